What follows belongs to an exercise in optimizing a design on an open flow for small area, a short achievable clock period and few clock cycles; a production flow would make more cautious choices. Where RTL was checked, it was by simulation tests only, not by an equivalence proof against the original. Order is by start time. A run may have started before the one above it ended, and the first run may already hold edits. Some runs may be left out. An edit can pass the tests and still lose a function that they never use. Only the layout flow was run in runs 2 and 3; the RTL was not checked for function there. Power is estimated from default activity; no workload was simulated.

<file path="design/flow/design.v">
module MonMult(
    input pclk,
    input nreset,
    input GO,
    input [63:0] A,
    input [63:0] B,
    input [63:0] M,
    output reg [65:0] P,
    output reg is_ready);
    reg [65:0] P_n;
    reg is_ready_n;
    reg [6:0] counter;
    reg [6:0] counter_n;
    reg [2:0] state;
    reg [2:0] state_n;
    reg [63:0] add;
    reg [63:0] add_n;
    always @* begin
        P_n = P;
        is_ready_n = is_ready;
        counter_n = counter;
        state_n = state;
        add_n = add;
        if (~counter[6]) begin
            is_ready_n = 1'b0;
            if(state == 3'd0) begin
                add_n = (P[0] ^ (A[counter] & B[0])) ? M : 64'b0;
                state_n = 3'd1;
            end else if(state == 3'd1) begin
                state_n = 3'd2;
            end else if(state == 3'd2) begin
                add_n = A[counter] ? B : 64'b0;
                state_n = 3'd3;
            end else if(state == 3'd3) begin
                state_n = 3'd4;
            end else if(state == 3'd4) begin
                P_n = P >> 1;
                state_n = 3'd5;
            end else if(state == 3'd5) begin
                add_n = ~M + 1;
                state_n = 3'd6;
            end else if(state == 3'd6) begin
                counter_n = counter + 1'b1;
                state_n = 3'd0;
            end
            if(state == 3'd1 || state == 3'd3 || (state == 3'd6 && (& counter[5:0]) && P >= M) ) begin
                P_n = P + add;
            end
        end
        else if (counter[6]) begin
            is_ready_n = 1'b1;
            counter_n = counter;
        end
    end
    always @(posedge pclk) begin
        if(~nreset | ~GO) begin
            P <= 66'b0;
            is_ready <= 1'b0;
            counter <= 7'b0;
            state <= 1'b0;
        end else begin
            counter <= counter_n;
            is_ready <= is_ready_n;
            P <= P_n;
            state <= state_n;
            add <= add_n;
        end
    end
endmodule
module rsa(
    input pclk,  
    input nreset,  
    input bus_write_en,
    input bus_read_en,
    input RSA_ENABLE,
    input [7:0] bus_addr,  
    input wire [31:0] bus_write_data,  
    output reg [31:0] bus_read_data,  
    output reg result_valid,
    output reg [31:0] RAM_DINA,
    output reg [31:0] RAM_DINB,
    output reg [6:0] RAM_ADDRA,
    output reg [6:0] RAM_ADDRB,
    output reg RAM_RWA,
    output reg RAM_RWB,
    output reg RAM_BLKA,
    output reg RAM_BLKB,
    input [31:0] RAM_DOUTA,
    input [31:0] RAM_DOUTB
);
reg bit_switch;
reg bit_switch_n;
reg [31:0] RAM_DINA_n;
reg [31:0] RAM_DINB_n;
reg [6:0] RAM_ADDRA_n;
reg [6:0] RAM_ADDRB_n;
reg RAM_RWA_n;
reg RAM_RWB_n;
reg RAM_BLKA_n;
reg RAM_BLKB_n;
reg [2:0] read_wait_counter;
reg [2:0] read_wait_counter_n;
reg [31:0] modulus_upper;  
reg [31:0] modulus_lower;
reg [31:0] modulus_upper_n;
reg [31:0] modulus_lower_n;
reg rsa_encrypt;  
reg rsa_encrypt_n;
reg [4:0] encrypt_state;
reg [4:0] encrypt_state_n;
reg [6:0] counter;
reg [6:0] counter_n;
reg result_valid_n;
reg MonMult_GO;
reg MonMult_GO_n;
reg [63:0] A;
reg [63:0] A_n;
reg [63:0] B;
reg [63:0] B_n;
wire [65:0] P;
wire MonMult_ready;
MonMult MonMult_0(
    .pclk(pclk),
    .nreset(nreset),
    .GO(MonMult_GO),
    .A(A),
    .B(B),
    .M({modulus_upper, modulus_lower}),
    .P(P),
    .is_ready(MonMult_ready));
wire rsa_write;
wire rsa_read;
assign rsa_write = bus_write_en && RSA_ENABLE;
assign rsa_read = bus_read_en && RSA_ENABLE;
always @* begin
    bit_switch_n = bit_switch;
    modulus_upper_n = modulus_upper;
    modulus_lower_n = modulus_lower;
    rsa_encrypt_n = rsa_encrypt;
    A_n = A;
    B_n = B;
    encrypt_state_n = encrypt_state;
    counter_n = counter;
    result_valid_n = (encrypt_state == 5'd21) && rsa_encrypt;
    RAM_DINA_n = RAM_DINA; 
    RAM_DINB_n = RAM_DINB; 
    RAM_ADDRA_n = RAM_ADDRA; 
    RAM_ADDRB_n = RAM_ADDRB; 
    RAM_RWA_n = RAM_RWA; 
    RAM_RWB_n = RAM_RWB; 
    RAM_BLKA_n = RAM_BLKA; 
    RAM_BLKB_n = RAM_BLKB; 
    read_wait_counter_n = read_wait_counter;
    MonMult_GO_n = MonMult_GO;
    bus_read_data = 32'b0;
    if(bus_addr == 8'h10 && rsa_write) begin
        if(bit_switch)
            modulus_upper_n = bus_write_data;
        else
            modulus_lower_n = bus_write_data;
    end
    if(bus_addr == 8'h08 & rsa_write) begin
        bit_switch_n = bus_write_data[0];
    end else if((bus_addr == 8'h0C ||
                 bus_addr == 8'h10 ||
                 bus_addr == 8'h14 ||
                 bus_addr == 8'h18)
                && rsa_write) begin
        if(bit_switch) begin
            RAM_DINB_n = bus_write_data;
            RAM_BLKB_n = 1'b0;
            RAM_ADDRB_n = bus_addr[6:0] + 1;
            RAM_RWB_n = 1'b0;
        end else begin
            RAM_DINA_n = bus_write_data;
            RAM_BLKA_n = 1'b0;
            RAM_ADDRA_n = bus_addr[6:0];
            RAM_RWA_n = 1'b0;
        end
        rsa_encrypt_n = 1'b0;
        result_valid_n = 1'b0;
    end else if(bus_addr == 8'h1C) begin
        if (rsa_write) begin
            rsa_encrypt_n = bus_write_data[0];
            encrypt_state_n = 5'b0;
            if(rsa_encrypt == 1'b1 && bus_write_data[0] == 0) begin
                result_valid_n = 1'b0;
            end
        end
        if (rsa_read) begin
            bus_read_data = {31'b0, rsa_encrypt}; 
        end
    end else if (bus_addr == 8'h20 & rsa_read) begin
            bus_read_data = (bit_switch) ? P[63:32] : P[31:0];
    end else if (bus_addr == 8'h24 & rsa_read) begin
            bus_read_data = {31'b0, result_valid};
    end
    if(rsa_encrypt) begin
        if(encrypt_state == 5'd0) begin
            RAM_ADDRA_n = 8'h18;
            RAM_ADDRB_n = 8'h18 + 1;
            RAM_RWA_n = 1'b1;
            RAM_RWB_n = 1'b1;
            RAM_BLKA_n = 1'b0;
            RAM_BLKB_n = 1'b0;
            MonMult_GO_n = 1'b0;
            read_wait_counter_n = 3'd0;
            B_n = 64'd1;
            encrypt_state_n = 5'd1;
        end else if(encrypt_state == 5'd1) begin
            if(read_wait_counter == 3'd5) begin
                A_n = {RAM_DOUTB, RAM_DOUTA};
                MonMult_GO_n = 1'b1;
                encrypt_state_n = 5'd2;
            end else begin
                read_wait_counter_n = read_wait_counter + 1;
            end
        end else if(encrypt_state == 5'd2) begin
            if(MonMult_ready) begin
                encrypt_state_n = 5'd3;
            end
        end else if(encrypt_state == 5'd3) begin
            RAM_ADDRA_n = 8'h20;
            RAM_ADDRB_n = 8'h20 + 1;
            RAM_RWA_n = 1'b0;
            RAM_RWB_n = 1'b0;
            RAM_BLKA_n = 1'b0;
            RAM_BLKB_n = 1'b0;
            RAM_DINA_n = P[31:0];
            RAM_DINB_n = P[63:32];
            MonMult_GO_n = 1'b0;
            encrypt_state_n = 5'd4;
        end else if(encrypt_state == 5'd4) begin
            RAM_ADDRA_n = 8'h0C;
            RAM_ADDRB_n = 8'h0C + 1;
            RAM_RWA_n = 1'b1;
            RAM_RWB_n = 1'b1;
            RAM_BLKA_n = 1'b0;
            RAM_BLKB_n = 1'b0;
            read_wait_counter_n = 3'd0;
            encrypt_state_n = 5'd5;
        end else if(encrypt_state == 5'd5) begin
            if(read_wait_counter == 3'd5) begin
                B_n = {RAM_DOUTB, RAM_DOUTA};
                MonMult_GO_n = 1'b1;
                encrypt_state_n = 5'd6;
            end else begin
                read_wait_counter_n = read_wait_counter + 1;
            end
        end else if(encrypt_state == 5'd6) begin
            if(MonMult_ready) begin
                encrypt_state_n = 5'd7;
            end
        end else if(encrypt_state == 5'd7) begin
            MonMult_GO_n = 1'b0;
            RAM_ADDRA_n = 8'h20;
            RAM_ADDRB_n = 8'h20 + 1;
            RAM_RWA_n = 1'b1;
            RAM_RWB_n = 1'b1;
            RAM_BLKA_n = 1'b0;
            RAM_BLKB_n = 1'b0;
            B_n = P[63:0];
            read_wait_counter_n = 3'd0;
            counter_n = 1'b0;
            encrypt_state_n = 5'd8;
        end else if(encrypt_state == 5'd8) begin
            if(read_wait_counter == 3'd5) begin
                A_n = {RAM_DOUTB, RAM_DOUTA};
                MonMult_GO_n = 1'b1;
                encrypt_state_n = 5'd9;
            end else begin
                read_wait_counter_n = read_wait_counter + 1;
            end
        end else if(encrypt_state == 5'd9) begin
            if(MonMult_ready) begin
                encrypt_state_n = 5'd10;
            end
        end else if(encrypt_state == 5'd10) begin
            RAM_ADDRA_n = 8'h28;
            RAM_ADDRB_n = 8'h28 + 1;
            RAM_RWA_n = 1'b0;
            RAM_RWB_n = 1'b0;
            RAM_BLKA_n = 1'b0;
            RAM_BLKB_n = 1'b0;
            RAM_DINA_n = P[31:0];
            RAM_DINB_n = P[63:32];
            MonMult_GO_n = 1'b0;
            A_n = B;
            encrypt_state_n = 5'd11;
        end else if(encrypt_state == 5'd11) begin
            MonMult_GO_n = 1'b1;
            if(MonMult_ready & MonMult_GO) begin
                encrypt_state_n = 5'd12;
            end
        end else if(encrypt_state == 5'd12) begin
            B_n = P[63:0];
            MonMult_GO_n = 1'b0;
            RAM_ADDRA_n = 8'h14;
            RAM_ADDRB_n = 8'h14 + 1;
            RAM_RWA_n = 1'b1;
            RAM_RWB_n = 1'b1;
            RAM_BLKA_n = 1'b0;
            RAM_BLKB_n = 1'b0;
            read_wait_counter_n = 3'd0;
            encrypt_state_n = 5'd13;
        end else if(encrypt_state == 5'd13) begin
            if(read_wait_counter == 3'd5) begin
                encrypt_state_n = 5'd14;
            end else begin
                read_wait_counter_n = read_wait_counter + 1;
            end
        end else if(encrypt_state == 5'd14) begin
            counter_n = counter + 1'b1;
            if((counter[5] & RAM_DOUTB[counter[4:0]]) |
               (~counter[5] & RAM_DOUTA[counter[4:0]])) begin
                RAM_ADDRA_n = 8'h28;
                RAM_ADDRB_n = 8'h28 + 1;
                RAM_RWA_n = 1'b1;
                RAM_RWB_n = 1'b1;
                RAM_BLKA_n = 1'b0;
                RAM_BLKB_n = 1'b0;
                read_wait_counter_n = 3'd0;
                encrypt_state_n = 5'd15;
            end else begin
                encrypt_state_n = 5'd17;
            end
        end else if(encrypt_state == 5'd15) begin
            if(read_wait_counter == 3'd5) begin
                RAM_DINA_n = RAM_DOUTA;
                RAM_DINB_n = RAM_DOUTB;
                encrypt_state_n = 5'd16;
            end else begin
                read_wait_counter_n = read_wait_counter + 1;
            end
        end else if(encrypt_state == 5'd16) begin
            RAM_ADDRA_n = 8'h20;
            RAM_ADDRB_n = 8'h20 + 1;
            RAM_RWA_n = 1'b0;
            RAM_RWB_n = 1'b0;
            RAM_BLKA_n = 1'b0;
            RAM_BLKB_n = 1'b0;
            encrypt_state_n = 5'd17;
        end else if(encrypt_state == 5'd17) begin
            RAM_ADDRA_n = 8'h20;
            RAM_ADDRB_n = 8'h20 + 1;
            RAM_RWA_n = 1'b1;
            RAM_RWB_n = 1'b1;
            RAM_BLKA_n = 1'b0;
            RAM_BLKB_n = 1'b0;
            read_wait_counter_n = 3'd0;
            encrypt_state_n = 5'd18;
        end else if(encrypt_state == 5'd18) begin
            if(read_wait_counter == 3'd5) begin
                encrypt_state_n = 5'd19;
            end else begin
                read_wait_counter_n = read_wait_counter + 1;
            end
        end else if(encrypt_state == 5'd19) begin
            if(counter[6]) begin
                A_n = 64'd1;
                B_n = {RAM_DOUTB, RAM_DOUTA};
                encrypt_state_n = 5'd20;
                MonMult_GO_n = 1'b1;
            end else begin
                A_n = {RAM_DOUTB, RAM_DOUTA};
                encrypt_state_n = 5'd9;
                MonMult_GO_n = 1'b1;
            end
        end else if(encrypt_state == 5'd20) begin
            if(MonMult_ready) begin
                encrypt_state_n = 5'd21;
            end
        end else if(encrypt_state == 5'd21) begin
            encrypt_state_n = 5'd21;
        end
    end
end
always @(posedge pclk) begin
    if(!nreset) begin
        bit_switch <= 1'b0;
        modulus_upper <= 32'b0;
        modulus_lower <= 32'b0;
        rsa_encrypt <= 1'b0;
        result_valid <= 1'b0;
        MonMult_GO <= 1'b0;
        A <= 64'b0;
        B <= 64'b0;
        encrypt_state <= 5'b0;
        counter <= 7'b0;
        RAM_DINA <= 32'b0;
        RAM_DINB <= 32'b0;
        RAM_ADDRA <= 7'b0;
        RAM_ADDRB <= 7'b0;
        RAM_RWA <= 1'b1;
        RAM_RWB <= 1'b1;
        RAM_BLKA <= 1'b1;
        RAM_BLKB <= 1'b1;
        read_wait_counter <= 3'b0;
    end else begin 
        RAM_DINA <= RAM_DINA_n;
        RAM_DINB <= RAM_DINB_n;
        RAM_ADDRA <= RAM_ADDRA_n;
        RAM_ADDRB <= RAM_ADDRB_n;
        RAM_RWA <= RAM_RWA_n;
        RAM_RWB <= RAM_RWB_n;
        RAM_BLKA <= RAM_BLKA_n;
        RAM_BLKB <= RAM_BLKB_n;
        bit_switch <= bit_switch_n;
        read_wait_counter <= read_wait_counter_n;
        modulus_upper <= modulus_upper_n;
        modulus_lower <= modulus_lower_n;
        rsa_encrypt <= rsa_encrypt_n;
        result_valid <= result_valid_n;
        MonMult_GO <= MonMult_GO_n;
        A <= A_n;
        B <= B_n;
        encrypt_state <= encrypt_state_n;
        counter <= counter_n;
    end
end
endmodule
module rsa_ram(
    input             clk,
    input      [31:0] DINA,
    input      [31:0] DINB,
    input      [6:0]  ADDRA,
    input      [6:0]  ADDRB,
    input             RWA,
    input             RWB,
    input             BLKA,
    input             BLKB,
    output reg [31:0] DOUTA,
    output reg [31:0] DOUTB
);
reg [31:0] mem [0:11];
function [3:0] slot(input [6:0] a);
    case (a)
        7'h0C: slot = 4'd0;
        7'h0D: slot = 4'd1;
        7'h10: slot = 4'd2;
        7'h11: slot = 4'd3;
        7'h14: slot = 4'd4;
        7'h15: slot = 4'd5;
        7'h18: slot = 4'd6;
        7'h19: slot = 4'd7;
        7'h20: slot = 4'd8;
        7'h21: slot = 4'd9;
        7'h28: slot = 4'd10;
        7'h29: slot = 4'd11;
        default: slot = 4'd15;
    endcase
endfunction
wire [3:0] sa = slot(ADDRA);
wire [3:0] sb = slot(ADDRB);
integer i;
always @(posedge clk) begin
    for (i = 0; i < 12; i = i + 1) begin
        if (!BLKA && !RWA && sa == i[3:0])
            mem[i] <= DINA;
        if (!BLKB && !RWB && sb == i[3:0])
            mem[i] <= DINB;
    end
    if (!BLKA && RWA)
        DOUTA <= (sa == 4'd15) ? 32'b0 : mem[sa];
    if (!BLKB && RWB)
        DOUTB <= (sb == 4'd15) ? 32'b0 : mem[sb];
end
endmodule
module locknet_rsa(
    input         PCLK,
    input         PRESETN,
    input         PSEL,
    input         PENABLE,
    input         PWRITE,
    input  [7:0]  PADDR,
    input  [31:0] PWDATA,
    output [31:0] PRDATA,
    output        PREADY,
    output        PSLVERR,
    output        FABINT
);
wire BUS_WRITE_EN = PENABLE & PWRITE & PSEL;
wire BUS_READ_EN = ~PWRITE & PSEL;
assign PREADY = 1'b1;
assign PSLVERR = 1'b0;
wire RSA_EN = (PADDR[7:0] == 8'h08 || PADDR[7:0] == 8'h0C
              || PADDR[7:0] == 8'h10 || PADDR[7:0] == 8'h14
              || PADDR[7:0] == 8'h18 || PADDR[7:0] == 8'h1C
              || PADDR[7:0] == 8'h20 || PADDR[7:0] == 8'h24);
wire [31:0] RSA_PRDATA;
assign PRDATA = RSA_EN ? RSA_PRDATA : 32'b0;
wire [31:0] RAM_DINA, RAM_DINB, RAM_DOUTA, RAM_DOUTB;
wire [6:0] RAM_ADDRA, RAM_ADDRB;
wire RAM_RWA, RAM_RWB, RAM_BLKA, RAM_BLKB;
rsa rsa_0(
    .pclk(PCLK),
    .nreset(PRESETN),
    .bus_write_en(BUS_WRITE_EN),
    .bus_read_en(BUS_READ_EN),
    .RSA_ENABLE(RSA_EN),
    .bus_addr(PADDR),
    .bus_write_data(PWDATA),
    .bus_read_data(RSA_PRDATA),
    .result_valid(FABINT),
    .RAM_DINA(RAM_DINA),
    .RAM_DINB(RAM_DINB),
    .RAM_ADDRA(RAM_ADDRA),
    .RAM_ADDRB(RAM_ADDRB),
    .RAM_RWA(RAM_RWA),
    .RAM_RWB(RAM_RWB),
    .RAM_BLKA(RAM_BLKA),
    .RAM_BLKB(RAM_BLKB),
    .RAM_DOUTA(RAM_DOUTA),
    .RAM_DOUTB(RAM_DOUTB)
);
rsa_ram ram_0(
    .clk(PCLK),
    .DINA(RAM_DINA),
    .DINB(RAM_DINB),
    .ADDRA(RAM_ADDRA),
    .ADDRB(RAM_ADDRB),
    .RWA(RAM_RWA),
    .RWB(RAM_RWB),
    .BLKA(RAM_BLKA),
    .BLKB(RAM_BLKB),
    .DOUTA(RAM_DOUTA),
    .DOUTB(RAM_DOUTB)
);
endmodule
</file>
<file path="design/flow/run.sh">
#!/bin/bash
# synth_recipe.tcl (not shown) runs the flow's synth.tcl, then flattens the netlist and writes it again
# the make line also repeats each setting of config.mk as NAME=value (left out here)
make -C /OpenROAD-flow-scripts/flow DESIGN_CONFIG=/design/flow/config.mk WORK_HOME=/design/flow/orfs CLKGATE_MAP_FILE= SYNTH_SCRIPT=/design/flow/synth_recipe.tcl finish
</file>
<file path="design/flow/config.mk">
export PLATFORM = sky130hd
export DESIGN_NAME = locknet_rsa
export DESIGN_NICKNAME = locknet_rsa
export VERILOG_FILES = /design/flow/design.v
export SDC_FILE = /design/flow/constraint.sdc
export NUM_CORES = 4
export LEC_CHECK = 0
export CAP_MARGIN = 20
export CORE_MARGIN = 2
export CORE_UTILIZATION = 40
export PLACE_DENSITY = 0.6
export SLEW_MARGIN = 20
</file>
<file path="design/flow/constraint.sdc">
create_clock -name core_clock -period 10.0 [get_ports {PCLK}]
set_input_delay 2.0000 -clock core_clock [delete_from_list [all_inputs] [get_ports {PCLK}]]
set_output_delay 2.0000 -clock core_clock [all_outputs]
set_load 0.01 [all_outputs]
</file>
==> flow_summary.rst, run 1 <==
.. list-table::
   :header-rows: 1

   * - Metric
     - Value
   * - Max-cap viol count
     - 0
   * - Area fraction of the dominant cell type after synthesis
     - between 20% and 30%
   * - Class of the most critical setup path
     - in2out
   * - Setup TNS Final
     - 0 ps
   * - Share of the yosys chip area belonging to registers
     - a little over two fifths
   * - Number of buffers and inverters on the critical path
     - 4
   * - Crit path setup slack, layout
     - ~3600 ps
   * - Routed wirelength normalized by instance count
     - around 29 um
   * - Post-place instance area
     - approximately 55,000 sq um
   * - Nature of the critical path startpoint
     - primary input
   * - Final critical path time including I/O delays and setup
     - 6370 ps
   * - Die area
     - 134,000 sq um
   * - Clock transition at path regs
     - about 60 ps
   * - Worst-case clock buffer depth
     - 3
   * - RR Endpoint
     - ram_0.mem[4][26]
   * - Class of the tightest hold or removal check
     - reg2reg
   * - Critical path required time
     - 8000 ps
   * - Cell-by-cell listing of the critical path
     - clkdlybuf4s50_1, inv_1, ha_1, nand4_1, or3_1, buf_4, nor2_1, clkdlybuf4s50_1
   * - Final weighted congestion of routability-driven global placement
     - ~0.95
   * - Reg2Reg Launch Point
     - rsa_0.RAM_ADDRB[5]
   * - Fraction of registers with async set/reset
     - 0%
   * - FMAX
     - 0.157 GHz
   * - Most common library cell in the layout ignoring fill and taps
     - a21oi_1
   * - # nets final
     - 5,458
   * - Vias per std cell
     - 6.56
   * - Setup slack, reg-to-reg
     - 4860 ps
   * - Number of H-tree branching levels
     - 3
   * - Final setup violation count
     - 0
   * - Warnings, synthesis
     - 4
   * - HPWL reported at the end of detailed placement
     - 131,000 um
   * - Max Fanout on Critical Path
     - 31
   * - Post-route cell area
     - roughly 58,000 sq um
   * - Placeable core region
     - 130,000 sq um
   * - Post-route clock period utilization
     - around 64%
   * - Worst Hold Path EP
     - rsa_0.modulus_upper[24]
   * - Total wire length
     - between 200,000 and 250,000 um
   * - Number of search-and-repair iterations in the first detailed-routing pass
     - 11
   * - Worst Hold Depth
     - 2
   * - Transition at the pin with the smallest max-transition slack
     - 1180 ps
   * - Commonest cells after routing, fill and taps aside
     - a21oi_1, edfxtp_1, nor2_1
   * - Global Route Usage Sum
     - 29.2%
   * - Via count of the first global-routing pass
     - 44,100
   * - DR DRC count
     - 0
   * - Number of pins exceeding their max-slew limit in the final report
     - 0
   * - Worst EP arrival
     - 4370 ps
   * - Cell type contributing the most total cell area after synthesis
     - edfxtp_1
   * - Count of boundary I/O pins
     - 80
   * - Clock Sinks
     - 882
   * - # rows
     - 132
   * - Minimum setup slack after placement
     - 3640 ps
   * - Number of fill cells
     - 12,400
   * - Cell type with the highest occurrence count on the critical path
     - clkdlybuf4s50_1
   * - Number of cells produced by synthesis
     - around 5,500
   * - Max stage delay on crit path
     - 570 ps
   * - Number of cells on the worst reg-to-reg path
     - 11
   * - Max transition margin
     - 21.4%
   * - Die Y-Extent
     - 366 um
   * - CTS hold repair buffers
     - 0
   * - Antenna violations before repair
     - 3
   * - Effective utilization at floorplan
     - 40.4%
   * - Post-Syn Nets
     - 5,680
   * - Cell types with the largest area share after synthesis
     - edfxtp_1, dfxtp_1, mux2_2
   * - Violation count after the first detailed-route iteration
     - 7,670
   * - Number of distinct library cells after synthesis
     - 97
   * - Global-route wire length before repair
     - about 300,000 um
   * - Count of antenna-violating nets left after detailed routing
     - 0
   * - Number of buffers added on ports
     - 77
   * - Syn_area_per_cell
     - 9.57 sq um
   * - Kind of cell with the highest combined delay on the critical path
     - buffers and inverters
   * - Total CTS buffers
     - 100
   * - Share of layout cells above drive strength 1
     - 14.6%
   * - Clock Tree Root
     - clkbuf_16
   * - Pin count of the biggest net entering global routing
     - 127
   * - Synth Flop Type
     - edfxtp_1
   * - Library cell contributing the largest single delay on the critical path
     - clkdlybuf4s50_1
   * - Post-cts resize count
     - 0
   * - Routed via count
     - 46,600
   * - Remaining Overflow, GRT
     - 0
   * - Area growth from synthesis to layout
     - 10.3%
   * - Final hold violations
     - 0
   * - Setup crit end kind
     - output pin
   * - Status
     - timing/DRC/antenna clean
   * - Clock Skews
     - 37.6 ps
   * - EDFF count, synth
     - 512
   * - Synthesized flop and latch total
     - 882
   * - Number of placed instances with taps included
     - 6,910
   * - Die X-Extent
     - ~370 um
   * - HP Start
     - rsa_0.modulus_upper[24]
   * - Final standard cell count with taps included and fillers excluded
     - 7,101
   * - Cell area after technology mapping
     - 52,500 sq um
   * - Setup repair after global routing missed its margin
     - false
   * - Clock latency of the later-clocked register in the worst-skew pair
     - 730 ps
   * - Clock tree from TritonCTS
     - done
   * - Total setup buffers inserted after CTS
     - 0
## layer usage
metal	GRT usage, %	share of wire, %	vias to the layer above
li1	-	-	20500
met1	38.4	40	22500
met2	46.2	45	2966
met3	5.21	10	661
met4	14.8	5.5	0
met5	0	0	-
## how the worst max path moves through the flow
stage                 endpoint  depth (start not counted)  slack, ps          startpoint
2_1_floorplan  ram_0.mem[0][0]                          6       4380  rsa_0.RAM_ADDRA[5]
3_3_place_gp         PRDATA[0]                          7       3680            PADDR[0]
3_5_place_dp         PRDATA[9]                          8       3640            PADDR[0]
4_1_cts              PRDATA[9]                          8       3630            PADDR[0]
5_1_grt              PRDATA[0]                          7       3510            PADDR[0]
6_report            PRDATA[22]                          8       3630            PADDR[0]
## stage by stage
step           hold slack [ps]  utilization (%)
2_1_floorplan              441                -
3_3_place_gp               455             42.0
3_5_place_dp               462             42.0
4_1_cts                    472             44.6
5_1_grt                    502             44.6
6_report                   474             44.6
## state kept, by name, indices dropped and copies added (netlist names), 3 cells and up
name,count
ram_0.mem,384
rsa_0.MonMult_0.P,66
rsa_0.A,64
rsa_0.B,64
rsa_0.MonMult_0.add,64
ram_0.DOUTA,32
ram_0.DOUTB,32
rsa_0.RAM_DINA,32
rsa_0.RAM_DINB,32
rsa_0.modulus_lower,32
rsa_0.modulus_upper,32
rsa_0.MonMult_0.counter,7
rsa_0.RAM_ADDRA,7
rsa_0.RAM_ADDRB,7
rsa_0.counter,7
rsa_0.encrypt_state,5
rsa_0.MonMult_0.state,3
rsa_0.read_wait_counter,3
## logic make-up (layout without fill, tap and decap cells)
group | count (synthesis) | count (layout) | share of synthesized area, %
AND/OR/NAND/NOR | 1430 | 1430 | 12.5
buffers and inverters | 631 | 496 | 4.72
other | 2 | 3 | 0.0143
adder cells (fa/ha/maj) | 142 | 142 | 3.40
multiplexers | 561 | 561 | 12.6
flip-flops | 882 | 882 | 43.4
XOR/XNOR | 92 | 92 | 1.53
AO/OA/AOI/OAI | 1753 | 1753 | 21.9
## final cells by class
| cell class | count | area [sq um] | share of cell area [%] |
|---|---|---|---|
| Multi-Input combinational cell | 3980 | 27600 | 47.6 |
| Clock buffer | 141 | 2820 | 4.86 |
| Inverter | 115 | 437 | 0.753 |
| Antenna cell | 1 | 2.50 | 0.00432 |
| Sequential cell | 882 | 22800 | 39.3 |
| Tap cell | 1742 | 2180 | 3.76 |
| Clock inverter | 48 | 479 | 0.826 |
| Timing Repair Buffer | 192 | 1650 | 2.85 |
## Yosys cell counts, drive strengths merged (67+ instances only)
cell type / count
a211oi: 98
a21oi: 592
a221oi: 67
a222oi: 67
a22oi: 177
buf: 86
clkbuf: 430
dfxtp: 370
edfxtp: 512
ha: 141
inv: 114
mux2: 385
mux2i: 135
nand2: 432
nand3: 111
nor2: 447
nor3: 151
o21ai: 310
## worst register-to-register path, cell delays in order (launching register included)
cell and delay, ps:
dfxtp_1 440, nor2b_1 190, nor4b_1 580, inv_1 150
ha_1 250, o21ai_2 50, buf_4 520, o41ai_1 230
nor2b_1 510, nand3_4 740, o21ai_4 470, buf_4 620
Testbench counts, summed over its fixed seeds: cycles 965,795.
Power of run 1 is not shown: the default activity estimate is doubtful for this run.
==> run 2: changes to the inputs <==
==> design/flow/design.v (replaced) <==
module MonMult #(parameter W = 3) (
    input  [64:0]  s_in,
    input  [64:0]  c_in,
    input  [W-1:0] a,
    input  [63:0]  B,
    input  [63:0]  M,
    output [64:0]  s_out,
    output [64:0]  c_out
);
reg [65:0] s, c, ab, ts, tc, qm, us, uc;
reg q;
integer j;
always @* begin
    s = {1'b0, s_in};
    c = {1'b0, c_in};
    for (j = 0; j < W; j = j + 1) begin
        ab = a[j] ? {2'b0, B} : 66'd0;
        ts = s ^ c ^ ab;
        tc = {((s[64:0] & c[64:0]) | (s[64:0] & ab[64:0]) | (c[64:0] & ab[64:0])), 1'b0};
        q  = ts[0];
        qm = q ? {2'b0, M} : 66'd0;
        us = ts ^ tc ^ qm;
        uc = {((ts[64:0] & tc[64:0]) | (ts[64:0] & qm[64:0]) | (tc[64:0] & qm[64:0])), 1'b0};
        s  = {1'b0, us[65:1]};
        c  = {1'b0, uc[65:1]};
    end
end
assign s_out = s[64:0];
assign c_out = c[64:0];
endmodule
module rsa #(parameter W = 3, parameter K = 66) (
    input             clk,
    input             nreset,
    input             wr_bs,
    input             wr_msg,
    input             wr_mod,
    input             wr_exp,
    input             wr_res,
    input             wr_ctl,
    input      [31:0] wdata,
    input      [7:0]  raddr,
    output     [31:0] rdata,
    output            fabint
);
localparam NC = K / W;            
localparam AW = NC * W;           
localparam ST_IDLE = 3'd0;
localparam ST_DBL  = 3'd1;        
localparam ST_MM   = 3'd2;        
localparam ST_FIN  = 3'd3;        
localparam ST_DONE = 3'd4;
localparam ST_LOAD = 3'd5;        
localparam K_SQ  = 2'd0;
localparam K_MUL = 2'd1;
localparam K_OUT = 2'd2;
reg        bs;
reg        flag;
reg        done;
reg [2:0]  st;
reg [1:0]  kind;
reg [6:0]  cnt;
reg [5:0]  idx;
reg        found;
reg [63:0] acc;
reg [63:0] xb;
reg [64:0] ss, sc;
wire [63:0] msg, M, E;
rsa_ram ram_0(
    .clk(clk), .bs(bs),
    .wr_msg(wr_msg), .wr_mod(wr_mod), .wr_exp(wr_exp),
    .wdata(wdata),
    .msg(msg), .mod(M), .ex(E));
wire [AW+W-1:0] a_all = acc;
wire [4:0]      a_ix  = cnt[4:0] + 5'd1;
reg  [W-1:0]    a_sl;
wire [63:0]   B     = (kind == K_SQ)  ? acc :
                      (kind == K_MUL) ? xb  : 64'd1;
wire [64:0] s_nx, c_nx;
MonMult #(.W(W)) mm_0(
    .s_in(ss), .c_in(sc), .a(a_sl), .B(B), .M(M),
    .s_out(s_nx), .c_out(c_nx));
wire        dbl  = (st == ST_DBL);
wire [64:0] X    = (ss + sc) | ({acc, 1'b0} & {65{dbl}});
wire [65:0] D    = {1'b0, X} - {2'b0, M};
wire [63:0] red  = D[65] ? X[63:0] : D[63:0];
always @(posedge clk)
    a_sl <= (st == ST_MM) ? a_all[a_ix*W +: W] : red[W-1:0];
wire ebit    = E[idx];
wire found_n = found | ebit;
wire op_wr = wr_msg | wr_mod | wr_exp | wr_res;
wire start = wr_ctl &  wdata[0];
wire stop  = wr_ctl & ~wdata[0];
always @(posedge clk) begin
    if (st == ST_MM) begin
        ss <= s_nx;
        sc <= c_nx;
    end else begin
        ss <= 65'd0;
        sc <= 65'd0;
    end
end
always @(posedge clk) begin
    if (!nreset) begin
        bs   <= 1'b0;
        flag <= 1'b0;
        done <= 1'b0;
        st   <= ST_IDLE;
    end else begin
        if (wr_bs)
            bs <= wdata[0];
        if (op_wr | stop) begin
            flag <= 1'b0;
            done <= 1'b0;
            st   <= ST_IDLE;
        end else if (start) begin
            flag  <= 1'b1;
            done  <= 1'b0;
            st    <= ST_LOAD;
        end else begin
            case (st)
            ST_LOAD: begin
                acc   <= msg;
                cnt   <= 7'd0;
                idx   <= 6'd63;
                found <= 1'b0;
                st    <= ST_DBL;
            end
            ST_DBL: begin
                acc <= red;
                xb  <= red;
                cnt <= cnt + 7'd1;
                if (!found) begin
                    if (ebit)
                        found <= 1'b1;
                    else if (idx != 6'd0)
                        idx <= idx - 6'd1;
                end
                if (cnt == K - 1) begin
                    cnt <= 7'd0;
                    if (!found_n) begin
                        acc  <= 64'd1;       
                        done <= 1'b1;
                        st   <= ST_DONE;
                    end else begin
                        st <= ST_MM;
                        if (idx == 6'd0) begin
                            kind <= K_OUT;
                        end else begin
                            kind <= K_SQ;
                            idx  <= idx - 6'd1;
                        end
                    end
                end
            end
            ST_MM: begin
                cnt <= cnt + 7'd1;
                if (cnt == NC - 1)
                    st <= ST_FIN;
            end
            ST_FIN: begin
                acc <= red;
                cnt <= 7'd0;
                st  <= ST_MM;
                if (kind == K_OUT) begin
                    done <= 1'b1;
                    st   <= ST_DONE;
                end else if (kind == K_SQ && ebit) begin
                    kind <= K_MUL;
                end else if (idx == 6'd0) begin
                    kind <= K_OUT;
                end else begin
                    kind <= K_SQ;
                    idx  <= idx - 6'd1;
                end
            end
            default: ;
            endcase
        end
    end
end
assign fabint = done;
assign rdata = ~raddr[5] ? {31'd0, flag} :
                raddr[2] ? {31'd0, done} :
                (bs ? acc[63:32] : acc[31:0]);
endmodule
module rsa_ram(
    input             clk,
    input             bs,
    input             wr_msg,
    input             wr_mod,
    input             wr_exp,
    input      [31:0] wdata,
    output reg [63:0] msg,
    output reg [63:0] mod,
    output reg [63:0] ex
);
always @(posedge clk) begin
    if (wr_msg & ~bs) msg[31:0]  <= wdata;
    if (wr_msg &  bs) msg[63:32] <= wdata;
    if (wr_mod & ~bs) mod[31:0]  <= wdata;
    if (wr_mod &  bs) mod[63:32] <= wdata;
    if (wr_exp & ~bs) ex[31:0]   <= wdata;
    if (wr_exp &  bs) ex[63:32]  <= wdata;
end
endmodule
module locknet_rsa(
    input         PCLK,
    input         PRESETN,
    input         PSEL,
    input         PENABLE,
    input         PWRITE,
    input  [7:0]  PADDR,
    input  [31:0] PWDATA,
    output [31:0] PRDATA,
    output        PREADY,
    output        PSLVERR,
    output        FABINT
);
assign PREADY  = 1'b1;
assign PSLVERR = 1'b0;
wire wr   = PSEL & PENABLE & PWRITE;
wire wsel = wr & (PADDR[7:5] == 3'b000) & (PADDR[1:0] == 2'b00);
rsa rsa_0(
    .clk(PCLK),
    .nreset(PRESETN),
    .wr_bs (wsel & (PADDR[4:2] == 3'b010)),    
    .wr_msg(wsel & (PADDR[4:2] == 3'b011)),    
    .wr_mod(wsel & (PADDR[4:2] == 3'b100)),    
    .wr_exp(wsel & (PADDR[4:2] == 3'b101)),    
    .wr_res(wsel & (PADDR[4:2] == 3'b110)),    
    .wr_ctl(wsel & (PADDR[4:2] == 3'b111)),    
    .wdata(PWDATA),
    .raddr(PADDR),
    .rdata(PRDATA),
    .fabint(FABINT)
);
endmodule
--- a/design/flow/config.mk
+++ b/design/flow/config.mk
@@ -5,8 +5,10 @@
 export SDC_FILE = /design/flow/constraint.sdc
 export NUM_CORES = 4
 export LEC_CHECK = 0
+export ABC_CLOCK_PERIOD_IN_PS = 5000
 export CAP_MARGIN = 20
 export CORE_MARGIN = 2
 export CORE_UTILIZATION = 40
 export PLACE_DENSITY = 0.6
+export SETUP_SLACK_MARGIN = 4.5
 export SLEW_MARGIN = 20
==> run 2 against run 1 <==
Still clean. Synthesized cell count down 35%. Critical path depth up 19. Non-clock buffer count up 58. Core utilization up 4.0 points. Global-route usage down 2.5 points. Hold slack worse by 3.5 ps. First-iteration DRC count down 58%. Die area down 30%. Worst setup slack better by 440 ps. Register-to-register slack worse by 790 ps. Clock-buffer cell count down 78. Flip-flop and latch count down 407. Critical path type is now reg2reg.
==> flow_summary.rst, run 2 <==
.. list-table::
   :header-rows: 1

   * - Metric
     - Value
   * - Synth top cells by count
     - nand2_1, inv_1, fa_1, edfxtp_1, nor2_1 (was a21oi_1, edfxtp_1, nor2_1, nand2_1, clkbuf_1)
   * - Remaining Overflow, GRT
     - 0 (unchanged)
   * - CTS hold repair buffers
     - 0 (unchanged)
   * - Final weighted congestion of routability-driven global placement
     - 1.00 (was 0.946)
   * - Placeable core region
     - 91,500 sq um (was 130,000 sq um)
   * - Number of pins exceeding their max-slew limit in the final report
     - 0 (unchanged)
   * - Nature of the critical path startpoint
     - register (was primary input)
   * - Clock Skews
     - 29.6 ps (was 37.6 ps)
   * - DR DRC count
     - 0 (unchanged)
   * - Post-route clock period utilization
     - 59.3% (was 63.7%)
   * - Clock tree from TritonCTS
     - done (unchanged)
   * - Max Fanout on Critical Path
     - 7 (was 31)
   * - Count of antenna-violating nets left after detailed routing
     - 0 (unchanged)
   * - Global Route Usage Sum
     - 26.7% (was 29.2%)
   * - Share of the yosys chip area belonging to registers
     - 34.9% (was 43.4%)
   * - Count of boundary I/O pins
     - 80 (unchanged)
   * - Max transition margin
     - 21.5% (was 21.4%)
   * - Combined area of the multi-input logic cells
     - 24,100 sq um (was 27,600 sq um)
   * - Die Y-Extent
     - 308 um (was 366 um)
   * - Antenna violations before repair
     - 13 (was 3)
   * - EDFF count, synth
     - 336 (was 512)
   * - Class of the tightest hold or removal check
     - reg2reg (unchanged)
   * - Status
     - timing/DRC/antenna clean (unchanged)
   * - Total wire length
     - 129,000 um (was 205,000 um)
   * - Setup crit end kind
     - register (was output pin)
   * - Top flop regs
     - rsa_0.sc: 65 flops, rsa_0.ss: 65 flops (was ram_0.mem: 384 flops, rsa_0.MonMult_0.P: 66 flops)
   * - Violation count after the first detailed-route iteration
     - 3,204 (was 7,670)
   * - Via count of the first global-routing pass
     - 28,100 (was 44,100)
   * - Most common library cell in the layout ignoring fill and taps
     - nand2_1 (was a21oi_1)
   * - Fraction of registers with async set/reset
     - 0% (unchanged)
   * - Synthesized flop and latch total
     - 475 (was 882)
   * - Die X-Extent
     - 308 um (was 366 um)
   * - Worst-case clock buffer depth
     - 3 (unchanged)
   * - Setup TNS Final
     - 0 ps (unchanged)
   * - Final setup violation count
     - 0 (unchanged)
   * - Clock latency of the later-clocked register in the worst-skew pair
     - 650 ps (was 730 ps)
   * - Total CTS buffers
     - 54 (was 100)
   * - Cell type contributing the most total cell area after synthesis
     - edfxtp_1 (unchanged)
   * - Cell area after technology mapping
     - 36,900 sq um (was 52,500 sq um)
   * - Vias per std cell
     - 5.72 (was 6.56)
   * - # nets final
     - 4,282 (was 5,458)
   * - Clock Sinks
     - 475 (was 882)
   * - Worst EP arrival
     - 6320 ps (was 4370 ps)
   * - Max-cap viol count
     - 0 (unchanged)
   * - Critical path required time
     - 10,390 ps (was 8000 ps)
   * - Flip-flop and latch area
     - 12,900 sq um (was 22,800 sq um)
   * - Cell types with the largest area share after synthesis
     - edfxtp_1, fa_1, dfxtp_1 (was edfxtp_1, dfxtp_1, mux2_2)
   * - Area growth from synthesis to layout
     - 20.7% (was 10.3%)
   * - Number of buffers added on ports
     - 77 (unchanged)
   * - Number of fill cells
     - 8,267 (was 12,400)
   * - Commonest cells after routing, fill and taps aside
     - nand2_1, inv_1, fa_1 (was a21oi_1, edfxtp_1, nor2_1)
   * - Max stage delay on crit path
     - 380 ps (was 570 ps)
   * - Final hold violations
     - 0 (unchanged)
   * - Clock transition at path regs
     - 60 ps (about the same)
   * - Number of search-and-repair iterations in the first detailed-routing pass
     - 5 (was 11)
   * - Library cell contributing the largest single delay on the critical path
     - ha_4 (was clkdlybuf4s50_1)
   * - Routed via count
     - 28,300 (was 46,600)
   * - Number of cells produced by synthesis
     - 3,565 (was 5,493)
   * - Dominant cell by count in the synthesized netlist
     - nand2_1 (was a21oi_1)
   * - Number of distinct library cells after synthesis
     - 80 (was 97)
   * - Die area
     - 94,700 sq um (was 134,000 sq um)
   * - Post-Syn Nets
     - 4,133 (was 5,680)
   * - Number of H-tree branching levels
     - 2 (was 3)
   * - Syn_area_per_cell
     - 10.3 sq um (was 9.57 sq um)
   * - Warnings, synthesis
     - 3 (was 4)
   * - Clock Tree Root
     - clkbuf_16 (unchanged)
   * - Pin count of the biggest net entering global routing
     - 96 (was 127)
   * - HPWL reported at the end of detailed placement
     - 87,500 um (was 131,000 um)
   * - Effective utilization at floorplan
     - 40.3% (was 40.4%)
   * - FMAX
     - 0.169 GHz (was 0.157 GHz)
   * - Transition at the pin with the smallest max-transition slack
     - 1180 ps (about the same)
   * - Area fraction of the dominant cell type after synthesis
     - 27.4% (was 29.3%)
   * - Global-route wire length before repair
     - 187,000 um (was 297,000 um)
   * - Routed wirelength normalized by instance count
     - 26.0 um (was 28.8 um)
   * - Synth Flop Type
     - edfxtp_1 (unchanged)
   * - Class of the most critical setup path
     - reg2reg (was in2out)
   * - Cell type with the highest occurrence count on the critical path
     - buf_12 (was clkdlybuf4s50_1)
   * - Final critical path time including I/O delays and setup
     - 5930 ps (was 6370 ps)
   * - # rows
     - 111 (was 132)
   * - Share of layout cells above drive strength 1
     - 18.6% (was 14.6%)
   * - Setup repair after global routing missed its margin
     - true (was false)
-- run 2: worst paths after layout --
check	startpoint	end	slack, ps	cells after the start
setup / recovery	rsa_0.sc[0]	rsa_0.acc[62]	4070	27
hold / removal	rsa_0.flag	rsa_0.flag	470	2
setup reg to reg	rsa_0.sc[0]	rsa_0.acc[62]	4070	27
hold reg to reg	rsa_0.flag	rsa_0.flag	470	2
-- run 2: what timing repair did --
item / 4_1_cts / 5_1_grt
pin swaps: 80 / 84
hold endpoints to repair: 0 / 0
resized for setup: 331 / 206
gates cloned: 15 / 6
setup buffers: 73 / 54
endpoints found under the setup margin: 292 / 264
-- run 2: cell families (layout without fill, tap and decap cells) --
| group | Yosys count | in the layout | synth area share, % |
|---|---|---|---|
| flip-flops | 475 | 475 | 34.9 |
| XOR/XNOR | 124 | 124 | 2.94 |
| adder cells (fa/ha/maj) | 523 | 523 | 25.6 |
| AO/OA/AOI/OAI | 614 | 614 | 10.8 |
| other | 2 | 7 | 0.0204 |
| AND/OR/NAND/NOR | 1128 | 1128 | 14.4 |
| buffers and inverters | 547 | 741 | 5.73 |
| multiplexers | 152 | 152 | 5.66 |
-- run 2: layer usage --
layer | share of wire, % | wire (um) | up-vias | global-route usage (%)
met3 | 9.3 | 12000 | 310 | 4.52
met1 | 42 | 54100 | 14200 | 37.8
met4 | 5.9 | 7550 | 2 | 12.4
met5 | 0.010 | 13 | - | 0
met2 | 43 | 55200 | 1468 | 40.0
li1 | - | - | 12300 | -
-- run 2: cell type report --
cell class / count / share of cell area [%]
Timing Repair inverter: 1 / 0.0197
Sequential cell: 475 / 29.0
Tap cell: 1186 / 3.33
Clock inverter: 38 / 0.829
Multi-Input combinational cell: 2543 / 54.1
Timing Repair Buffer: 250 / 6.27
Clock buffer: 63 / 3.11
Antenna cell: 5 / 0.0281
Inverter: 389 / 3.32
-- run 2: worst max-delay path, delay by kind of cell (launching register included) --
kind                       cells  cell delay, ps
xor gates and xnor gates       1             260
and+or+nand+nor                4             870
adders and majority gates      3             900
buffers and inverters          7            1010
DFF                            1             350
AOI/OAI and AO/OA             12            2230
-- run 2: through the flow --
stage / hold slack [ps] / cell area [sq um] / utilization (%) / setup WS, ps / std cells
4_1_cts: 466 / 43000 / 47.0 / 4140 / 4885
6_report: 471 / 44500 / 48.6 / 4070 / 4950
5_1_grt: 489 / 44500 / 48.6 / 3950 / 4945
2_1_floorplan: 427 / 37100 / - / 4500 / 3565
3_5_place_dp: 456 / 38900 / 42.5 / 2490 / 4696
3_3_place_gp: 451 / 38900 / 42.5 / 2640 / 4696
Power of run 2 is not shown: the default activity estimate is doubtful for this run.
==> run 3: changes to the inputs <==
==> design/flow/config.mk (replaced) <==
export PLATFORM = sky130hd
export DESIGN_NAME = locknet_rsa
export DESIGN_NICKNAME = locknet_rsa
export VERILOG_FILES = /design/flow/design.v
export SDC_FILE = /design/flow/constraint.sdc
export NUM_CORES = 4
export LEC_CHECK = 0
export CAP_MARGIN = 20
export CORE_MARGIN = 2
export CORE_UTILIZATION = 40
export PLACE_DENSITY = 0.6
export SLEW_MARGIN = 20
==> run 3 against run 2 <==
Still clean on timing, DRC and antenna. Critical path depth shrank 3. Fmax decreased by 25%. Register-to-register slack lost 2000 ps. Routed wire length fell by 9.8%. Clock-buffer cell count grew 2. Non-clock buffer count down 140. Core utilization is 4.2 points lower. Hold slack got worse by 7.4 ps. Via count fell by 5.4%. Synthesized area unchanged. Clock skew down 8.0 ps. Die area is the same. Critical path type unchanged. Largest cell class unchanged. Highest routed layer unchanged.
==> flow_summary.rst, run 3 <==
.. list-table::
   :header-rows: 1

   * - Metric
     - Value
   * - Count of boundary I/O pins
     - 80 (unchanged)
   * - Library cell contributing the largest single delay on the critical path
     - a221oi_2 (was ha_4)
   * - Max-cap viol count
     - 0 (unchanged)
   * - Die area
     - 94,700 sq um (unchanged)
   * - Global Route Usage Sum
     - 24.9% (was 26.7%)
   * - Remaining Overflow, GRT
     - 0 (unchanged)
   * - Flip-flop and latch area
     - 12,900 sq um (about the same)
   * - Cell area after technology mapping
     - 36,900 sq um (unchanged)
   * - Top flop regs
     - rsa_0.sc: 65 flops, rsa_0.ss: 65 flops (unchanged)
   * - Antenna violations before repair
     - 6 (was 13)
   * - Max Fanout on Critical Path
     - 29 (was 7)
   * - CTS hold repair buffers
     - 0 (unchanged)
   * - Area fraction of the dominant cell type after synthesis
     - 27.4% (unchanged)
   * - Cell types with the largest area share after synthesis
     - edfxtp_1, fa_1, dfxtp_1 (unchanged)
   * - Syn_area_per_cell
     - 10.3 sq um (unchanged)
   * - Worst-case clock buffer depth
     - 3 (unchanged)
   * - Synth Flop Type
     - edfxtp_1 (unchanged)
   * - Clock latency of the later-clocked register in the worst-skew pair
     - 630 ps (was 650 ps)
   * - Setup crit end kind
     - register (unchanged)
   * - Post-cts resize count
     - 0 (was 331)
   * - Post-Syn Nets
     - 4,133 (unchanged)
   * - HP Start
     - rsa_0.flag (unchanged)
   * - Setup repair after global routing missed its margin
     - false (was true)
   * - EDFF count, synth
     - 336 (unchanged)
   * - # nets final
     - 4,139 (was 4,282)
   * - Number of search-and-repair iterations in the first detailed-routing pass
     - 6 (was 5)
   * - Number of buffers added on ports
     - 77 (unchanged)
   * - Die X-Extent
     - 308 um (unchanged)
   * - Minimum setup slack after placement
     - 2280 ps (was 2490 ps)
   * - Nature of the critical path startpoint
     - register (unchanged)
   * - Placeable core region
     - 91,500 sq um (unchanged)
   * - Number of cells produced by synthesis
     - 3,565 (unchanged)
   * - Crit path setup slack, layout
     - 2100 ps (was 4070 ps)
   * - RR Endpoint
     - rsa_0.acc[59] (was rsa_0.acc[62])
   * - Count of antenna-violating nets left after detailed routing
     - 0 (unchanged)
   * - Final critical path time including I/O delays and setup
     - 7900 ps (was 5930 ps)
   * - Critical path required time
     - 10,380 ps (was 10,390 ps)
   * - Class of the most critical setup path
     - reg2reg (unchanged)
   * - Post-route clock period utilization
     - 79.0% (was 59.3%)
   * - Fraction of registers with async set/reset
     - 0% (unchanged)
   * - Most common library cell in the layout ignoring fill and taps
     - nand2_1 (unchanged)
   * - Cell type contributing the most total cell area after synthesis
     - edfxtp_1 (unchanged)
   * - Dominant cell by count in the synthesized netlist
     - nand2_1 (unchanged)
   * - Area growth from synthesis to layout
     - 10.2% (was 20.7%)
   * - Setup slack, reg-to-reg
     - 2100 ps (was 4070 ps)
   * - Number of H-tree branching levels
     - 2 (unchanged)
   * - DR DRC count
     - 0 (unchanged)
   * - FMAX
     - 0.127 GHz (was 0.169 GHz)
   * - Vias per std cell
     - 5.58 (was 5.72)
   * - Cell type with the highest occurrence count on the critical path
     - o21ai_1 (was buf_12)
   * - Class of the tightest hold or removal check
     - reg2reg (unchanged)
   * - Clock Skews
     - 21.6 ps (was 29.6 ps)
   * - Commonest cells after routing, fill and taps aside
     - nand2_1, inv_1, fa_1 (unchanged)
   * - Grt met3 use
     - 4.96% (was 4.52%)
   * - Synthesized flop and latch total
     - 475 (unchanged)
   * - Number of cells on the worst reg-to-reg path
     - 24 (was 27)
   * - Combined area of the multi-input logic cells
     - 22,000 sq um (was 24,100 sq um)
   * - Number of fill cells
     - 8,634 (was 8,267)
   * - Final weighted congestion of routability-driven global placement
     - 1.00 (about the same)
   * - Routed via count
     - 26,800 (was 28,300)
   * - Worst Hold Depth
     - 2 (unchanged)
   * - # rows
     - 111 (unchanged)
   * - Final hold violations
     - 0 (unchanged)
   * - Cell-by-cell listing of the critical path
     - ha_1, fa_1, a211oi_1, o21ai_1, a221oi_2, o21ai_0, a21boi_0, nor3_1, or3_1, a22o_1, ha_1, nand2_1, nor4_1, a221oi_1, o21ai_0, o21ai_1, a211oi_1, o21ai_1, o21ai_2, a21oi_4, buf_4, inv_2, mux2_2, a22o_1
   * - HPWL reported at the end of detailed placement
     - 88,000 um (was 87,500 um)
   * - Worst EP arrival
     - 8280 ps (was 6320 ps)
   * - Clock tree from TritonCTS
     - done (unchanged)
   * - Share of layout cells above drive strength 1
     - 7.11% (was 18.6%)
   * - Total wire length
     - 116,000 um (was 129,000 um)
   * - Effective utilization at floorplan
     - 40.3% (unchanged)
   * - Max transition margin
     - 26.5% (was 21.5%)
   * - Pin count of the biggest net entering global routing
     - 100 (was 96)
   * - Violation count after the first detailed-route iteration
     - 2,828 (was 3,204)
   * - Routed wirelength normalized by instance count
     - 24.2 um (was 26.0 um)
   * - Final setup violation count
     - 0 (unchanged)
   * - Share of the yosys chip area belonging to registers
     - 34.9% (unchanged)
   * - Status
     - timing/DRC/antenna clean (unchanged)
   * - GR met1 Demand/Resource
     - 36.1% (was 37.8%)
   * - Reg2Reg Launch Point
     - rsa_0.ss[0] (was rsa_0.sc[0])
   * - Met2 demand-to-capacity share in global routing
     - 36.9% (was 40.0%)
   * - Total setup buffers inserted after CTS
     - 0 (was 73)
   * - Clock transition at path regs
     - 70 ps (was 60 ps)
   * - Die Y-Extent
     - 308 um (unchanged)
   * - Total CTS buffers
     - 52 (was 54)
   * - Via count of the first global-routing pass
     - 27,000 (was 28,100)
   * - Setup TNS Final
     - 0 ps (unchanged)
   * - Synth top cells by count
     - nand2_1, inv_1, fa_1, edfxtp_1, nor2_1 (unchanged)
   * - Warnings, synthesis
     - 3 (unchanged)
   * - Max stage delay on crit path
     - 630 ps (was 380 ps)
   * - Transition at the pin with the smallest max-transition slack
     - 1100 ps (was 1180 ps)
   * - Number of pins exceeding their max-slew limit in the final report
     - 0 (unchanged)
   * - Clock Sinks
     - 475 (unchanged)
   * - Global-route wire length before repair
     - 175,000 um (was 187,000 um)
   * - GR peak layer
     - met2 (unchanged)
   * - Clock Tree Root
     - clkbuf_16 (unchanged)
   * - Worst Hold Path EP
     - rsa_0.flag (unchanged)
   * - Number of distinct library cells after synthesis
     - 80 (unchanged)
run 3: stage by stage:
| stage | hold slack [ps] | std cells | area (sq um) | utilization, % |
|---|---|---|---|---|
| 6_report | 464 | 4803 | 40600 | 44.4 |
| 5_1_grt | 513 | 4800 | 40600 | 44.4 |
| 4_1_cts | 465 | 4799 | 40600 | 44.4 |
| 3_5_place_dp | 453 | 4702 | 38800 | 42.4 |
| 3_3_place_gp | 450 | 4702 | 38800 | 42.4 |
| 2_1_floorplan | 427 | 3565 | 36900 | - |
run 3: cell type report:
class | instances | area share (%)
Multi-Input combinational cell | 2543 | 54.1
Inverter | 389 | 3.59
Tap cell | 1186 | 3.65
Sequential cell | 475 | 31.7
Clock inverter | 32 | 0.948
Clock buffer | 65 | 3.40
Timing Repair Buffer | 110 | 2.59
Antenna cell | 3 | 0.0185
run 3: worst max path at each step:
stage	start	endpoint	slack, ps	depth (start not counted)
after floorplan	PADDR[2]	rsa_0.xb[0]	2190	6
after global placement	rsa_0.ss[0]	rsa_0.acc[59]	2440	24
after detailed placement	rsa_0.ss[0]	rsa_0.acc[59]	2280	24
after CTS	rsa_0.ss[0]	rsa_0.acc[59]	2230	24
after global routing	rsa_0.ss[0]	rsa_0.acc[59]	1640	24
final	rsa_0.ss[0]	rsa_0.acc[59]	2100	24
run 3: per-layer routing:
layer / vias up / wire length [um] / part of all wire [%]
li1: 12000 / - / -
met1: 13500 / 51700 / 44
met2: 1076 / 49400 / 42
met3: 183 / 10500 / 9.0
met4: 2 / 4660 / 4.0
met5: - / 13 / 0.011
run 3: cell families (layout without fill, tap and decap cells):
group | after synthesis | count (layout) | share of synthesized area (%)
and+or+nand+nor | 1128 | 1128 | 14.4
DFF | 475 | 475 | 34.9
other | 2 | 5 | 0.0204
muxes | 152 | 152 | 5.66
AOI/OAI and AO/OA | 614 | 614 | 10.8
adders and majority gates | 523 | 523 | 25.6
buffers and inverters | 547 | 596 | 5.73
xor gates and xnor gates | 124 | 124 | 2.94
run 3: worst max-delay path: cells and delay by family (launching register included):
kind	cells	cell delay [ps]
adder cells (fa/ha/maj)	3	1080
buffers and inverters	2	640
AO/OA/AOI/OAI	14	4130
multiplexers	1	400
AND/OR/NAND/NOR	4	1020
flip-flops	1	330
Power of run 3 is not shown: the default activity estimate is doubtful for this run.
==> run 4: changes to the inputs <==
==> design/flow/design.v (replaced) <==
module MonMult #(parameter W = 3) (
    input  [65:0]  s_in,
    input  [65:0]  c_in,
    input  [W-1:0] a,
    input  [64:0]  B,
    input  [63:0]  M,
    output [65:0]  s_out,
    output [65:0]  c_out
);
reg [66:0] s, c, ab, ts, tc, qm, us, uc;
reg q;
integer j;
always @* begin
    s = {1'b0, s_in};
    c = {1'b0, c_in};
    for (j = 0; j < W; j = j + 1) begin
        ab = a[j] ? {2'b0, B} : 67'd0;
        ts = s ^ c ^ ab;
        tc = {((s[65:0] & c[65:0]) | (s[65:0] & ab[65:0]) | (c[65:0] & ab[65:0])), 1'b0};
        q  = ts[0];
        qm = q ? {3'b0, M} : 67'd0;
        us = ts ^ tc ^ qm;
        uc = {((ts[65:0] & tc[65:0]) | (ts[65:0] & qm[65:0]) | (tc[65:0] & qm[65:0])), 1'b0};
        s  = {1'b0, us[66:1]};
        c  = {1'b0, uc[66:1]};
    end
end
assign s_out = s[65:0];
assign c_out = c[65:0];
endmodule
module rsa #(parameter W = 3) (
    input             clk,
    input             nreset,
    input             wr_bs,
    input             wr_msg,
    input             wr_mod,
    input             wr_exp,
    input             wr_res,
    input             wr_ctl,
    input      [31:0] wdata,
    input      [7:0]  raddr,
    output     [31:0] rdata,
    output            fabint
);
localparam NC = (66 + W - 1) / W;    
localparam K  = NC * W;              
localparam ST_IDLE = 7'b0000001;
localparam ST_LOAD = 7'b0000010;    
localparam ST_DBL  = 7'b0000100;    
localparam ST_MM   = 7'b0001000;    
localparam ST_FIN  = 7'b0010000;    
localparam ST_RED  = 7'b0100000;    
localparam ST_DONE = 7'b1000000;
localparam K_SQ  = 2'd0;
localparam K_MUL = 2'd1;
localparam K_OUT = 2'd2;
reg        bs;
reg        flag;
reg        done;
reg [6:0]  st;
reg [1:0]  kind;
reg [6:0]  cnt;
reg [5:0]  idx;
reg        found;
reg [64:0] acc;
reg [63:0] xb;
reg [65:0] ss, sc;
reg [W-1:0] a_sl;
wire [63:0] msg, M, E;
rsa_ram ram_0(
    .clk(clk), .bs(bs),
    .wr_msg(wr_msg), .wr_mod(wr_mod), .wr_exp(wr_exp),
    .wdata(wdata),
    .msg(msg), .mod(M), .ex(E));
wire [65:0] s_nx, c_nx;
MonMult #(.W(W)) mm_0(
    .s_in(ss), .c_in(sc), .a(a_sl), .B(acc), .M(M),
    .s_out(s_nx), .c_out(c_nx));
wire        dbl  = st[2];
wire        rst_ = st[5];
wire        sub  = dbl | rst_;
wire [64:0] X    = dbl ? {acc[63:0], 1'b0} : acc;
wire [65:0] P    = {1'b0, ss[64:0] | (X & {65{sub}})};
wire [65:0] Q    = sub ? {2'b11, ~M} : {1'b0, sc[64:0]};
wire [65:0] R    = P + Q + {65'd0, sub};
wire [64:0] sum  = R[64:0];
wire [63:0] red  = R[65] ? X[63:0] : R[63:0];
wire ebit    = E[idx];
wire found_n = found | ebit;
wire dbl_end = st[2] && (cnt == K - 1);
wire mm_end  = st[3] && (cnt == NC - 1);
wire       last = (idx == 6'd0);
wire [1:0] kind_n = (st[4] && kind == K_SQ && ebit) ? K_MUL :
                    last ? K_OUT : K_SQ;
wire [K+W-1:0] a_acc = acc;
wire [K+W-1:0] a_xb  = xb;
wire [4:0]     a_ix  = cnt[4:0] + 5'd1;
wire [W-1:0]   a_one = 1;
always @(posedge clk) begin
    if (st[3])
        a_sl <= (kind == K_SQ)  ? a_acc[a_ix*W +: W] :
                (kind == K_MUL) ? a_xb[a_ix*W +: W]  : {W{1'b0}};
    else if (st[4])
        a_sl <= (kind_n == K_SQ)  ? sum[W-1:0] :
                (kind_n == K_MUL) ? xb[W-1:0]  : a_one;
    else
        a_sl <= (kind_n == K_SQ)  ? red[W-1:0] : a_one;
end
always @(posedge clk) begin
    if (st[3]) begin
        ss <= s_nx;
        sc <= c_nx;
    end else begin
        ss <= 66'd0;
        sc <= 66'd0;
    end
end
always @(posedge clk) begin
    case (1'b1)
    st[1]: begin
        acc   <= {1'b0, msg};
        cnt   <= 7'd0;
        idx   <= 6'd63;
        found <= 1'b0;
    end
    st[2]: begin
        acc <= {1'b0, red};
        xb  <= red;
        cnt <= cnt + 7'd1;
        if (!found) begin
            if (ebit)
                found <= 1'b1;
            else if (!last)
                idx <= idx - 6'd1;
        end
        if (dbl_end) begin
            cnt  <= 7'd0;
            kind <= kind_n;
            if (!found_n)
                acc <= 65'd1;            
            else if (kind_n == K_SQ)
                idx <= idx - 6'd1;
        end
    end
    st[3]: begin
        cnt <= cnt + 7'd1;
    end
    st[4]: begin
        acc  <= sum;
        cnt  <= 7'd0;
        kind <= kind_n;
        if (kind_n == K_SQ)
            idx <= idx - 6'd1;
    end
    st[5]: begin
        acc <= {1'b0, red};
    end
    default: ;
    endcase
end
wire op_wr = wr_msg | wr_mod | wr_exp | wr_res;
wire start = wr_ctl &  wdata[0];
wire stop  = wr_ctl & ~wdata[0];
always @(posedge clk) begin
    if (!nreset) begin
        bs   <= 1'b0;
        flag <= 1'b0;
        done <= 1'b0;
        st   <= ST_IDLE;
    end else begin
        if (wr_bs)
            bs <= wdata[0];
        if (op_wr | stop) begin
            flag <= 1'b0;
            done <= 1'b0;
            st   <= ST_IDLE;
        end else if (start) begin
            flag <= 1'b1;
            done <= 1'b0;
            st   <= ST_LOAD;
        end else begin
            case (1'b1)
            st[1]:   st <= ST_DBL;
            st[2]:   if (dbl_end) begin
                         if (!found_n) begin
                             done <= 1'b1;
                             st   <= ST_DONE;
                         end else
                             st <= ST_MM;
                     end
            st[3]:   if (mm_end) st <= ST_FIN;
            st[4]:   st <= (kind == K_OUT) ? ST_RED : ST_MM;
            st[5]:   begin
                         done <= 1'b1;
                         st   <= ST_DONE;
                     end
            default: ;
            endcase
        end
    end
end
assign fabint = done;
assign rdata = ~raddr[5] ? {31'd0, flag} :
                raddr[2] ? {31'd0, done} :
                (bs ? acc[63:32] : acc[31:0]);
endmodule
module rsa_ram(
    input             clk,
    input             bs,
    input             wr_msg,
    input             wr_mod,
    input             wr_exp,
    input      [31:0] wdata,
    output reg [63:0] msg,
    output reg [63:0] mod,
    output reg [63:0] ex
);
always @(posedge clk) begin
    if (wr_msg & ~bs) msg[31:0]  <= wdata;
    if (wr_msg &  bs) msg[63:32] <= wdata;
    if (wr_mod & ~bs) mod[31:0]  <= wdata;
    if (wr_mod &  bs) mod[63:32] <= wdata;
    if (wr_exp & ~bs) ex[31:0]   <= wdata;
    if (wr_exp &  bs) ex[63:32]  <= wdata;
end
endmodule
module locknet_rsa(
    input         PCLK,
    input         PRESETN,
    input         PSEL,
    input         PENABLE,
    input         PWRITE,
    input  [7:0]  PADDR,
    input  [31:0] PWDATA,
    output [31:0] PRDATA,
    output        PREADY,
    output        PSLVERR,
    output        FABINT
);
assign PREADY  = 1'b1;
assign PSLVERR = 1'b0;
wire wr   = PSEL & PENABLE & PWRITE;
wire wsel = wr & (PADDR[7:5] == 3'b000) & (PADDR[1:0] == 2'b00);
rsa rsa_0(
    .clk(PCLK),
    .nreset(PRESETN),
    .wr_bs (wsel & (PADDR[4:2] == 3'b010)),    
    .wr_msg(wsel & (PADDR[4:2] == 3'b011)),    
    .wr_mod(wsel & (PADDR[4:2] == 3'b100)),    
    .wr_exp(wsel & (PADDR[4:2] == 3'b101)),    
    .wr_res(wsel & (PADDR[4:2] == 3'b110)),    
    .wr_ctl(wsel & (PADDR[4:2] == 3'b111)),    
    .wdata(PWDATA),
    .raddr(PADDR),
    .rdata(PRDATA),
    .fabint(FABINT)
);
endmodule
--- a/design/flow/config.mk
+++ b/design/flow/config.mk
@@ -5,8 +5,10 @@
 export SDC_FILE = /design/flow/constraint.sdc
 export NUM_CORES = 4
 export LEC_CHECK = 0
+export ABC_CLOCK_PERIOD_IN_PS = 5000
 export CAP_MARGIN = 20
 export CORE_MARGIN = 2
 export CORE_UTILIZATION = 40
 export PLACE_DENSITY = 0.6
+export SETUP_SLACK_MARGIN = 4.5
 export SLEW_MARGIN = 20
==> run 4 against run 3 <==
Cell count shrank 2.8%. Still clean. Global-route usage grew 1.7 points. Die area shrank 0.50%. First-iteration DRC count grew 14%. Synthesized cell count shrank 2.2%. Largest cell class unchanged. Synthesized area shrank 0.51%.
==> flow_summary.rst, run 4 <==
.. list-table::
   :header-rows: 1

   * - Metric
     - Value
   * - Max transition margin
     - 27.3% (was 26.5%)
   * - Cell area after technology mapping
     - 36,700 sq um (was 36,900 sq um)
   * - Number of buffers added on ports
     - 77 (unchanged)
   * - Dominant cell by count in the synthesized netlist
     - fa_1 (was nand2_1)
   * - Fraction of registers with async set/reset
     - 0% (unchanged)
   * - Routed wirelength normalized by instance count
     - 26.9 um (was 24.2 um)
   * - Via count of the first global-routing pass
     - 27,400 (was 27,000)
   * - Commonest cells after routing, fill and taps aside
     - fa_1, edfxtp_1, inv_1 (was nand2_1, inv_1, fa_1)
   * - Clock network fraction of total power
     - 49.4%
   * - Critical path required time
     - 10,520 ps (was 10,380 ps)
   * - Routed via count
     - 27,700 (was 26,800)
   * - DR DRC count
     - 0 (unchanged)
   * - Number of distinct library cells after synthesis
     - 87 (was 80)
   * - Vias per std cell
     - 5.94 (was 5.58)
   * - Synth Flop Type
     - edfxtp_1 (unchanged)
   * - Most common library cell in the layout ignoring fill and taps
     - fa_1 (was nand2_1)
   * - Clock tree from TritonCTS
     - done (unchanged)
   * - GR met1 Demand/Resource
     - 38.8% (was 36.1%)
   * - Setup crit end kind
     - register (unchanged)
   * - Pin count of the biggest net entering global routing
     - 86 (was 100)
   * - Cell-internal power
     - 0.00362 W
   * - Total CTS buffers
     - 60 (was 52)
   * - Worst-case clock buffer depth
     - 3 (unchanged)
   * - FMAX
     - 0.179 GHz (was 0.127 GHz)
   * - Worst EP arrival
     - 6110 ps (was 8280 ps)
   * - Synthesized flop and latch total
     - 480 (was 475)
   * - Post-route clock period utilization
     - 55.9% (was 79.0%)
   * - Synth top cells by count
     - fa_1, edfxtp_1, inv_1, nor2_1, and2_1 (was nand2_1, inv_1, fa_1, edfxtp_1, nor2_1)
   * - Clock Tree Root
     - clkbuf_16 (unchanged)
   * - Max-cap viol count
     - 0 (unchanged)
   * - GR peak layer
     - met2 (unchanged)
   * - Final setup violation count
     - 0 (unchanged)
   * - Count of antenna-violating nets left after detailed routing
     - 0 (unchanged)
   * - CTS hold repair buffers
     - 0 (unchanged)
   * - Worst Hold Depth
     - 1 (was 2)
   * - Post-route cell area
     - 40,800 sq um (was 40,600 sq um)
   * - Final weighted congestion of routability-driven global placement
     - 1.00 (about the same)
   * - Count of boundary I/O pins
     - 80 (unchanged)
   * - Total wire length
     - 126,000 um (was 116,000 um)
   * - Cell-by-cell listing of the critical path
     - or2_4, buf_16, a21oi_1, ha_1, nand2_1, o211a_1, o31ai_2, o311a_1, a31o_2, nand3_2, and4_4, or3_4, buf_16, mux2_4, o41a_1 (was ha_1, fa_1, a211oi_1, o21ai_1, a221oi_2, o21ai_0, a21boi_0, nor3_1, or3_1, a22o_1, ha_1, nand2_1, nor4_1, a221oi_1, o21ai_0, o21ai_1, a211oi_1, o21ai_1, o21ai_2, a21oi_4, buf_4, inv_2, mux2_2, a22o_1)
   * - Clock latency of the later-clocked register in the worst-skew pair
     - 660 ps (was 630 ps)
   * - Clock Skews
     - 38.4 ps (was 21.6 ps)
   * - Power spent charging and discharging nets
     - ~0.0011 W
   * - Grt met3 use
     - 5.58% (was 4.96%)
   * - Die X-Extent
     - 307 um (was 308 um)
   * - Top flop regs
     - rsa_0.sc: 66 flops, rsa_0.ss: 66 flops, rsa_0.acc: 65 flops (was rsa_0.sc: 65 flops, rsa_0.ss: 65 flops)
   * - Antenna violations before repair
     - 9 (was 6)
   * - EDFF count, synth
     - 322 (was 336)
   * - Remaining Overflow, GRT
     - 0 (unchanged)
   * - Nature of the critical path startpoint
     - register (unchanged)
   * - Share of the yosys chip area belonging to registers
     - 35.0% (was 34.9%)
   * - Die area
     - 94,200 sq um (was 94,700 sq um)
   * - Met2 demand-to-capacity share in global routing
     - 39.7% (was 36.9%)
   * - Share of layout cells above drive strength 1
     - 7.47% (was 7.11%)
   * - Cell types with the largest area share after synthesis
     - edfxtp_1, fa_1, dfxtp_1 (unchanged)
   * - Placeable core region
     - 91,200 sq um (was 91,500 sq um)
   * - Number of search-and-repair iterations in the first detailed-routing pass
     - 6 (unchanged)
   * - Stages on the worst setup path
     - 15 (was 24)
   * - Global Route Usage Sum
     - 26.6% (was 24.9%)
   * - Area fraction of the dominant cell type after synthesis
     - 26.4% (was 27.4%)
   * - Fraction of power consumed by sequential logic
     - between 40% and 50%
   * - Post-Syn Nets
     - 3,996 (was 4,133)
   * - Leakage
     - 15.2 nW
   * - Proportion of power drawn by combinational gates
     - 6.0%
   * - Number of buffers and inverters on the critical path
     - 2 (unchanged)
   * - Kind of cell with the highest combined delay on the critical path
     - compound AO/OA/AOI/OAI gates (unchanged)
   * - Area growth from synthesis to layout
     - 11.2% (was 10.2%)
   * - Areal power density over the cells
     - around 120 nW/um^2
   * - Max stage delay on crit path
     - 540 ps (was 630 ps)
   * - Syn_area_per_cell
     - 10.5 sq um (was 10.3 sq um)
   * - Share of total power consumed by net switching
     - 23.7%
   * - Minimum setup slack after placement
     - 3710 ps (was 2280 ps)
   * - Cell type with the highest occurrence count on the critical path
     - buf_16 (was o21ai_1)
   * - Violation count after the first detailed-route iteration
     - 3,220 (was 2,828)
   * - Status
     - timing/DRC/antenna clean (unchanged)
   * - Crit path setup slack, layout
     - 4410 ps (was 2100 ps)
   * - Final Power
     - roughly 0.0047 W
   * - Clock Sinks
     - 480 (was 475)
   * - Clock transition at path regs
     - 60 ps (was 70 ps)
   * - Class of the most critical setup path
     - reg2reg (unchanged)
   * - Effective utilization at floorplan
     - 40.2% (was 40.3%)
   * - Post-place instance area
     - 38,400 sq um (was 38,800 sq um)
   * - Transition at the pin with the smallest max-transition slack
     - 1080 ps (was 1100 ps)
   * - Number of pins exceeding their max-slew limit in the final report
     - 0 (unchanged)
   * - Warnings, synthesis
     - 3 (unchanged)
   * - Number of H-tree branching levels
     - 2 (unchanged)
   * - Maximum vdd ir drop
     - between 0.1 and 0.15 mV
   * - Number of fill cells
     - 8,593 (was 8,634)
   * - Final critical path time including I/O delays and setup
     - 5590 ps (was 7900 ps)
   * - Setup TNS Final
     - 0 ps (unchanged)
   * - Global-route wire length before repair
     - 186,000 um (was 175,000 um)
   * - Die Y-Extent
     - 307 um (was 308 um)
   * - Setup repair after global routing missed its margin
     - true (was false)
   * - Class of the tightest hold or removal check
     - reg2reg (unchanged)
   * - # rows
     - 111 (unchanged)
   * - Max Fanout on Critical Path
     - 85 (was 29)
   * - Final hold violations
     - 0 (unchanged)
   * - Cell type contributing the most total cell area after synthesis
     - edfxtp_1 (unchanged)
   * - Library cell contributing the largest single delay on the critical path
     - dfxtp_4 (was a221oi_2)
   * - # nets final
     - 3,937 (was 4,139)
   * - Number of cells produced by synthesis
     - 3,487 (was 3,565)
   * - HPWL reported at the end of detailed placement
     - 86,200 um (was 88,000 um)
   * - Number of cells on the worst reg-to-reg path
     - 15 (was 24)
[run 4: cell count changes after synthesis, moves of 54 or more]
cell	change
nand2_1	-311
and2_1	+127
inv_1	-84
mux2i_1	+70
clkbuf_1	+69
mux2_2	-64
nand2b_1	+63
ha_1	-61
a22o_1	-57
a21oi_1	+55
a221o_1	+54
[run 4: cells by family (layout without fill, tap and decap cells)]
logic type      Yosys count  after routing  share of synthesized area [%]
simple gates           1101           1107                           15.8
compound gates          650            650                           11.6
buf+inv                 559            546                           5.92
flops                   480            480                           35.0
fa+ha+maj               464            464                           23.7
mux                     167            167                           6.35
xor+xnor                 64             64                           1.53
other cells               2              3                         0.0205
[run 4: stage by stage]
step	utilization (%)	cells	hold WS (ps)
2_1_floorplan	-	3487	472
3_3_place_gp	42.0	4534	507
3_5_place_dp	42.0	4534	511
4_1_cts	44.6	4659	522
5_1_grt	44.7	4666	556
6_report	44.7	4667	522
[run 4: final timing paths]
| path | slack, ps | end | from |
|---|---|---|---|
| hold reg to reg | 520 | rsa_0.cnt[5] | rsa_0.cnt[5] |
| setup / recovery | 4410 | rsa_0.a_sl[0] | rsa_0.st[2] |
| setup reg to reg | 4410 | rsa_0.a_sl[0] | rsa_0.st[2] |
| hold / removal | 520 | rsa_0.cnt[5] | rsa_0.cnt[5] |
[run 4: metal layers]
metal	share of wire [%]	vias up	wire, um
li1	-	11800	-
met4	3.3	6	4170
met5	0.036	-	45
met1	43	14100	53800
met2	43	1542	54400
met3	10	264	13100
[run 4: worst reg2reg max path: stages, from the launching register on]
cell     delay, ps
dfxtp_4        540
or2_4          370
buf_16         300
a21oi_1        340
ha_1           440
nand2_1        120
o211a_1        250
o31ai_2        480
o311a_1        380
a31o_2         240
nand3_2        150
and4_4         320
or3_4          410
buf_16         230
mux2_4         480
o41a_1         380
[run 4: power groups by stage]
stage,clock (W),sequential (W),combinational [W]
2_1_floorplan,0,0.00215,0.000158
3_3_place_gp,0,0.00216,0.000265
3_5_place_dp,0,0.00216,0.000268
4_1_cts,0.00237,0.00211,0.000283
5_1_grt,0.00244,0.00211,0.000310
6_report,0.00234,0.00211,0.000286
[run 4: what timing repair did]
item | CTS | global route
cloned | 5 | 2
endpoints found under the setup margin | 188 | 120
gates resized for setup | 17 | 12
pin swaps | 3 | 1
setup buffers | 6 | 4
[run 4: final cells by class]
type	count	area, sq um	area share, %
Antenna cell	1	2.50	0.00613
Clock buffer	72	1600	3.92
Clock inverter	42	479	1.17
Inverter	306	1150	2.82
Multi-Input combinational cell	2454	21900	53.7
Sequential cell	480	12800	31.5
Tap cell	1186	1480	3.64
Timing Repair Buffer	126	1340	3.28
Testbench counts for the RTL of run 4, summed over its fixed seeds: cycles 35,344.
==> run 5: changes to the inputs <==
==> design/flow/config.mk (replaced) <==
export PLATFORM = sky130hd
export DESIGN_NAME = locknet_rsa
export DESIGN_NICKNAME = locknet_rsa
export VERILOG_FILES = /design/flow/design.v
export SDC_FILE = /design/flow/constraint.sdc
export NUM_CORES = 4
export LEC_CHECK = 0
export ABC_CLOCK_PERIOD_IN_PS = 4000
export CAP_MARGIN = 20
export CORE_MARGIN = 2
export CORE_UTILIZATION = 50
export PLACE_DENSITY = 0.65
export SETUP_SLACK_MARGIN = 5
export SLEW_MARGIN = 20
==> run 5 against run 4 <==
Fmax grew 8.5%. Via count grew 2.9%. Critical endpoint is now rsa_0.ss[21]. Non-clock buffer count grew 39. Largest cell class unchanged. Worst setup slack gained 440 ps. Synthesized area is the same. Global-route usage grew 8.8 points. Still clean on timing, DRC and antenna. First-iteration DRC count grew 20%. Register-to-register slack gained 440 ps. Clock power is essentially flat. Combinational power grew 17%. Core utilization grew 12 points.
==> flow_summary.rst, run 5 <==
.. list-table::
   :header-rows: 1

   * - Metric
     - Value
   * - Status
     - timing/DRC/antenna clean (unchanged)
   * - Global-route wire length before repair
     - 194,000 um (was 186,000 um)
   * - Vias per std cell
     - 6.37 (was 5.94)
   * - Worst-case clock buffer depth
     - 3 (unchanged)
   * - Fraction of registers with async set/reset
     - 0% (unchanged)
   * - Area growth from synthesis to layout
     - 13.5% (was 11.2%)
   * - Setup crit end kind
     - register (unchanged)
   * - Post-layout utilization of the core
     - 57.2% (was 44.7%)
   * - Most common library cell in the layout ignoring fill and taps
     - fa_1 (unchanged)
   * - Dominant cell by count in the synthesized netlist
     - fa_1 (unchanged)
   * - Clock network fraction of total power
     - 48.7% (was 49.4%)
   * - Effective utilization at floorplan
     - 50.4% (was 40.2%)
   * - Synth top cells by count
     - fa_1, edfxtp_1, inv_1, nor2_1, and2_1 (unchanged)
   * - Worst EP arrival
     - 5730 ps (was 6110 ps)
   * - Clock tree from TritonCTS
     - done (unchanged)
   * - EDFF count, synth
     - 322 (unchanged)
   * - Clock latency of the later-clocked register in the worst-skew pair
     - 640 ps (was 660 ps)
   * - Syn_area_per_cell
     - 10.5 sq um (unchanged)
   * - Die area
     - 75,600 sq um (was 94,200 sq um)
   * - Cell type contributing the most total cell area after synthesis
     - edfxtp_1 (unchanged)
   * - Placeable core region
     - 72,800 sq um (was 91,200 sq um)
   * - Number of pins exceeding their max-slew limit in the final report
     - 0 (unchanged)
   * - Synthesized flop and latch total
     - 480 (unchanged)
   * - Total CTS buffers
     - 58 (was 60)
   * - Fraction of power consumed by sequential logic
     - 44.3% (was 44.6%)
   * - Number of buffers added on ports
     - 77 (unchanged)
   * - Post-Syn Nets
     - 3,996 (unchanged)
   * - Maximum vdd ir drop
     - 0.223 mV (was 0.137 mV)
   * - Setup TNS Final
     - 0 ps (unchanged)
   * - Number of search-and-repair iterations in the first detailed-routing pass
     - 6 (unchanged)
   * - Violation count after the first detailed-route iteration
     - 3,878 (was 3,220)
   * - Remaining Overflow, GRT
     - 0 (unchanged)
   * - Count of boundary I/O pins
     - 80 (unchanged)
   * - Class of the most critical setup path
     - reg2reg (unchanged)
   * - Post-route cell area
     - 41,700 sq um (was 40,800 sq um)
   * - Clock Skews
     - 17.9 ps (was 38.4 ps)
   * - Final hold violations
     - 0 (unchanged)
   * - Clock Tree Root
     - clkbuf_16 (unchanged)
   * - Post-place instance area
     - 38,300 sq um (was 38,400 sq um)
   * - Final setup violation count
     - 0 (unchanged)
   * - Area fraction of the dominant cell type after synthesis
     - 26.4% (unchanged)
   * - Top flop regs
     - rsa_0.sc: 66 flops, rsa_0.ss: 66 flops, rsa_0.acc: 65 flops (unchanged)
   * - Transition at the pin with the smallest max-transition slack
     - 1100 ps (was 1080 ps)
   * - Final critical path time including I/O delays and setup
     - 5150 ps (was 5590 ps)
   * - Share of the yosys chip area belonging to registers
     - 35.0% (unchanged)
   * - DR DRC count
     - 0 (unchanged)
   * - Nature of the critical path startpoint
     - register (unchanged)
   * - Max Fanout on Critical Path
     - 6 (was 85)
   * - Cell-internal power
     - 0.00363 W (was 0.00362 W)
   * - Max-cap viol count
     - 0 (unchanged)
   * - Number of H-tree branching levels
     - 2 (unchanged)
   * - Crit path setup slack, layout
     - 4850 ps (was 4410 ps)
   * - Count of antenna-violating nets left after detailed routing
     - 0 (unchanged)
   * - Critical path required time
     - 10,580 ps (was 10,520 ps)
   * - Clock Sinks
     - 480 (unchanged)
   * - Combined area of the multi-input logic cells
     - 22,500 sq um (was 21,900 sq um)
   * - Share of layout cells above drive strength 1
     - 11.8% (was 7.47%)
   * - # nets final
     - 3,975 (was 3,937)
   * - FMAX
     - 0.194 GHz (was 0.179 GHz)
   * - Flip-flop and latch area
     - 12,900 sq um (was 12,800 sq um)
   * - Final weighted congestion of routability-driven global placement
     - 1.03 (was 1.00)
   * - Cell area after technology mapping
     - 36,700 sq um (unchanged)
   * - Share of total power consumed by net switching
     - 24.0% (was 23.7%)
   * - Cell types with the largest area share after synthesis
     - edfxtp_1, fa_1, dfxtp_1 (unchanged)
   * - Number of distinct library cells after synthesis
     - 87 (unchanged)
   * - Die Y-Extent
     - 275 um (was 307 um)
   * - Pin count of the biggest net entering global routing
     - 97 (was 86)
   * - Setup repair after global routing missed its margin
     - true (unchanged)
   * - Die X-Extent
     - 275 um (was 307 um)
   * - Routed wirelength normalized by instance count
     - 29.6 um (was 26.9 um)
   * - HPWL reported at the end of detailed placement
     - 88,600 um (was 86,200 um)
   * - Commonest cells after routing, fill and taps aside
     - fa_1, edfxtp_1, inv_1 (unchanged)
   * - Clock transition at path regs
     - 60 ps (about the same)
   * - Final standard cell count with taps included and fillers excluded
     - 4,479 (was 4,667)
   * - Minimum setup slack after placement
     - 3220 ps (was 3710 ps)
   * - Global Route Usage Sum
     - 35.4% (was 26.6%)
   * - Number of cells produced by synthesis
     - 3,487 (unchanged)
   * - Warnings, synthesis
     - 3 (unchanged)
   * - Post-route clock period utilization
     - 51.5% (was 55.9%)
   * - Via count of the first global-routing pass
     - 28,900 (was 27,400)
   * - Antenna violations before repair
     - 9 (unchanged)
   * - Total wire length
     - 133,000 um (was 126,000 um)
   * - Leakage
     - 15.8 nW (was 15.2 nW)
   * - # rows
     - 99 (was 111)
   * - Synth Flop Type
     - edfxtp_1 (unchanged)
   * - Class of the tightest hold or removal check
     - reg2reg (unchanged)
   * - Areal power density over the cells
     - 115 nW/um^2 (was 116 nW/um^2)
   * - Power spent charging and discharging nets
     - 0.00115 W (was 0.00112 W)
   * - Routed via count
     - 28,500 (was 27,700)
   * - Proportion of power drawn by combinational gates
     - 7.0% (was 6.0%)
   * - Number of placed instances with taps included
     - 4,311 (was 4,534)
   * - Max transition margin
     - 26.6% (was 27.3%)
   * - Number of fill cells
     - 6,089 (was 8,593)
[run 5: repair_timing]
item                                    CTS  global route
resized for setup                       149            48
endpoints found under the setup margin  291           177
endpoints found under the hold margin     0             0
pin swaps                                29            26
setup buffers                            27            11
gates cloned                             13             3
hold buffers                              0             0
[run 5: layout make-up]
| class | instances | share of cell area, % |
|---|---|---|
| tap | 959 | 2.88 |
| sequential | 480 | 30.8 |
| clock inverter | 42 | 1.25 |
| multi-input combinational | 2455 | 54.1 |
| antenna | 5 | 0.0300 |
| inverter | 306 | 2.76 |
| clock buffer | 67 | 3.69 |
| timing repair buffer | 165 | 4.44 |
[run 5: power by group through the flow]
stage	Clock, W	Combinational (W)	Sequential (W)
floorplan	0	0.000175	0.00215
CTS	0.00235	0.000320	0.00212
global placement	0	0.000268	0.00216
detailed placement	0	0.000276	0.00216
finish	0.00233	0.000336	0.00212
global route	0.00242	0.000358	0.00212
[run 5: logic make-up (layout without fill, tap and decap cells)]
group | count (synthesis) | in the layout | synth area share [%]
and+or+nand+nor | 1101 | 1108 | 15.8
AOI/OAI and AO/OA | 650 | 650 | 11.6
buffers and inverters | 559 | 580 | 5.92
DFF | 480 | 480 | 35.0
adders and majority gates | 464 | 464 | 23.7
muxes | 167 | 167 | 6.35
xor gates and xnor gates | 64 | 64 | 1.53
other | 2 | 7 | 0.0205
[run 5: per-stage QoR]
stage                     hold slack, ps  power, W
after detailed placement             511   0.00244
final                                535   0.00478
after global placement               505   0.00243
after floorplan                      472   0.00233
after CTS                            525   0.00478
after global routing                 554   0.00489
[run 5: critical path, cell delays in order, from the launching register on]
cell	delay, ps
edfxtp_1	520
nand2_2	110
fa_2	480
nand2b_4	170
fa_1	570
fa_4	640
nand2b_4	170
fa_1	470
fa_4	810
buf_12	190
buf_16	210
nor2b_4	60
fa_2	530
and2_4	140
[run 5: path summary, 6_finish.rpt]
path | to | slack (ps) | cells past startpoint | startpoint
max | rsa_0.ss[21] | 4850 | 13 | rsa_0.acc[0]
min | rsa_0.acc[61] | 530 | 2 | rsa_0.ram_0.msg[61]
max reg2reg | rsa_0.ss[21] | 4850 | 13 | rsa_0.acc[0]
min reg2reg | rsa_0.acc[61] | 530 | 2 | rsa_0.ram_0.msg[61]
[run 5: metal layers]
| metal | track usage, % | share of wire [%] | wire length, um |
|---|---|---|---|
| met4 | 15.6 | 5.2 | 6920 |
| met2 | 52.4 | 43 | 57100 |
| met3 | 10.1 | 12 | 16100 |
| met5 | 0 | 0.026 | 35 |
| met1 | 48.7 | 40 | 52400 |
==> run 6: changes to the inputs <==
--- a/design/flow/design.v
+++ b/design/flow/design.v
@@ -1,4 +1,4 @@
-module MonMult #(parameter W = 3) (
+module MonMult #(parameter W = 4) (
     input  [65:0]  s_in,
     input  [65:0]  c_in,
     input  [W-1:0] a,
@@ -8,27 +8,32 @@
     output [65:0]  c_out
 );
 reg [66:0] s, c, ab, ts, tc, qm, us, uc;
-reg q;
+reg q, qp;
 integer j;
 always @* begin
-    s = {1'b0, s_in};
-    c = {1'b0, c_in};
+    s  = {1'b0, s_in};
+    c  = {1'b0, c_in};
+    qp = 1'b0;
     for (j = 0; j < W; j = j + 1) begin
+        if (j == 0)
+            q = s[0] ^ c[0] ^ (a[0] & B[0]);
+        else
+            q = ts[1] ^ tc[1] ^ (a[j] & B[0]) ^ (qp & ~M[1]);
         ab = a[j] ? {2'b0, B} : 67'd0;
         ts = s ^ c ^ ab;
         tc = {((s[65:0] & c[65:0]) | (s[65:0] & ab[65:0]) | (c[65:0] & ab[65:0])), 1'b0};
-        q  = ts[0];
         qm = q ? {3'b0, M} : 67'd0;
         us = ts ^ tc ^ qm;
         uc = {((ts[65:0] & tc[65:0]) | (ts[65:0] & qm[65:0]) | (tc[65:0] & qm[65:0])), 1'b0};
         s  = {1'b0, us[66:1]};
         c  = {1'b0, uc[66:1]};
+        qp = q;
     end
 end
 assign s_out = s[65:0];
 assign c_out = c[65:0];
 endmodule
-module rsa #(parameter W = 3) (
+module rsa #(parameter W = 4) (
     input             clk,
     input             nreset,
     input             wr_bs,
--- a/design/flow/config.mk
+++ b/design/flow/config.mk
@@ -8,7 +8,7 @@
 export ABC_CLOCK_PERIOD_IN_PS = 4000
 export CAP_MARGIN = 20
 export CORE_MARGIN = 2
-export CORE_UTILIZATION = 50
-export PLACE_DENSITY = 0.65
+export CORE_UTILIZATION = 40
+export PLACE_DENSITY = 0.6
 export SETUP_SLACK_MARGIN = 5
 export SLEW_MARGIN = 20
==> run 6 against run 5 <==
Synthesized cell count grew 4.9%. Fmax fell by 5.8%. Still clean on timing, DRC and antenna. Clock power down 15%. Combinational power up 6%. Flip-flop and latch count up 1. Critical endpoint unchanged.
==> flow_summary.rst, run 6 <==
.. list-table::
   :header-rows: 1

   * - Metric
     - Value
   * - Placeable core region
     - 96,900 sq um (was 72,800 sq um)
   * - Clock Skews
     - 27.3 ps (was 17.9 ps)
   * - DR DRC count
     - 0 (unchanged)
   * - Via count of the first global-routing pass
     - 29,600 (was 28,900)
   * - Launching element of the worst setup path
     - rsa_0.acc[0] (unchanged)
   * - Met1 wire length
     - 57,500 um (was 52,400 um)
   * - Worst-case clock buffer depth
     - 3 (unchanged)
   * - Class of the most critical setup path
     - reg2reg (unchanged)
   * - Final critical path time including I/O delays and setup
     - 5470 ps (was 5150 ps)
   * - Critical path required time
     - 10,550 ps (was 10,580 ps)
   * - Commonest cells after routing, fill and taps aside
     - nand2_1, fa_1, edfxtp_1 (was fa_1, edfxtp_1, inv_1)
   * - Clock transition at path regs
     - 60 ps (about the same)
   * - Count of antenna-violating nets left after detailed routing
     - 0 (unchanged)
   * - Total CTS buffers
     - 54 (was 58)
   * - Total length of routed met3 wires
     - 15,900 um (was 16,100 um)
   * - Antenna violations before repair
     - 10 (was 9)
   * - Max transition margin
     - 27.8% (was 26.6%)
   * - EDFF count, synth
     - 322 (unchanged)
   * - Leakage
     - 15.7 nW (was 15.8 nW)
   * - Maximum vdd ir drop
     - 0.136 mV (was 0.223 mV)
   * - # nets final
     - 4,320 (was 3,975)
   * - Clock Sinks
     - 481 (was 480)
   * - Total wire length
     - 143,000 um (was 133,000 um)
   * - Nature of the critical path startpoint
     - register (unchanged)
   * - Final hold violations
     - 0 (unchanged)
   * - Cell area after technology mapping
     - 39,200 sq um (was 36,700 sq um)
   * - Post-Syn Nets
     - 4,303 (was 3,996)
   * - Status
     - timing/DRC/antenna clean (unchanged)
   * - Setup repair after global routing missed its margin
     - true (unchanged)
   * - Violation count after the first detailed-route iteration
     - 3,861 (was 3,878)
   * - Final weighted congestion of routability-driven global placement
     - 1.02 (was 1.03)
   * - Routed via count
     - 29,700 (was 28,500)
   * - HPWL reported at the end of detailed placement
     - 95,000 um (was 88,600 um)
   * - Worst EP arrival
     - 6010 ps (was 5730 ps)
   * - Met2 wire length
     - 63,000 um (was 57,100 um)
   * - Class of the tightest hold or removal check
     - reg2reg (unchanged)
   * - Warnings, synthesis
     - 3 (unchanged)
   * - Clock Tree Root
     - clkbuf_16 (unchanged)
   * - Setup crit end kind
     - register (unchanged)
   * - Cell type contributing the most total cell area after synthesis
     - fa_1 (was edfxtp_1)
   * - Area growth from synthesis to layout
     - 15.6% (was 13.5%)
   * - Synthesized flop and latch total
     - 481 (was 480)
   * - Number of search-and-repair iterations in the first detailed-routing pass
     - 8 (was 6)
   * - Vias per std cell
     - 5.94 (was 6.37)
   * - Clock latency of the later-clocked register in the worst-skew pair
     - 660 ps (was 640 ps)
   * - Syn_area_per_cell
     - 10.7 sq um (was 10.5 sq um)
   * - Synth top cells by count
     - fa_1, nand2_1, edfxtp_1, inv_1, and2_1 (was fa_1, edfxtp_1, inv_1, nor2_1, and2_1)
   * - Number of buffers added on ports
     - 77 (unchanged)
   * - Number of distinct library cells after synthesis
     - 83 (was 87)
   * - Crit path setup slack, layout
     - 4530 ps (was 4850 ps)
   * - CTS hold repair buffers
     - 0 (unchanged)
   * - Cell types with the largest area share after synthesis
     - fa_1, edfxtp_1, dfxtp_1 (was edfxtp_1, fa_1, dfxtp_1)
   * - Die Y-Extent
     - 317 um (was 275 um)
   * - Pin count of the biggest net entering global routing
     - 86 (was 97)
   * - Transition at the pin with the smallest max-transition slack
     - 1080 ps (was 1100 ps)
   * - Post-route clock period utilization
     - 54.7% (was 51.5%)
   * - Global Route Usage Sum
     - 28.6% (was 35.4%)
   * - Max Fanout on Critical Path
     - 7 (was 6)
   * - Areal power density over the cells
     - 98.6 nW/um^2 (was 115 nW/um^2)
   * - Reg2Reg Launch Point
     - rsa_0.acc[0] (unchanged)
   * - Share of layout cells above drive strength 1
     - 16.9% (was 11.8%)
   * - Most common library cell in the layout ignoring fill and taps
     - nand2_1 (was fa_1)
   * - Clock tree from TritonCTS
     - done (unchanged)
   * - # rows
     - 114 (was 99)
   * - Die area
     - 100,000 sq um (was 75,600 sq um)
   * - FMAX
     - 0.183 GHz (was 0.194 GHz)
   * - Remaining Overflow, GRT
     - 0 (unchanged)
   * - Fraction of registers with async set/reset
     - 0% (unchanged)
   * - Die X-Extent
     - 317 um (was 275 um)
   * - Dominant cell by count in the synthesized netlist
     - fa_1 (unchanged)
   * - Highest metal layer with signal wires
     - met5 (unchanged)
   * - Top flop regs
     - rsa_0.sc: 66 flops, rsa_0.ss: 66 flops, rsa_0.acc: 65 flops (unchanged)
   * - Synth Flop Type
     - edfxtp_1 (unchanged)
   * - Count of boundary I/O pins
     - 80 (unchanged)
   * - Global-route wire length before repair
     - 207,000 um (was 194,000 um)
   * - Minimum setup slack after placement
     - 3010 ps (was 3220 ps)
   * - Share of the yosys chip area belonging to registers
     - 32.8% (was 35.0%)
   * - Routed wirelength normalized by instance count
     - 28.7 um (was 29.6 um)
   * - HP Start
     - rsa_0.cnt[6] (was rsa_0.ram_0.msg[61])
   * - Setup TNS Final
     - 0 ps (unchanged)
   * - Number of pins exceeding their max-slew limit in the final report
     - 0 (unchanged)
   * - Effective utilization at floorplan
     - 40.4% (was 50.4%)
   * - Number of cells produced by synthesis
     - 3,659 (was 3,487)
   * - Final setup violation count
     - 0 (unchanged)
   * - Number of H-tree branching levels
     - 2 (unchanged)
   * - Area fraction of the dominant cell type after synthesis
     - 26.4% (about the same)
   * - Max-cap viol count
     - 0 (unchanged)
run 6: cell types whose count changed after synthesis, moves of 33 or more:
cell      delta
a21oi_1     -36
clkbuf_1    -36
a31oi_1     -33
nor2b_1     -63
fa_1       +130
nor2_1      -53
or3_1       -35
nand2_1    +313
nand2b_1    -71
run 6: timing repair:
action | 4_1_cts | 5_1_grt
resized for setup | 373 | 104
buffers inserted | 32 | 16
pin swaps | 39 | 40
gates cloned | 20 | 3
setup endpoints to repair | 296 | 216
run 6: area by class of cell:
cell class	instances	area, sq um
fillers	8822	51600
multi-input cells	2627	25500
flip-flops and latches	481	12900
repair buffers	191	2400
well taps	1276	1600
clock buffers	73	1500
inverters	320	1210
clock inverters	26	190
diodes	5	12.5
repair inverters	1	8.76
run 6: per-stage QoR:
stage                     hold slack, ps  area [sq um]  utilization (%)  total power (W)  cells
after floorplan                      454         39500                -          0.00234   3659
after global placement               485         41200             42.6          0.00246   4823
after detailed placement             494         41200             42.6          0.00247   4823
after CTS                            503         44700             46.2          0.00447   4974
after global routing                 537         45300             46.7          0.00457   4996
final                                509         45300             46.7          0.00447   5000
run 6: worst paths after layout:
path	to	slack [ps]	cells past startpoint
max	rsa_0.ss[21]	4530	16
min	rsa_0.cnt[6]	510	2
max reg2reg	rsa_0.ss[21]	4530	16
min reg2reg	rsa_0.cnt[6]	510	2
run 6: layer usage:
layer	track usage, %	up-vias
met2	43.4	1732
met3	7.42	317
met4	11.1	2
met1	39.3	15400
met5	0	-
li1	-	12300
run 6: cell families after synthesis:
| group | synth area share, % |
|---|---|
| and+or+nand+nor | 14.6 |
| buffers and inverters | 5.57 |
| DFF | 32.8 |
| other | 0.0192 |
| adders and majority gates | 29.0 |
| xor gates and xnor gates | 1.63 |
| muxes | 6.91 |
| AOI/OAI and AO/OA | 9.37 |
run 6: worst max-delay path, cell delays in order, from the launching register on:
cell and delay (ps):
edfxtp_1 400, buf_8 170, nand2_4 60, fa_2 520, buf_12 200, buf_12 150, buf_6 110, nand2b_4 130
fa_1 550, fa_1 470, fa_2 550, fa_1 440, fa_2 550, fa_1 410, inv_1 80, fa_2 420
and2_1 160
run 6: report_power, final:
part	total, W	switching (W)	internal [W]	leakage (nW)
Sequential	0.00212	0.00000810	0.00211	4.22
Clock	0.00199	0.000913	0.00108	0.827
Combinational	0.000355	0.000203	0.000153	10.6
Total	0.00447	0.00112	0.00334	15.7
Testbench counts for the RTL of run 6, summed over its fixed seeds: cycles 28,016.
==> run 7: changes to the inputs <==
--- a/design/flow/design.v
+++ b/design/flow/design.v
@@ -2,6 +2,7 @@
     input  [65:0]  s_in,
     input  [65:0]  c_in,
     input  [W-1:0] a,
+    input          q0,               
     input  [64:0]  B,
     input  [63:0]  M,
     output [65:0]  s_out,
@@ -16,7 +17,7 @@
     qp = 1'b0;
     for (j = 0; j < W; j = j + 1) begin
         if (j == 0)
-            q = s[0] ^ c[0] ^ (a[0] & B[0]);
+            q = q0;
         else
             q = ts[1] ^ tc[1] ^ (a[j] & B[0]) ^ (qp & ~M[1]);
         ab = a[j] ? {2'b0, B} : 67'd0;
@@ -78,8 +79,9 @@
     .wdata(wdata),
     .msg(msg), .mod(M), .ex(E));
 wire [65:0] s_nx, c_nx;
+reg q0;
 MonMult #(.W(W)) mm_0(
-    .s_in(ss), .c_in(sc), .a(a_sl), .B(acc), .M(M),
+    .s_in(ss), .c_in(sc), .a(a_sl), .q0(q0), .B(acc), .M(M),
     .s_out(s_nx), .c_out(c_nx));
 wire        dbl  = st[2];
 wire        rst_ = st[5];
@@ -101,15 +103,21 @@
 wire [K+W-1:0] a_xb  = xb;
 wire [4:0]     a_ix  = cnt[4:0] + 5'd1;
 wire [W-1:0]   a_one = 1;
-always @(posedge clk) begin
+reg [W-1:0] a_sl_n;
+always @* begin
     if (st[3])
-        a_sl <= (kind == K_SQ)  ? a_acc[a_ix*W +: W] :
-                (kind == K_MUL) ? a_xb[a_ix*W +: W]  : {W{1'b0}};
+        a_sl_n = (kind == K_SQ)  ? a_acc[a_ix*W +: W] :
+                 (kind == K_MUL) ? a_xb[a_ix*W +: W]  : {W{1'b0}};
     else if (st[4])
-        a_sl <= (kind_n == K_SQ)  ? sum[W-1:0] :
-                (kind_n == K_MUL) ? xb[W-1:0]  : a_one;
+        a_sl_n = (kind_n == K_SQ)  ? sum[W-1:0] :
+                 (kind_n == K_MUL) ? xb[W-1:0]  : a_one;
     else
-        a_sl <= (kind_n == K_SQ)  ? red[W-1:0] : a_one;
+        a_sl_n = (kind_n == K_SQ)  ? red[W-1:0] : a_one;
+end
+wire b0_n = st[3] ? acc[0] : st[4] ? sum[0] : red[0];
+always @(posedge clk) begin
+    a_sl <= a_sl_n;
+    q0   <= (st[3] ? (s_nx[0] ^ c_nx[0]) : 1'b0) ^ (a_sl_n[0] & b0_n);
 end
 always @(posedge clk) begin
     if (st[3]) begin
--- a/design/flow/config.mk
+++ b/design/flow/config.mk
@@ -8,7 +8,7 @@
 export ABC_CLOCK_PERIOD_IN_PS = 4000
 export CAP_MARGIN = 20
 export CORE_MARGIN = 2
-export CORE_UTILIZATION = 40
-export PLACE_DENSITY = 0.6
+export CORE_UTILIZATION = 50
+export PLACE_DENSITY = 0.65
 export SETUP_SLACK_MARGIN = 5
 export SLEW_MARGIN = 20
==> run 7 against run 6 <==
Cell count fell by 4.0%. Critical path depth rose by 1. Fmax rose by 1.4%. Still clean on timing, DRC and antenna. Clock-buffer cell count rose by 1. Worst setup slack improved by 75 ps. Critical endpoint is now rsa_0.ss[55].
==> flow_summary.rst, run 7 <==
.. list-table::
   :header-rows: 1

   * - Metric
     - Value
   * - Number of pins exceeding their max-slew limit in the final report
     - 0 (unchanged)
   * - Nature of the critical path startpoint
     - register (unchanged)
   * - Number of cells produced by synthesis
     - 3,585 (was 3,659)
   * - Crit path setup slack, layout
     - 4610 ps (was 4530 ps)
   * - Die X-Extent
     - 283 um (was 317 um)
   * - Pin count of the biggest net entering global routing
     - 75 (was 86)
   * - Warnings, synthesis
     - 3 (unchanged)
   * - Post-route clock period utilization
     - 53.9% (was 54.7%)
   * - Top flop regs
     - rsa_0.sc: 66 flops, rsa_0.ss: 66 flops, rsa_0.acc: 65 flops (unchanged)
   * - Synthesized flop and latch total
     - 482 (was 481)
   * - Clock latency of the later-clocked register in the worst-skew pair
     - 650 ps (was 660 ps)
   * - Critical path required time
     - 10,530 ps (was 10,550 ps)
   * - Synth top cells by count
     - nand2_1, fa_1, edfxtp_1, inv_1, and2_1 (was fa_1, nand2_1, edfxtp_1, inv_1, and2_1)
   * - Syn_area_per_cell
     - 10.9 sq um (was 10.7 sq um)
   * - Cell type contributing the most total cell area after synthesis
     - fa_1 (unchanged)
   * - Max-cap viol count
     - 0 (unchanged)
   * - Final hold violations
     - 0 (unchanged)
   * - CTS hold repair buffers
     - 0 (unchanged)
   * - Effective utilization at floorplan
     - 50.4% (was 40.4%)
   * - FMAX
     - 0.185 GHz (was 0.183 GHz)
   * - Share of the yosys chip area belonging to registers
     - 33.0% (was 32.8%)
   * - Area fraction of the dominant cell type after synthesis
     - 26.5% (was 26.4%)
   * - Class of the most critical setup path
     - reg2reg (unchanged)
   * - Max Fanout on Critical Path
     - 9 (was 7)
   * - Clock Skews
     - 30.6 ps (was 27.3 ps)
   * - Die area
     - 80,300 sq um (was 100,000 sq um)
   * - Worst EP arrival
     - 5920 ps (was 6010 ps)
   * - Antenna violations before repair
     - 12 (was 10)
   * - Number of distinct library cells after synthesis
     - 88 (was 83)
   * - Count of antenna-violating nets left after detailed routing
     - 0 (unchanged)
   * - Area growth from synthesis to layout
     - 21.0% (was 15.6%)
   * - Setup TNS Final
     - 0 ps (unchanged)
   * - Number of fill cells
     - 6,275 (was 8,822)
   * - Final critical path time including I/O delays and setup
     - 5390 ps (was 5470 ps)
   * - Worst-case clock buffer depth
     - 3 (unchanged)
   * - Class of the tightest hold or removal check
     - reg2reg (unchanged)
   * - Maximum vdd ir drop
     - 0.127 mV (was 0.136 mV)
   * - Number of H-tree branching levels
     - 2 (unchanged)
   * - Total wire length
     - 144,000 um (was 143,000 um)
   * - Number of search-and-repair iterations in the first detailed-routing pass
     - 5 (was 8)
   * - Power spent charging and discharging nets
     - 0.00113 W (was 0.00112 W)
   * - Violation count after the first detailed-route iteration
     - 3,974 (was 3,861)
   * - Die Y-Extent
     - 283 um (was 317 um)
   * - Minimum setup slack after placement
     - 3110 ps (was 3010 ps)
   * - Post-place instance area
     - 40,500 sq um (was 41,200 sq um)
   * - Clock Sinks
     - 482 (was 481)
   * - Clock Tree Root
     - clkbuf_16 (unchanged)
   * - Areal power density over the cells
     - 99.9 nW/um^2 (was 98.6 nW/um^2)
   * - Post-Syn Nets
     - 4,229 (was 4,303)
   * - DR DRC count
     - 0 (unchanged)
   * - Status
     - timing/DRC/antenna clean (unchanged)
   * - Remaining Overflow, GRT
     - 0 (unchanged)
   * - Routed via count
     - 30,300 (was 29,700)
   * - Setup crit end kind
     - register (unchanged)
   * - Cell area after technology mapping
     - 39,000 sq um (was 39,200 sq um)
   * - HPWL reported at the end of detailed placement
     - 86,700 um (was 95,000 um)
   * - EDFF count, synth
     - 322 (unchanged)
   * - Setup repair after global routing missed its margin
     - true (unchanged)
   * - Dominant cell by count in the synthesized netlist
     - nand2_1 (was fa_1)
   * - Count of boundary I/O pins
     - 80 (unchanged)
   * - Total CTS buffers
     - 56 (was 54)
   * - Final setup violation count
     - 0 (unchanged)
   * - Max transition margin
     - 18.4% (was 27.8%)
   * - Synth Flop Type
     - edfxtp_1 (unchanged)
   * - Vias per std cell
     - 6.31 (was 5.94)
   * - Cell types with the largest area share after synthesis
     - fa_1, edfxtp_1, dfxtp_1 (unchanged)
   * - Final Power
     - 0.00471 W (was 0.00447 W)
   * - Share of layout cells above drive strength 1
     - 25.2% (was 16.9%)
   * - Final hold slack
     - 510 ps (was 509 ps)
   * - Clock transition at path regs
     - 60 ps (about the same)
   * - Post-route cell area
     - 47,200 sq um (was 45,300 sq um)
   * - Commonest cells after routing, fill and taps aside
     - nand2_1, fa_1, edfxtp_1 (unchanged)
   * - Transition at the pin with the smallest max-transition slack
     - 1220 ps (was 1080 ps)
   * - Routed wirelength normalized by instance count
     - 29.9 um (was 28.7 um)
   * - Final weighted congestion of routability-driven global placement
     - 0.978 (was 1.02)
   * - Cell-internal power
     - 0.00359 W (was 0.00334 W)
   * - Clock network fraction of total power
     - 46.8% (was 44.6%)
   * - Proportion of power drawn by combinational gates
     - 8.2% (was 8.0%)
   * - # nets final
     - 4,351 (was 4,320)
   * - Fraction of registers with async set/reset
     - 0% (unchanged)
   * - Leakage
     - 16.6 nW (was 15.7 nW)
   * - Share of total power consumed by net switching
     - 23.9% (was 25.2%)
   * - Global-route wire length before repair
     - 207,000 um (about the same)
   * - Via count of the first global-routing pass
     - 30,100 (was 29,600)
   * - # rows
     - 102 (was 114)
   * - Fraction of power consumed by sequential logic
     - 45.0% (was 47.5%)
   * - Clock tree from TritonCTS
     - done (unchanged)
   * - Most common library cell in the layout ignoring fill and taps
     - nand2_1 (unchanged)
   * - Number of buffers added on ports
     - 77 (unchanged)
   * - Global Route Usage Sum
     - 35.2% (was 28.6%)
   * - Placeable core region
     - 77,300 sq um (was 96,900 sq um)
run 7: changes by cell type after synthesis, sizes merged, moves of 14 or more:
| cell | change |
|---|---|
| nand2 | +96 |
| nand2b | -54 |
| nor2 | -101 |
| o21ai | +53 |
| a21oi | -69 |
| o32ai | +18 |
| a221o | +31 |
| o21bai | -29 |
| a21o | +17 |
| mux2i | -14 |
run 7: layout make-up:
| type | instances | area (sq um) | area share (%) |
|---|---|---|---|
| multi-input cells | 2545 | 25900 | 54.9 |
| repair buffers | 306 | 3940 | 8.35 |
| inverters | 316 | 1190 | 2.52 |
| clock inverters | 32 | 390 | 0.827 |
| well taps | 1040 | 1300 | 2.76 |
| clock buffers | 74 | 1530 | 3.25 |
| diodes | 6 | 15.0 | 0.0318 |
| flip-flops and latches | 482 | 12900 | 27.3 |
run 7: routing by layer:
layer | wire, um | GRT usage (%) | vias to the layer above
li1 | - | - | 12300
met1 | 53100 | 46.7 | 15400
met2 | 61700 | 51.2 | 2045
met3 | 19200 | 11.4 | 501
met4 | 9490 | 19.5 | 14
met5 | 77 | 0 | -
run 7: what timing repair did:
action,in CTS,in global routing
gates resized for setup,567,227
pin swaps,98,121
setup buffers,82,65
gates cloned,36,9
setup endpoints to repair,296,216
run 7: worst max-delay path, cell delays in order, from the launching register on:
cell and delay (ps):
edfxtp_1 490, and2_4 210, fa_1 450, fa_1 510, fa_1 430, fa_1 530
fa_1 450, buf_4 150, buf_6 110, ha_4 270, xor2_4 210, xnor2_4 150
buf_12 240, buf_12 150, buf_16 140, and2_4 150, fa_2 420, and2_4 160
run 7: logic make-up (layout without fill, tap and decap cells):
family,Yosys count,in the layout,synth area share [%]
adder cells (fa/ha/maj),599,599,29.2
XOR/XNOR,77,77,1.80
AND/OR/NAND/NOR,1120,1124,13.6
flip-flops,482,482,33.0
other,2,8,0.0193
AO/OA/AOI/OAI,549,549,9.89
multiplexers,194,194,6.81
buffers and inverters,562,728,5.74
run 7: power groups by stage:
stage	Sequential [W]	Clock, W	Combinational [W]
6_report	0.00212	0.00221	0.000385
5_1_grt	0.00212	0.00228	0.000393
4_1_cts	0.00212	0.00220	0.000359
3_5_place_dp	0.00217	0	0.000296
3_3_place_gp	0.00216	0	0.000296
2_1_floorplan	0.00216	0	0.000167
run 7: metrics by stage:
stage	util, %	cells
4_1_cts	58.7	4721
6_report	61.0	4801
5_1_grt	61.0	4795
3_3_place_gp	52.4	4497
3_5_place_dp	52.4	4497
2_1_floorplan	-	3585
run 7: final timing paths:
kind | startpoint | to | slack (ps) | cells after the start
worst max-delay path | rsa_0.acc[3] | rsa_0.ss[55] | 4610 | 17
worst min-delay path | rsa_0.found | rsa_0.found | 510 | 1
worst min register to register | rsa_0.found | rsa_0.found | 510 | 1
worst max register to register | rsa_0.acc[3] | rsa_0.ss[55] | 4610 | 17
Testbench counts for the RTL of run 7, summed over its fixed seeds: cycles 28,016.
==> run 8: changes to the inputs <==
--- a/design/flow/config.mk
+++ b/design/flow/config.mk
@@ -8,7 +8,7 @@
 export ABC_CLOCK_PERIOD_IN_PS = 4000
 export CAP_MARGIN = 20
 export CORE_MARGIN = 2
-export CORE_UTILIZATION = 50
-export PLACE_DENSITY = 0.65
+export CORE_UTILIZATION = 65
+export PLACE_DENSITY = 0.75
 export SETUP_SLACK_MARGIN = 5
 export SLEW_MARGIN = 20
==> run 8 against run 7 <==
Largest cell class unchanged. Power is 2.5% lower. Register-to-register slack hardly changed. Routed wire length is 5.8% lower. Still clean on timing, DRC and antenna. Cell count shrank 7.0%. Synthesized cell count is the same. First-iteration DRC count rose by 5.6%. Hold slack improved by 9.0 ps. Synthesized area did not move.
==> flow_summary.rst, run 8 <==
.. list-table::
   :header-rows: 1

   * - Metric
     - Value
   * - Clock transition at path regs
     - 70 ps (was 60 ps)
   * - Library cell contributing the largest single delay on the critical path
     - fa_2 (was fa_1)
   * - Clock Sinks
     - 482 (unchanged)
   * - Worst-case clock buffer depth
     - 3 (unchanged)
   * - Worst EP arrival
     - 5910 ps (was 5920 ps)
   * - Fraction of registers with async set/reset
     - 0% (unchanged)
   * - Clock latency of the later-clocked register in the worst-skew pair
     - 640 ps (was 650 ps)
   * - Nature of the critical path startpoint
     - register (unchanged)
   * - Count of antenna-violating nets left after detailed routing
     - 0 (unchanged)
   * - Max stage delay on crit path
     - 620 ps (was 530 ps)
   * - Routed via count
     - 30,300 (about the same)
   * - Number of cells produced by synthesis
     - 3,585 (unchanged)
   * - Total wire length
     - 135,000 um (was 144,000 um)
   * - Clock Tree Root
     - clkbuf_16 (unchanged)
   * - Status
     - timing/DRC/antenna clean (unchanged)
   * - Placeable core region
     - 59,100 sq um (was 77,300 sq um)
   * - Post-route clock period utilization
     - 53.9% (about the same)
   * - Max-cap viol count
     - 0 (unchanged)
   * - Vias per std cell
     - 6.80 (was 6.31)
   * - Leakage
     - 15.8 nW (was 16.6 nW)
   * - Number of buffers and inverters on the critical path
     - 3 (was 5)
   * - EDFF count, synth
     - 322 (unchanged)
   * - Setup TNS Final
     - 0 ps (unchanged)
   * - Final critical path time including I/O delays and setup
     - 5390 ps (about the same)
   * - Cell-by-cell listing of the critical path
     - and2_4, fa_1, fa_1, fa_2, inv_1, fa_1, inv_1, fa_1, inv_2, fa_2, fa_2, fa_2, xnor2_1, xnor2_1, nand2_1, o31a_1 (was and2_4, fa_1, fa_1, fa_1, fa_1, fa_1, buf_4, buf_6, ha_4, xor2_4, xnor2_4, buf_12, buf_12, buf_16, and2_4, fa_2, and2_4)
   * - Area growth from synthesis to layout
     - 14.7% (was 21.0%)
   * - Number of pins exceeding their max-slew limit in the final report
     - 0 (unchanged)
   * - Power spent charging and discharging nets
     - 0.00111 W (was 0.00113 W)
   * - Final setup violation count
     - 0 (unchanged)
   * - Top flop regs
     - rsa_0.sc: 66 flops, rsa_0.ss: 66 flops, rsa_0.acc: 65 flops (unchanged)
   * - Areal power density over the cells
     - 103 nW/um^2 (was 99.9 nW/um^2)
   * - Cell type contributing the most total cell area after synthesis
     - fa_1 (unchanged)
   * - Most common library cell in the layout ignoring fill and taps
     - nand2_1 (unchanged)
   * - Setup repair after global routing missed its margin
     - true (unchanged)
   * - Number of placed instances with taps included
     - 4,226 (was 4,497)
   * - Maximum vdd ir drop
     - 0.128 mV (was 0.127 mV)
   * - Die Y-Extent
     - 249 um (was 283 um)
   * - Post-Syn Nets
     - 4,229 (unchanged)
   * - Setup crit end kind
     - register (unchanged)
   * - Final weighted congestion of routability-driven global placement
     - 1.00 (was 0.978)
   * - Global Route Usage Sum
     - 44.1% (was 35.2%)
   * - Critical path required time
     - 10,520 ps (was 10,530 ps)
   * - Kind of cell with the highest combined delay on the critical path
     - adder cells (unchanged)
   * - Cell types with the largest area share after synthesis
     - fa_1, edfxtp_1, dfxtp_1 (unchanged)
   * - Area fraction of the dominant cell type after synthesis
     - 26.5% (unchanged)
   * - HPWL reported at the end of detailed placement
     - 84,100 um (was 86,700 um)
   * - Synth Flop Type
     - edfxtp_1 (unchanged)
   * - # nets final
     - 4,281 (was 4,351)
   * - Syn_area_per_cell
     - 10.9 sq um (unchanged)
   * - Class of the most critical setup path
     - reg2reg (unchanged)
   * - Violation count after the first detailed-route iteration
     - 4,195 (was 3,974)
   * - Number of fill cells
     - 3,897 (was 6,275)
   * - Share of total power consumed by net switching
     - 24.1% (was 23.9%)
   * - # rows
     - 89 (was 102)
   * - Proportion of power drawn by combinational gates
     - 7.9% (was 8.2%)
   * - DR DRC count
     - 0 (unchanged)
   * - Pin count of the biggest net entering global routing
     - 76 (was 75)
   * - Synthesized flop and latch total
     - 482 (unchanged)
   * - Class of the tightest hold or removal check
     - reg2reg (unchanged)
   * - Clock Skews
     - 28.3 ps (was 30.6 ps)
   * - Number of buffers added on ports
     - 77 (unchanged)
   * - Share of layout cells above drive strength 1
     - 17.9% (was 25.2%)
   * - Max Fanout on Critical Path
     - 2 (was 9)
   * - CTS hold repair buffers
     - 0 (unchanged)
   * - Final standard cell count with taps included and fillers excluded
     - 4,464 (was 4,801)
   * - Global-route wire length before repair
     - 200,000 um (was 207,000 um)
   * - FMAX
     - 0.185 GHz (about the same)
   * - Transition at the pin with the smallest max-transition slack
     - 1120 ps (was 1220 ps)
   * - Remaining Overflow, GRT
     - 0 (unchanged)
   * - Synth top cells by count
     - nand2_1, fa_1, edfxtp_1, inv_1, and2_1 (unchanged)
   * - Count of boundary I/O pins
     - 80 (unchanged)
   * - Dominant cell by count in the synthesized netlist
     - nand2_1 (unchanged)
   * - Number of H-tree branching levels
     - 2 (unchanged)
   * - Via count of the first global-routing pass
     - 30,900 (was 30,100)
   * - Final hold violations
     - 0 (unchanged)
   * - Number of search-and-repair iterations in the first detailed-routing pass
     - 8 (was 5)
   * - Fraction of power consumed by sequential logic
     - 46.1% (was 45.0%)
   * - Number of distinct library cells after synthesis
     - 88 (unchanged)
   * - Total CTS buffers
     - 53 (was 56)
   * - Routed wirelength normalized by instance count
     - 30.3 um (was 29.9 um)
   * - Cell-internal power
     - 0.00349 W (was 0.00359 W)
   * - Die X-Extent
     - 249 um (was 283 um)
   * - Die area
     - 62,000 sq um (was 80,300 sq um)
   * - Antenna violations before repair
     - 5 (was 12)
   * - Share of the yosys chip area belonging to registers
     - 33.0% (unchanged)
   * - Clock network fraction of total power
     - 46.0% (was 46.8%)
   * - Effective utilization at floorplan
     - 66.0% (was 50.4%)
   * - Commonest cells after routing, fill and taps aside
     - nand2_1, fa_1, edfxtp_1 (unchanged)
   * - Max transition margin
     - 24.3% (was 18.4%)
   * - Warnings, synthesis
     - 3 (unchanged)
   * - Clock tree from TritonCTS
     - done (unchanged)
   * - Cell area after technology mapping
     - 39,000 sq um (unchanged)
[run 8: cell types whose count changed in the layout (fill, tap and decap cells not counted), sizes merged, moves of 2 or more]
cell,change
buf,-86
bufbuf,-3
clkbuf,+9
clkdlybuf4s15,-2
clkinv,+2
clkinvlp,+5
diode,+3
dlygate4sd2,-2
[run 8: layout make-up]
class / instances / area [sq um] / share of cell area (%)
multi-input combinational: 2548 / 24900 / 55.7
sequential: 482 / 12900 / 28.8
timing repair buffer: 236 / 2910 / 6.51
clock buffer: 60 / 1360 / 3.05
inverter: 316 / 1190 / 2.65
tap: 773 / 967 / 2.16
clock inverter: 40 / 469 / 1.05
antenna: 9 / 22.5 / 0.0503
[run 8: worst paths after layout]
path	slack, ps	cells after the start	start	endpoint
worst min-delay path	520	1	rsa_0.ram_0.msg[33]	rsa_0.acc[33]
worst max register to register	4610	16	rsa_0.acc[2]	rsa_0.q0
worst min register to register	520	1	rsa_0.ram_0.msg[33]	rsa_0.acc[33]
worst max-delay path	4610	16	rsa_0.acc[2]	rsa_0.q0
[run 8: stage by stage]
stage	area, sq um	hold WS [ps]	setup slack (ps)	utilization [%]	power, W
6_report	44700	519	4610	75.7	0.00460
5_1_grt	44700	541	4490	75.6	0.00468
4_1_cts	44300	520	4690	74.9	0.00457
3_5_place_dp	40200	505	3420	67.9	0.00245
3_3_place_gp	40200	502	3600	67.9	0.00244
2_1_floorplan	39100	477	4820	-	0.00233
[run 8: logic make-up (layout without fill, tap and decap cells)]
kind of cell	count (synthesis)	after routing	synth area share, %
simple gates	1120	1124	13.6
fa+ha+maj	599	599	29.2
buf+inv	562	652	5.74
compound gates	549	550	9.89
flops	482	482	33.0
mux	194	194	6.81
xor+xnor	77	79	1.80
other cells	2	11	0.0193
[run 8: repair_timing]
| item | 4_1_cts | 5_1_grt |
|---|---|---|
| pin swaps | 93 | 46 |
| endpoints found under the setup margin | 283 | 221 |
| cloned | 29 | 6 |
| resized for setup | 361 | 115 |
| setup buffers | 75 | 19 |
[run 8: worst reg2reg max path: stages (launching register included)]
cell and delay (ps):
edfxtp_1 440, and2_4 190, fa_1 500, fa_1 460
fa_2 590, inv_1 60, fa_1 360, inv_1 80
fa_1 470, inv_2 100, fa_2 470, fa_2 430
fa_2 620, xnor2_1 140, xnor2_1 140, nand2_1 80
o31a_1 150
[run 8: power by group through the flow]
stage               Combinational, W  Sequential [W]  Clock, W
floorplan                   0.000167         0.00216         0
global placement            0.000280         0.00216         0
detailed placement          0.000287         0.00216         0
CTS                         0.000343         0.00212   0.00211
global route                0.000371         0.00212   0.00219
finish                      0.000363         0.00212   0.00211
[run 8: per-layer routing]
| metal | wire [um] | vias to the layer above | share of wire, % | global-route usage [%] |
|---|---|---|---|---|
| met2 | 57600 | 2391 | 43 | 63.8 |
| met1 | 48300 | 15300 | 36 | 59.4 |
| li1 | - | 12200 | - | - |
| met5 | 0 | - | 0 | 0 |
| met3 | 20400 | 476 | 15 | 14.0 |
| met4 | 8930 | 0 | 6.6 | 24.5 |
==> run 9: changes to the inputs <==
--- a/design/flow/config.mk
+++ b/design/flow/config.mk
@@ -9,6 +9,8 @@
 export CAP_MARGIN = 20
 export CORE_MARGIN = 2
 export CORE_UTILIZATION = 65
+export CTS_BUF_LIST = sky130_fd_sc_hd__clkbuf_8
+export CTS_CLUSTER_SIZE = 20
 export PLACE_DENSITY = 0.75
-export SETUP_SLACK_MARGIN = 5
+export SETUP_SLACK_MARGIN = 4.6
 export SLEW_MARGIN = 20
==> run 9 against run 8 <==
Clock skew up 2.8 ps. Sequential power about the same. Core utilization down 3.0 points. Die area unchanged. Flip-flop and latch count unchanged. Non-clock buffer count down 79. Critical endpoint is now rsa_0.ss[29]. Largest power group unchanged.
==> flow_summary.rst, run 9 <==
.. list-table::
   :header-rows: 1

   * - Metric
     - Value
   * - Status
     - timing/DRC/antenna clean (unchanged)
   * - Most common library cell in the layout ignoring fill and taps
     - nand2_1 (unchanged)
   * - Cell types with the largest area share after synthesis
     - fa_1, edfxtp_1, dfxtp_1 (unchanged)
   * - Share of layout cells above drive strength 1
     - 10.6% (was 17.9%)
   * - Power spent charging and discharging nets
     - 0.00111 W (about the same)
   * - Cell-by-cell listing of the critical path
     - buf_12, buf_6, buf_12, and2_1, fa_1, inv_1, fa_1, fa_2, fa_1, fa_1, fa_1, fa_1, inv_1, fa_1, and2_1 (was and2_4, fa_1, fa_1, fa_2, inv_1, fa_1, inv_1, fa_1, inv_2, fa_2, fa_2, fa_2, xnor2_1, xnor2_1, nand2_1, o31a_1)
   * - Kind of cell with the highest combined delay on the critical path
     - adder cells (unchanged)
   * - Remaining Overflow, GRT
     - 0 (unchanged)
   * - Clock tree from TritonCTS
     - done (unchanged)
   * - Antenna violations before repair
     - 5 (unchanged)
   * - Share of the yosys chip area belonging to registers
     - 33.0% (unchanged)
   * - Commonest cells after routing, fill and taps aside
     - nand2_1, fa_1, inv_1 (was nand2_1, fa_1, edfxtp_1)
   * - Critical path required time
     - 10,580 ps (was 10,520 ps)
   * - Clock network fraction of total power
     - 44.9% (was 46.0%)
   * - DR DRC count
     - 0 (unchanged)
   * - Count of boundary I/O pins
     - 80 (unchanged)
   * - Clock latency of the later-clocked register in the worst-skew pair
     - 710 ps (was 640 ps)
   * - Worst EP arrival
     - 5960 ps (was 5910 ps)
   * - Pin count of the biggest net entering global routing
     - 92 (was 76)
   * - Clock Sinks
     - 482 (unchanged)
   * - Proportion of power drawn by combinational gates
     - 7.3% (was 7.9%)
   * - Fraction of registers with async set/reset
     - 0% (unchanged)
   * - Routed wirelength normalized by instance count
     - 28.4 um (was 30.3 um)
   * - # rows
     - 89 (unchanged)
   * - Number of fill cells
     - 4,167 (was 3,897)
   * - Area growth from synthesis to layout
     - 10.2% (was 14.7%)
   * - HPWL reported at the end of detailed placement
     - 83,000 um (was 84,100 um)
   * - Post-Syn Nets
     - 4,229 (unchanged)
   * - Warnings, synthesis
     - 3 (unchanged)
   * - Number of buffers and inverters on the critical path
     - 5 (was 3)
   * - Total CTS buffers
     - 85 (was 53)
   * - Final hold violations
     - 0 (unchanged)
   * - Number of search-and-repair iterations in the first detailed-routing pass
     - 6 (was 8)
   * - Die X-Extent
     - 249 um (unchanged)
   * - Number of buffers added on ports
     - 77 (unchanged)
   * - Area fraction of the dominant cell type after synthesis
     - 26.5% (unchanged)
   * - Cell-internal power
     - 0.00332 W (was 0.00349 W)
   * - Setup TNS Final
     - 0 ps (unchanged)
   * - Number of distinct library cells after synthesis
     - 88 (unchanged)
   * - Global Route Usage Sum
     - 41.0% (was 44.1%)
   * - Count of antenna-violating nets left after detailed routing
     - 0 (unchanged)
   * - Clock Skews
     - 31.1 ps (was 28.3 ps)
   * - Setup crit end kind
     - register (unchanged)
   * - Global-route wire length before repair
     - 188,000 um (was 200,000 um)
   * - Violation count after the first detailed-route iteration
     - 3,414 (was 4,195)
   * - Top flop regs
     - rsa_0.sc: 66 flops, rsa_0.ss: 66 flops, rsa_0.acc: 65 flops (unchanged)
   * - Placeable core region
     - 59,100 sq um (unchanged)
   * - Routed via count
     - 29,200 (was 30,300)
   * - Cell type with the highest occurrence count on the critical path
     - fa_1
   * - Clock Tree Root
     - clkbuf_8 (was clkbuf_16)
   * - Leakage
     - 15.2 nW (was 15.8 nW)
   * - Via count of the first global-routing pass
     - 30,000 (was 30,900)
   * - Die area
     - 62,000 sq um (unchanged)
   * - Clock transition at path regs
     - 60 ps (was 70 ps)
   * - Final weighted congestion of routability-driven global placement
     - 0.997 (was 1.00)
   * - Worst-case clock buffer depth
     - 3 (unchanged)
   * - Number of cells produced by synthesis
     - 3,585 (unchanged)
   * - EDFF count, synth
     - 322 (unchanged)
   * - Final critical path time including I/O delays and setup
     - 5380 ps (was 5390 ps)
   * - Library cell contributing the largest single delay on the critical path
     - fa_2 (unchanged)
   * - Share of total power consumed by net switching
     - 25.1% (was 24.1%)
   * - FMAX
     - 0.186 GHz (was 0.185 GHz)
   * - Effective utilization at floorplan
     - 66.0% (unchanged)
   * - Synth Flop Type
     - edfxtp_1 (unchanged)
   * - Class of the tightest hold or removal check
     - reg2reg (unchanged)
   * - Synthesized flop and latch total
     - 482 (unchanged)
   * - Number of pins exceeding their max-slew limit in the final report
     - 0 (unchanged)
   * - Synth top cells by count
     - nand2_1, fa_1, edfxtp_1, inv_1, and2_1 (unchanged)
   * - Class of the most critical setup path
     - reg2reg (unchanged)
   * - Cell type contributing the most total cell area after synthesis
     - fa_1 (unchanged)
   * - Fraction of power consumed by sequential logic
     - 47.8% (was 46.1%)
   * - Max Fanout on Critical Path
     - 10 (was 2)
   * - Flip-flop and latch area
     - 12,900 sq um (about the same)
   * - Nature of the critical path startpoint
     - register (unchanged)
   * - Max stage delay on crit path
     - 650 ps (was 620 ps)
   * - Final Power
     - 0.00443 W (was 0.00460 W)
   * - Areal power density over the cells
     - 103 nW/um^2 (about the same)
   * - Syn_area_per_cell
     - 10.9 sq um (unchanged)
   * - Combined area of the multi-input logic cells
     - 24,300 sq um (was 24,900 sq um)
   * - Max-cap viol count
     - 0 (unchanged)
   * - Total wire length
     - 126,000 um (was 135,000 um)
   * - Transition at the pin with the smallest max-transition slack
     - 1140 ps (was 1120 ps)
   * - Setup repair after global routing missed its margin
     - true (unchanged)
   * - Dominant cell by count in the synthesized netlist
     - nand2_1 (unchanged)
   * - Post-route clock period utilization
     - 53.8% (was 53.9%)
   * - Final setup violation count
     - 0 (unchanged)
   * - Max transition margin
     - 24.2% (was 24.3%)
   * - Vias per std cell
     - 6.58 (was 6.80)
   * - Number of H-tree branching levels
     - 3 (was 2)
   * - Die Y-Extent
     - 249 um (unchanged)
   * - Cell area after technology mapping
     - 39,000 sq um (unchanged)
   * - Maximum vdd ir drop
     - 0.126 mV (was 0.128 mV)
   * - # nets final
     - 4,230 (was 4,281)
==> run 9: through the flow <==
step                      hold WS [ps]  utilization [%]  area (sq um)  setup slack, ps  cells
after floorplan                    477                -         39000             4610   3585
after global placement             502             67.9         40100             3530   4227
after detailed placement           508             67.9         40100             3350   4227
after CTS                          520             71.9         42500             4610   4417
after global routing               542             72.7         43000             4520   4432
final                              507             72.7         43000             4620   4438
==> run 9: routing by layer <==
metal | vias up | part of all wire [%] | global-route usage [%] | wire, um
met4 | 2 | 6.9 | 22.3 | 8720
met3 | 450 | 13 | 11.7 | 16400
li1 | 12100 | - | - | -
met5 | - | 0.0055 | 0 | 7
met2 | 2060 | 43 | 61.1 | 54700
met1 | 14600 | 37 | 54.9 | 46400
==> run 9: kinds of logic after synthesis <==
logic type                 count (synthesis)  share of synthesized area (%)
adders and majority gates                599                           29.2
xor gates and xnor gates                  77                           1.80
buffers and inverters                    562                           5.74
and+or+nand+nor                         1120                           13.6
AOI/OAI and AO/OA                        549                           9.89
other                                      2                         0.0193
muxes                                    194                           6.81
DFF                                      482                           33.0
==> run 9: worst paths after layout <==
path	end	startpoint	cells past startpoint	slack (ps)
worst min-delay path	rsa_0.acc[63]	rsa_0.ram_0.msg[63]	1	510
worst max-delay path	rsa_0.ss[29]	rsa_0.a_sl[0]	15	4620
worst max register to register	rsa_0.ss[29]	rsa_0.a_sl[0]	15	4620
worst min register to register	rsa_0.acc[63]	rsa_0.ram_0.msg[63]	1	510
==> run 9: final cells by class <==
| cell class | instances | share of cell area (%) |
|---|---|---|
| timing repair buffer | 157 | 4.27 |
| clock inverter | 66 | 1.19 |
| tap | 773 | 2.25 |
| clock buffer | 93 | 2.98 |
| multi-input combinational | 2544 | 56.5 |
| sequential | 482 | 30.0 |
| inverter | 316 | 2.76 |
| antenna | 7 | 0.0407 |
==> run 9: power by group through the flow <==
stage | clock, W | sequential (W) | combinational (W)
6_report | 0.00199 | 0.00212 | 0.000325
5_1_grt | 0.00208 | 0.00212 | 0.000336
4_1_cts | 0.00199 | 0.00212 | 0.000304
3_3_place_gp | 0 | 0.00216 | 0.000284
2_1_floorplan | 0 | 0.00216 | 0.000166
3_5_place_dp | 0 | 0.00216 | 0.000288
==> run 9: worst reg2reg max path: stages (launching register included) <==
cell and delay [ps]:
dfxtp_4 350, buf_12 130, buf_6 120, buf_12 150
and2_1 170, fa_1 490, inv_1 70, fa_1 480
fa_2 650, fa_1 470, fa_1 490, fa_1 560
fa_1 500, inv_1 50, fa_1 430, and2_1 160
==> run 9: repair_timing <==
item | in CTS | in global routing
hold endpoints to repair | 0 | 0
hold buffers | 0 | 0
buffers inserted | 22 | 7
resized for setup | 66 | 63
endpoints found under the setup margin | 282 | 186
cloned | 9 | 6
pin swaps | 6 | 31
==> run 10: changes to the inputs <==
--- a/design/flow/config.mk
+++ b/design/flow/config.mk
@@ -12,5 +12,5 @@
 export CTS_BUF_LIST = sky130_fd_sc_hd__clkbuf_8
 export CTS_CLUSTER_SIZE = 20
 export PLACE_DENSITY = 0.75
-export SETUP_SLACK_MARGIN = 4.6
+export SETUP_SLACK_MARGIN = 5
 export SLEW_MARGIN = 20
==> run 10 against run 9 <==
Via count up 2.5%. Flip-flop and latch count unchanged. Clock power fell by 5%. Sequential power hardly changed. Routed wire length is 4.7% higher. Critical path depth grew 3. Die area is the same. Synthesized area is the same. Largest power group unchanged.
==> flow_summary.rst, run 10 <==
.. list-table::
   :header-rows: 1

   * - Metric
     - Value
   * - Number of cells on the worst reg-to-reg path
     - 18 (was 15)
   * - Setup TNS Final
     - 0 ps (unchanged)
   * - Class of the tightest hold or removal check
     - reg2reg (unchanged)
   * - Status
     - timing/DRC/antenna clean (unchanged)
   * - Final setup violation count
     - 0 (unchanged)
   * - Final critical path time including I/O delays and setup
     - 5350 ps (was 5380 ps)
   * - Leakage
     - 15.7 nW (was 15.2 nW)
   * - # rows
     - 89 (unchanged)
   * - Areal power density over the cells
     - 98.9 nW/um^2 (was 103 nW/um^2)
   * - Cell type contributing the most total cell area after synthesis
     - fa_1 (unchanged)
   * - Area growth from synthesis to layout
     - 12.9% (was 10.2%)
   * - Die area
     - 62,000 sq um (unchanged)
   * - Cell area after technology mapping
     - 39,000 sq um (unchanged)
   * - Violation count after the first detailed-route iteration
     - 3,754 (was 3,414)
   * - Number of pins exceeding their max-slew limit in the final report
     - 0 (unchanged)
   * - Nature of the critical path startpoint
     - register (unchanged)
   * - Dominant cell by count in the synthesized netlist
     - nand2_1 (unchanged)
   * - Count of antenna-violating nets left after detailed routing
     - 0 (unchanged)
   * - Global Route Usage Sum
     - 42.9% (was 41.0%)
   * - Effective utilization at floorplan
     - 66.0% (unchanged)
   * - Setup repair after global routing missed its margin
     - true (unchanged)
   * - Total CTS buffers
     - 86 (was 85)
   * - Clock Skews
     - 41.7 ps (was 31.1 ps)
   * - Share of the yosys chip area belonging to registers
     - 33.0% (unchanged)
   * - # nets final
     - 4,298 (was 4,230)
   * - Clock tree from TritonCTS
     - done (unchanged)
   * - Top flop regs
     - rsa_0.sc: 66 flops, rsa_0.ss: 66 flops, rsa_0.acc: 65 flops (unchanged)
   * - Setup slack, reg-to-reg
     - 4650 ps (was 4620 ps)
   * - Commonest cells after routing, fill and taps aside
     - nand2_1, fa_1, inv_1 (unchanged)
   * - Post-route clock period utilization
     - 53.5% (was 53.8%)
   * - Fraction of registers with async set/reset
     - 0% (unchanged)
   * - Class of the most critical setup path
     - reg2reg (unchanged)
   * - Syn_area_per_cell
     - 10.9 sq um (unchanged)
   * - Synthesized flop and latch total
     - 482 (unchanged)
   * - Setup crit end kind
     - register (unchanged)
   * - Antenna violations before repair
     - 12 (was 5)
   * - Worst Hold Depth
     - 1 (unchanged)
   * - Number of distinct library cells after synthesis
     - 88 (unchanged)
   * - Die X-Extent
     - 249 um (unchanged)
   * - DR DRC count
     - 0 (unchanged)
   * - Global-route wire length before repair
     - 196,000 um (was 188,000 um)
   * - Max transition margin
     - 23.2% (was 24.2%)
   * - Synth top cells by count
     - nand2_1, fa_1, edfxtp_1, inv_1, and2_1 (unchanged)
   * - Transition at the pin with the smallest max-transition slack
     - 1140 ps (about the same)
   * - Count of boundary I/O pins
     - 80 (unchanged)
   * - Via count of the first global-routing pass
     - 30,800 (was 30,000)
   * - Clock transition at path regs
     - 70 ps (was 60 ps)
   * - Warnings, synthesis
     - 3 (unchanged)
   * - Pin count of the biggest net entering global routing
     - 76 (was 92)
   * - Final Power
     - 0.00436 W (was 0.00443 W)
   * - Share of layout cells above drive strength 1
     - 15.3% (was 10.6%)
   * - Final hold violations
     - 0 (unchanged)
   * - Worst-case clock buffer depth
     - 3 (unchanged)
   * - Clock Tree Root
     - clkbuf_8 (unchanged)
   * - Final weighted congestion of routability-driven global placement
     - 1.00 (was 0.997)
   * - Worst EP arrival
     - 5950 ps (was 5960 ps)
   * - Number of cells produced by synthesis
     - 3,585 (unchanged)
   * - Number of buffers added on ports
     - 77 (unchanged)
   * - Flip-flop and latch area
     - 12,900 sq um (about the same)
   * - Die Y-Extent
     - 249 um (unchanged)
   * - Max Fanout on Critical Path
     - 8 (was 10)
   * - HPWL reported at the end of detailed placement
     - 84,100 um (was 83,000 um)
   * - Vias per std cell
     - 6.64 (was 6.58)
   * - Most common library cell in the layout ignoring fill and taps
     - nand2_1 (unchanged)
   * - Clock Sinks
     - 482 (unchanged)
   * - Total wire length
     - 132,000 um (was 126,000 um)
   * - Placeable core region
     - 59,100 sq um (unchanged)
   * - EDFF count, synth
     - 322 (unchanged)
   * - Clock latency of the later-clocked register in the worst-skew pair
     - 730 ps (was 710 ps)
   * - Critical path required time
     - 10,600 ps (was 10,580 ps)
   * - Number of H-tree branching levels
     - 3 (unchanged)
   * - Routed via count
     - 29,900 (was 29,200)
   * - Remaining Overflow, GRT
     - 0 (unchanged)
   * - Cell types with the largest area share after synthesis
     - fa_1, edfxtp_1, dfxtp_1 (unchanged)
   * - Combined area of the multi-input logic cells
     - 24,700 sq um (was 24,300 sq um)
   * - FMAX
     - 0.187 GHz (was 0.186 GHz)
   * - Number of search-and-repair iterations in the first detailed-routing pass
     - 6 (unchanged)
   * - Maximum vdd ir drop
     - 0.122 mV (was 0.126 mV)
   * - Number of fill cells
     - 4,028 (was 4,167)
   * - Max-cap viol count
     - 0 (unchanged)
   * - CTS hold repair buffers
     - 0 (unchanged)
   * - Post-Syn Nets
     - 4,229 (unchanged)
   * - Area fraction of the dominant cell type after synthesis
     - 26.5% (unchanged)
   * - Routed wirelength normalized by instance count
     - 29.3 um (was 28.4 um)
   * - Synth Flop Type
     - edfxtp_1 (unchanged)
-- run 10: cell counts after synthesis --
No cell type changed its count.
-- run 10: metal layers --
metal	GRT usage [%]	vias up	share of wire, %
met5	0	-	0.042
met4	23.9	10	7.1
met3	13.8	533	15
met2	61.8	2184	42
met1	58.0	15000	36
li1	-	12200	-
-- run 10: worst paths after layout --
check / startpoint / end
max reg2reg: rsa_0.acc[1] / rsa_0.ss[61]
min: rsa_0.ram_0.msg[33] / rsa_0.acc[33]
min reg2reg: rsa_0.ram_0.msg[33] / rsa_0.acc[33]
max: rsa_0.acc[1] / rsa_0.ss[61]
-- run 10: cells by family after synthesis --
kind of cell    count (synthesis)  share of synthesized area [%]
compound gates                549                           9.89
xor+xnor                       77                           1.80
fa+ha+maj                     599                           29.2
buf+inv                       562                           5.74
flops                         482                           33.0
mux                           194                           6.81
other cells                     2                         0.0193
simple gates                 1120                           13.6
-- run 10: what timing repair did --
| item | 4_1_cts | 5_1_grt |
|---|---|---|
| setup endpoints to repair | 284 | 224 |
| cloned | 21 | 11 |
| buffers inserted | 54 | 27 |
| gates resized for setup | 241 | 104 |
| pin swaps | 63 | 39 |
-- run 10: area by class of cell --
class,instances,area share [%]
multi-input combinational,2548,56.1
sequential,482,29.3
timing repair buffer,220,5.75
clock buffer,94,2.94
inverter,316,2.69
tap,773,2.20
clock inverter,67,0.974
antenna,5,0.0284
-- run 10: power by group --
group	switching [W]	total, W	internal (W)
logic	0.000198	0.000342	0.000144
clock network	0.000915	0.00189	0.000979
registers	0.00000459	0.00212	0.00212
-- run 10: critical path, cell delays in order (launching register included) --
cell and delay, ps:
edfxtp_1 420, and2_4 190, fa_1 510, inv_1 70, fa_2 540, inv_2 50, fa_2 410, ha_4 320
xor2_4 200, xnor2_4 150, buf_4 140, buf_12 140, buf_12 150, buf_16 200, and2_4 170, fa_2 430
fa_2 540, fa_2 420, and2_1 160
-- run 10: metrics by stage --
step / util [%] / hold WS, ps / std cells / cell area, sq um / setup slack [ps]
after CTS: 73.4 / 523 / 4462 / 43400 / 4710
after global routing: 74.5 / 544 / 4502 / 44000 / 4510
final: 74.5 / 518 / 4505 / 44100 / 4650
after floorplan: - / 477 / 3585 / 39100 / 4820
after detailed placement: 67.9 / 505 / 4226 / 40200 / 3420
after global placement: 67.9 / 502 / 4226 / 40200 / 3600
==> run 11: changes to the inputs <==
--- a/design/flow/config.mk
+++ b/design/flow/config.mk
@@ -10,7 +10,7 @@
 export CORE_MARGIN = 2
 export CORE_UTILIZATION = 65
 export CTS_BUF_LIST = sky130_fd_sc_hd__clkbuf_8
-export CTS_CLUSTER_SIZE = 20
+export CTS_CLUSTER_SIZE = 30
 export PLACE_DENSITY = 0.75
-export SETUP_SLACK_MARGIN = 5
+export SETUP_SLACK_MARGIN = 4.8
 export SLEW_MARGIN = 20
==> run 11 against run 10 <==
Hold slack worse by 5.6 ps. Clock-buffer cell count is 10 higher. Synthesized area stayed put. Sequential share of layout area is 0.071 points higher. Largest power group unchanged.
==> flow_summary.rst, run 11 <==
.. list-table::
   :header-rows: 1

   * - Metric
     - Value
   * - Max stage delay on crit path
     - 600 ps (was 540 ps)
   * - Worst EP arrival
     - 5920 ps (was 5950 ps)
   * - Syn_area_per_cell
     - 10.9 sq um (unchanged)
   * - Number of pins exceeding their max-slew limit in the final report
     - 0 (unchanged)
   * - Number of search-and-repair iterations in the first detailed-routing pass
     - 8 (was 6)
   * - Vias per std cell
     - 6.75 (was 6.64)
   * - Share of the yosys chip area belonging to registers
     - 33.0% (unchanged)
   * - Die X-Extent
     - 249 um (unchanged)
   * - Routed wirelength normalized by instance count
     - 29.9 um (was 29.3 um)
   * - Transition at the pin with the smallest max-transition slack
     - 1160 ps (was 1140 ps)
   * - Most common library cell in the layout ignoring fill and taps
     - nand2_1 (unchanged)
   * - Warnings, synthesis
     - 3 (unchanged)
   * - Clock Tree Root
     - clkbuf_8 (unchanged)
   * - EDFF count, synth
     - 322 (unchanged)
   * - DR DRC count
     - 0 (unchanged)
   * - Post-route clock period utilization
     - 53.2% (was 53.5%)
   * - Cell types with the largest area share after synthesis
     - fa_1, edfxtp_1, dfxtp_1 (unchanged)
   * - Placeable core region
     - 59,100 sq um (unchanged)
   * - Top flop regs
     - rsa_0.sc: 66 flops, rsa_0.ss: 66 flops, rsa_0.acc: 65 flops (unchanged)
   * - Post-layout utilization of the core
     - 74.3% (was 74.5%)
   * - # rows
     - 89 (unchanged)
   * - Clock Sinks
     - 482 (unchanged)
   * - Kind of cell with the highest combined delay on the critical path
     - adder cells (unchanged)
   * - Violation count after the first detailed-route iteration
     - 4,257 (was 3,754)
   * - Global Route Usage Sum
     - 43.1% (was 42.9%)
   * - Effective utilization at floorplan
     - 66.0% (unchanged)
   * - Final setup violation count
     - 0 (unchanged)
   * - FMAX
     - 0.188 GHz (was 0.187 GHz)
   * - Setup crit end kind
     - register (unchanged)
   * - Setup repair after global routing missed its margin
     - true (unchanged)
   * - Max transition margin
     - 22.7% (was 23.2%)
   * - Library cell contributing the largest single delay on the critical path
     - fa_1 (was fa_2)
   * - Antenna violations before repair
     - 10 (was 12)
   * - Final critical path time including I/O delays and setup
     - 5320 ps (was 5350 ps)
   * - Number of cells produced by synthesis
     - 3,585 (unchanged)
   * - Number of fill cells
     - 3,977 (was 4,028)
   * - Clock Skews
     - 50.9 ps (was 41.7 ps)
   * - Die Y-Extent
     - 249 um (unchanged)
   * - Class of the tightest hold or removal check
     - reg2reg (unchanged)
   * - Count of boundary I/O pins
     - 80 (unchanged)
   * - Area fraction of the dominant cell type after synthesis
     - 26.5% (unchanged)
   * - Max Fanout on Critical Path
     - 8 (unchanged)
   * - Leakage
     - 15.7 nW (about the same)
   * - Fraction of registers with async set/reset
     - 0% (unchanged)
   * - Reg2Reg Launch Point
     - rsa_0.acc[2] (was rsa_0.acc[1])
   * - Cell area after technology mapping
     - 39,000 sq um (unchanged)
   * - # nets final
     - 4,272 (was 4,298)
   * - Synth top cells by count
     - nand2_1, fa_1, edfxtp_1, inv_1, and2_1 (unchanged)
   * - Count of antenna-violating nets left after detailed routing
     - 0 (unchanged)
   * - Via count of the first global-routing pass
     - 31,500 (was 30,800)
   * - Area growth from synthesis to layout
     - 12.7% (was 12.9%)
   * - Post-Syn Nets
     - 4,229 (unchanged)
   * - HPWL reported at the end of detailed placement
     - 81,500 um (was 84,100 um)
   * - Final hold slack
     - 513 ps (was 518 ps)
   * - Launching element of the worst setup path
     - rsa_0.acc[2] (was rsa_0.acc[1])
   * - Cell type with the highest occurrence count on the critical path
     - fa_1 (was fa_2)
   * - Maximum vdd ir drop
     - 0.0908 mV (was 0.122 mV)
   * - Nature of the critical path startpoint
     - register (unchanged)
   * - Max-cap viol count
     - 0 (unchanged)
   * - Number of buffers added on ports
     - 77 (unchanged)
   * - Routed via count
     - 30,200 (was 29,900)
   * - Critical path required time
     - 10,600 ps (about the same)
   * - Status
     - timing/DRC/antenna clean (unchanged)
   * - Total wire length
     - 134,000 um (was 132,000 um)
   * - Number of H-tree branching levels
     - 3 (unchanged)
   * - Commonest cells after routing, fill and taps aside
     - nand2_1, fa_1, inv_1 (unchanged)
   * - Clock transition at path regs
     - 70 ps (about the same)
   * - HP Start
     - rsa_0.ram_0.msg[60] (was rsa_0.ram_0.msg[33])
   * - Final weighted congestion of routability-driven global placement
     - 1.00 (about the same)
   * - Die area
     - 62,000 sq um (unchanged)
   * - Class of the most critical setup path
     - reg2reg (unchanged)
   * - Clock tree from TritonCTS
     - done (unchanged)
   * - Clock latency of the later-clocked register in the worst-skew pair
     - 730 ps (about the same)
   * - Worst-case clock buffer depth
     - 3 (unchanged)
   * - Synth Flop Type
     - edfxtp_1 (unchanged)
   * - Synthesized flop and latch total
     - 482 (unchanged)
   * - Global-route wire length before repair
     - 196,000 um (about the same)
   * - Setup TNS Final
     - 0 ps (unchanged)
   * - Remaining Overflow, GRT
     - 0 (unchanged)
   * - Cell type contributing the most total cell area after synthesis
     - fa_1 (unchanged)
   * - Dominant cell by count in the synthesized netlist
     - nand2_1 (unchanged)
   * - Number of buffers and inverters on the critical path
     - 6 (unchanged)
   * - Cell-by-cell listing of the critical path
     - and2_4, fa_1, fa_1, fa_2, buf_6, ha_4, xor2_4, xnor2_4, buf_4, buf_6, buf_12, buf_16, nand2_2, fa_1, fa_1, inv_1, fa_2, and2_1 (was and2_4, fa_1, inv_1, fa_2, inv_2, fa_2, ha_4, xor2_4, xnor2_4, buf_4, buf_12, buf_12, buf_16, and2_4, fa_2, fa_2, fa_2, and2_1)
   * - Final hold violations
     - 0 (unchanged)
   * - Number of distinct library cells after synthesis
     - 88 (unchanged)
   * - Total CTS buffers
     - 88 (was 86)
   * - Share of layout cells above drive strength 1
     - 15.0% (was 15.3%)
   * - Areal power density over the cells
     - 99.7 nW/um^2 (was 98.9 nW/um^2)
   * - Pin count of the biggest net entering global routing
     - 75 (was 76)
[run 11: through the flow]
stage | setup slack, ps | total power [W] | std cells | area (sq um)
after global routing | 4540 | 0.00447 | 4476 | 43900
after detailed placement | 3070 | 0.00245 | 4223 | 40100
after global placement | 3150 | 0.00244 | 4223 | 40100
final | 4680 | 0.00438 | 4481 | 43900
after floorplan | 4820 | 0.00233 | 3585 | 39100
after CTS | 4720 | 0.00435 | 4447 | 43100
[run 11: metal layers]
| metal | vias up | global-route usage (%) | share of wire (%) | wire length [um] |
|---|---|---|---|---|
| li1 | 12200 | - | - | - |
| met1 | 15000 | 55.0 | 34 | 45200 |
| met2 | 2461 | 64.5 | 44 | 58600 |
| met3 | 645 | 11.2 | 14 | 18600 |
| met4 | 14 | 30.8 | 8.5 | 11400 |
| met5 | - | 0 | 0.068 | 91 |
[run 11: logic make-up (layout without fill, tap and decap cells)]
| group | after synthesis | count (layout) | synth area share, % |
|---|---|---|---|
| simple gates | 1120 | 1125 | 13.6 |
| fa+ha+maj | 599 | 599 | 29.2 |
| buf+inv | 562 | 673 | 5.74 |
| compound gates | 549 | 549 | 9.89 |
| flops | 482 | 482 | 33.0 |
| mux | 194 | 194 | 6.81 |
| xor+xnor | 77 | 77 | 1.80 |
| other cells | 2 | 9 | 0.0193 |
[run 11: what timing repair did]
item / CTS / global route
cloned: 18 / 7
resized for setup: 143 / 174
setup endpoints to repair: 296 / 210
pin swaps: 56 / 62
setup buffers: 43 / 20
hold buffers: 0 / 0
[run 11: path summary, 6_finish.rpt]
path / to / slack [ps] / cells past startpoint
setup / recovery: rsa_0.ss[37] / 4680 / 18
hold reg to reg: rsa_0.acc[60] / 510 / 1
setup reg to reg: rsa_0.ss[37] / 4680 / 18
hold / removal: rsa_0.acc[60] / 510 / 1
[run 11: final cells by class]
cell class / instances / area (sq um) / share of cell area (%)
tap: 773 / 967 / 2.20
antenna: 7 / 17.5 / 0.0399
sequential: 482 / 12900 / 29.4
multi-input combinational: 2546 / 24700 / 56.3
inverter: 316 / 1190 / 2.70
clock buffer: 104 / 1430 / 3.26
timing repair buffer: 194 / 2410 / 5.48
clock inverter: 59 / 313 / 0.712
[run 11: power by group]
group | switching, W | internal, W
Combinational | 0.000194 | 0.000141
Clock | 0.000926 | 0.000999
Sequential | 0.00000477 | 0.00212
Total | 0.00112 | 0.00326
==> run 12: changes to the inputs <==
--- a/design/flow/design.v
+++ b/design/flow/design.v
@@ -57,21 +57,32 @@
 localparam ST_FIN  = 7'b0010000;    
 localparam ST_RED  = 7'b0100000;    
 localparam ST_DONE = 7'b1000000;
-localparam K_SQ  = 2'd0;
-localparam K_MUL = 2'd1;
-localparam K_OUT = 2'd2;
+localparam K_SQ   = 3'd0;           
+localparam K_MUL  = 3'd1;           
+localparam K_MUL3 = 3'd2;           
+localparam K_MULP = 3'd3;           
+localparam K_OUT  = 3'd4;           
+localparam PL_NONE = 2'd0;          
+localparam PL_W1   = 2'd1;          
+localparam PL_M3   = 2'd2;          
+localparam PL_P    = 2'd3;          
 reg        bs;
 reg        flag;
 reg        done;
 reg [6:0]  st;
-reg [1:0]  kind;
+reg [2:0]  kind;
+reg [1:0]  plan;
+reg        w11;                     
 reg [6:0]  cnt;
-reg [5:0]  idx;
+reg [5:0]  idx;                     
+reg        none;                    
 reg        found;
 reg [64:0] acc;
 reg [63:0] xb;
+reg [64:0] x3;
 reg [65:0] ss, sc;
 reg [W-1:0] a_sl;
+reg        q0;
 wire [63:0] msg, M, E;
 rsa_ram ram_0(
     .clk(clk), .bs(bs),
@@ -79,7 +90,6 @@
     .wdata(wdata),
     .msg(msg), .mod(M), .ex(E));
 wire [65:0] s_nx, c_nx;
-reg q0;
 MonMult #(.W(W)) mm_0(
     .s_in(ss), .c_in(sc), .a(a_sl), .q0(q0), .B(acc), .M(M),
     .s_out(s_nx), .c_out(c_nx));
@@ -96,25 +106,71 @@
 wire found_n = found | ebit;
 wire dbl_end = st[2] && (cnt == K - 1);
 wire mm_end  = st[3] && (cnt == NC - 1);
-wire       last = (idx == 6'd0);
-wire [1:0] kind_n = (st[4] && kind == K_SQ && ebit) ? K_MUL :
-                    last ? K_OUT : K_SQ;
+wire last    = (idx == 6'd0);
+reg [2:0] kind_n;
+reg [1:0] plan_n;
+reg       take;                     
+always @* begin
+    kind_n = K_SQ;
+    plan_n = PL_NONE;
+    take   = 1'b0;
+    if (st[2]) begin
+        if (last) begin
+            kind_n = K_OUT;
+        end else begin
+            plan_n = PL_P;
+            take   = 1'b1;
+        end
+    end else if (kind == K_SQ && plan == PL_P) begin
+        kind_n = K_MULP;
+        take   = 1'b1;
+    end else if (kind == K_SQ && plan == PL_W1) begin
+        if (!none && ebit) begin
+            plan_n = PL_M3;
+            take   = 1'b1;
+        end else begin
+            kind_n = K_MUL;
+        end
+    end else if (kind == K_SQ && plan == PL_M3) begin
+        kind_n = K_MUL3;
+    end else begin
+        if (none) begin
+            kind_n = K_OUT;
+        end else begin
+            plan_n = ebit ? PL_W1 : PL_NONE;
+            take   = 1'b1;
+        end
+    end
+end
+wire       acc_we  = !(kind == K_MULP && !w11);
+wire [64:0] acc_fin = acc_we ? sum : acc;
 wire [K+W-1:0] a_acc = acc;
 wire [K+W-1:0] a_xb  = xb;
+wire [K+W-1:0] a_x3  = x3;
 wire [4:0]     a_ix  = cnt[4:0] + 5'd1;
 wire [W-1:0]   a_one = 1;
-reg [W-1:0] a_sl_n;
+reg  [W-1:0]   a_sl_n;
 always @* begin
     if (st[3])
-        a_sl_n = (kind == K_SQ)  ? a_acc[a_ix*W +: W] :
-                 (kind == K_MUL) ? a_xb[a_ix*W +: W]  : {W{1'b0}};
+        case (kind)
+        K_SQ:    a_sl_n = a_acc[a_ix*W +: W];
+        K_MUL,
+        K_MULP:  a_sl_n = a_xb[a_ix*W +: W];
+        K_MUL3:  a_sl_n = a_x3[a_ix*W +: W];
+        default: a_sl_n = {W{1'b0}};
+        endcase
     else if (st[4])
-        a_sl_n = (kind_n == K_SQ)  ? sum[W-1:0] :
-                 (kind_n == K_MUL) ? xb[W-1:0]  : a_one;
+        case (kind_n)
+        K_SQ:    a_sl_n = acc_fin[W-1:0];
+        K_MUL,
+        K_MULP:  a_sl_n = xb[W-1:0];
+        K_MUL3:  a_sl_n = x3[W-1:0];
+        default: a_sl_n = a_one;
+        endcase
     else
-        a_sl_n = (kind_n == K_SQ)  ? red[W-1:0] : a_one;
+        a_sl_n = (kind_n == K_SQ) ? red[W-1:0] : a_one;
 end
-wire b0_n = st[3] ? acc[0] : st[4] ? sum[0] : red[0];
+wire b0_n = st[3] ? acc[0] : st[4] ? acc_fin[0] : red[0];
 always @(posedge clk) begin
     a_sl <= a_sl_n;
     q0   <= (st[3] ? (s_nx[0] ^ c_nx[0]) : 1'b0) ^ (a_sl_n[0] & b0_n);
@@ -134,6 +190,7 @@
         acc   <= {1'b0, msg};
         cnt   <= 7'd0;
         idx   <= 6'd63;
+        none  <= 1'b0;
         found <= 1'b0;
     end
     st[2]: begin
@@ -149,9 +206,10 @@
         if (dbl_end) begin
             cnt  <= 7'd0;
             kind <= kind_n;
+            plan <= plan_n;
             if (!found_n)
                 acc <= 65'd1;            
-            else if (kind_n == K_SQ)
+            else if (take)
                 idx <= idx - 6'd1;
         end
     end
@@ -159,11 +217,21 @@
         cnt <= cnt + 7'd1;
     end
     st[4]: begin
-        acc  <= sum;
+        if (acc_we)
+            acc <= sum;
+        if (kind == K_MULP)
+            x3 <= sum;
+        if (kind == K_SQ && plan == PL_P)
+            w11 <= ebit;
         cnt  <= 7'd0;
         kind <= kind_n;
-        if (kind_n == K_SQ)
-            idx <= idx - 6'd1;
+        plan <= plan_n;
+        if (take) begin
+            if (last)
+                none <= 1'b1;
+            else
+                idx <= idx - 6'd1;
+        end
     end
     st[5]: begin
         acc <= {1'b0, red};
--- a/design/flow/config.mk
+++ b/design/flow/config.mk
@@ -10,7 +10,7 @@
 export CORE_MARGIN = 2
 export CORE_UTILIZATION = 65
 export CTS_BUF_LIST = sky130_fd_sc_hd__clkbuf_8
-export CTS_CLUSTER_SIZE = 30
+export CTS_CLUSTER_SIZE = 20
 export PLACE_DENSITY = 0.75
-export SETUP_SLACK_MARGIN = 4.8
+export SETUP_SLACK_MARGIN = 4.6
 export SLEW_MARGIN = 20
==> run 12 against run 11 <==
Critical path type unchanged. Via count up 8.1%. Synthesized cell count up 9.6%. Still clean. Critical path depth down 4. Hold slack worse by 18 ps. Power up 7.1%. Sequential share of layout area up 3.2 points. Global-route usage up 1.6 points. Largest cell class unchanged. Combinational power down 24%. Clock-buffer cell count down 4.
==> flow_summary.rst, run 12 <==
.. list-table::
   :header-rows: 1

   * - Metric
     - Value
   * - Number of distinct library cells after synthesis
     - 88 (unchanged)
   * - Effective utilization at floorplan
     - 65.6% (was 66.0%)
   * - Reg2Reg Launch Point
     - rsa_0.a_sl[0] (was rsa_0.acc[2])
   * - Worst-case clock buffer depth
     - 3 (unchanged)
   * - Class of the most critical setup path
     - reg2reg (unchanged)
   * - Status
     - timing/DRC/antenna clean (unchanged)
   * - Class of the tightest hold or removal check
     - reg2reg (unchanged)
   * - Cell area after technology mapping
     - 42,200 sq um (was 39,000 sq um)
   * - Max-cap viol count
     - 0 (unchanged)
   * - EDFF count, synth
     - 391 (was 322)
   * - Via count of the first global-routing pass
     - 33,200 (was 31,500)
   * - Final setup violation count
     - 0 (unchanged)
   * - Area growth from synthesis to layout
     - 9.06% (was 12.7%)
   * - Nature of the critical path startpoint
     - register (unchanged)
   * - Leakage
     - 16.5 nW (was 15.7 nW)
   * - Number of pins exceeding their max-slew limit in the final report
     - 0 (unchanged)
   * - Cell types with the largest area share after synthesis
     - edfxtp_1, fa_1, dfxtp_1 (was fa_1, edfxtp_1, dfxtp_1)
   * - # nets final
     - 4,546 (was 4,272)
   * - Global-route wire length before repair
     - 216,000 um (was 196,000 um)
   * - Die X-Extent
     - 259 um (was 249 um)
   * - Dominant cell by count in the synthesized netlist
     - nand2_1 (unchanged)
   * - Clock latency of the later-clocked register in the worst-skew pair
     - 740 ps (was 730 ps)
   * - Clock tree from TritonCTS
     - done (unchanged)
   * - Number of cells on the worst reg-to-reg path
     - 14 (was 18)
   * - Clock Sinks
     - 552 (was 482)
   * - Synth top cells by count
     - nand2_1, fa_1, edfxtp_1, inv_1, and2_1 (unchanged)
   * - Post-Syn Nets
     - 4,572 (was 4,229)
   * - Global Route Usage Sum
     - 44.6% (was 43.1%)
   * - CTS hold repair buffers
     - 0 (unchanged)
   * - Worst EP arrival
     - 6060 ps (was 5920 ps)
   * - Share of the yosys chip area belonging to registers
     - 35.5% (was 33.0%)
   * - Total CTS buffers
     - 94 (was 88)
   * - Final critical path time including I/O delays and setup
     - 5460 ps (was 5320 ps)
   * - Die area
     - 67,000 sq um (was 62,000 sq um)
   * - Routed via count
     - 32,700 (was 30,200)
   * - Areal power density over the cells
     - 102 nW/um^2 (was 99.7 nW/um^2)
   * - Flip-flop and latch area
     - 15,000 sq um (was 12,900 sq um)
   * - Post-route clock period utilization
     - 54.6% (was 53.2%)
   * - Most common library cell in the layout ignoring fill and taps
     - nand2_1 (unchanged)
   * - Count of antenna-violating nets left after detailed routing
     - 0 (unchanged)
   * - HPWL reported at the end of detailed placement
     - 98,300 um (was 81,500 um)
   * - Count of boundary I/O pins
     - 80 (unchanged)
   * - Fraction of registers with async set/reset
     - 0% (unchanged)
   * - Transition at the pin with the smallest max-transition slack
     - 1320 ps (was 1160 ps)
   * - Number of H-tree branching levels
     - 3 (unchanged)
   * - Post-place instance area
     - 43,400 sq um (was 40,100 sq um)
   * - Commonest cells after routing, fill and taps aside
     - nand2_1, fa_1, inv_1 (unchanged)
   * - Synthesized flop and latch total
     - 552 (was 482)
   * - Worst Hold Path EP
     - rsa_0.acc[31] (was rsa_0.acc[60])
   * - Remaining Overflow, GRT
     - 0 (unchanged)
   * - Pin count of the biggest net entering global routing
     - 79 (was 75)
   * - Violation count after the first detailed-route iteration
     - 4,534 (was 4,257)
   * - RR Endpoint
     - rsa_0.ss[29] (was rsa_0.ss[37])
   * - Number of search-and-repair iterations in the first detailed-routing pass
     - 8 (unchanged)
   * - Combined area of the multi-input logic cells
     - 25,200 sq um (was 24,700 sq um)
   * - Number of fill cells
     - 4,643 (was 3,977)
   * - Post-route cell area
     - 46,000 sq um (was 43,900 sq um)
   * - Synth Flop Type
     - edfxtp_1 (unchanged)
   * - Max Fanout on Critical Path
     - 25 (was 8)
   * - Critical path required time
     - 10,600 ps (about the same)
   * - HP Start
     - rsa_0.ram_0.msg[31] (was rsa_0.ram_0.msg[60])
   * - Setup repair after global routing missed its margin
     - true (unchanged)
   * - DR DRC count
     - 0 (unchanged)
   * - Setup TNS Final
     - 0 ps (unchanged)
   * - Setup crit end kind
     - register (unchanged)
   * - Area fraction of the dominant cell type after synthesis
     - 27.8% (was 26.5%)
   * - FMAX
     - 0.183 GHz (was 0.188 GHz)
   * - Clock Skews
     - 43.4 ps (was 50.9 ps)
   * - # rows
     - 93 (was 89)
   * - Max transition margin
     - 10.9% (was 22.7%)
   * - Maximum vdd ir drop
     - 0.127 mV (was 0.0908 mV)
   * - Placeable core region
     - 64,300 sq um (was 59,100 sq um)
   * - Top flop regs
     - rsa_0.sc: 66 flops, rsa_0.ss: 66 flops (was rsa_0.sc: 66 flops, rsa_0.ss: 66 flops, rsa_0.acc: 65 flops)
   * - Die Y-Extent
     - 259 um (was 249 um)
   * - Clock transition at path regs
     - 60 ps (was 70 ps)
   * - Final hold violations
     - 0 (unchanged)
   * - Total wire length
     - 148,000 um (was 134,000 um)
   * - Setup slack, reg-to-reg
     - 4540 ps (was 4680 ps)
   * - Warnings, synthesis
     - 3 (unchanged)
   * - Final weighted congestion of routability-driven global placement
     - 1.01 (was 1.00)
   * - Worst Hold Depth
     - 2 (was 1)
   * - Share of layout cells above drive strength 1
     - 8.01% (was 15.0%)
   * - Routed wirelength normalized by instance count
     - 30.5 um (was 29.9 um)
   * - Number of buffers added on ports
     - 77 (unchanged)
   * - Number of cells produced by synthesis
     - 3,928 (was 3,585)
   * - Antenna violations before repair
     - 16 (was 10)
   * - Vias per std cell
     - 6.74 (was 6.75)
   * - Clock Tree Root
     - clkbuf_8 (unchanged)
   * - Syn_area_per_cell
     - 10.7 sq um (was 10.9 sq um)
   * - Cell type contributing the most total cell area after synthesis
     - edfxtp_1 (was fa_1)
[run 12: changes by cell type in the layout (fill, tap and decap cells not counted), moves of 47 or more]
cell	before	now
nor2_1	105	208
a21oi_1	104	180
edfxtp_1	322	391
fa_1	446	509
fa_2	71	8
inv_1	341	393
nand2_1	519	566
[run 12: what timing repair did]
item,in CTS,in global routing
resized for setup,83,39
pin swaps,8,10
endpoints found under the setup margin,316,185
buffers inserted,23,7
cloned,6,3
[run 12: layout make-up]
cell class / instances / share of cell area [%]
multi-input cells: 2745 / 54.7
flip-flops and latches: 552 / 32.6
repair buffers: 155 / 3.68
clock buffers: 100 / 2.99
inverters: 354 / 2.90
well taps: 855 / 2.32
clock inverters: 78 / 0.843
diodes: 9 / 0.0489
[run 12: worst max-delay path by stage]
stage	cells past startpoint	end	from	slack [ps]
floorplan	19	rsa_0.acc[41]	rsa_0.st[2]	4640
global placement	18	rsa_0.acc[2]	rsa_0.st[2]	2770
detailed placement	16	rsa_0.ss[23]	rsa_0.acc[1]	3130
CTS	17	rsa_0.acc[60]	rsa_0.st[5]	4600
global route	15	rsa_0.q0	rsa_0.a_sl[0]	4470
finish	14	rsa_0.ss[29]	rsa_0.a_sl[0]	4540
[run 12: metal layers]
layer | vias up | track usage, % | wire, um
li1 | 13300 | - | -
met1 | 16400 | 60.1 | 53800
met2 | 2510 | 64.2 | 62800
met3 | 511 | 16.0 | 22300
met4 | 14 | 22.9 | 9000
met5 | - | 0 | 98
[run 12: power breakdown]
group | switching [W] | total, W | internal (W)
clock | 0.00102 | 0.00200 | 0.000978
sequential | 0.00000886 | 0.00244 | 0.00243
combinational | 0.000161 | 0.000254 | 0.0000927
total | 0.00119 | 0.00469 | 0.00350
[run 12: critical path: stages (launching register included)]
cell and delay, ps:
dfxtp_4 380, buf_12 140, buf_16 180, and2_1 190, fa_1 380, inv_2 150, fa_2 540, fa_2 480
fa_2 690, fa_2 500, fa_1 440, fa_1 420, inv_1 210, fa_1 450, and2_1 170
[run 12: cell families after synthesis]
| group | share of synthesized area (%) |
|---|---|
| AND/OR/NAND/NOR | 13.5 |
| AO/OA/AOI/OAI | 10.5 |
| buffers and inverters | 5.90 |
| adder cells (fa/ha/maj) | 27.0 |
| flip-flops | 35.5 |
| multiplexers | 6.18 |
| XOR/XNOR | 1.54 |
| other | 0.0178 |
[run 12: metrics by stage]
stage	hold WS (ps)	std cells	utilization [%]	power (W)	worst slack [ps]
global placement	506	4621	67.4	0.00273	2770
CTS	507	4828	71.0	0.00467	4600
finish	495	4848	71.5	0.00469	4540
global route	533	4841	71.5	0.00478	4470
detailed placement	498	4621	67.4	0.00273	3130
floorplan	481	3928	-	0.00261	4640
Testbench counts for the RTL of run 12, summed over its fixed seeds: cycles 25,460.
==> run 13: changes to the inputs <==
--- a/design/flow/config.mk
+++ b/design/flow/config.mk
@@ -12,5 +12,5 @@
 export CTS_BUF_LIST = sky130_fd_sc_hd__clkbuf_8
 export CTS_CLUSTER_SIZE = 20
 export PLACE_DENSITY = 0.75
-export SETUP_SLACK_MARGIN = 4.6
+export SETUP_SLACK_MARGIN = 5
 export SLEW_MARGIN = 20
==> run 13 against run 12 <==
Non-clock buffer count rose by 73. Register-to-register slack gained 140 ps. Die area unchanged. Synthesized area stayed put. Power is 0.38% higher. Clock power about the same. First-iteration DRC count increased by 20%. Core utilization is 2.5 points higher. Clock-buffer cell count is 2 higher. Clock skew down 8.5 ps. Combinational power grew 6%. Cell count grew 1.7%. Largest cell class unchanged. Largest power group unchanged. Highest routed layer unchanged.
==> flow_summary.rst, run 13 <==
.. list-table::
   :header-rows: 1

   * - Metric
     - Value
   * - Clock transition at path regs
     - 60 ps (about the same)
   * - Pin count of the biggest net entering global routing
     - 95 (was 79)
   * - Setup TNS Final
     - 0 ps (unchanged)
   * - Post-route cell area
     - 47,600 sq um (was 46,000 sq um)
   * - Post-Syn Nets
     - 4,572 (unchanged)
   * - Synth top cells by count
     - nand2_1, fa_1, edfxtp_1, inv_1, and2_1 (unchanged)
   * - Clock tree from TritonCTS
     - done (unchanged)
   * - # nets final
     - 4,623 (was 4,546)
   * - Synthesized flop and latch total
     - 552 (unchanged)
   * - # rows
     - 93 (unchanged)
   * - Cell type contributing the most total cell area after synthesis
     - edfxtp_1 (unchanged)
   * - Leakage
     - 17.1 nW (was 16.5 nW)
   * - Transition at the pin with the smallest max-transition slack
     - 1220 ps (was 1320 ps)
   * - Flip-flop and latch area
     - 15,000 sq um (about the same)
   * - Post-route clock period utilization
     - 53.2% (was 54.6%)
   * - Clock Sinks
     - 552 (unchanged)
   * - Clock Tree Root
     - clkbuf_8 (unchanged)
   * - Number of buffers added on ports
     - 77 (unchanged)
   * - Violation count after the first detailed-route iteration
     - 5,452 (was 4,534)
   * - Commonest cells after routing, fill and taps aside
     - nand2_1, fa_1, edfxtp_1 (was nand2_1, fa_1, inv_1)
   * - Effective utilization at floorplan
     - 65.6% (unchanged)
   * - FMAX
     - 0.188 GHz (was 0.183 GHz)
   * - Die Y-Extent
     - 259 um (unchanged)
   * - Clock Skews
     - 34.8 ps (was 43.4 ps)
   * - Number of fill cells
     - 4,479 (was 4,643)
   * - Count of boundary I/O pins
     - 80 (unchanged)
   * - Die area
     - 67,000 sq um (unchanged)
   * - Fraction of registers with async set/reset
     - 0% (unchanged)
   * - Final hold violations
     - 0 (unchanged)
   * - Die X-Extent
     - 259 um (unchanged)
   * - Number of pins exceeding their max-slew limit in the final report
     - 0 (unchanged)
   * - Antenna violations before repair
     - 9 (was 16)
   * - Total wire length
     - 155,000 um (was 148,000 um)
   * - Clock latency of the later-clocked register in the worst-skew pair
     - 750 ps (was 740 ps)
   * - Status
     - timing/DRC/antenna clean (unchanged)
   * - Number of search-and-repair iterations in the first detailed-routing pass
     - 9 (was 8)
   * - Number of H-tree branching levels
     - 3 (unchanged)
   * - Synth Flop Type
     - edfxtp_1 (unchanged)
   * - Remaining Overflow, GRT
     - 0 (unchanged)
   * - Class of the tightest hold or removal check
     - reg2reg (unchanged)
   * - Max Fanout on Critical Path
     - 2 (was 25)
   * - Final setup violation count
     - 0 (unchanged)
   * - Dominant cell by count in the synthesized netlist
     - nand2_1 (unchanged)
   * - Cell types with the largest area share after synthesis
     - edfxtp_1, fa_1, dfxtp_1 (unchanged)
   * - Combined area of the multi-input logic cells
     - 25,700 sq um (was 25,200 sq um)
   * - Placeable core region
     - 64,300 sq um (unchanged)
   * - Worst-case clock buffer depth
     - 3 (unchanged)
   * - Post-place instance area
     - 43,500 sq um (was 43,400 sq um)
   * - Critical path required time
     - 10,580 ps (was 10,600 ps)
   * - Global-route wire length before repair
     - 218,000 um (was 216,000 um)
   * - Post-layout utilization of the core
     - 74.0% (was 71.5%)
   * - Area fraction of the dominant cell type after synthesis
     - 27.8% (unchanged)
   * - Nature of the critical path startpoint
     - register (unchanged)
   * - Final critical path time including I/O delays and setup
     - 5320 ps (was 5460 ps)
   * - Final Power
     - 0.00471 W (was 0.00469 W)
   * - EDFF count, synth
     - 391 (unchanged)
   * - Setup crit end kind
     - register (unchanged)
   * - Maximum vdd ir drop
     - 0.128 mV (was 0.127 mV)
   * - Count of antenna-violating nets left after detailed routing
     - 0 (unchanged)
   * - Global Route Usage Sum
     - 44.9% (was 44.6%)
   * - Cell area after technology mapping
     - 42,200 sq um (unchanged)
   * - Setup repair after global routing missed its margin
     - true (unchanged)
   * - Class of the most critical setup path
     - reg2reg (unchanged)
   * - Worst EP arrival
     - 5900 ps (was 6060 ps)
   * - CTS hold repair buffers
     - 0 (unchanged)
   * - Area growth from synthesis to layout
     - 12.9% (was 9.06%)
   * - Max transition margin
     - 17.8% (was 10.9%)
   * - Routed wirelength normalized by instance count
     - 31.4 um (was 30.5 um)
   * - Via count of the first global-routing pass
     - 33,700 (was 33,200)
   * - Number of distinct library cells after synthesis
     - 88 (unchanged)
   * - Top flop regs
     - rsa_0.sc: 66 flops, rsa_0.ss: 66 flops (unchanged)
   * - Routed via count
     - 33,800 (was 32,700)
   * - Share of the yosys chip area belonging to registers
     - 35.5% (unchanged)
   * - Warnings, synthesis
     - 3 (unchanged)
   * - Syn_area_per_cell
     - 10.7 sq um (unchanged)
   * - Share of layout cells above drive strength 1
     - 13.5% (was 8.01%)
   * - DR DRC count
     - 0 (unchanged)
   * - Vias per std cell
     - 6.87 (was 6.74)
   * - Most common library cell in the layout ignoring fill and taps
     - nand2_1 (unchanged)
   * - HPWL reported at the end of detailed placement
     - 97,600 um (was 98,300 um)
   * - Final weighted congestion of routability-driven global placement
     - 0.992 (was 1.01)
   * - Number of cells produced by synthesis
     - 3,928 (unchanged)
   * - Areal power density over the cells
     - 98.9 nW/um^2 (was 102 nW/um^2)
   * - Total CTS buffers
     - 98 (was 94)
   * - Max-cap viol count
     - 0 (unchanged)
-- run 13: final timing paths --
| kind | startpoint | endpoint | slack (ps) | cells after the start |
|---|---|---|---|---|
| max | rsa_0.acc[3] | rsa_0.q0 | 4680 | 13 |
| min | rsa_0.ram_0.msg[52] | rsa_0.acc[52] | 530 | 1 |
| max reg2reg | rsa_0.acc[3] | rsa_0.q0 | 4680 | 13 |
| min reg2reg | rsa_0.ram_0.msg[52] | rsa_0.acc[52] | 530 | 1 |
-- run 13: power by group --
group          internal, W  switching, W
Combinational    0.0000974      0.000172
Clock             0.000956       0.00104
Sequential         0.00243    0.00000644
Total              0.00349       0.00122
-- run 13: area by class of cell --
cell class | instances | share of cell area [%]
clock inverter | 83 | 0.806
multi-input combinational | 2744 | 53.9
clock buffer | 102 | 2.95
sequential | 552 | 31.5
timing repair buffer | 228 | 5.69
tap | 855 | 2.25
timing repair inverter | 1 | 0.0184
antenna | 10 | 0.0525
inverter | 354 | 2.82
-- run 13: logic make-up (layout without fill, tap and decap cells) --
family          after synthesis  after routing  synth area share (%)
buf+inv                     633            768                  5.90
simple gates               1221           1222                  13.5
flops                       552            552                  35.5
other cells                   2             12                0.0178
fa+ha+maj                   599            599                  27.0
xor+xnor                     74             74                  1.54
compound gates              646            646                  10.5
mux                         201            201                  6.18
-- run 13: metrics by stage --
stage,worst slack [ps],cells,hold slack (ps)
after floorplan,4890,3928,481
after detailed placement,2980,4631,508
after global routing,4590,4920,533
after CTS,4620,4854,514
after global placement,3080,4631,500
final,4680,4929,526
-- run 13: repair_timing --
| action | CTS | global route |
|---|---|---|
| resized for setup | 137 | 184 |
| endpoints found under the setup margin | 342 | 196 |
| gates cloned | 9 | 17 |
| setup buffers | 29 | 46 |
| pin swaps | 31 | 49 |
-- run 13: per-layer routing --
| layer | up-vias | routed length [um] | GRT usage [%] |
|---|---|---|---|
| li1 | 13400 | - | - |
| met1 | 16800 | 53300 | 61.2 |
| met2 | 3027 | 65400 | 65.4 |
| met3 | 638 | 25200 | 14.2 |
| met4 | 6 | 10800 | 23.1 |
| met5 | - | 48 | 0 |
-- run 13: worst max-delay path: stages (launching register included) --
cell	delay [ps]
edfxtp_1	530
and2_4	210
fa_1	510
fa_1	460
fa_1	510
fa_1	430
fa_2	590
inv_2	60
fa_2	380
fa_2	600
fa_2	480
xnor2_2	200
xnor2_1	160
a21oi_2	70
==> run 14: changes to the inputs <==
--- a/design/flow/config.mk
+++ b/design/flow/config.mk
@@ -10,7 +10,7 @@
 export CORE_MARGIN = 2
 export CORE_UTILIZATION = 65
 export CTS_BUF_LIST = sky130_fd_sc_hd__clkbuf_8
-export CTS_CLUSTER_SIZE = 20
+export CTS_CLUSTER_SIZE = 30
 export PLACE_DENSITY = 0.75
-export SETUP_SLACK_MARGIN = 5
+export SETUP_SLACK_MARGIN = 4.8
 export SLEW_MARGIN = 20
==> run 14 against run 13 <==
Largest cell class unchanged. Flip-flop and latch count did not move. Combinational power fell by 2%. Global-route usage rose by 0.88 points. Non-clock buffer count rose by 39. Critical path depth rose by 5. Sequential share of layout area fell by 0.13 points. Cell count rose by 1.2%. Cell area rose by 0.42%. Still clean on timing, DRC and antenna. Via count rose by 1.5%. Sequential power barely moved.
==> flow_summary.rst, run 14 <==
.. list-table::
   :header-rows: 1

   * - Metric
     - Value
   * - Status
     - timing/DRC/antenna clean (unchanged)
   * - Routed wirelength normalized by instance count
     - 31.9 um (was 31.4 um)
   * - Clock transition at path regs
     - 60 ps (about the same)
   * - Clock Sinks
     - 552 (unchanged)
   * - Transition at the pin with the smallest max-transition slack
     - 1230 ps (was 1220 ps)
   * - Number of buffers added on ports
     - 77 (unchanged)
   * - DR DRC count
     - 0 (unchanged)
   * - Post-route clock period utilization
     - 53.3% (was 53.2%)
   * - Area fraction of the dominant cell type after synthesis
     - 27.8% (unchanged)
   * - Share of total power consumed by net switching
     - 25.9% (was 26.0%)
   * - Routed via count
     - 34,400 (was 33,800)
   * - Critical path required time
     - 10,610 ps (was 10,580 ps)
   * - Area growth from synthesis to layout
     - 13.4% (was 12.9%)
   * - Number of H-tree branching levels
     - 3 (unchanged)
   * - Final setup violation count
     - 0 (unchanged)
   * - Final weighted congestion of routability-driven global placement
     - 1.00 (was 0.992)
   * - Final standard cell count with taps included and fillers excluded
     - 4,988 (was 4,929)
   * - Number of search-and-repair iterations in the first detailed-routing pass
     - 8 (was 9)
   * - Max Fanout on Critical Path
     - 15 (was 2)
   * - Final hold violations
     - 0 (unchanged)
   * - Clock Tree Root
     - clkbuf_8 (unchanged)
   * - Die Y-Extent
     - 259 um (unchanged)
   * - Total CTS buffers
     - 101 (was 98)
   * - Setup crit end kind
     - register (unchanged)
   * - Synth Flop Type
     - edfxtp_1 (unchanged)
   * - Worst EP arrival
     - 5940 ps (was 5900 ps)
   * - Total wire length
     - 159,000 um (was 155,000 um)
   * - Commonest cells after routing, fill and taps aside
     - nand2_1, fa_1, edfxtp_1 (unchanged)
   * - Max-cap viol count
     - 0 (unchanged)
   * - Warnings, synthesis
     - 3 (unchanged)
   * - Count of boundary I/O pins
     - 80 (unchanged)
   * - Clock tree from TritonCTS
     - done (unchanged)
   * - Leakage
     - 17.3 nW (was 17.1 nW)
   * - Count of antenna-violating nets left after detailed routing
     - 0 (unchanged)
   * - Cell-internal power
     - 0.00356 W (was 0.00349 W)
   * - Syn_area_per_cell
     - 10.7 sq um (unchanged)
   * - Synthesized flop and latch total
     - 552 (unchanged)
   * - Proportion of power drawn by combinational gates
     - 5.5% (was 5.7%)
   * - Violation count after the first detailed-route iteration
     - 5,170 (was 5,452)
   * - Share of layout cells above drive strength 1
     - 13.9% (was 13.5%)
   * - Number of distinct library cells after synthesis
     - 88 (unchanged)
   * - Cell area after technology mapping
     - 42,200 sq um (unchanged)
   * - Antenna violations before repair
     - 17 (was 9)
   * - Setup repair after global routing missed its margin
     - true (unchanged)
   * - Number of placed instances with taps included
     - 4,628 (was 4,631)
   * - Worst-case clock buffer depth
     - 3 (unchanged)
   * - Power spent charging and discharging nets
     - 0.00125 W (was 0.00122 W)
   * - Synth top cells by count
     - nand2_1, fa_1, edfxtp_1, inv_1, and2_1 (unchanged)
   * - Setup TNS Final
     - 0 ps (unchanged)
   * - # rows
     - 93 (unchanged)
   * - Number of pins exceeding their max-slew limit in the final report
     - 0 (unchanged)
   * - Cell type contributing the most total cell area after synthesis
     - edfxtp_1 (unchanged)
   * - Nature of the critical path startpoint
     - register (unchanged)
   * - Die X-Extent
     - 259 um (unchanged)
   * - Via count of the first global-routing pass
     - 33,700 (about the same)
   * - Dominant cell by count in the synthesized netlist
     - nand2_1 (unchanged)
   * - Global-route wire length before repair
     - 221,000 um (was 218,000 um)
   * - Fraction of registers with async set/reset
     - 0% (unchanged)
   * - Final critical path time including I/O delays and setup
     - 5330 ps (was 5320 ps)
   * - Vias per std cell
     - 6.89 (was 6.87)
   * - Clock network fraction of total power
     - 43.7% (was 42.5%)
   * - # nets final
     - 4,664 (was 4,623)
   * - Fraction of power consumed by sequential logic
     - 50.8% (was 51.8%)
   * - Max transition margin
     - 17.8% (about the same)
   * - Areal power density over the cells
     - 101 nW/um^2 (was 98.9 nW/um^2)
   * - Top flop regs
     - rsa_0.sc: 66 flops, rsa_0.ss: 66 flops (unchanged)
   * - Placeable core region
     - 64,300 sq um (unchanged)
   * - Post-Syn Nets
     - 4,572 (unchanged)
   * - Minimum setup slack after placement
     - 3430 ps (was 2980 ps)
   * - Share of the yosys chip area belonging to registers
     - 35.5% (unchanged)
   * - Effective utilization at floorplan
     - 65.6% (unchanged)
   * - Cell types with the largest area share after synthesis
     - edfxtp_1, fa_1, dfxtp_1 (unchanged)
   * - Crit path setup slack, layout
     - 4670 ps (was 4680 ps)
   * - EDFF count, synth
     - 391 (unchanged)
   * - Post-place instance area
     - 43,400 sq um (was 43,500 sq um)
   * - FMAX
     - 0.188 GHz (about the same)
   * - HPWL reported at the end of detailed placement
     - 98,600 um (was 97,600 um)
   * - Post-layout utilization of the core
     - 74.3% (was 74.0%)
   * - Class of the most critical setup path
     - reg2reg (unchanged)
   * - Clock latency of the later-clocked register in the worst-skew pair
     - 750 ps (about the same)
   * - Post-route cell area
     - 47,800 sq um (was 47,600 sq um)
   * - Clock Skews
     - 41.1 ps (was 34.8 ps)
   * - Pin count of the biggest net entering global routing
     - 114 (was 95)
   * - Die area
     - 67,000 sq um (unchanged)
   * - Class of the tightest hold or removal check
     - reg2reg (unchanged)
   * - Remaining Overflow, GRT
     - 0 (unchanged)
   * - Most common library cell in the layout ignoring fill and taps
     - nand2_1 (unchanged)
   * - Global Route Usage Sum
     - 45.8% (was 44.9%)
   * - Number of cells produced by synthesis
     - 3,928 (unchanged)
   * - Maximum vdd ir drop
     - 0.106 mV (was 0.128 mV)
-- run 14: area by class of cell --
class                   instances  area [sq um]
flip-flops and latches        552         15000
repair buffers                267          2980
clock inverters                80           377
fillers                      4430         16500
inverters                     354          1340
clock buffers                 109          1500
well taps                     855          1070
diodes                         27          67.6
multi-input cells            2744         25500
-- run 14: kinds of logic (layout without fill, tap and decap cells) --
| family | count (synthesis) | after routing | synth area share, % |
|---|---|---|---|
| DFF | 552 | 552 | 35.5 |
| muxes | 201 | 201 | 6.18 |
| xor gates and xnor gates | 74 | 74 | 1.54 |
| and+or+nand+nor | 1221 | 1222 | 13.5 |
| other | 2 | 29 | 0.0178 |
| AOI/OAI and AO/OA | 646 | 646 | 10.5 |
| buffers and inverters | 633 | 810 | 5.90 |
| adders and majority gates | 599 | 599 | 27.0 |
-- run 14: per-layer routing --
layer	part of all wire [%]	vias to the layer above	wire length, um	GRT usage [%]
li1	-	13500	-	-
met3	17	695	26900	16.4
met1	34	16900	54400	60.8
met5	0.057	-	91	0
met2	42	3193	67400	66.0
met4	6.5	14	10400	25.6
-- run 14: worst paths after layout --
check                           start       endpoint  slack [ps]  cells after the start
setup / recovery         rsa_0.acc[1]   rsa_0.ss[26]        4670                     18
hold / removal    rsa_0.ram_0.msg[39]  rsa_0.acc[39]         520                      2
hold reg to reg   rsa_0.ram_0.msg[39]  rsa_0.acc[39]         520                      2
setup reg to reg         rsa_0.acc[1]   rsa_0.ss[26]        4670                     18
-- run 14: critical path, stage by stage, from the launching register on --
cell and delay (ps):
edfxtp_1 450, and2_4 200, fa_1 560, inv_1 80
fa_2 330, inv_2 70, fa_1 450, buf_6 150
ha_4 280, xor2_4 220, xnor2_4 170, buf_12 140
buf_16 200, nand2_1 130, fa_1 640, fa_1 450
inv_1 90, fa_1 400, and2_1 160
-- run 14: timing repair --
| action | in CTS | in global routing |
|---|---|---|
| setup endpoints to repair | 318 | 232 |
| buffers inserted | 31 | 83 |
| resized for setup | 102 | 180 |
| gates cloned | 9 | 19 |
| hold buffers | 0 | 0 |
| pin swaps | 19 | 79 |
-- run 14: power by group through the flow --
stage / sequential (W) / combinational (W) / clock, W
after global routing: 0.00244 / 0.000266 / 0.00218
after floorplan: 0.00249 / 0.000127 / 0
final: 0.00244 / 0.000264 / 0.00210
after CTS: 0.00244 / 0.000243 / 0.00208
after global placement: 0.00249 / 0.000238 / 0
after detailed placement: 0.00249 / 0.000242 / 0
-- run 14: per-stage QoR --
stage          total power [W]  hold slack [ps]
6_report               0.00481              523
5_1_grt                0.00489              536
4_1_cts                0.00477              516
2_1_floorplan          0.00261              481
3_5_place_dp           0.00273              513
3_3_place_gp           0.00273              502

==> re-timing with driven ports <==
No port has a modelled driver above. Below, the same layouts with a new extraction and two added sets of constraints.
Step 1 (the two cells are an assumption about what drives the block):
set clk [get_ports {PCLK}]
set_driving_cell -lib_cell sky130_fd_sc_hd__clkbuf_16 $clk
set_driving_cell -lib_cell sky130_fd_sc_hd__buf_2 [delete_from_list [all_inputs] $clk]
Step 2 also shifts input and output timing later by t, the mid clock arrival at the registers, as if the neighbouring blocks saw the same clock.
a / b / c = no drivers / after step 1 / after step 2; a / b = the first two.
run	t (ns)	setup WS [ns]	latest minus earliest clock arrival (ns)	worst slew at a driven data input, ns	pins driven straight from the clock port
run 1	0.782	3.631 / 3.611 / 3.611	0.039 / 0.039	0.06	1
run 2	0.706	4.070 / 4.070 / 4.070	0.029 / 0.030	0.03	1
run 3	0.679	2.102 / 2.102 / 2.102	0.023 / 0.022	0.03	1
run 4	0.708	4.411 / 4.411 / 4.411	0.039 / 0.039	0.04	1
run 5	0.697	4.849 / 4.849 / 4.849	0.018 / 0.018	0.06	1
run 6	0.711	4.533 / 4.533 / 4.533	0.028 / 0.028	0.04	1
run 7	0.704	4.609 / 4.609 / 4.609	0.031 / 0.031	0.04	1
run 8	0.693	4.607 / 4.607 / 4.607	0.029 / 0.028	0.04	1
run 9	0.758	4.616 / 4.616 / 4.616	0.031 / 0.031	0.05	1
run 10	0.771	4.646 / 4.646 / 4.646	0.042 / 0.042	0.05	1
run 11	0.772	4.683 / 4.683 / 4.683	0.051 / 0.050	0.04	1
run 12	0.778	4.536 / 4.536 / 4.536	0.043 / 0.043	0.09	1
run 13	0.784	4.678 / 4.678 / 4.678	0.034 / 0.034	0.13	1
run 14	0.795	4.674 / 4.674 / 4.674	0.042 / 0.042	0.14	1
After both steps every run listed still meets setup and hold. The setup slack of run 1, which loses most, moves by -0.020 ns with the drivers and by -0.020 ns with both steps.
